Background: an optimization exercise with open tools, aiming at small area, a short achievable clock period and few clock cycles. Do not read the settings as production practice.
In this exercise RTL edits were held to simulation tests only and were not proved equivalent to the original.
Runs are listed by start time; runs that overlapped did not see each other's results, and the first one shown may already differ from the original design.
The series may have gaps, and a smaller design here may also do less where the tests do not look.
No activity file was given, so power comes from the tool's default toggle rates.

--- flow/run.sh ---
#!/bin/bash
# synth_recipe.tcl (not shown) runs the flow's synth.tcl, then flattens the netlist and writes it again
# the make line also repeats each setting of config.mk as NAME=value (left out here)
make -C /OpenROAD-flow-scripts/flow DESIGN_CONFIG=/design/flow/config.mk WORK_HOME=/design/flow/orfs CLKGATE_MAP_FILE= SYNTH_SCRIPT=/design/flow/synth_recipe.tcl finish
--- flow/config.mk ---
export PLATFORM = sky130hd
export DESIGN_NAME = FPTrig
export DESIGN_NICKNAME = FPTrig
export VERILOG_FILES = /design/flow/design.v
export SDC_FILE = /design/flow/constraint.sdc
export NUM_CORES = 4
export LEC_CHECK = 0
export CAP_MARGIN = 20
export CORE_MARGIN = 2
export CORE_UTILIZATION = 40
export SLEW_MARGIN = 20
--- flow/constraint.sdc ---
create_clock -name core_clock -period 20.0 [get_ports {clock}]
set_input_delay 4.0000 -clock core_clock [delete_from_list [all_inputs] [get_ports {clock}]]
set_output_delay 4.0000 -clock core_clock [all_outputs]
set_load 0.01 [all_outputs]
--- flow/design.v ---
`timescale 1ns / 1ps
module FPTrig(
    input clock,
    input reset,
    input start,
    input [1:0] func,
    input [31:0] a_in,
    output reg [31:0] result,
    output reg done
    );
    reg Input_1_sign, Input_2_sign, Adder_Float_sign, temp_sign;
    reg [7:0] Input_1_exp, Input_2_exp, Adder_Float_exp, Inputs_exp_diff;
    reg [23:0] Input_1_mnt, Input_2_mnt, Larger_Input_mnt, Smallerr_Input_mnt;
    reg [24:0] Adder_Float_mnt;
    reg Multiplier_Float_sign;
    reg [7:0]  Multiplier_Float_exp;
    reg [47:0] Multiplier_Float_mnt, temp_mnt;
    reg [22:0] Divider_Float_mnt;
    reg [7:0]  Divider_Float_exp;
    reg Divider_Float_sign;
    reg Divider_special;
    reg sub_flag;
    reg [24:0] partial_remainder, temp_remainder;
    reg [8:0] temp_exp;
    reg [25:0] quotient;
    reg [31:0] Adder_Float, Subtractor_Float, Multiplier_Float, Divider_Float;
    reg [31:0] Input_1, Input_2;
    reg [31:0] t1, t2, t3, a_tmp;
    reg [1:0] op;
    integer i_for;
    reg [5:0] state;
    reg [5:0] temp_state;
    localparam IDLE = 6'd63;
    always @(posedge clock)
    begin
    done = 1'b0;
    if (reset)
    begin
        state = IDLE;
        sub_flag = 1'b0;
    end
    else
    case (state)
    'd0:
    begin
        Input_1_sign = Input_1[31];
        Input_2_sign = Input_2[31];
        Input_1_exp = Input_1[30:23];
        Input_2_exp = Input_2[30:23];
        Input_1_mnt = {1'b1, Input_1[22:0]};
        Input_2_mnt = {1'b1, Input_2[22:0]};
        if(Input_1_exp == Input_2_exp)
        begin
            Larger_Input_mnt = Input_1_mnt;
            Smallerr_Input_mnt = Input_2_mnt;
            Adder_Float_exp = Input_1_exp + 1'b1;
            Adder_Float_sign = Input_1_sign;
        end
        else if(Input_1_exp > Input_2_exp)
        begin
            Inputs_exp_diff = Input_1_exp - Input_2_exp;
            Larger_Input_mnt = Input_1_mnt;
            Smallerr_Input_mnt = Input_2_mnt >> Inputs_exp_diff;  
            Adder_Float_exp = Input_1_exp + 1'b1;
            Adder_Float_sign = Input_1_sign;
        end
        else
        begin
            Inputs_exp_diff = Input_2_exp - Input_1_exp;
            Larger_Input_mnt = Input_2_mnt;
            Smallerr_Input_mnt = Input_1_mnt >> Inputs_exp_diff;  
            Adder_Float_exp = Input_2_exp + 1'b1;
            Adder_Float_sign = Input_2_sign;
        end
        temp_sign = Input_1_sign ^ Input_2_sign;
        state = 'd1;
    end
    'd1:
    begin
        if(temp_sign == 0)  
        begin
            Adder_Float_mnt = Larger_Input_mnt + Smallerr_Input_mnt;
            Adder_Float_sign = Input_1_sign;
        end
        else                
        begin
            if(Larger_Input_mnt >= Smallerr_Input_mnt)
                Adder_Float_mnt = Larger_Input_mnt - Smallerr_Input_mnt;
            else
                Adder_Float_mnt = Smallerr_Input_mnt - Larger_Input_mnt;
        end
        if(Input_1_sign == 0 && Input_2_sign == 0)               
            Adder_Float_sign = 1'b0;
        else if (Input_1_sign == 1 && Input_2_sign == 1)         
            Adder_Float_sign = 1'b1;
        else if (Input_1_sign == 0 && Input_2_sign == 1)         
        begin
            if(Input_1_exp < Input_2_exp || ((Input_1_exp == Input_2_exp) && (Input_1_mnt < Input_2_mnt)))
                Adder_Float_sign = 1'b1;                         
            else
                Adder_Float_sign = 1'b0;                         
        end
        else
        begin
            if(Input_1_exp < Input_2_exp || ((Input_1_exp == Input_2_exp) && (Input_1_mnt < Input_2_mnt)))
                Adder_Float_sign = 1'b0;                         
            else
                Adder_Float_sign = 1'b1;                         
        end
        state = 'd2;
    end
    'd2:
    begin
        for(i_for = 0; i_for < 12; i_for = i_for + 1)
            if (Adder_Float_mnt[24] == 0)
            begin
                Adder_Float_mnt = Adder_Float_mnt << 1;
                Adder_Float_exp = Adder_Float_exp - 1;
            end
        state = 'd3;
    end
    'd3:
    begin
        for(i_for = 12; i_for < 24; i_for = i_for + 1)
            if (Adder_Float_mnt[24] == 0)
            begin
                Adder_Float_mnt = Adder_Float_mnt << 1;
                Adder_Float_exp = Adder_Float_exp - 1;
            end
        if(Input_1[30:0] == 31'b0)
            Adder_Float = Input_2[31:0];
        else if (Input_2[30:0] == 31'b0)
            Adder_Float = Input_1[31:0];
        else
            Adder_Float = {Adder_Float_sign, Adder_Float_exp, Adder_Float_mnt[23:1]};
        if (sub_flag)
            Subtractor_Float = Adder_Float;
        sub_flag = 1'b0;
        state = temp_state;
    end
    'd4:
    begin
        if (Input_2[30:0] == 31'b0)
        begin
            Subtractor_Float = Input_1[31:0];
            state = temp_state;
        end
        else if(Input_1[31:0] == Input_2[31:0])
        begin
            Subtractor_Float = 32'b0;
            state = temp_state;
        end
        else
        begin
            Input_2[31:0] = {{!Input_2[31]}, {Input_2[30:0]}};
            sub_flag = 1'b1;                     
            state = 'd0;
        end
    end
    'd5:
    begin
        Input_1_sign = Input_1[31];
        Input_2_sign = Input_2[31];
        Input_1_exp = Input_1[30:23];
        Input_2_exp = Input_2[30:23];
        Input_1_mnt = {1'b1, Input_1[22:0]};
        Input_2_mnt = {1'b1, Input_2[22:0]};
        Multiplier_Float_exp = Input_1_exp + Input_2_exp;
        Multiplier_Float_exp = Multiplier_Float_exp - 8'b01111110;
        state = 'd6;
    end
    'd6:
    begin
        temp_mnt = Input_1_mnt * Input_2_mnt;    
        Multiplier_Float_mnt = temp_mnt[47:24];
        state = 'd7;
    end
    'd7:
    begin
        if(Multiplier_Float_mnt == 0)
        begin
            Multiplier_Float = 32'b0;
            state = 'd9;
        end
        else
        begin
            for(i_for = 0; i_for < 12; i_for = i_for + 1)
                if(Multiplier_Float_mnt[23] == 0)
                begin
                    Multiplier_Float_mnt = Multiplier_Float_mnt << 1;
                    Multiplier_Float_exp = Multiplier_Float_exp - 1;
                end
            state = 'd8;
        end
    end
    'd8:
    begin
        for(i_for = 12; i_for < 23; i_for = i_for + 1)
            if (Multiplier_Float_mnt[23] == 0)
            begin
                Multiplier_Float_mnt = Multiplier_Float_mnt << 1;
                Multiplier_Float_exp = Multiplier_Float_exp - 1;
            end
        state = 'd9;
    end
    'd9:
    begin
        Multiplier_Float_sign = Input_1_sign ^ Input_2_sign;     
        if(Input_1[30:0] == 31'b0 || Input_2[30:0] == 31'b0)     
            Multiplier_Float = 32'b0;
        else
            Multiplier_Float = {Multiplier_Float_sign, Multiplier_Float_exp, Multiplier_Float_mnt[22:0]};
        state = temp_state;
    end
    'd10:
    begin
        Input_1_mnt = {1'b0, Input_1[22:0]};
        Input_1_exp = Input_1[30:23];
        Input_1_sign = Input_1[31];
        Input_2_mnt = {1'b0, Input_2[22:0]};
        Input_2_exp = Input_2[30:23];
        Input_2_sign = Input_2[31];
        Divider_Float_sign = Input_1_sign ^ Input_2_sign;    
        Divider_special = 1'b1;
        if(Input_2_exp == 255)                               
        begin
            Divider_Float_exp = 'b0;
            Divider_Float_mnt = 'b0;
        end
        else if(Input_2_exp == 0 || Input_1_exp == 255)      
        begin
            Divider_Float_exp = 'b11111111;
            Divider_Float_mnt = 'b0;
        end
        else
            Divider_special = 1'b0;
        temp_exp = {{1'b0}, Input_1_exp} - {{1'b0}, Input_2_exp} + 127;
        partial_remainder = {{2'b01}, Input_1_mnt[22:0]};   
        state = 'd11;
    end
    'd11:
    begin
        for(i_for = 0; i_for < 3; i_for = i_for + 1)
        begin
            temp_remainder = partial_remainder - {{2'b01}, Input_2_mnt[22:0]};
            if(temp_remainder[24] == 1'b0)
            begin
                quotient = {quotient[24:0], 1'b1};
                partial_remainder = temp_remainder;
            end
            else
                quotient = {quotient[24:0], 1'b0};
            partial_remainder = {{partial_remainder[23:0]}, {1'b0}};
        end
        state = 'd12;
    end
    'd12, 'd13, 'd14, 'd15, 'd16, 'd17, 'd18, 'd19, 'd20, 'd21:
    begin
        for(i_for = 0; i_for < 2; i_for = i_for + 1)
        begin
            temp_remainder = partial_remainder - {{2'b01}, Input_2_mnt[22:0]};
            if(temp_remainder[24] == 1'b0)
            begin
                quotient = {quotient[24:0], 1'b1};
                partial_remainder = temp_remainder;
            end
            else
                quotient = {quotient[24:0], 1'b0};
            partial_remainder = {{partial_remainder[23:0]}, {1'b0}};
        end
        state = state + 1'b1;
    end
    'd22:
    begin
        for(i_for = 0; i_for < 3; i_for = i_for + 1)
        begin
            temp_remainder = partial_remainder - {{2'b01}, Input_2_mnt[22:0]};
            if(temp_remainder[24] == 1'b0)
            begin
                quotient = {quotient[24:0], 1'b1};
                partial_remainder = temp_remainder;
            end
            else
                quotient = {quotient[24:0], 1'b0};
            partial_remainder = {{partial_remainder[23:0]}, {1'b0}};
        end
        state = 'd23;
    end
    'd23:
    begin
        quotient = quotient + 1;         
        if(quotient[25] == 1'b1)
            Divider_Float_mnt = quotient[24:2];
        else
        begin
            Divider_Float_mnt = quotient[23:1];
            temp_exp = temp_exp - 1;
        end
        state = 'd24;
    end
    'd24:
    begin
        if(Divider_special)
        begin
            if(Input_2_exp == 255)
                Divider_Float_exp = 'b0;
            else
                Divider_Float_exp = 'b11111111;
            Divider_Float_mnt = 'b0;
        end
        else if(temp_exp[8] == 1'b1)
        begin
            if(temp_exp[7] == 1'b1)      
            begin
                Divider_Float_exp = 'b0;
                Divider_Float_mnt = 'b0;
            end
            else                         
            begin
                Divider_Float_exp = 'b11111111;
                Divider_Float_mnt = 'b0;
            end
        end
        else
            Divider_Float_exp = temp_exp[7:0];
        Divider_Float[31:0] = {{Divider_Float_sign}, {Divider_Float_exp}, {Divider_Float_mnt}};
        state = temp_state;
    end
    'd25:  
    begin
        Input_1 = a_tmp;
        Input_2 = a_tmp;
        state = 'd5;  
        temp_state = (op == 2'd1) ? 'd40 : 'd26;
    end
    'd26:
    begin
        t1 = Multiplier_Float;
        Input_1 = t1;            
        Input_2 = a_tmp;
        state = 'd5;
        temp_state = 'd27;
    end
    'd27:
    begin
        t2 = Multiplier_Float;
        Input_1 = t1;            
        Input_2 = t2;
        state = 'd5;
        temp_state = (op == 2'd0) ? 'd28 : 'd33;
    end
    'd28:
    begin
        t3 = Multiplier_Float;
        Input_1 = t2;            
        Input_2 = 32'b01000000110000000000000000000000;
        state = 'd10;
        temp_state = 'd29;
    end
    'd29:
    begin
        t2 = Divider_Float;
        Input_1 = t3;            
        Input_2 = 32'b01000010111100000000000000000000;
        state = 'd10;
        temp_state = 'd30;
    end
    'd30:
    begin
        t3 = Divider_Float;
        Input_1 = a_tmp;         
        Input_2 = t2;
        state = 'd4;
        temp_state = 'd31;
    end
    'd31:
    begin
        t1 = Subtractor_Float;
        Input_1 = t1;            
        Input_2 = t3;
        state = 'd0;
        temp_state = 'd32;
    end
    'd32:
    begin
        result = Adder_Float;
        done = 1'b1;
        state = IDLE;
    end
    'd33:
    begin
        t1 = Multiplier_Float;
        Input_1 = t2;            
        Input_2 = 32'b01000000110000000000000000000000;
        state = 'd10;
        temp_state = 'd34;
    end
    'd34:
    begin
        t2 = Divider_Float;
        Input_1 = t1;            
        Input_2 = 32'b01000000010000000000000000000000;
        state = 'd5;
        temp_state = 'd35;
    end
    'd35:
    begin
        t1 = Multiplier_Float;
        Input_1 = t1;            
        Input_2 = 32'b01000010001000000000000000000000;
        state = 'd10;
        temp_state = (op == 2'd2) ? 'd36 : 'd44;
    end
    'd36:
    begin
        t1 = Divider_Float;
        Input_1 = t1;
        Input_2 = t2;
        state = 'd0;
        temp_state = 'd37;
    end
    'd37:
    begin
        t1 = Adder_Float;
        Input_1 = a_tmp;
        Input_2 = t1;
        state = 'd0;
        temp_state = 'd38;
    end
    'd38:
    begin
        result = Adder_Float;
        done = 1'b1;
        state = IDLE;
    end
    'd40:
    begin
        t1 = Multiplier_Float;
        Input_1 = t1;            
        Input_2 = t1;
        state = 'd5;
        temp_state = 'd41;
    end
    'd41:
    begin
        t2 = Multiplier_Float;
        Input_1 = t1;            
        Input_2 = 32'b01000000000000000000000000000000;
        state = 'd10;
        temp_state = 'd42;
    end
    'd42:
    begin
        t1 = Divider_Float;
        Input_1 = t2;            
        Input_2 = 32'b01000001110000000000000000000000;
        state = 'd10;
        temp_state = 'd43;
    end
    'd43:
    begin
        t2 = Divider_Float;
        Input_1 = 32'b00111111100000000000000000000000;  
        Input_2 = t1;
        state = 'd4;
        temp_state = 'd45;
    end
    'd45:
    begin
        t1 = Subtractor_Float;
        Input_1 = t1;            
        Input_2 = t2;
        state = 'd0;
        temp_state = 'd32;
    end
    'd44:
    begin
        t1 = Divider_Float;
        Input_1 = 32'b00111111110010001111010111000011;  
        Input_2 = a_tmp;
        state = 'd4;
        temp_state = 'd46;
    end
    'd46:
    begin
        t3 = Subtractor_Float;
        Input_1 = t3;            
        Input_2 = t2;
        state = 'd4;
        temp_state = 'd47;
    end
    'd47:
    begin
        t2 = Subtractor_Float;
        Input_1 = t2;            
        Input_2 = t1;
        state = 'd4;
        temp_state = 'd48;
    end
    'd48:
    begin
        result = Subtractor_Float;
        done = 1'b1;
        state = IDLE;
    end
    IDLE:
    begin
        if (start)
        begin
            a_tmp = a_in;
            op = func;
            state = 'd25;
        end
    end
    default:
        state = IDLE;
    endcase
    end  
endmodule
==> results of run 1 <==
==> area by class of cell <==
type	count	share of cell area, %
antenna	8	0.0259
clock buffer	84	2.61
clock inverter	56	0.680
inverter	729	3.54
multi-input combinational	6122	61.3
sequential	656	25.4
tap	2355	3.81
timing repair buffer	243	2.58
==> flip-flops by register name (all words and copies together), names as in the netlist, 24 cells and up <==
signal                cells
t3                       32
Input_2_mnt              24
Smallerr_Input_mnt       24
t1                       32
result                   32
Input_2                  32
Multiplier_Float         32
a_tmp                    32
Multiplier_Float_mnt     48
Adder_Float              32
partial_remainder        25
Subtractor_Float         32
quotient                 26
Input_1                  32
Divider_Float            32
t2                       32
Adder_Float_mnt          25
==> cells by family (layout without fill, tap and decap cells) <==
family,after synthesis,after routing
compound gates,1857,1857
xor+xnor,298,298
fa+ha+maj,918,918
buf+inv,1253,1112
flops,656,656
mux,409,409
other cells,0,8
simple gates,2640,2640
==> per-layer routing <==
layer	track usage [%]	up-vias	wire, um
li1	-	27800	-
met1	38.6	30500	107000
met2	42.8	3549	113000
met3	6.13	727	27300
met4	15.7	4	16800
met5	0	-	27
==> power by group <==
| part | switching, mW | internal [mW] |
|---|---|---|
| registers | 0.200 | 1.73 |
| logic | 1.86 | 0.941 |
| clock network | 0.642 | 0.824 |
==> synth_stat cells (61+ instances only) <==
master	n
a21o_1	106
o22ai_1	68
and2_1	236
a222oi_1	103
nand3_1	184
mux2_2	147
xor2_1	107
nor3_1	119
a21oi_1	506
xnor2_1	165
edfxtp_1	648
a22oi_1	149
ha_1	422
fa_1	496
a31oi_1	75
clkbuf_1	450
inv_1	721
nand2_1	1164
nor2_1	528
a211oi_1	61
o21ai_0	375
mux2i_1	247
nor2b_1	66
==> through the flow <==
step	cell area, sq um	cells
6_report	77200	10300
3_3_place_gp	74600	10100
4_1_cts	77200	10200
5_1_grt	77200	10200
2_1_floorplan	71400	8031
3_5_place_dp	74700	10100
==> path summary, 6_finish.rpt <==
path	endpoint	slack, ps	cells past startpoint
setup / recovery	partial_remainder[16]$_DFFE_PP_	6850	40
setup reg to reg	partial_remainder[16]$_DFFE_PP_	6850	40
hold / removal	Divider_Float[31]$_DFFE_PP_	430	0
hold reg to reg	Divider_Float[31]$_DFFE_PP_	430	0
==> worst max-delay path, delay by kind of cell (launching register included) <==
kind                     cells  cell delay, ps
XOR/XNOR                     2            1020
multiplexers                 2             720
flip-flops                   1             980
AND/OR/NAND/NOR              6            1250
adder cells (fa/ha/maj)      3            1210
buffers and inverters        3            1230
AO/OA/AOI/OAI               24            6370
==> run notes, run 1 <==
* Slew Limit Headroom at 15.8%
* Core area at 178,000 sq um
* Final setup fails at 0
* Synth Register Bits at 656
* Leak Pwr at 31.6 nW
* Unrepaired setup endpoints after global routing: false
* Max stage delay on crit path at 980 ps
* Tightest Pin Transition at 1230 ps
* CP startpoint kind: register
* Synth Area in Compound Gates at 17.1%
* PwrDens at 80.3 nW/um^2
* Synth Area in Simple Gates at 17.1%
* Worst Path Max Fanout at 46
* Post-route setup slack at 6850 ps
* DIE HEIGHT at 426 um
* Hold Worst Slack at 427 ps
* Mean Syn Cell Area at 8.89 sq um
* CP Launch Point: Input_2_mnt[1]$_DFFE_PP_
* Initial antenna violation count at 11
* DP HPWL at 188,000 um
* Dominant cells by area after synthesis: edfxtp_1 (27%), fa_1 (14%), ha_1 (7.4%)
* Synth Flop Type: edfxtp_1
* Post-cts sizing count at 0
* WP data required at 20,420 ps
* Achievable Freq at 76.1 MHz
* Mapped cell area at 71,400 sq um
* Num ports at 70
* Main combinational cell family by area after synthesis: adder cells
* Clock sink count at 656
* Pre-CTS WS at 7170 ps
* # DRC at 0
* Routed Antenna Nets at 0
* GRT Total Usage at 28.6%
* Hold buffer count at cts at 0
* Clk buf depth at 3
* CP Data Arrival Time at 13,560 ps
* Netlist cell types at 116
* Clk latency of the worst-skew pair at 700 ps
* Hold path startpoint: Divider_Float_sign$_DFFE_PP_
* Layout area overhead at 8.23%
* Vias at 62,600
* Reg area at 19,600 sq um
* Critical path class: reg2reg
* Synthesis Warnings at 1
* CTS buffer count at 76
* Total setup buffers inserted after CTS at 0
* Total power at 6.20 mW
* Synth area leader: edfxtp_1
* Fin crit share at 65.7%
* # fillers at 17,200
* Remaining global-route overflow at 0
* Synth Area in Adders at 21.3%
* TritonCTS clock tree: built
* Yosys top cell area share at 27.3%
* Final Wtd Congestion at 0.980
* Synth Instances at 8,031
* FF-to-FF Start: Input_2_mnt[1]$_DFFE_PP_
* Clk root buf: clkbuf_16
* Hold Path Class: reg2reg
* Vias per inst at 6.11
* Commonest cells after routing, fill and taps aside: nand2_1 (1,159), inv_1 (720), edfxtp_1 (648), nor2_1 (513), fa_1 (496)
* Fin crit period at 13,150 ps
* Synth Area in XOR/XNOR at 4.08%
* Setup tns final at 0 ps
* Most used cell, CP: a21o_1
* Max Cap Viol at 0
* Crit end category: register
* Max Slew Vio Count at 0
* DR pass1 iterations at 10
* Max H-tree Level at 3
* Final wirelength at 265,000 um
* Post-synthesis mux area share at 6.23%
* Die width at 426 um
* Critical path's slowest cell: edfxtp_1
* Reg clk slew, reported paths at 70 ps
* Pin count of the biggest net entering global routing at 60
* Utilization after layout at 43.4%
* Iteration-0 DRC Markers at 8,284
* Vias in the first global route at 61,000
* I/O Buffers at 69
* Ys async rst share at 0%
* Nets at 8,783
* WL/cell at 25.8 um
* Fin. Hold Viols at 0
* Commonest non-fill, non-tap cell in the layout: nand2_1
* Multi-input logic area at 47,400 sq um
* Max IR drop VDD at 0.0000772 V
* Num rows at 155
* Die area at 182,000 sq um
* Status: finished clean
* Initial Util at 40.1%
* Worst clock skew at 41.9 ps
* Post-synthesis sequential area ratio at 27.5%
* Layout cells sized above 1 at 7.81%
* Number of synthesized flops with an enable pin at 648
* First-pass GRT wire length at 394,000 um
Testbench counts, summed over its fixed seeds: cycles 527,368.
## Run 2: large edit since run 1, in outline
flow/design.v: 519 -> 2704 lines; modules unchanged: 0
  FPTrig: edited, 518 -> 747 lines
  mul24: new, 1956 lines, shown in part
==> module FPTrig as of run 2 <==
module FPTrig(
    input clock,
    input reset,
    input start,
    input [1:0] func,
    input [31:0] a_in,
    output reg [31:0] result,
    output reg done
    );
    localparam [31:0] ONE  = 32'h3f800000;
    localparam [31:0] PI_2 = 32'h3fc8f5c3;
    function [31:0] fadd_core(input [31:0] a, input [31:0] b);
        reg [7:0]  ea, eb, emax, e_far, e_near;
        reg [8:0]  dab, dba;
        reg        blt, eq, esub, near, d1a, d1b, neg, swap;
        reg [7:0]  d;
        reg [23:0] ma, mb, L, Sx, S, Sn;
        reg [24:0] mf, x1, x2, mn, mfar, mns;
        reg [4:0]  lz;
        reg [1:0]  lzf;
        begin
            ea = a[30:23]; eb = b[30:23];
            ma = {1'b1, a[22:0]}; mb = {1'b1, b[22:0]};
            esub = a[31] ^ b[31];
            dab = {1'b0, ea} - {1'b0, eb};
            dba = {1'b0, eb} - {1'b0, ea};
            blt = dab[8];                   
            eq  = ea == eb;
            emax = blt ? eb : ea;
            d  = blt ? dba[7:0] : dab[7:0];
            L  = blt ? mb : ma;
            Sx = blt ? ma : mb;
            S  = (d >= 8'd24) ? 24'd0 : Sx >> d[4:0];
            mf = esub ? {1'b0, L} - {1'b0, S} : {1'b0, L} + {1'b0, S};
            lzf = mf[24] ? 2'd0 : (mf[23] ? 2'd1 : 2'd2);
            mfar = mf << lzf;
            e_far = emax + 8'd1 - {6'd0, lzf};
            d1a = dab == 9'd1;              
            d1b = dba == 9'd1;              
            Sn = d1a ? {1'b0, mb[23:1]} : (d1b ? {1'b0, ma[23:1]} : mb);
            x1 = {1'b0, (d1b ? mb : ma)} - {1'b0, Sn};
            x2 = {1'b0, Sn} - {1'b0, ma};
            neg = eq & x1[24];              
            mn = neg ? x2 : x1;
            lz = 5'd24;
            begin : lzc
                integer k;
                for (k = 0; k < 24; k = k + 1)
                    if (mn[k + 1]) lz = 5'd23 - k;
            end
            near = esub & (eq | d1a | d1b);
            swap = blt | neg;
            e_near = emax + 8'd1 - {3'd0, lz};
            mns = mn << lz;
            if (near)
                fadd_core = {a[31] ^ swap, e_near, mns[23:1]};
            else
                fadd_core = {a[31] ^ (esub & swap), e_far, mfar[23:1]};
        end
    endfunction
    function [31:0] faddsub(input [31:0] a, input [31:0] b, input sub);
        reg [31:0] bb;
        reg a0, b0;
        begin
            bb = {b[31] ^ sub, b[30:0]};
            a0 = a[30:0] == 31'd0;
            b0 = b[30:0] == 31'd0;
            if (sub ? b0 : (b0 & ~a0))
                faddsub = a;
            else if (sub && a == b)
                faddsub = 32'd0;
            else if (a0)
                faddsub = bb;
            else
                faddsub = fadd_core(a, bb);
        end
    endfunction
    function [31:0] fdivk(input [31:0] a, input [1:0] k, input [7:0] ed);
        reg        ge;
        reg [27:0] v;
        reg [1:0]  r3 [1:7];
        reg [2:0]  r5 [1:7];
        reg [22:0] q;
        reg [3:0]  qd;
        reg [8:0]  te;
        integer i;
        begin
            case (k)
            2'd0: begin
                ge = a[22];
                v  = ge ? {3'd0, 1'b1, a[22:0], 1'b0} : {2'd0, 1'b1, a[22:0], 2'b01};
            end
            2'd1: begin
                ge = a[22] & a[21] & a[20];
                v  = ge ? {1'b0, 1'b1, a[22:0], 3'b011} : {1'b1, a[22:0], 4'b0111};
            end
            default: begin
                ge = a[22] | a[21];
                v  = ge ? {2'd0, 1'b1, a[22:0], 2'b01} : {1'd0, 1'b1, a[22:0], 3'b010};
            end
            endcase
            r3[7] = 2'd0;
            r5[7] = 3'd0;
            for (i = 6; i >= 1; i = i - 1) begin
                r3[i] = m3add(r3[i+1], v[4*i +: 4]);
                r5[i] = m5add(r5[i+1], v[4*i +: 4]);
            end
            for (i = 0; i < 6; i = i + 1) begin
                case (k)
                2'd0:    qd = q3(r3[i+1], v[4*i +: 4]);
                2'd1:    qd = q15(r3[i+1], r5[i+1], v[4*i +: 4]);
                default: qd = q5(r5[i+1], v[4*i +: 4]);
                endcase
                if (i < 5) q[4*i +: 4] = qd;
                else       q[22:20] = qd[2:0];
            end
            te = {1'b0, a[30:23]} - {1'b0, ed} + 9'd127 - {8'd0, ~ge};
            if (a[30:23] == 8'd255)
                fdivk = {a[31], 8'd255, 23'd0};
            else if (te[8])
                fdivk = {a[31], te[7] ? 8'd0 : 8'd255, 23'd0};
            else
                fdivk = {a[31], te[7:0], q};
        end
    endfunction
    function [31:0] fhalf(input [31:0] a);
        begin
            if (a[30:23] == 8'd255)
                fhalf = {a[31], 8'd255, 23'd0};
            else if (a[30:23] == 8'd0)
                fhalf = {a[31], 31'd0};
            else
                fhalf = {a[31], a[30:23] - 8'd1, a[22:0]};
        end
    endfunction
    function [31:0] fmul3(input [31:0] a);
        reg [25:0] p;
        begin
            p = {1'b1, a[22:0], 1'b0} + {2'b01, a[22:0]};
            if (a[30:0] == 31'b0)
                fmul3 = 32'b0;
            else if (p[25])
                fmul3 = {a[31], a[30:23] + 8'd2, p[24:2]};
            else
                fmul3 = {a[31], a[30:23] + 8'd1, p[23:2], 1'b0};
        end
    endfunction
    reg [31:0] X, R2, R3;
    reg [1:0]  op;
    reg [2:0]  step;
    reg        busy;
    wire s1 = step == 3'd1, s2 = step == 3'd2, s3 = step == 3'd3,
         s4 = step == 3'd4, s5 = step == 3'd5, s6 = step == 3'd6;
    wire f_sin = op == 2'd0, f_cos = op == 2'd1, f_asin = op == 2'd2, f_acos = op == 2'd3;
    wire [31:0] mul_a = s1 ? X : R2;
    wire [31:0] mul_b = s1 ? X : (s3 ? R3 : (f_cos ? R2 : X));
    wire [47:0] mul_p;
    mul24 u_mul(.x({1'b1, mul_a[22:0]}), .z({1'b1, mul_b[22:0]}), .p(mul_p));
    wire [7:0]  mul_e = mul_a[30:23] + mul_b[30:23] - 8'd126;
    wire [31:0] mul_y = (mul_a[30:0] == 31'b0 || mul_b[30:0] == 31'b0) ? 32'b0 :
                        mul_p[47] ? {mul_a[31] ^ mul_b[31], mul_e, mul_p[46:24]} :
                                    {mul_a[31] ^ mul_b[31], mul_e - 8'd1, mul_p[45:24], 1'b0};
    wire [31:0] div_in = (s3 & ~f_cos) ? R3 :
                         (f_sin | f_cos) ? result : fmul3(f_acos ? R2 : result);
    wire [1:0]  div_k  = (s3 | f_cos) ? 2'd0 : (f_sin ? 2'd1 : 2'd2);
    wire [7:0]  div_ed = f_cos ? 8'd131 : s3 ? 8'd129 : (f_sin ? 8'd133 : 8'd132);
    wire [31:0] div_y  = fdivk(div_in, div_k, div_ed);
    reg  [31:0] add_a, add_b;
    reg         add_sub;
    always @* begin
        case (op)
        2'd0: begin
            add_a = s4 ? X : R3;
            add_b = s4 ? R3 : result;
            add_sub = s4;
        end
        2'd1: begin
            add_a = s2 ? ONE : R3;
            add_b = s2 ? fhalf(R2) : result;
            add_sub = s2;
        end
        2'd2: begin
            add_a = s5 ? result : X;
            add_b = s5 ? R3 : result;
            add_sub = 1'b0;
        end
        default: begin
            add_a = s2 ? PI_2 : result;
            add_b = s2 ? X : (s4 ? R3 : R2);
            add_sub = 1'b1;
        end
        endcase
    end
    wire [31:0] add_y = faddsub(add_a, add_b, add_sub);
    wire last = (f_sin & s5) | (f_cos & s4) | (f_asin & s6) | (f_acos & s5);
    always @(posedge clock) begin
        done <= 1'b0;
        if (reset) begin
            busy <= 1'b0;
            step <= 3'd0;
        end else if (!busy) begin
            if (start) begin
                X <= a_in;
                op <= func;
                busy <= 1'b1;
                step <= 3'd1;
            end
        end else begin
            step <= step + 3'd1;
            if (last) begin
                busy <= 1'b0;
                done <= 1'b1;
            end
            if (s1) R2 <= mul_y;
            else if (f_acos & s3) R2 <= mul_y;
            else if (f_acos & s4) R2 <= div_y;
            if (s2 & ~f_cos) R3 <= mul_y;
            else if (s2 & f_cos) R3 <= add_y;
            else if (s3 & ~f_cos) R3 <= div_y;
            else if (s4 & f_sin) R3 <= add_y;
            if ((s2 & f_cos) | (s3 & (f_sin | f_asin))) result <= mul_y;
            else if ((s3 & f_cos) | (s4 & (f_sin | f_asin))) result <= div_y;
            else if (last | (s2 & f_acos) | (s4 & f_acos) | (s5 & f_asin)) result <= add_y;
        end
    end
    function [1:0] m3add(input [1:0] r, input [3:0] d);
        case ({r, d})
        6'd0: m3add = 2'd0;
        6'd1: m3add = 2'd1;
        6'd2: m3add = 2'd2;
        6'd3: m3add = 2'd0;
        6'd4: m3add = 2'd1;
        6'd5: m3add = 2'd2;
        6'd6: m3add = 2'd0;
        6'd7: m3add = 2'd1;
        6'd8: m3add = 2'd2;
        6'd9: m3add = 2'd0;
        6'd10: m3add = 2'd1;
        6'd11: m3add = 2'd2;
        6'd12: m3add = 2'd0;
        6'd13: m3add = 2'd1;
        6'd14: m3add = 2'd2;
        6'd15: m3add = 2'd0;
        6'd16: m3add = 2'd1;
        6'd17: m3add = 2'd2;
        6'd18: m3add = 2'd0;
        6'd19: m3add = 2'd1;
        6'd20: m3add = 2'd2;
        6'd21: m3add = 2'd0;
        6'd22: m3add = 2'd1;
        6'd23: m3add = 2'd2;
        6'd24: m3add = 2'd0;
        6'd25: m3add = 2'd1;
        6'd26: m3add = 2'd2;
        6'd27: m3add = 2'd0;
        6'd28: m3add = 2'd1;
        6'd29: m3add = 2'd2;
        6'd30: m3add = 2'd0;
        6'd31: m3add = 2'd1;
        6'd32: m3add = 2'd2;
        6'd33: m3add = 2'd0;
        6'd34: m3add = 2'd1;
        6'd35: m3add = 2'd2;
        6'd36: m3add = 2'd0;
        6'd37: m3add = 2'd1;
        6'd38: m3add = 2'd2;
        6'd39: m3add = 2'd0;
        6'd40: m3add = 2'd1;
        6'd41: m3add = 2'd2;
        6'd42: m3add = 2'd0;
        6'd43: m3add = 2'd1;
        6'd44: m3add = 2'd2;
        6'd45: m3add = 2'd0;
        6'd46: m3add = 2'd1;
        6'd47: m3add = 2'd2;
        default: m3add = 2'd0;
        endcase
    endfunction
    function [2:0] m5add(input [2:0] r, input [3:0] d);
        case ({r, d})
        7'd0: m5add = 3'd0;
        7'd1: m5add = 3'd1;
        7'd2: m5add = 3'd2;
        7'd3: m5add = 3'd3;
        7'd4: m5add = 3'd4;
        7'd5: m5add = 3'd0;
        7'd6: m5add = 3'd1;
        7'd7: m5add = 3'd2;
        7'd8: m5add = 3'd3;
        7'd9: m5add = 3'd4;
        7'd10: m5add = 3'd0;
        7'd11: m5add = 3'd1;
        7'd12: m5add = 3'd2;
        7'd13: m5add = 3'd3;
        7'd14: m5add = 3'd4;
        7'd15: m5add = 3'd0;
        7'd16: m5add = 3'd1;
        7'd17: m5add = 3'd2;
        7'd18: m5add = 3'd3;
        7'd19: m5add = 3'd4;
        7'd20: m5add = 3'd0;
        7'd21: m5add = 3'd1;
        7'd22: m5add = 3'd2;
        7'd23: m5add = 3'd3;
        7'd24: m5add = 3'd4;
        7'd25: m5add = 3'd0;
        7'd26: m5add = 3'd1;
        7'd27: m5add = 3'd2;
        7'd28: m5add = 3'd3;
        7'd29: m5add = 3'd4;
        7'd30: m5add = 3'd0;
        7'd31: m5add = 3'd1;
        7'd32: m5add = 3'd2;
        7'd33: m5add = 3'd3;
        7'd34: m5add = 3'd4;
        7'd35: m5add = 3'd0;
        7'd36: m5add = 3'd1;
        7'd37: m5add = 3'd2;
        7'd38: m5add = 3'd3;
        7'd39: m5add = 3'd4;
        7'd40: m5add = 3'd0;
        7'd41: m5add = 3'd1;
        7'd42: m5add = 3'd2;
        7'd43: m5add = 3'd3;
        7'd44: m5add = 3'd4;
        7'd45: m5add = 3'd0;
        7'd46: m5add = 3'd1;
        7'd47: m5add = 3'd2;
        7'd48: m5add = 3'd3;
        7'd49: m5add = 3'd4;
        7'd50: m5add = 3'd0;
        7'd51: m5add = 3'd1;
        7'd52: m5add = 3'd2;
        7'd53: m5add = 3'd3;
        7'd54: m5add = 3'd4;
        7'd55: m5add = 3'd0;
        7'd56: m5add = 3'd1;
        7'd57: m5add = 3'd2;
        7'd58: m5add = 3'd3;
        7'd59: m5add = 3'd4;
        7'd60: m5add = 3'd0;
        7'd61: m5add = 3'd1;
        7'd62: m5add = 3'd2;
        7'd63: m5add = 3'd3;
        7'd64: m5add = 3'd4;
        7'd65: m5add = 3'd0;
        7'd66: m5add = 3'd1;
        7'd67: m5add = 3'd2;
        7'd68: m5add = 3'd3;
        7'd69: m5add = 3'd4;
        7'd70: m5add = 3'd0;
        7'd71: m5add = 3'd1;
        7'd72: m5add = 3'd2;
        7'd73: m5add = 3'd3;
        7'd74: m5add = 3'd4;
        7'd75: m5add = 3'd0;
        7'd76: m5add = 3'd1;
        7'd77: m5add = 3'd2;
        7'd78: m5add = 3'd3;
        7'd79: m5add = 3'd4;
        default: m5add = 3'd0;
        endcase
    endfunction
    function [3:0] q3(input [1:0] r, input [3:0] d);
        case ({r, d})
        6'd0: q3 = 4'd0;
        6'd1: q3 = 4'd0;
        6'd2: q3 = 4'd0;
        6'd3: q3 = 4'd1;
        6'd4: q3 = 4'd1;
        6'd5: q3 = 4'd1;
        6'd6: q3 = 4'd2;
        6'd7: q3 = 4'd2;
        6'd8: q3 = 4'd2;
        6'd9: q3 = 4'd3;
        6'd10: q3 = 4'd3;
        6'd11: q3 = 4'd3;
        6'd12: q3 = 4'd4;
        6'd13: q3 = 4'd4;
        6'd14: q3 = 4'd4;
        6'd15: q3 = 4'd5;
        6'd16: q3 = 4'd5;
        6'd17: q3 = 4'd5;
        6'd18: q3 = 4'd6;
        6'd19: q3 = 4'd6;
        6'd20: q3 = 4'd6;
        6'd21: q3 = 4'd7;
        6'd22: q3 = 4'd7;
        6'd23: q3 = 4'd7;
        6'd24: q3 = 4'd8;
        6'd25: q3 = 4'd8;
        6'd26: q3 = 4'd8;
        6'd27: q3 = 4'd9;
        6'd28: q3 = 4'd9;
        6'd29: q3 = 4'd9;
        6'd30: q3 = 4'd10;
        6'd31: q3 = 4'd10;
        6'd32: q3 = 4'd10;
        6'd33: q3 = 4'd11;
        6'd34: q3 = 4'd11;
        6'd35: q3 = 4'd11;
        6'd36: q3 = 4'd12;
        6'd37: q3 = 4'd12;
        6'd38: q3 = 4'd12;
        6'd39: q3 = 4'd13;
        6'd40: q3 = 4'd13;
        6'd41: q3 = 4'd13;
        6'd42: q3 = 4'd14;
        6'd43: q3 = 4'd14;
        6'd44: q3 = 4'd14;
        6'd45: q3 = 4'd15;
        6'd46: q3 = 4'd15;
        6'd47: q3 = 4'd15;
        default: q3 = 4'd0;
        endcase
    endfunction
    function [3:0] q5(input [2:0] r, input [3:0] d);
        case ({r, d})
        7'd0: q5 = 4'd0;
        7'd1: q5 = 4'd0;
        7'd2: q5 = 4'd0;
        7'd3: q5 = 4'd0;
        7'd4: q5 = 4'd0;
        7'd5: q5 = 4'd1;
        7'd6: q5 = 4'd1;
        7'd7: q5 = 4'd1;
        7'd8: q5 = 4'd1;
        7'd9: q5 = 4'd1;
        7'd10: q5 = 4'd2;
        7'd11: q5 = 4'd2;
        7'd12: q5 = 4'd2;
        7'd13: q5 = 4'd2;
        7'd14: q5 = 4'd2;
        7'd15: q5 = 4'd3;
        7'd16: q5 = 4'd3;
        7'd17: q5 = 4'd3;
        7'd18: q5 = 4'd3;
        7'd19: q5 = 4'd3;
        7'd20: q5 = 4'd4;
        7'd21: q5 = 4'd4;
        7'd22: q5 = 4'd4;
        7'd23: q5 = 4'd4;
        7'd24: q5 = 4'd4;
        7'd25: q5 = 4'd5;
        7'd26: q5 = 4'd5;
        7'd27: q5 = 4'd5;
        7'd28: q5 = 4'd5;
        7'd29: q5 = 4'd5;
        7'd30: q5 = 4'd6;
        7'd31: q5 = 4'd6;
        7'd32: q5 = 4'd6;
        7'd33: q5 = 4'd6;
        7'd34: q5 = 4'd6;
        7'd35: q5 = 4'd7;
        7'd36: q5 = 4'd7;
        7'd37: q5 = 4'd7;
        7'd38: q5 = 4'd7;
        7'd39: q5 = 4'd7;
        7'd40: q5 = 4'd8;
        7'd41: q5 = 4'd8;
        7'd42: q5 = 4'd8;
        7'd43: q5 = 4'd8;
        7'd44: q5 = 4'd8;
        7'd45: q5 = 4'd9;
        7'd46: q5 = 4'd9;
        7'd47: q5 = 4'd9;
        7'd48: q5 = 4'd9;
        7'd49: q5 = 4'd9;
        7'd50: q5 = 4'd10;
        7'd51: q5 = 4'd10;
        7'd52: q5 = 4'd10;
        7'd53: q5 = 4'd10;
        7'd54: q5 = 4'd10;
        7'd55: q5 = 4'd11;
        7'd56: q5 = 4'd11;
        7'd57: q5 = 4'd11;
        7'd58: q5 = 4'd11;
        7'd59: q5 = 4'd11;
        7'd60: q5 = 4'd12;
        7'd61: q5 = 4'd12;
        7'd62: q5 = 4'd12;
        7'd63: q5 = 4'd12;
        7'd64: q5 = 4'd12;
        7'd65: q5 = 4'd13;
        7'd66: q5 = 4'd13;
        7'd67: q5 = 4'd13;
        7'd68: q5 = 4'd13;
        7'd69: q5 = 4'd13;
        7'd70: q5 = 4'd14;
        7'd71: q5 = 4'd14;
        7'd72: q5 = 4'd14;
        7'd73: q5 = 4'd14;
        7'd74: q5 = 4'd14;
        7'd75: q5 = 4'd15;
        7'd76: q5 = 4'd15;
        7'd77: q5 = 4'd15;
        7'd78: q5 = 4'd15;
        7'd79: q5 = 4'd15;
        default: q5 = 4'd0;
        endcase
    endfunction
    function [3:0] q15(input [1:0] r3, input [2:0] r5, input [3:0] d);
        case ({r3, r5, d})
        9'd0: q15 = 4'd0;
        9'd1: q15 = 4'd0;
        9'd2: q15 = 4'd0;
        9'd3: q15 = 4'd0;
        9'd4: q15 = 4'd0;
        9'd5: q15 = 4'd0;
        9'd6: q15 = 4'd0;
        9'd7: q15 = 4'd0;
        9'd8: q15 = 4'd0;
        9'd9: q15 = 4'd0;
        9'd10: q15 = 4'd0;
        9'd11: q15 = 4'd0;
        9'd12: q15 = 4'd0;
        9'd13: q15 = 4'd0;
        9'd14: q15 = 4'd0;
        9'd15: q15 = 4'd1;
        9'd16: q15 = 4'd6;
        9'd17: q15 = 4'd6;
        9'd18: q15 = 4'd6;
        9'd19: q15 = 4'd6;
        9'd20: q15 = 4'd6;
        9'd21: q15 = 4'd6;
        9'd22: q15 = 4'd6;
        9'd23: q15 = 4'd6;
        9'd24: q15 = 4'd6;
        9'd25: q15 = 4'd7;
        9'd26: q15 = 4'd7;
        9'd27: q15 = 4'd7;
        9'd28: q15 = 4'd7;
        9'd29: q15 = 4'd7;
        9'd30: q15 = 4'd7;
        9'd31: q15 = 4'd7;
        9'd32: q15 = 4'd12;
        9'd33: q15 = 4'd12;
        9'd34: q15 = 4'd12;
        9'd35: q15 = 4'd13;
        9'd36: q15 = 4'd13;
        9'd37: q15 = 4'd13;
        9'd38: q15 = 4'd13;
        9'd39: q15 = 4'd13;
        9'd40: q15 = 4'd13;
        9'd41: q15 = 4'd13;
        9'd42: q15 = 4'd13;
        9'd43: q15 = 4'd13;
        9'd44: q15 = 4'd13;
        9'd45: q15 = 4'd13;
        9'd46: q15 = 4'd13;
        9'd47: q15 = 4'd13;
        9'd48: q15 = 4'd3;
        9'd49: q15 = 4'd3;
        9'd50: q15 = 4'd3;
        9'd51: q15 = 4'd3;
        9'd52: q15 = 4'd3;
        9'd53: q15 = 4'd3;
        9'd54: q15 = 4'd3;
        9'd55: q15 = 4'd3;
        9'd56: q15 = 4'd3;
        9'd57: q15 = 4'd3;
        9'd58: q15 = 4'd3;
        9'd59: q15 = 4'd3;
        9'd60: q15 = 4'd4;
        9'd61: q15 = 4'd4;
        9'd62: q15 = 4'd4;
        9'd63: q15 = 4'd4;
        9'd64: q15 = 4'd9;
        9'd65: q15 = 4'd9;
        9'd66: q15 = 4'd9;
        9'd67: q15 = 4'd9;
        9'd68: q15 = 4'd9;
        9'd69: q15 = 4'd9;
        9'd70: q15 = 4'd10;
        9'd71: q15 = 4'd10;
        9'd72: q15 = 4'd10;
        9'd73: q15 = 4'd10;
        9'd74: q15 = 4'd10;
        9'd75: q15 = 4'd10;
        9'd76: q15 = 4'd10;
        9'd77: q15 = 4'd10;
        9'd78: q15 = 4'd10;
        9'd79: q15 = 4'd10;
        9'd128: q15 = 4'd10;
        9'd129: q15 = 4'd10;
        9'd130: q15 = 4'd10;
        9'd131: q15 = 4'd10;
        9'd132: q15 = 4'd10;
        9'd133: q15 = 4'd11;
        9'd134: q15 = 4'd11;
        9'd135: q15 = 4'd11;
        9'd136: q15 = 4'd11;
        9'd137: q15 = 4'd11;
        9'd138: q15 = 4'd11;
        9'd139: q15 = 4'd11;
        9'd140: q15 = 4'd11;
        9'd141: q15 = 4'd11;
        9'd142: q15 = 4'd11;
        9'd143: q15 = 4'd11;
        9'd144: q15 = 4'd1;
        9'd145: q15 = 4'd1;
        9'd146: q15 = 4'd1;
        9'd147: q15 = 4'd1;
        9'd148: q15 = 4'd1;
        9'd149: q15 = 4'd1;
        9'd150: q15 = 4'd1;
        9'd151: q15 = 4'd1;
        9'd152: q15 = 4'd1;
        9'd153: q15 = 4'd1;
        9'd154: q15 = 4'd1;
        9'd155: q15 = 4'd1;
        9'd156: q15 = 4'd1;
        9'd157: q15 = 4'd1;
        9'd158: q15 = 4'd2;
        9'd159: q15 = 4'd2;
        9'd160: q15 = 4'd7;
        9'd161: q15 = 4'd7;
        9'd162: q15 = 4'd7;
        9'd163: q15 = 4'd7;
        9'd164: q15 = 4'd7;
        9'd165: q15 = 4'd7;
        9'd166: q15 = 4'd7;
        9'd167: q15 = 4'd7;
        9'd168: q15 = 4'd8;
        9'd169: q15 = 4'd8;
        9'd170: q15 = 4'd8;
        9'd171: q15 = 4'd8;
        9'd172: q15 = 4'd8;
        9'd173: q15 = 4'd8;
        9'd174: q15 = 4'd8;
        9'd175: q15 = 4'd8;
        9'd176: q15 = 4'd13;
        9'd177: q15 = 4'd13;
        9'd178: q15 = 4'd14;
        9'd179: q15 = 4'd14;
        9'd180: q15 = 4'd14;
        9'd181: q15 = 4'd14;
        9'd182: q15 = 4'd14;
        9'd183: q15 = 4'd14;
        9'd184: q15 = 4'd14;
        9'd185: q15 = 4'd14;
        9'd186: q15 = 4'd14;
        9'd187: q15 = 4'd14;
        9'd188: q15 = 4'd14;
        9'd189: q15 = 4'd14;
        9'd190: q15 = 4'd14;
        9'd191: q15 = 4'd14;
        9'd192: q15 = 4'd4;
        9'd193: q15 = 4'd4;
        9'd194: q15 = 4'd4;
        9'd195: q15 = 4'd4;
        9'd196: q15 = 4'd4;
        9'd197: q15 = 4'd4;
        9'd198: q15 = 4'd4;
        9'd199: q15 = 4'd4;
        9'd200: q15 = 4'd4;
        9'd201: q15 = 4'd4;
        9'd202: q15 = 4'd4;
        9'd203: q15 = 4'd5;
        9'd204: q15 = 4'd5;
        9'd205: q15 = 4'd5;
        9'd206: q15 = 4'd5;
        9'd207: q15 = 4'd5;
        9'd256: q15 = 4'd5;
        9'd257: q15 = 4'd5;
        9'd258: q15 = 4'd5;
        9'd259: q15 = 4'd5;
        9'd260: q15 = 4'd5;
        9'd261: q15 = 4'd5;
        9'd262: q15 = 4'd5;
        9'd263: q15 = 4'd5;
        9'd264: q15 = 4'd5;
        9'd265: q15 = 4'd5;
        9'd266: q15 = 4'd6;
        9'd267: q15 = 4'd6;
        9'd268: q15 = 4'd6;
        9'd269: q15 = 4'd6;
        9'd270: q15 = 4'd6;
        9'd271: q15 = 4'd6;
        9'd272: q15 = 4'd11;
        9'd273: q15 = 4'd11;
        9'd274: q15 = 4'd11;
        9'd275: q15 = 4'd11;
        9'd276: q15 = 4'd12;
        9'd277: q15 = 4'd12;
        9'd278: q15 = 4'd12;
        9'd279: q15 = 4'd12;
        9'd280: q15 = 4'd12;
        9'd281: q15 = 4'd12;
        9'd282: q15 = 4'd12;
        9'd283: q15 = 4'd12;
        9'd284: q15 = 4'd12;
        9'd285: q15 = 4'd12;
        9'd286: q15 = 4'd12;
        9'd287: q15 = 4'd12;
        9'd288: q15 = 4'd2;
        9'd289: q15 = 4'd2;
        9'd290: q15 = 4'd2;
        9'd291: q15 = 4'd2;
        9'd292: q15 = 4'd2;
        9'd293: q15 = 4'd2;
        9'd294: q15 = 4'd2;
        9'd295: q15 = 4'd2;
        9'd296: q15 = 4'd2;
        9'd297: q15 = 4'd2;
        9'd298: q15 = 4'd2;
        9'd299: q15 = 4'd2;
        9'd300: q15 = 4'd2;
        9'd301: q15 = 4'd3;
        9'd302: q15 = 4'd3;
        9'd303: q15 = 4'd3;
        9'd304: q15 = 4'd8;
        9'd305: q15 = 4'd8;
        9'd306: q15 = 4'd8;
        9'd307: q15 = 4'd8;
        9'd308: q15 = 4'd8;
        9'd309: q15 = 4'd8;
        9'd310: q15 = 4'd8;
        9'd311: q15 = 4'd9;
        9'd312: q15 = 4'd9;
        9'd313: q15 = 4'd9;
        9'd314: q15 = 4'd9;
        9'd315: q15 = 4'd9;
        9'd316: q15 = 4'd9;
        9'd317: q15 = 4'd9;
        9'd318: q15 = 4'd9;
        9'd319: q15 = 4'd9;
        9'd320: q15 = 4'd14;
        9'd321: q15 = 4'd15;
        9'd322: q15 = 4'd15;
        9'd323: q15 = 4'd15;
        9'd324: q15 = 4'd15;
        9'd325: q15 = 4'd15;
        9'd326: q15 = 4'd15;
        9'd327: q15 = 4'd15;
        9'd328: q15 = 4'd15;
        9'd329: q15 = 4'd15;
        9'd330: q15 = 4'd15;
        9'd331: q15 = 4'd15;
        9'd332: q15 = 4'd15;
        9'd333: q15 = 4'd15;
        9'd334: q15 = 4'd15;
        9'd335: q15 = 4'd15;
        default: q15 = 4'd0;
        endcase
    endfunction
endmodule
==> module mul24 as of run 2, first 107 of 1956 lines <==
module mul24(input [23:0] x, input [23:0] z, output [47:0] p);
    wire bo0;
    wire bt0;
    wire bn0;
    wire pp0_0;
    wire pp0_1;
    wire pp0_2;
    wire pp0_3;
    wire pp0_4;
    wire pp0_5;
    wire pp0_6;
    wire pp0_7;
    wire pp0_8;
    wire pp0_9;
    wire pp0_10;
    wire pp0_11;
    wire pp0_12;
    wire pp0_13;
    wire pp0_14;
    wire pp0_15;
    wire pp0_16;
    wire pp0_17;
    wire pp0_18;
    wire pp0_19;
    wire pp0_20;
    wire pp0_21;
    wire pp0_22;
    wire pp0_23;
    wire pp0_24;
    wire bnn0;
    wire bo1;
    wire bt1;
    wire bn1;
    wire pp1_0;
    wire pp1_1;
    wire pp1_2;
    wire pp1_3;
    wire pp1_4;
    wire pp1_5;
    wire pp1_6;
    wire pp1_7;
    wire pp1_8;
    wire pp1_9;
    wire pp1_10;
    wire pp1_11;
    wire pp1_12;
    wire pp1_13;
    wire pp1_14;
    wire pp1_15;
    wire pp1_16;
    wire pp1_17;
    wire pp1_18;
    wire pp1_19;
    wire pp1_20;
    wire pp1_21;
    wire pp1_22;
    wire pp1_23;
    wire pp1_24;
    wire bnn1;
    wire bo2;
    wire bt2;
    wire bn2;
    wire pp2_0;
    wire pp2_1;
    wire pp2_2;
    wire pp2_3;
    wire pp2_4;
    wire pp2_5;
    wire pp2_6;
    wire pp2_7;
    wire pp2_8;
    wire pp2_9;
    wire pp2_10;
    wire pp2_11;
    wire pp2_12;
    wire pp2_13;
    wire pp2_14;
    wire pp2_15;
    wire pp2_16;
    wire pp2_17;
    wire pp2_18;
    wire pp2_19;
    wire pp2_20;
    wire pp2_21;
    wire pp2_22;
    wire pp2_23;
    wire pp2_24;
    wire bnn2;
    wire bo3;
    wire bt3;
    wire bn3;
    wire pp3_0;
    wire pp3_1;
    wire pp3_2;
    wire pp3_3;
    wire pp3_4;
    wire pp3_5;
    wire pp3_6;
    wire pp3_7;
    wire pp3_8;
    wire pp3_9;
    wire pp3_10;
    wire pp3_11;
    wire pp3_12;
    wire pp3_13;
    wire pp3_14;
    wire pp3_15;
--- a/flow/config.mk
+++ b/flow/config.mk
@@ -6,4 +6,5 @@
 export NUM_CORES = 4
 export LEC_CHECK = 0
+export ABC_AREA = 1
 export CAP_MARGIN = 20
 export CORE_MARGIN = 2
==> run notes, run 2 <==
* First-pass GRT wire length at 356,000 um (-9.6%)
* Crit end category: register
* Worst clock skew at 42.5 ps (+0.570 ps)
* Fin. Hold Viols at 0 (unchanged)
* Top delay family on crit path: simple AND/OR/NAND/NOR gates
* Pin count of the biggest net entering global routing at 78 (+30%)
* Synthesis Warnings at 3 (+2)
* Num rows at 127 (-18%)
* Reg2reg setup slack at 4760 ps (-2090 ps)
* Netlist cell types at 87 (-25%)
* Clock sink count at 135 (-79%)
* Status: finished clean
* Synth Flop Type: edfxtp_1
* Iteration-0 DRC Markers at 7,182 (-13%)
* CTS buffer count at 17 (-78%)
* Critical path depth at 76 (+90%)
* # DRC at 0 (unchanged)
* Post-cts sizing count at 0 (unchanged)
* Clk root buf: clkbuf_16
* DP HPWL at 191,000 um (+1.7%)
* Core area at 120,000 sq um (-33%)
* Met3 WL at 23,200 um (-15%)
* DR pass1 iterations at 9 (-1)
* TritonCTS clock tree: built
* Nets at 8,261 (-5.9%)
* Ys async rst share at 0% (unchanged)
* Endpoint, Worst Hold: step[2]$_SDFFE_PP0P_
* Reg2Reg Depth at 76 (+90%)
* Die width at 352 um (-17%)
* Setup tns final at 0 ps (unchanged)
* Design Area, Final at 51,000 sq um (-34%)
* Top Metal Used: met5
* Mapped cell area at 48,400 sq um (-32%)
* Routed Antenna Nets at 0 (unchanged)
* Total setup buffers inserted after CTS at 0 (unchanged)
* Vias in the first global route at 52,400 (-14%)
* WP data required at 20,230 ps (-190 ps)
* Max H-tree Level at 4 (+1)
* Vias at 56,400 (-10%)
* Commonest non-fill, non-tap cell in the layout: nand2_1
* Die area at 124,000 sq um (-32%)
* Most used cell, CP: nand2_1
* CP Data Arrival Time at 15,470 ps (+1910 ps)
* Max Cap Viol at 0 (unchanged)
* Final setup fails at 0 (unchanged)
* Initial Util at 40.4% (+0.24 points)
* GRT Total Usage at 38.1% (+9.5 points)
* # fillers at 13,200 (-24%)
* Max stage delay on crit path at 780 ps (-200 ps)
* DIE HEIGHT at 352 um (-17%)
* Utilization after layout at 42.5% (-0.92 points)
* Hold Worst Slack at 551 ps (+124 ps)
* Commonest cells after routing, fill and taps aside: nand2_1 (1,848), inv_1 (1,069), o21ai_0 (678), nor2_1 (511), a21oi_1 (448)
* Fin crit period at 15,240 ps (+2090 ps)
* Critical path's slowest cell: edfxtp_1
* Unrepaired setup endpoints after global routing: false
* Final Wtd Congestion at 1.05 (+7.2%)
* Layout area overhead at 5.30%
* Dominant cells by area after synthesis: nand2_1 (14%), fa_1 (10%), inv_1 (8.3%)
* Cell Area, Placed at 50,400 sq um (-33%)
* Slew Limit Headroom at 15.6% (-0.21 points)
* Worst Path Max Fanout at 32 (-30%)
* Clk buf depth at 2 (-1)
* Wire length on met1 at 102,000 um (-4.2%)
* Critical path class: reg2reg
* Clk latency of the worst-skew pair at 520 ps (-180 ps)
* Achievable Freq at 65.6 MHz (-14%)
* Reg clk slew, reported paths at 100 ps (+30 ps)
* Crit path buffers/inverters at 9 (+6)
* Synth top cells by count: nand2_1 (1,854), inv_1 (1,072), o21ai_0 (679), nor2_1 (521), a21oi_1 (449)
* Num ports at 70 (unchanged)
* Final wirelength at 245,000 um (-7.2%)
* CP startpoint kind: register
* Post-synthesis sequential area ratio at 8.27% (-19 points)
* Hold buffer count at cts at 0 (unchanged)
* Hold path depth at 2 (+2)
* Tightest Pin Transition at 1260 ps (+27.5 ps)
* Yosys top cell area share at 14.4% (-13 points)
* Synth Register Bits at 135 (-79%)
* WL/cell at 26.3 um (+2.1%)
* Remaining global-route overflow at 0 (unchanged)
* Number of synthesized flops with an enable pin at 130 (-80%)
* I/O Buffers at 69 (unchanged)
* Vias per inst at 6.05 (-1.0%)
* R2r endpoint: R3[29]$_DFFE_PP_
* Synth area leader: nand2_1
* Initial antenna violation count at 9 (-2)
* FF-to-FF Start: op[0]$_DFFE_PP_
* Hold Path Class: reg2reg
* Layout cells sized above 1 at 5.55% (-2.3 points)
* Mean Syn Cell Area at 6.15 sq um (-31%)
* Met2 Wirelength at 104,000 um (-8.0%)
* Fin crit share at 76.2% (+10 points)
* Max Slew Vio Count at 0 (unchanged)
* Synth Instances at 7,879 (-1.9%)
* Most common cell in the netlist: nand2_1
* Hold path startpoint: step[2]$_SDFFE_PP0P_
==> run 2: kinds of logic (layout without fill, tap and decap cells) <==
| kind of cell | count (synthesis) | count (layout) | share of synthesized area (%) |
|---|---|---|---|
| AO/OA/AOI/OAI | 2049 | 2049 | 25.1 |
| XOR/XNOR | 459 | 459 | 8.30 |
| adder cells (fa/ha/maj) | 542 | 542 | 17.9 |
| buffers and inverters | 1576 | 1394 | 13.0 |
| flip-flops | 135 | 135 | 8.27 |
| multiplexers | 10 | 10 | 0.207 |
| other | 0 | 11 | 0 |
| AND/OR/NAND/NOR | 3108 | 3108 | 27.3 |
==> run 2: layer usage <==
layer | vias to the layer above | track usage [%]
li1 | 25900 | -
met4 | 4 | 21.1
met3 | 536 | 6.90
met2 | 3128 | 57.5
met1 | 26800 | 51.3
met5 | - | 0
==> run 2: through the flow <==
stage	worst slack, ps	std cells
6_report	4760	9320
5_1_grt	3420	9309
4_1_cts	5010	9309
3_5_place_dp	5060	9277
3_3_place_gp	5090	9277
2_1_floorplan	8660	7879
==> run 2: how the worst max path moves through the flow <==
stage / to / startpoint
floorplan: R3[29]$_DFFE_PP_ / step[0]$_SDFFE_PP0P_
global placement: R3[29]$_DFFE_PP_ / op[0]$_DFFE_PP_
detailed placement: R3[29]$_DFFE_PP_ / op[0]$_DFFE_PP_
CTS: R3[29]$_DFFE_PP_ / op[0]$_DFFE_PP_
global route: R3[29]$_DFFE_PP_ / op[0]$_DFFE_PP_
finish: R3[29]$_DFFE_PP_ / op[0]$_DFFE_PP_
==> run 2: tightest hold or removal path: stages (launching register included) <==
cell	delay, ps
dfxtp_1	350
nand2_1	80
o22ai_1	70
==> run 2: area by class of cell <==
cell class	count	area (sq um)	area share (%)
repair buffers	208	1730	3.40
diodes	11	27.5	0.0540
flip-flops and latches	135	4000	7.85
multi-input cells	6168	38300	75.1
well taps	1612	2020	3.95
clock buffers	17	425	0.834
inverters	1154	4350	8.54
clock inverters	15	158	0.309
Testbench counts for the RTL of run 2, summed over its fixed seeds: cycles 47,984.
Power of run 2 is not shown: default switching activity piles up to over one toggle a cycle in this logic, so the estimate is an artifact.
==> inputs of run 3 (changes only) <==
--- a/flow/design.v
+++ b/flow/design.v
@@ -44,16 +44,15 @@
             neg = eq & x1[24];              
             mn = neg ? x2 : x1;
-            lz = 5'd24;
-            begin : lzc
-                integer k;
-                for (k = 0; k < 24; k = k + 1)
-                    if (mn[k + 1]) lz = 5'd23 - k;
-            end
+            mns = mn;
+            lz[4] = mns[23:8] == 16'd0;  if (lz[4]) mns = mns << 16;
+            lz[3] = mns[23:16] == 8'd0;  if (lz[3]) mns = mns << 8;
+            lz[2] = mns[23:20] == 4'd0;  if (lz[2]) mns = mns << 4;
+            lz[1] = mns[23:22] == 2'd0;  if (lz[1]) mns = mns << 2;
+            lz[0] = ~mns[23];            if (lz[0]) mns = mns << 1;
             near = esub & (eq | d1a | d1b);
             swap = blt | neg;
-            e_near = emax + 8'd1 - {3'd0, lz};
-            mns = mn << lz;
+            e_near = emax - (mns[23] ? {3'd0, lz} : 8'd23);
             if (near)
-                fadd_core = {a[31] ^ swap, e_near, mns[23:1]};
+                fadd_core = {a[31] ^ swap, e_near, mns[22:0]};
             else
                 fadd_core = {a[31] ^ (esub & swap), e_far, mfar[23:1]};
@@ -148,12 +147,14 @@
     endfunction
     reg [31:0] X, R2, R3;
-    reg [1:0]  op;
-    reg [2:0]  step;
-    reg        busy;
-    wire s1 = step == 3'd1, s2 = step == 3'd2, s3 = step == 3'd3,
-         s4 = step == 3'd4, s5 = step == 3'd5, s6 = step == 3'd6;
-    wire f_sin = op == 2'd0, f_cos = op == 2'd1, f_asin = op == 2'd2, f_acos = op == 2'd3;
-    wire [31:0] mul_a = s1 ? X : R2;
-    wire [31:0] mul_b = s1 ? X : (s3 ? R3 : (f_cos ? R2 : X));
+    reg sn1, sn2, sn3, sn4, sn5;
+    reg c1, c2, c3, c4;
+    reg a1, a2, a3, a4, a5, a6;
+    reg ac1, ac2, ac3, ac4, ac5;
+    wire first = sn1 | c1 | a1 | ac1;
+    wire last  = sn5 | c4 | a6 | ac5;
+    wire busy  = first | sn2 | sn3 | sn4 | c2 | c3 | a2 | a3 | a4 | a5 | ac2 | ac3 | ac4;
+    wire mb_r3 = sn3 | a3 | ac3;
+    wire [31:0] mul_a = first ? X : R2;
+    wire [31:0] mul_b = ({32{first | sn2 | a2 | ac2}} & X) | ({32{c2}} & R2) | ({32{mb_r3}} & R3);
     wire [47:0] mul_p;
     mul24 u_mul(.x({1'b1, mul_a[22:0]}), .z({1'b1, mul_b[22:0]}), .p(mul_p));
@@ -162,66 +163,41 @@
                         mul_p[47] ? {mul_a[31] ^ mul_b[31], mul_e, mul_p[46:24]} :
                                     {mul_a[31] ^ mul_b[31], mul_e - 8'd1, mul_p[45:24], 1'b0};
-    wire [31:0] div_in = (s3 & ~f_cos) ? R3 :
-                         (f_sin | f_cos) ? result : fmul3(f_acos ? R2 : result);
-    wire [1:0]  div_k  = (s3 | f_cos) ? 2'd0 : (f_sin ? 2'd1 : 2'd2);
-    wire [7:0]  div_ed = f_cos ? 8'd131 : s3 ? 8'd129 : (f_sin ? 8'd133 : 8'd132);
+    wire [31:0] div_in = ({32{mb_r3}} & R3) | ({32{sn4 | c3}} & result) |
+                         ({32{a4 | ac4}} & fmul3(a4 ? result : R2));
+    wire [1:0]  div_k  = sn4 ? 2'd1 : ((a4 | ac4) ? 2'd2 : 2'd0);
+    wire [7:0]  div_ed = c3 ? 8'd131 : (sn4 ? 8'd133 : ((a4 | ac4) ? 8'd132 : 8'd129));
     wire [31:0] div_y  = fdivk(div_in, div_k, div_ed);
-    reg  [31:0] add_a, add_b;
-    reg         add_sub;
-    always @* begin
-        case (op)
-        2'd0: begin
-            add_a = s4 ? X : R3;
-            add_b = s4 ? R3 : result;
-            add_sub = s4;
-        end
-        2'd1: begin
-            add_a = s2 ? ONE : R3;
-            add_b = s2 ? fhalf(R2) : result;
-            add_sub = s2;
-        end
-        2'd2: begin
-            add_a = s5 ? result : X;
-            add_b = s5 ? R3 : result;
-            add_sub = 1'b0;
-        end
-        default: begin
-            add_a = s2 ? PI_2 : result;
-            add_b = s2 ? X : (s4 ? R3 : R2);
-            add_sub = 1'b1;
-        end
-        endcase
-    end
+    wire [31:0] add_a = ({32{sn4 | a6}} & X) | ({32{sn5 | c4}} & R3) | ({32{c2}} & ONE) |
+                        ({32{a5 | ac4 | ac5}} & result) | ({32{ac2}} & PI_2);
+    wire [31:0] add_b = ({32{sn4 | a5 | ac4}} & R3) | ({32{sn5 | c4 | a6}} & result) |
+                        ({32{c2}} & fhalf(R2)) | ({32{ac2}} & X) | ({32{ac5}} & R2);
+    wire        add_sub = sn4 | c2 | ac2 | ac4 | ac5;
     wire [31:0] add_y = faddsub(add_a, add_b, add_sub);
-    wire last = (f_sin & s5) | (f_cos & s4) | (f_asin & s6) | (f_acos & s5);
     always @(posedge clock) begin
-        done <= 1'b0;
         if (reset) begin
-            busy <= 1'b0;
-            step <= 3'd0;
-        end else if (!busy) begin
-            if (start) begin
-                X <= a_in;
-                op <= func;
-                busy <= 1'b1;
-                step <= 3'd1;
-            end
+            {sn1, sn2, sn3, sn4, sn5} <= 5'd0;
+            {c1, c2, c3, c4} <= 4'd0;
+            {a1, a2, a3, a4, a5, a6} <= 6'd0;
+            {ac1, ac2, ac3, ac4, ac5} <= 5'd0;
         end else begin
-            step <= step + 3'd1;
-            if (last) begin
-                busy <= 1'b0;
-                done <= 1'b1;
-            end
-            if (s1) R2 <= mul_y;
-            else if (f_acos & s3) R2 <= mul_y;
-            else if (f_acos & s4) R2 <= div_y;
-            if (s2 & ~f_cos) R3 <= mul_y;
-            else if (s2 & f_cos) R3 <= add_y;
-            else if (s3 & ~f_cos) R3 <= div_y;
-            else if (s4 & f_sin) R3 <= add_y;
-            if ((s2 & f_cos) | (s3 & (f_sin | f_asin))) result <= mul_y;
-            else if ((s3 & f_cos) | (s4 & (f_sin | f_asin))) result <= div_y;
-            else if (last | (s2 & f_acos) | (s4 & f_acos) | (s5 & f_asin)) result <= add_y;
-        end
+            sn1 <= start & ~busy & (func == 2'd0);
+            c1  <= start & ~busy & (func == 2'd1);
+            a1  <= start & ~busy & (func == 2'd2);
+            ac1  <= start & ~busy & (func == 2'd3);
+            {sn2, sn3, sn4, sn5} <= {sn1, sn2, sn3, sn4};
+            {c2, c3, c4} <= {c1, c2, c3};
+            {a2, a3, a4, a5, a6} <= {a1, a2, a3, a4, a5};
+            {ac2, ac3, ac4, ac5} <= {ac1, ac2, ac3, ac4};
+        end
+        done <= ~reset & last;
+        if (start & ~busy) X <= a_in;
+        if (first | ac3) R2 <= mul_y;
+        else if (ac4) R2 <= div_y;
+        if (sn2 | a2 | ac2) R3 <= mul_y;
+        else if (mb_r3) R3 <= div_y;
+        else if (sn4 | c2) R3 <= add_y;
+        if (c2 | sn3 | a3) result <= mul_y;
+        else if (c3 | sn4 | a4) result <= div_y;
+        else if (sn5 | c4 | a5 | a6 | ac2 | ac4 | ac5) result <= add_y;
     end
     function [1:0] m3add(input [1:0] r, input [3:0] d);
--- a/flow/config.mk
+++ b/flow/config.mk
@@ -10,3 +10,4 @@
 export CORE_MARGIN = 2
 export CORE_UTILIZATION = 40
+export SETUP_SLACK_MARGIN = 5
 export SLEW_MARGIN = 20
==> run notes, run 3 <==
* Nets at 8,034 (-2.7%)
* Most used cell, CP: nand2_1
* Die area at 121,000 sq um (-2.6%)
* Clock sink count at 149 (+10%)
* Fin crit share at 68.8% (-7.4 points)
* Fin. Hold Viols at 0 (unchanged)
* Synth area leader: nand2_1
* Tightest Pin Transition at 1220 ps (-33.5 ps)
* Mean Syn Cell Area at 6.19 sq um (+0.67%)
* Die width at 347 um (-1.3%)
* Number of synthesized flops with an enable pin at 128 (-1.5%)
* CP startpoint kind: register
* Final setup fails at 0 (unchanged)
* Vias per inst at 6.09 (+0.77%)
* Max Slew Vio Count at 0 (unchanged)
* WP data required at 20,230 ps (about the same)
* Synth top cells by count: nand2_1 (1,803), inv_1 (1,061), o21ai_0 (579), nor2_1 (504), nand3_1 (466)
* # DRC at 0 (unchanged)
* Commonest cells after routing, fill and taps aside: nand2_1 (1,798), inv_1 (1,057), o21ai_0 (576), nor2_1 (498), nand3_1 (464)
* Core area at 117,000 sq um (-2.9%)
* DR pass1 iterations at 7 (-2)
* Synth Flop Type: edfxtp_1
* Iteration-0 DRC Markers at 7,404 (+3.1%)
* Max Cap Viol at 0 (unchanged)
* GRT Total Usage at 35.8% (-2.3 points)
* Setup tns final at 0 ps (unchanged)
* Ys async rst share at 0% (unchanged)
* Worst Path Max Fanout at 79 (+150%)
* Dominant cells by area after synthesis: nand2_1 (14%), fa_1 (11%), inv_1 (8.4%)
* # fillers at 12,600 (-4.5%)
* Synth Register Bits at 149 (+10%)
* First-pass GRT wire length at 328,000 um (-7.8%)
* Max H-tree Level at 4 (unchanged)
* TritonCTS clock tree: built
* Clk buf depth at 2 (unchanged)
* Reg clk slew, reported paths at 80 ps (-20 ps)
* WL/cell at 24.9 um (-5.3%)
* Initial antenna violation count at 7 (-2)
* DP HPWL at 172,000 um (-9.9%)
* Hold Path Class: reg2reg
* Initial Util at 40.5% (+0.098 points)
* DIE HEIGHT at 347 um (-1.3%)
* Worst clock skew at 16.9 ps (-25.6 ps)
* Vias at 54,800 (-2.8%)
* Remaining global-route overflow at 0 (unchanged)
* Post-synthesis sequential area ratio at 9.04% (+0.78 points)
* Num ports at 70 (unchanged)
* Reg area at 4270 sq um (+6.5%)
* Mapped cell area at 47,100 sq um (-2.6%)
* CTS buffer count at 17 (unchanged)
* Vias in the first global route at 50,500 (-3.6%)
* Num rows at 125 (-1.6%)
* Crit end category: register
* Synthesis Warnings at 3 (unchanged)
* Yosys top cell area share at 14.4% (-0.016 points)
* Slew Limit Headroom at 17.7% (+2.1 points)
* CP Data Arrival Time at 14,000 ps (-1470 ps)
* Status: finished clean
* Final wirelength at 224,000 um (-8.6%)
* Layout area overhead at 5.86%
* Layout cells sized above 1 at 5.93% (+0.39 points)
* Unrepaired setup endpoints after global routing: false
* I/O Buffers at 69 (unchanged)
* Netlist cell types at 81 (-6.9%)
* Achievable Freq at 72.6 MHz (+11%)
* Critical path class: reg2reg
* Routed Antenna Nets at 0 (unchanged)
* Clk latency of the worst-skew pair at 500 ps (-20 ps)
* Clk root buf: clkbuf_16
* Multi-input logic area at 37,100 sq um (-3.0%)
* Max stage delay on crit path at 520 ps (-260 ps)
* Commonest non-fill, non-tap cell in the layout: nand2_1
* Most common cell in the netlist: nand2_1
* Critical path's slowest cell: nand2_1
* Fin crit period at 13,770 ps (-1470 ps)
* Pin count of the biggest net entering global routing at 92 (+18%)
* Final Wtd Congestion at 1.05 (about the same)
* Synth Instances at 7,620 (-3.3%)
run 3: changes by cell type in the layout (fill, tap and decap cells not counted), sizes merged, moves of 23 or more:
cell | before | now
nor2 | 546 | 523
nor4 | 16 | 43
nand3 | 461 | 492
nand2 | 1910 | 1858
o21ai | 773 | 659
a31oi | 71 | 44
nor3 | 54 | 83
a22oi | 62 | 39
o22ai | 318 | 281
inv | 1144 | 1116
run 3: kinds of logic (layout without fill, tap and decap cells):
| kind of cell | Yosys count | count (layout) | share of synthesized area (%) |
|---|---|---|---|
| xor gates and xnor gates | 436 | 436 | 8.10 |
| other | 0 | 2 | 0 |
| muxes | 14 | 14 | 0.297 |
| DFF | 149 | 149 | 9.04 |
| and+or+nand+nor | 3144 | 3144 | 28.8 |
| buffers and inverters | 1524 | 1370 | 12.7 |
| adders and majority gates | 545 | 545 | 18.5 |
| AOI/OAI and AO/OA | 1808 | 1808 | 22.6 |
run 3: path summary, 6_finish.rpt:
path | start | cells past startpoint | endpoint | slack, ps
worst max register to register | c4$_SDFF_PP0_ | 69 | result[30]$_DFFE_PP_ | 6230
worst min-delay path | a3$_SDFF_PP0_ | 2 | a4$_SDFF_PP0_ | 420
worst min register to register | a3$_SDFF_PP0_ | 2 | a4$_SDFF_PP0_ | 420
worst max-delay path | c4$_SDFF_PP0_ | 69 | result[30]$_DFFE_PP_ | 6230
run 3: final cells by class:
class	instances	area share, %
antenna	2	0.0100
clock inverter	15	0.286
timing repair buffer	210	3.54
clock buffer	17	0.852
tap	1524	3.82
inverter	1128	8.55
sequential	149	8.55
multi-input combinational	5947	74.4
run 3: through the flow:
| stage | hold slack [ps] | util, % | setup WS (ps) | cells | area [sq um] |
|---|---|---|---|---|---|
| after detailed placement | 409 | 42.3 | 4320 | 8956 | 49300 |
| after CTS | 421 | 42.8 | 5190 | 8988 | 49800 |
| after global placement | 408 | 42.2 | 4410 | 8955 | 49200 |
| after floorplan | 403 | - | 9220 | 7620 | 47100 |
| final | 424 | 42.8 | 6230 | 8992 | 49900 |
| after global routing | 440 | 42.8 | 5120 | 8990 | 49900 |
run 3: worst max-delay path: cells and delay by family, from the launching register on:
family / cells / cell delay, ps
adder cells (fa/ha/maj): 6 / 1980
buffers and inverters: 10 / 1940
flip-flops: 1 / 300
AND/OR/NAND/NOR: 26 / 4610
XOR/XNOR: 2 / 340
AO/OA/AOI/OAI: 25 / 4240
run 3: repair_timing:
action / CTS / global route
resized for setup: 2 / 17
hold buffers: 0 / 0
buffers inserted: 0 / 2
setup endpoints to repair: 22 / 60
pin swaps: 0 / 0
run 3: metal layers:
metal | up-vias | share of wire [%] | track usage (%)
li1 | 25000 | - | -
met1 | 25700 | 42 | 49.8
met2 | 3566 | 40 | 51.2
met3 | 518 | 14 | 11.5
met4 | 8 | 4.5 | 13.2
met5 | - | 0.023 | 0.0400
Testbench counts for the RTL of run 3, summed over its fixed seeds: cycles 47,984.
Power of run 3 is left out for the same reason.
==> inputs of run 4 (changes only) <==
==> flow/flow/run.sh (new file) <==
#!/bin/bash
# The standard layout (standard.sh, standard synthesis included) with
# a larger setup margin for the resizer's timing repair, so that it keeps
# shortening paths below the 20 ns clock. Full make output goes to flow.log.
set -euo pipefail
bash standard.sh SETUP_SLACK_MARGIN=10 finish > flow.log 2>&1
==> flow/standard.sh (new file) <==
#!/bin/bash
# synth_recipe.tcl (not shown) runs the flow's synth.tcl, then flattens the netlist and writes it again
# the make line also repeats each setting of config.mk as NAME=value (left out here)
make -C /OpenROAD-flow-scripts/flow DESIGN_CONFIG=/design/flow/config.mk WORK_HOME=/design/flow/orfs CLKGATE_MAP_FILE= SYNTH_SCRIPT=/design/flow/synth_recipe.tcl "${@:-finish}"
--- a/flow/config.mk
+++ b/flow/config.mk
@@ -10,4 +10,3 @@
 export CORE_MARGIN = 2
 export CORE_UTILIZATION = 40
-export SETUP_SLACK_MARGIN = 5
 export SLEW_MARGIN = 20
removed: flow/run.sh
==> run notes, run 4 <==
* GRT Total Usage at 37.0% (+1.2 points)
* Tightest Pin Transition at 1280 ps (+54.5 ps)
* Vias at 57,200 (+4.5%)
* Final wirelength at 235,000 um (+5.0%)
* Max Cap Viol at 0 (unchanged)
* Mapped cell area at 47,100 sq um (unchanged)
* WL/cell at 25.4 um (+1.7%)
* Commonest cells after routing, fill and taps aside: nand2_1 (1,734), inv_1 (1,021), o21ai_0 (461), nor2_1 (459), nand3_1 (439)
* Iteration-0 DRC Markers at 7,669 (+3.6%)
* Mean Syn Cell Area at 6.19 sq um (unchanged)
* Ys async rst share at 0% (unchanged)
* Initial Util at 40.5% (unchanged)
* Number of synthesized flops with an enable pin at 128 (unchanged)
* Met3 usage at 11.6% (+0.085 points)
* Worst Path Max Fanout at 20 (-75%)
* Routed Antenna Nets at 0 (unchanged)
* Die width at 347 um (unchanged)
* Worst clock skew at 26.3 ps (+9.38 ps)
* FF-to-FF Start: R2[26]$_DFFE_PP_
* Setup tns final at 0 ps (unchanged)
* Max stage delay on crit path at 490 ps (-30 ps)
* Netlist cell types at 81 (unchanged)
* Fin crit period at 10,380 ps (-3390 ps)
* Die area at 121,000 sq um (unchanged)
* First-pass GRT wire length at 340,000 um (+3.5%)
* Most Crowded Layer GR: met2
* Clk buf depth at 2 (unchanged)
* Reg clk slew, reported paths at 100 ps (+20 ps)
* Hold buffer count at cts at 0 (unchanged)
* M2 GR Usage at 53.8% (+2.6 points)
* Remaining global-route overflow at 0 (unchanged)
* Slew Limit Headroom at 14.3% (-3.3 points)
* CP startpoint kind: register
* Critical path class: reg2reg
* Hold path startpoint: a1$_SDFF_PP0_
* Dominant cells by area after synthesis: nand2_1 (14%), fa_1 (11%), inv_1 (8.4%)
* Final Wtd Congestion at 1.04 (-1.3%)
* GR Layer Usage met1 at 50.2% (+0.39 points)
* Synth area leader: nand2_1
* Yosys top cell area share at 14.4% (unchanged)
* Clk root buf: clkbuf_16
* Fin. Hold Viols at 0 (unchanged)
* DR pass1 iterations at 9 (+2)
* Layout cells sized above 1 at 14.4% (+8.5 points)
* Most used cell, CP: nand2_2
* CTS buffer count at 17 (unchanged)
* CP Data Arrival Time at 10,580 ps (-3420 ps)
* Fin crit share at 51.9% (-17 points)
* # DRC at 0 (unchanged)
* Reg2Reg Depth at 69 (unchanged)
* Initial antenna violation count at 11 (+4)
* Num rows at 125 (unchanged)
* WP data required at 20,200 ps (-30 ps)
* Clk latency of the worst-skew pair at 480 ps (-20 ps)
* Synth Instances at 7,620 (unchanged)
* Synth top cells by count: nand2_1 (1,803), inv_1 (1,061), o21ai_0 (579), nor2_1 (504), nand3_1 (466)
* Layout area overhead at 17.1%
* Synth Flop Type: edfxtp_1
* Synthesis Warnings at 3 (unchanged)
* Max H-tree Level at 4 (unchanged)
* Commonest non-fill, non-tap cell in the layout: nand2_1
* Inst Count DP at 8,952 (-0.045%)
* Core area at 117,000 sq um (unchanged)
* Nets at 8,323 (+3.6%)
* Hold Path Class: reg2reg
* Vias per inst at 6.17 (+1.2%)
* Status: finished clean
* Post-route insts no fill at 9,283 (+3.2%)
* Unrepaired setup endpoints after global routing: true
* Vias in the first global route at 52,400 (+3.8%)
* Synth Register Bits at 149 (unchanged)
* Final setup fails at 0 (unchanged)
* Pin count of the biggest net entering global routing at 52 (-43%)
* Endpoint, Worst Hold: a2$_SDFF_PP0_
* TritonCTS clock tree: built
* Num ports at 70 (unchanged)
* Hold path depth at 2 (unchanged)
* CP Launch Point: R2[26]$_DFFE_PP_
* Max Slew Vio Count at 0 (unchanged)
* DIE HEIGHT at 347 um (unchanged)
* Crit end category: register
* Critical path's slowest cell: edfxtp_1
* Post-synthesis sequential area ratio at 9.04% (unchanged)
* Utilization after layout at 47.4% (+4.6 points)
* Most common cell in the netlist: nand2_1
* Reg2reg setup slack at 9620 ps (+3390 ps)
* I/O Buffers at 69 (unchanged)
* Clock sink count at 149 (unchanged)
* R2r endpoint: result[30]$_DFFE_PP_
* DP HPWL at 174,000 um (+0.91%)
* Achievable Freq at 96.3 MHz (+33%)
==> run 4: cell counts after synthesis <==
No cell type changed its count.
==> run 4: what timing repair did <==
item | 4_1_cts | 5_1_grt
endpoints found under the setup margin | 93 | 92
pin swaps | 115 | 154
buffers inserted | 154 | 107
gates resized for setup | 388 | 342
gates cloned | 29 | 5
==> run 4: metrics by stage <==
step,hold slack (ps),setup slack (ps),instance area [sq um]
finish,432,9620,55200
global route,464,9140,55200
CTS,447,9830,53000
floorplan,403,10000,47300
global placement,422,5850,49300
detailed placement,424,5610,49300
==> run 4: critical path, delay by kind of cell (launching register included) <==
kind / cells / cell delay [ps]
xor gates and xnor gates: 3 / 530
AOI/OAI and AO/OA: 26 / 3790
adders and majority gates: 6 / 1520
DFF: 1 / 490
and+or+nand+nor: 22 / 2190
buffers and inverters: 11 / 1280
muxes: 1 / 210
==> run 4: layer usage <==
layer  share of wire [%]  wire length (um)  vias up
li1                    -                 -    25600
met1                  40             94200    27000
met2                  41             96100     3818
met3                  14             32700      768
met4                 5.3             12400       14
met5               0.051               121        -
==> run 4: kinds of logic (layout without fill, tap and decap cells) <==
group | count (synthesis) | count (layout) | share of synthesized area (%)
AO/OA/AOI/OAI | 1808 | 1810 | 22.6
XOR/XNOR | 436 | 436 | 8.10
adder cells (fa/ha/maj) | 545 | 545 | 18.5
buffers and inverters | 1524 | 1647 | 12.7
flip-flops | 149 | 149 | 9.04
multiplexers | 14 | 14 | 0.297
other | 0 | 4 | 0
AND/OR/NAND/NOR | 3144 | 3154 | 28.8
==> run 4: worst max-delay path by stage <==
| stage | cells after the start | endpoint | slack, ps |
|---|---|---|---|
| floorplan | 66 | R3[29]$_DFFE_PP_ | 10000 |
| global placement | 70 | result[30]$_DFFE_PP_ | 5850 |
| detailed placement | 67 | result[30]$_DFFE_PP_ | 5610 |
| CTS | 75 | result[30]$_DFFE_PP_ | 9830 |
| global route | 68 | result[30]$_DFFE_PP_ | 9140 |
| finish | 69 | result[30]$_DFFE_PP_ | 9620 |
==> run 4: area by class of cell <==
cell class	count	area [sq um]
repair buffers	482	4500
inverters	1128	4390
diodes	4	10.0
clock buffers	17	425
flip-flops and latches	149	4270
multi-input cells	5959	39500
fillers	12300	61300
well taps	1524	1910
repair inverters	5	32.5
clock inverters	15	199
Power of run 4 is left out for the same reason.
==> inputs of run 5 (changes only) <==
--- a/flow/design.v
+++ b/flow/design.v
@@ -12,49 +12,27 @@
     localparam [31:0] PI_2 = 32'h3fc8f5c3;
     function [31:0] fadd_core(input [31:0] a, input [31:0] b);
-        reg [7:0]  ea, eb, emax, e_far, e_near;
-        reg [8:0]  dab, dba;
-        reg        blt, eq, esub, near, d1a, d1b, neg, swap;
-        reg [7:0]  d;
-        reg [23:0] ma, mb, L, Sx, S, Sn;
-        reg [24:0] mf, x1, x2, mn, mfar, mns;
+        reg        swap;
+        reg [7:0]  d, E;
+        reg [23:0] L, Sx, S;
+        reg [24:0] m;
         reg [4:0]  lz;
-        reg [1:0]  lzf;
         begin
-            ea = a[30:23]; eb = b[30:23];
-            ma = {1'b1, a[22:0]}; mb = {1'b1, b[22:0]};
-            esub = a[31] ^ b[31];
-            dab = {1'b0, ea} - {1'b0, eb};
-            dba = {1'b0, eb} - {1'b0, ea};
-            blt = dab[8];                   
-            eq  = ea == eb;
-            emax = blt ? eb : ea;
-            d  = blt ? dba[7:0] : dab[7:0];
-            L  = blt ? mb : ma;
-            Sx = blt ? ma : mb;
+            swap = b[30:0] > a[30:0];
+            d  = swap ? b[30:23] - a[30:23] : a[30:23] - b[30:23];
+            L  = swap ? {1'b1, b[22:0]} : {1'b1, a[22:0]};
+            Sx = swap ? {1'b1, a[22:0]} : {1'b1, b[22:0]};
             S  = (d >= 8'd24) ? 24'd0 : Sx >> d[4:0];
-            mf = esub ? {1'b0, L} - {1'b0, S} : {1'b0, L} + {1'b0, S};
-            lzf = mf[24] ? 2'd0 : (mf[23] ? 2'd1 : 2'd2);
-            mfar = mf << lzf;
-            e_far = emax + 8'd1 - {6'd0, lzf};
-            d1a = dab == 9'd1;              
-            d1b = dba == 9'd1;              
-            Sn = d1a ? {1'b0, mb[23:1]} : (d1b ? {1'b0, ma[23:1]} : mb);
-            x1 = {1'b0, (d1b ? mb : ma)} - {1'b0, Sn};
-            x2 = {1'b0, Sn} - {1'b0, ma};
-            neg = eq & x1[24];              
-            mn = neg ? x2 : x1;
-            mns = mn;
-            lz[4] = mns[23:8] == 16'd0;  if (lz[4]) mns = mns << 16;
-            lz[3] = mns[23:16] == 8'd0;  if (lz[3]) mns = mns << 8;
-            lz[2] = mns[23:20] == 4'd0;  if (lz[2]) mns = mns << 4;
-            lz[1] = mns[23:22] == 2'd0;  if (lz[1]) mns = mns << 2;
-            lz[0] = ~mns[23];            if (lz[0]) mns = mns << 1;
-            near = esub & (eq | d1a | d1b);
-            swap = blt | neg;
-            e_near = emax - (mns[23] ? {3'd0, lz} : 8'd23);
-            if (near)
-                fadd_core = {a[31] ^ swap, e_near, mns[22:0]};
-            else
-                fadd_core = {a[31] ^ (esub & swap), e_far, mfar[23:1]};
+            E  = swap ? b[30:23] : a[30:23];
+            m  = (a[31] ^ b[31]) ? {1'b0, L} - {1'b0, S} : {1'b0, L} + {1'b0, S};
+            if (m[24]) begin
+                fadd_core = {a[31], E + 8'd1, m[23:1]};
+            end else begin
+                lz[4] = m[23:8] == 16'd0;  if (lz[4]) m = m << 16;
+                lz[3] = m[23:16] == 8'd0;  if (lz[3]) m = m << 8;
+                lz[2] = m[23:20] == 4'd0;  if (lz[2]) m = m << 4;
+                lz[1] = m[23:22] == 2'd0;  if (lz[1]) m = m << 2;
+                lz[0] = ~m[23];            if (lz[0]) m = m << 1;
+                fadd_core = {a[31] ^ ((a[31] ^ b[31]) & swap), E - (m[23] ? {3'd0, lz} : 8'd23), m[22:0]};
+            end
         end
     endfunction
@@ -76,50 +54,75 @@
         end
     endfunction
+    function [3:0] add15(input [3:0] x, input [3:0] y);
+        reg [4:0] s, t;
+        begin
+            s = {1'b0, x} + {1'b0, y};
+            t = {1'b0, x} + {1'b0, y} + 5'd1;
+            add15 = t[4] ? t[3:0] : s[3:0];
+        end
+    endfunction
+    function [3:0] qd15(input [3:0] r, input [3:0] d);
+        reg [4:0] t;
+        begin
+            t = {1'b0, r} + {1'b0, d} + 5'd1;
+            qd15 = r + {3'd0, t[4]};
+        end
+    endfunction
     function [31:0] fdivk(input [31:0] a, input [1:0] k, input [7:0] ed);
-        reg        ge;
-        reg [27:0] v;
-        reg [1:0]  r3 [1:7];
-        reg [2:0]  r5 [1:7];
-        reg [22:0] q;
-        reg [3:0]  qd;
+        reg        ge, p25, k5;
+        reg [23:0] n;
+        reg [21:0] u;
+        reg [2:0]  g;
+        reg [26:0] x, y, t;
+        reg [31:0] v;
+        reg [3:0]  c [0:7];
+        reg [3:0]  s1, s2, s3, s4, s5, s6, p23, p45, p123;
+        reg [23:0] q;
+        reg [7:0]  e;
         reg [8:0]  te;
         integer i;
         begin
+            n  = {1'b1, a[22:0]};
+            k5 = k == 2'd2;
+            u   = n[23:2];
+            g   = n[1] ? (n[0] ? 3'd6 : 3'd3) : 3'd0;
+            p25 = n >= 24'd11184811;
             case (k)
-            2'd0: begin
-                ge = a[22];
-                v  = ge ? {3'd0, 1'b1, a[22:0], 1'b0} : {2'd0, 1'b1, a[22:0], 2'b01};
-            end
-            2'd1: begin
-                ge = a[22] & a[21] & a[20];
-                v  = ge ? {1'b0, 1'b1, a[22:0], 3'b011} : {1'b1, a[22:0], 4'b0111};
-            end
-            default: begin
-                ge = a[22] | a[21];
-                v  = ge ? {2'd0, 1'b1, a[22:0], 2'b01} : {1'd0, 1'b1, a[22:0], 3'b010};
-            end
+            2'd0:    ge = a[22];
+            2'd1:    ge = a[22] & a[21] & a[20];
+            default: ge = ~p25 | (n >= 24'd13981014);
             endcase
-            r3[7] = 2'd0;
-            r5[7] = 3'd0;
-            for (i = 6; i >= 1; i = i - 1) begin
-                r3[i] = m3add(r3[i+1], v[4*i +: 4]);
-                r5[i] = m5add(r5[i+1], v[4*i +: 4]);
-            end
-            for (i = 0; i < 6; i = i + 1) begin
-                case (k)
-                2'd0:    qd = q3(r3[i+1], v[4*i +: 4]);
-                2'd1:    qd = q15(r3[i+1], r5[i+1], v[4*i +: 4]);
-                default: qd = q5(r5[i+1], v[4*i +: 4]);
-                endcase
-                if (i < 5) q[4*i +: 4] = qd;
-                else       q[22:20] = qd[2:0];
-            end
-            te = {1'b0, a[30:23]} - {1'b0, ed} + 9'd127 - {8'd0, ~ge};
-            if (a[30:23] == 8'd255)
+            x = k5 ? {5'd0, u} : {3'd0, n};
+            y = k5 ? {2'd0, u, g} : {1'b0, n, 2'b00};
+            t = x + y + {26'd0, ~k[1] & ~k[0] & ~ge};
+            case (k)
+            2'd0:    v = ge ? {4'd0, t, 1'b0} : {3'd0, t, 2'b01};           
+            2'd1:    v = ge ? {5'd0, n, 3'b011} : {4'd0, n, 4'b0111};       
+            default: v = p25 ? (ge ? {3'd0, t, 2'b11} : {2'd0, t, 3'b110})   
+                             : {2'd0, t, 3'b011};                             
+            endcase
+            for (i = 0; i < 8; i = i + 1)
+                c[i] = (v[4*i +: 4] == 4'd15) ? 4'd0 : v[4*i +: 4];
+            s6   = add15(c[6], c[7]);
+            p45  = add15(c[4], c[5]);
+            p23  = add15(c[2], c[3]);
+            s5   = add15(c[5], s6);
+            s4   = add15(p45, s6);
+            p123 = add15(c[1], p23);
+            s3   = add15(c[3], s4);
+            s2   = add15(p23, s4);
+            s1   = add15(p123, s4);
+            q = {qd15(s6, v[23:20]), qd15(s5, v[19:16]), qd15(s4, v[15:12]),
+                 qd15(s3, v[11:8]), qd15(s2, v[7:4]), qd15(s1, v[3:0])};
+            e  = k5 ? a[30:23] + 8'd1 + {7'd0, p25} : a[30:23];
+            te = {1'b0, e} - {1'b0, ed} + 9'd127 - {8'd0, ~ge};
+            if (k5 && a[30:0] == 31'd0)
+                fdivk = 32'd0;
+            else if (e == 8'd255)
                 fdivk = {a[31], 8'd255, 23'd0};
             else if (te[8])
                 fdivk = {a[31], te[7] ? 8'd0 : 8'd255, 23'd0};
             else
-                fdivk = {a[31], te[7:0], q};
+                fdivk = {a[31], te[7:0], q[22:0]};
         end
     endfunction
@@ -134,17 +137,5 @@
         end
     endfunction
-    function [31:0] fmul3(input [31:0] a);
-        reg [25:0] p;
-        begin
-            p = {1'b1, a[22:0], 1'b0} + {2'b01, a[22:0]};
-            if (a[30:0] == 31'b0)
-                fmul3 = 32'b0;
-            else if (p[25])
-                fmul3 = {a[31], a[30:23] + 8'd2, p[24:2]};
-            else
-                fmul3 = {a[31], a[30:23] + 8'd1, p[23:2], 1'b0};
-        end
-    endfunction
-    reg [31:0] X, R2, R3;
+    reg [31:0] X, A;
     reg sn1, sn2, sn3, sn4, sn5;
     reg c1, c2, c3, c4;
@@ -154,7 +145,8 @@
     wire last  = sn5 | c4 | a6 | ac5;
     wire busy  = first | sn2 | sn3 | sn4 | c2 | c3 | a2 | a3 | a4 | a5 | ac2 | ac3 | ac4;
-    wire mb_r3 = sn3 | a3 | ac3;
-    wire [31:0] mul_a = first ? X : R2;
-    wire [31:0] mul_b = ({32{first | sn2 | a2 | ac2}} & X) | ({32{c2}} & R2) | ({32{mb_r3}} & R3);
+    wire m3    = sn3 | a3 | ac3;           
+    wire m4    = sn4 | a4 | ac4;           
+    wire [31:0] mul_a = first ? X : A;
+    wire [31:0] mul_b = ({32{first | sn2 | a2 | ac2}} & X) | ({32{c2}} & A) | ({32{m3}} & result);
     wire [47:0] mul_p;
     mul24 u_mul(.x({1'b1, mul_a[22:0]}), .z({1'b1, mul_b[22:0]}), .p(mul_p));
@@ -163,13 +155,12 @@
                         mul_p[47] ? {mul_a[31] ^ mul_b[31], mul_e, mul_p[46:24]} :
                                     {mul_a[31] ^ mul_b[31], mul_e - 8'd1, mul_p[45:24], 1'b0};
-    wire [31:0] div_in = ({32{mb_r3}} & R3) | ({32{sn4 | c3}} & result) |
-                         ({32{a4 | ac4}} & fmul3(a4 ? result : R2));
+    wire [31:0] div_in = m4 ? A : result;
     wire [1:0]  div_k  = sn4 ? 2'd1 : ((a4 | ac4) ? 2'd2 : 2'd0);
     wire [7:0]  div_ed = c3 ? 8'd131 : (sn4 ? 8'd133 : ((a4 | ac4) ? 8'd132 : 8'd129));
     wire [31:0] div_y  = fdivk(div_in, div_k, div_ed);
-    wire [31:0] add_a = ({32{sn4 | a6}} & X) | ({32{sn5 | c4}} & R3) | ({32{c2}} & ONE) |
-                        ({32{a5 | ac4 | ac5}} & result) | ({32{ac2}} & PI_2);
-    wire [31:0] add_b = ({32{sn4 | a5 | ac4}} & R3) | ({32{sn5 | c4 | a6}} & result) |
-                        ({32{c2}} & fhalf(R2)) | ({32{ac2}} & X) | ({32{ac5}} & R2);
+    wire [31:0] add_a = ({32{sn4 | a6 | ac4}} & X) | ({32{sn5 | ac5}} & result) | ({32{c2}} & ONE) |
+                        ({32{c4 | a5}} & A) | ({32{ac2}} & PI_2);
+    wire [31:0] add_b = ({32{sn4 | c4 | a5 | ac4}} & result) | ({32{sn5 | a6 | ac5}} & A) |
+                        ({32{c2}} & fhalf(A)) | ({32{ac2}} & X);
     wire        add_sub = sn4 | c2 | ac2 | ac4 | ac5;
     wire [31:0] add_y = faddsub(add_a, add_b, add_sub);
@@ -184,5 +175,5 @@
             c1  <= start & ~busy & (func == 2'd1);
             a1  <= start & ~busy & (func == 2'd2);
-            ac1  <= start & ~busy & (func == 2'd3);
+            ac1 <= start & ~busy & (func == 2'd3);
             {sn2, sn3, sn4, sn5} <= {sn1, sn2, sn3, sn4};
             {c2, c3, c4} <= {c1, c2, c3};
@@ -192,534 +183,12 @@
         done <= ~reset & last;
         if (start & ~busy) X <= a_in;
-        if (first | ac3) R2 <= mul_y;
-        else if (ac4) R2 <= div_y;
-        if (sn2 | a2 | ac2) R3 <= mul_y;
-        else if (mb_r3) R3 <= div_y;
-        else if (sn4 | c2) R3 <= add_y;
-        if (c2 | sn3 | a3) result <= mul_y;
-        else if (c3 | sn4 | a4) result <= div_y;
-        else if (sn5 | c4 | a5 | a6 | ac2 | ac4 | ac5) result <= add_y;
+        else if (ac2) X <= add_y;
+        if (first | m3) A <= mul_y;
+        else if (m4) A <= div_y;
+        else if (c2 | a5) A <= add_y;
+        if (sn2 | a2 | ac2 | c2) result <= mul_y;
+        else if (m3 | c3) result <= div_y;
+        else if (sn4 | sn5 | c4 | a6 | ac4 | ac5) result <= add_y;
     end
-    function [1:0] m3add(input [1:0] r, input [3:0] d);
-        case ({r, d})
-        6'd0: m3add = 2'd0;
-        6'd1: m3add = 2'd1;
-        6'd2: m3add = 2'd2;
-        6'd3: m3add = 2'd0;
-        6'd4: m3add = 2'd1;
-        6'd5: m3add = 2'd2;
-        6'd6: m3add = 2'd0;
-        6'd7: m3add = 2'd1;
-        6'd8: m3add = 2'd2;
-        6'd9: m3add = 2'd0;
-        6'd10: m3add = 2'd1;
-        6'd11: m3add = 2'd2;
-        6'd12: m3add = 2'd0;
-        6'd13: m3add = 2'd1;
-        6'd14: m3add = 2'd2;
-        6'd15: m3add = 2'd0;
-        6'd16: m3add = 2'd1;
-        6'd17: m3add = 2'd2;
-        6'd18: m3add = 2'd0;
-        6'd19: m3add = 2'd1;
-        6'd20: m3add = 2'd2;
-        6'd21: m3add = 2'd0;
-        6'd22: m3add = 2'd1;
-        6'd23: m3add = 2'd2;
-        6'd24: m3add = 2'd0;
-        6'd25: m3add = 2'd1;
-        6'd26: m3add = 2'd2;
-        6'd27: m3add = 2'd0;
-        6'd28: m3add = 2'd1;
-        6'd29: m3add = 2'd2;
-        6'd30: m3add = 2'd0;
-        6'd31: m3add = 2'd1;
-        6'd32: m3add = 2'd2;
-        6'd33: m3add = 2'd0;
-        6'd34: m3add = 2'd1;
-        6'd35: m3add = 2'd2;
-        6'd36: m3add = 2'd0;
-        6'd37: m3add = 2'd1;
-        6'd38: m3add = 2'd2;
-        6'd39: m3add = 2'd0;
-        6'd40: m3add = 2'd1;
-        6'd41: m3add = 2'd2;
-        6'd42: m3add = 2'd0;
-        6'd43: m3add = 2'd1;
-        6'd44: m3add = 2'd2;
-        6'd45: m3add = 2'd0;
-        6'd46: m3add = 2'd1;
-        6'd47: m3add = 2'd2;
-        default: m3add = 2'd0;
-        endcase
-    endfunction
-    function [2:0] m5add(input [2:0] r, input [3:0] d);
-        case ({r, d})
-        7'd0: m5add = 3'd0;
-        7'd1: m5add = 3'd1;
-        7'd2: m5add = 3'd2;
-        7'd3: m5add = 3'd3;
-        7'd4: m5add = 3'd4;
-        7'd5: m5add = 3'd0;
-        7'd6: m5add = 3'd1;
-        7'd7: m5add = 3'd2;
-        7'd8: m5add = 3'd3;
-        7'd9: m5add = 3'd4;
-        7'd10: m5add = 3'd0;
-        7'd11: m5add = 3'd1;
-        7'd12: m5add = 3'd2;
-        7'd13: m5add = 3'd3;
-        7'd14: m5add = 3'd4;
-        7'd15: m5add = 3'd0;
-        7'd16: m5add = 3'd1;
-        7'd17: m5add = 3'd2;
-        7'd18: m5add = 3'd3;
-        7'd19: m5add = 3'd4;
-        7'd20: m5add = 3'd0;
-        7'd21: m5add = 3'd1;
-        7'd22: m5add = 3'd2;
-        7'd23: m5add = 3'd3;
-        7'd24: m5add = 3'd4;
-        7'd25: m5add = 3'd0;
-        7'd26: m5add = 3'd1;
-        7'd27: m5add = 3'd2;
-        7'd28: m5add = 3'd3;
-        7'd29: m5add = 3'd4;
-        7'd30: m5add = 3'd0;
-        7'd31: m5add = 3'd1;
-        7'd32: m5add = 3'd2;
-        7'd33: m5add = 3'd3;
-        7'd34: m5add = 3'd4;
-        7'd35: m5add = 3'd0;
-        7'd36: m5add = 3'd1;
-        7'd37: m5add = 3'd2;
-        7'd38: m5add = 3'd3;
-        7'd39: m5add = 3'd4;
-        7'd40: m5add = 3'd0;
-        7'd41: m5add = 3'd1;
-        7'd42: m5add = 3'd2;
-        7'd43: m5add = 3'd3;
-        7'd44: m5add = 3'd4;
-        7'd45: m5add = 3'd0;
-        7'd46: m5add = 3'd1;
-        7'd47: m5add = 3'd2;
-        7'd48: m5add = 3'd3;
-        7'd49: m5add = 3'd4;
-        7'd50: m5add = 3'd0;
-        7'd51: m5add = 3'd1;
-        7'd52: m5add = 3'd2;
-        7'd53: m5add = 3'd3;
-        7'd54: m5add = 3'd4;
-        7'd55: m5add = 3'd0;
-        7'd56: m5add = 3'd1;
-        7'd57: m5add = 3'd2;
-        7'd58: m5add = 3'd3;
-        7'd59: m5add = 3'd4;
-        7'd60: m5add = 3'd0;
-        7'd61: m5add = 3'd1;
-        7'd62: m5add = 3'd2;
-        7'd63: m5add = 3'd3;
-        7'd64: m5add = 3'd4;
-        7'd65: m5add = 3'd0;
-        7'd66: m5add = 3'd1;
-        7'd67: m5add = 3'd2;
-        7'd68: m5add = 3'd3;
-        7'd69: m5add = 3'd4;
-        7'd70: m5add = 3'd0;
-        7'd71: m5add = 3'd1;
-        7'd72: m5add = 3'd2;
-        7'd73: m5add = 3'd3;
-        7'd74: m5add = 3'd4;
-        7'd75: m5add = 3'd0;
-        7'd76: m5add = 3'd1;
-        7'd77: m5add = 3'd2;
-        7'd78: m5add = 3'd3;
-        7'd79: m5add = 3'd4;
-        default: m5add = 3'd0;
-        endcase
-    endfunction
-    function [3:0] q3(input [1:0] r, input [3:0] d);
-        case ({r, d})
-        6'd0: q3 = 4'd0;
-        6'd1: q3 = 4'd0;
-        6'd2: q3 = 4'd0;
-        6'd3: q3 = 4'd1;
-        6'd4: q3 = 4'd1;
-        6'd5: q3 = 4'd1;
-        6'd6: q3 = 4'd2;
-        6'd7: q3 = 4'd2;
-        6'd8: q3 = 4'd2;
-        6'd9: q3 = 4'd3;
-        6'd10: q3 = 4'd3;
-        6'd11: q3 = 4'd3;
-        6'd12: q3 = 4'd4;
-        6'd13: q3 = 4'd4;
-        6'd14: q3 = 4'd4;
-        6'd15: q3 = 4'd5;
-        6'd16: q3 = 4'd5;
-        6'd17: q3 = 4'd5;
-        6'd18: q3 = 4'd6;
-        6'd19: q3 = 4'd6;
-        6'd20: q3 = 4'd6;
-        6'd21: q3 = 4'd7;
-        6'd22: q3 = 4'd7;
-        6'd23: q3 = 4'd7;
-        6'd24: q3 = 4'd8;
-        6'd25: q3 = 4'd8;
-        6'd26: q3 = 4'd8;
-        6'd27: q3 = 4'd9;
-        6'd28: q3 = 4'd9;
-        6'd29: q3 = 4'd9;
-        6'd30: q3 = 4'd10;
-        6'd31: q3 = 4'd10;
-        6'd32: q3 = 4'd10;
-        6'd33: q3 = 4'd11;
-        6'd34: q3 = 4'd11;
-        6'd35: q3 = 4'd11;
-        6'd36: q3 = 4'd12;
-        6'd37: q3 = 4'd12;
-        6'd38: q3 = 4'd12;
-        6'd39: q3 = 4'd13;
-        6'd40: q3 = 4'd13;
-        6'd41: q3 = 4'd13;
-        6'd42: q3 = 4'd14;
-        6'd43: q3 = 4'd14;
-        6'd44: q3 = 4'd14;
-        6'd45: q3 = 4'd15;
-        6'd46: q3 = 4'd15;
-        6'd47: q3 = 4'd15;
-        default: q3 = 4'd0;
-        endcase
-    endfunction
-    function [3:0] q5(input [2:0] r, input [3:0] d);
-        case ({r, d})
-        7'd0: q5 = 4'd0;
-        7'd1: q5 = 4'd0;
-        7'd2: q5 = 4'd0;
-        7'd3: q5 = 4'd0;
-        7'd4: q5 = 4'd0;
-        7'd5: q5 = 4'd1;
-        7'd6: q5 = 4'd1;
-        7'd7: q5 = 4'd1;
-        7'd8: q5 = 4'd1;
-        7'd9: q5 = 4'd1;
-        7'd10: q5 = 4'd2;
-        7'd11: q5 = 4'd2;
-        7'd12: q5 = 4'd2;
-        7'd13: q5 = 4'd2;
-        7'd14: q5 = 4'd2;
-        7'd15: q5 = 4'd3;
-        7'd16: q5 = 4'd3;
-        7'd17: q5 = 4'd3;
-        7'd18: q5 = 4'd3;
-        7'd19: q5 = 4'd3;
-        7'd20: q5 = 4'd4;
-        7'd21: q5 = 4'd4;
-        7'd22: q5 = 4'd4;
-        7'd23: q5 = 4'd4;
-        7'd24: q5 = 4'd4;
-        7'd25: q5 = 4'd5;
-        7'd26: q5 = 4'd5;
-        7'd27: q5 = 4'd5;
-        7'd28: q5 = 4'd5;
-        7'd29: q5 = 4'd5;
-        7'd30: q5 = 4'd6;
-        7'd31: q5 = 4'd6;
-        7'd32: q5 = 4'd6;
-        7'd33: q5 = 4'd6;
-        7'd34: q5 = 4'd6;
-        7'd35: q5 = 4'd7;
-        7'd36: q5 = 4'd7;
-        7'd37: q5 = 4'd7;
-        7'd38: q5 = 4'd7;
-        7'd39: q5 = 4'd7;
-        7'd40: q5 = 4'd8;
-        7'd41: q5 = 4'd8;
-        7'd42: q5 = 4'd8;
-        7'd43: q5 = 4'd8;
-        7'd44: q5 = 4'd8;
-        7'd45: q5 = 4'd9;
-        7'd46: q5 = 4'd9;
-        7'd47: q5 = 4'd9;
-        7'd48: q5 = 4'd9;
-        7'd49: q5 = 4'd9;
-        7'd50: q5 = 4'd10;
-        7'd51: q5 = 4'd10;
-        7'd52: q5 = 4'd10;
-        7'd53: q5 = 4'd10;
-        7'd54: q5 = 4'd10;
-        7'd55: q5 = 4'd11;
-        7'd56: q5 = 4'd11;
-        7'd57: q5 = 4'd11;
-        7'd58: q5 = 4'd11;
-        7'd59: q5 = 4'd11;
-        7'd60: q5 = 4'd12;
-        7'd61: q5 = 4'd12;
-        7'd62: q5 = 4'd12;
-        7'd63: q5 = 4'd12;
-        7'd64: q5 = 4'd12;
-        7'd65: q5 = 4'd13;
-        7'd66: q5 = 4'd13;
-        7'd67: q5 = 4'd13;
-        7'd68: q5 = 4'd13;
-        7'd69: q5 = 4'd13;
-        7'd70: q5 = 4'd14;
-        7'd71: q5 = 4'd14;
-        7'd72: q5 = 4'd14;
-        7'd73: q5 = 4'd14;
-        7'd74: q5 = 4'd14;
-        7'd75: q5 = 4'd15;
-        7'd76: q5 = 4'd15;
-        7'd77: q5 = 4'd15;
-        7'd78: q5 = 4'd15;
-        7'd79: q5 = 4'd15;
-        default: q5 = 4'd0;
-        endcase
-    endfunction
-    function [3:0] q15(input [1:0] r3, input [2:0] r5, input [3:0] d);
-        case ({r3, r5, d})
-        9'd0: q15 = 4'd0;
-        9'd1: q15 = 4'd0;
-        9'd2: q15 = 4'd0;
-        9'd3: q15 = 4'd0;
-        9'd4: q15 = 4'd0;
-        9'd5: q15 = 4'd0;
-        9'd6: q15 = 4'd0;
-        9'd7: q15 = 4'd0;
-        9'd8: q15 = 4'd0;
-        9'd9: q15 = 4'd0;
-        9'd10: q15 = 4'd0;
-        9'd11: q15 = 4'd0;
-        9'd12: q15 = 4'd0;
-        9'd13: q15 = 4'd0;
-        9'd14: q15 = 4'd0;
-        9'd15: q15 = 4'd1;
-        9'd16: q15 = 4'd6;
-        9'd17: q15 = 4'd6;
-        9'd18: q15 = 4'd6;
-        9'd19: q15 = 4'd6;
-        9'd20: q15 = 4'd6;
-        9'd21: q15 = 4'd6;
-        9'd22: q15 = 4'd6;
-        9'd23: q15 = 4'd6;
-        9'd24: q15 = 4'd6;
-        9'd25: q15 = 4'd7;
-        9'd26: q15 = 4'd7;
-        9'd27: q15 = 4'd7;
-        9'd28: q15 = 4'd7;
-        9'd29: q15 = 4'd7;
-        9'd30: q15 = 4'd7;
-        9'd31: q15 = 4'd7;
-        9'd32: q15 = 4'd12;
-        9'd33: q15 = 4'd12;
-        9'd34: q15 = 4'd12;
-        9'd35: q15 = 4'd13;
-        9'd36: q15 = 4'd13;
-        9'd37: q15 = 4'd13;
-        9'd38: q15 = 4'd13;
-        9'd39: q15 = 4'd13;
-        9'd40: q15 = 4'd13;
-        9'd41: q15 = 4'd13;
-        9'd42: q15 = 4'd13;
-        9'd43: q15 = 4'd13;
-        9'd44: q15 = 4'd13;
-        9'd45: q15 = 4'd13;
-        9'd46: q15 = 4'd13;
-        9'd47: q15 = 4'd13;
-        9'd48: q15 = 4'd3;
-        9'd49: q15 = 4'd3;
-        9'd50: q15 = 4'd3;
-        9'd51: q15 = 4'd3;
-        9'd52: q15 = 4'd3;
-        9'd53: q15 = 4'd3;
-        9'd54: q15 = 4'd3;
-        9'd55: q15 = 4'd3;
-        9'd56: q15 = 4'd3;
-        9'd57: q15 = 4'd3;
-        9'd58: q15 = 4'd3;
-        9'd59: q15 = 4'd3;
-        9'd60: q15 = 4'd4;
-        9'd61: q15 = 4'd4;
-        9'd62: q15 = 4'd4;
-        9'd63: q15 = 4'd4;
-        9'd64: q15 = 4'd9;
-        9'd65: q15 = 4'd9;
-        9'd66: q15 = 4'd9;
-        9'd67: q15 = 4'd9;
-        9'd68: q15 = 4'd9;
-        9'd69: q15 = 4'd9;
-        9'd70: q15 = 4'd10;
-        9'd71: q15 = 4'd10;
-        9'd72: q15 = 4'd10;
-        9'd73: q15 = 4'd10;
-        9'd74: q15 = 4'd10;
-        9'd75: q15 = 4'd10;
-        9'd76: q15 = 4'd10;
-        9'd77: q15 = 4'd10;
-        9'd78: q15 = 4'd10;
-        9'd79: q15 = 4'd10;
-        9'd128: q15 = 4'd10;
-        9'd129: q15 = 4'd10;
-        9'd130: q15 = 4'd10;
-        9'd131: q15 = 4'd10;
-        9'd132: q15 = 4'd10;
-        9'd133: q15 = 4'd11;
-        9'd134: q15 = 4'd11;
-        9'd135: q15 = 4'd11;
-        9'd136: q15 = 4'd11;
-        9'd137: q15 = 4'd11;
-        9'd138: q15 = 4'd11;
-        9'd139: q15 = 4'd11;
-        9'd140: q15 = 4'd11;
-        9'd141: q15 = 4'd11;
-        9'd142: q15 = 4'd11;
-        9'd143: q15 = 4'd11;
-        9'd144: q15 = 4'd1;
-        9'd145: q15 = 4'd1;
-        9'd146: q15 = 4'd1;
-        9'd147: q15 = 4'd1;
-        9'd148: q15 = 4'd1;
-        9'd149: q15 = 4'd1;
-        9'd150: q15 = 4'd1;
-        9'd151: q15 = 4'd1;
-        9'd152: q15 = 4'd1;
-        9'd153: q15 = 4'd1;
-        9'd154: q15 = 4'd1;
-        9'd155: q15 = 4'd1;
-        9'd156: q15 = 4'd1;
-        9'd157: q15 = 4'd1;
-        9'd158: q15 = 4'd2;
-        9'd159: q15 = 4'd2;
-        9'd160: q15 = 4'd7;
-        9'd161: q15 = 4'd7;
-        9'd162: q15 = 4'd7;
-        9'd163: q15 = 4'd7;
-        9'd164: q15 = 4'd7;
-        9'd165: q15 = 4'd7;
-        9'd166: q15 = 4'd7;
-        9'd167: q15 = 4'd7;
-        9'd168: q15 = 4'd8;
-        9'd169: q15 = 4'd8;
-        9'd170: q15 = 4'd8;
-        9'd171: q15 = 4'd8;
-        9'd172: q15 = 4'd8;
-        9'd173: q15 = 4'd8;
-        9'd174: q15 = 4'd8;
-        9'd175: q15 = 4'd8;
-        9'd176: q15 = 4'd13;
-        9'd177: q15 = 4'd13;
-        9'd178: q15 = 4'd14;
-        9'd179: q15 = 4'd14;
-        9'd180: q15 = 4'd14;
-        9'd181: q15 = 4'd14;
-        9'd182: q15 = 4'd14;
-        9'd183: q15 = 4'd14;
-        9'd184: q15 = 4'd14;
-        9'd185: q15 = 4'd14;
-        9'd186: q15 = 4'd14;
-        9'd187: q15 = 4'd14;
-        9'd188: q15 = 4'd14;
-        9'd189: q15 = 4'd14;
-        9'd190: q15 = 4'd14;
-        9'd191: q15 = 4'd14;
-        9'd192: q15 = 4'd4;
-        9'd193: q15 = 4'd4;
-        9'd194: q15 = 4'd4;
-        9'd195: q15 = 4'd4;
-        9'd196: q15 = 4'd4;
-        9'd197: q15 = 4'd4;
-        9'd198: q15 = 4'd4;
-        9'd199: q15 = 4'd4;
-        9'd200: q15 = 4'd4;
-        9'd201: q15 = 4'd4;
-        9'd202: q15 = 4'd4;
-        9'd203: q15 = 4'd5;
-        9'd204: q15 = 4'd5;
-        9'd205: q15 = 4'd5;
-        9'd206: q15 = 4'd5;
-        9'd207: q15 = 4'd5;
-        9'd256: q15 = 4'd5;
-        9'd257: q15 = 4'd5;
-        9'd258: q15 = 4'd5;
-        9'd259: q15 = 4'd5;
-        9'd260: q15 = 4'd5;
-        9'd261: q15 = 4'd5;
-        9'd262: q15 = 4'd5;
-        9'd263: q15 = 4'd5;
-        9'd264: q15 = 4'd5;
-        9'd265: q15 = 4'd5;
-        9'd266: q15 = 4'd6;
-        9'd267: q15 = 4'd6;
-        9'd268: q15 = 4'd6;
-        9'd269: q15 = 4'd6;
-        9'd270: q15 = 4'd6;
-        9'd271: q15 = 4'd6;
-        9'd272: q15 = 4'd11;
-        9'd273: q15 = 4'd11;
-        9'd274: q15 = 4'd11;
-        9'd275: q15 = 4'd11;
-        9'd276: q15 = 4'd12;
-        9'd277: q15 = 4'd12;
-        9'd278: q15 = 4'd12;
-        9'd279: q15 = 4'd12;
-        9'd280: q15 = 4'd12;
-        9'd281: q15 = 4'd12;
-        9'd282: q15 = 4'd12;
-        9'd283: q15 = 4'd12;
-        9'd284: q15 = 4'd12;
-        9'd285: q15 = 4'd12;
-        9'd286: q15 = 4'd12;
-        9'd287: q15 = 4'd12;
-        9'd288: q15 = 4'd2;
-        9'd289: q15 = 4'd2;
-        9'd290: q15 = 4'd2;
-        9'd291: q15 = 4'd2;
-        9'd292: q15 = 4'd2;
-        9'd293: q15 = 4'd2;
-        9'd294: q15 = 4'd2;
-        9'd295: q15 = 4'd2;
-        9'd296: q15 = 4'd2;
-        9'd297: q15 = 4'd2;
-        9'd298: q15 = 4'd2;
-        9'd299: q15 = 4'd2;
-        9'd300: q15 = 4'd2;
-        9'd301: q15 = 4'd3;
-        9'd302: q15 = 4'd3;
-        9'd303: q15 = 4'd3;
-        9'd304: q15 = 4'd8;
-        9'd305: q15 = 4'd8;
-        9'd306: q15 = 4'd8;
-        9'd307: q15 = 4'd8;
-        9'd308: q15 = 4'd8;
-        9'd309: q15 = 4'd8;
-        9'd310: q15 = 4'd8;
-        9'd311: q15 = 4'd9;
-        9'd312: q15 = 4'd9;
-        9'd313: q15 = 4'd9;
-        9'd314: q15 = 4'd9;
-        9'd315: q15 = 4'd9;
-        9'd316: q15 = 4'd9;
-        9'd317: q15 = 4'd9;
-        9'd318: q15 = 4'd9;
-        9'd319: q15 = 4'd9;
-        9'd320: q15 = 4'd14;
-        9'd321: q15 = 4'd15;
-        9'd322: q15 = 4'd15;
-        9'd323: q15 = 4'd15;
-        9'd324: q15 = 4'd15;
-        9'd325: q15 = 4'd15;
-        9'd326: q15 = 4'd15;
-        9'd327: q15 = 4'd15;
-        9'd328: q15 = 4'd15;
-        9'd329: q15 = 4'd15;
-        9'd330: q15 = 4'd15;
-        9'd331: q15 = 4'd15;
-        9'd332: q15 = 4'd15;
-        9'd333: q15 = 4'd15;
-        9'd334: q15 = 4'd15;
-        9'd335: q15 = 4'd15;
-        default: q15 = 4'd0;
-        endcase
-    endfunction
 endmodule
 module mul24(input [23:0] x, input [23:0] z, output [47:0] p);
--- a/flow/flow/run.sh
+++ b/flow/flow/run.sh
@@ -4,3 +4,3 @@
 # shortening paths below the 20 ns clock. Full make output goes to flow.log.
 set -euo pipefail
-bash standard.sh SETUP_SLACK_MARGIN=10 finish > flow.log 2>&1
+bash standard.sh SETUP_SLACK_MARGIN=11 finish > flow.log 2>&1
--- a/flow/config.mk
+++ b/flow/config.mk
@@ -9,4 +9,4 @@
 export CAP_MARGIN = 20
 export CORE_MARGIN = 2
-export CORE_UTILIZATION = 40
+export CORE_UTILIZATION = 30
 export SLEW_MARGIN = 20
==> run notes, run 5 <==
* Status: finished clean
* CP Data Arrival Time at 11,650 ps (+1070 ps)
* Fin crit period at 11,450 ps (+1070 ps)
* WL/cell at 23.3 um (-8.0%)
* CP startpoint kind: register
* Dominant cells by area after synthesis: fa_1 (14%), nand2_1 (12%), ha_1 (10%)
* Fin crit share at 57.3% (+5.4 points)
* Commonest non-fill, non-tap cell in the layout: nand2_1
* Yosys top cell area share at 13.9% (-0.47 points)
* Worst Path Max Fanout at 5 (-75%)
* Die width at 357 um (+2.7%)
* Number of synthesized flops with an enable pin at 96 (-25%)
* Reg2reg setup slack at 8550 ps (-1070 ps)
* Mapped cell area at 37,300 sq um (-21%)
* Clk buf depth at 2 (unchanged)
* Commonest cells after routing, fill and taps aside: nand2_1 (1,018), inv_1 (792), buf_4 (401), xor2_1 (364), o22ai_1 (288)
* First-pass GRT wire length at 261,000 um (-23%)
* Layout area overhead at 30.5%
* Max Cap Viol at 0 (unchanged)
* Achievable Freq at 87.3 MHz (-9.4%)
* Core area at 124,000 sq um (+6.1%)
* ANT cells at 0 (-4)
* Pin count of the biggest net entering global routing at 57 (+9.6%)
* Synth Register Bits at 117 (-21%)
* Synthesis Warnings at 2 (-1)
* DR pass1 iterations at 7 (-2)
* Worst clock skew at 16.0 ps (-10.3 ps)
* Main combinational cell family by area after synthesis: simple AND/OR/NAND/NOR gates
* WP data required at 20,200 ps (about the same)
* Clk root buf: clkbuf_16
* Iteration-0 DRC Markers at 5,901 (-23%)
* Synth Area in XOR/XNOR at 11.2% (+3.1 points)
* Most common cell in the netlist: nand2_1
* Hold path startpoint: ac3$_SDFF_PP0_
* Final setup fails at 0 (unchanged)
* DIE HEIGHT at 357 um (+2.7%)
* Synth Area in Adders at 23.9% (+5.5 points)
* Num ports at 70 (unchanged)
* Synth area leader: fa_1
* Hold path depth at 2 (unchanged)
* Synth Area in Simple Gates at 25.0% (-3.8 points)
* Slew Limit Headroom at 19.2% (+4.9 points)
* Routed Antenna Nets at 0 (unchanged)
* Vias at 44,000 (-23%)
* GRT Total Usage at 26.8% (-10 points)
* Max H-tree Level at 4 (unchanged)
* Tightest Pin Transition at 1200 ps (-77.2 ps)
* Initial Util at 30.2% (-10 points)
* I/O Buffers at 69 (unchanged)
* Clk latency of the worst-skew pair at 450 ps (-30 ps)
* Crit end category: register
* Hold Path Class: reg2reg
* Post-synthesis mux area share at 0.0268% (-0.27 points)
* Reg2Reg Depth at 71 (+2.9%)
* Synth Area in Compound Gates at 18.9% (-3.7 points)
* Nets at 6,583 (-21%)
* Critical path class: reg2reg
* Remaining global-route overflow at 0 (unchanged)
* Final wirelength at 178,000 um (-24%)
* # DRC at 0 (unchanged)
* Fin. Hold Viols at 0 (unchanged)
* Ys async rst share at 0% (unchanged)
* Reg clk slew, reported paths at 60 ps (-40 ps)
* Synth Instances at 5,693 (-25%)
* Vias in the first global route at 42,100 (-20%)
* Initial antenna violation count at 4 (-7)
* CP Launch Point: sn4$_SDFF_PP0_
* Max Slew Vio Count at 0 (unchanged)
* Hold buffer count at cts at 0 (unchanged)
* Die area at 127,000 sq um (+5.5%)
* DP HPWL at 124,000 um (-28%)
* Post-synthesis sequential area ratio at 8.85% (-0.20 points)
* Mean Syn Cell Area at 6.56 sq um (+6.0%)
* Unrepaired setup endpoints after global routing: true
* TritonCTS clock tree: built
* Most used cell, CP: ha_4
* Vias per inst at 5.76 (-6.6%)
* CTS buffer count at 17 (unchanged)
* FF-to-FF Start: sn4$_SDFF_PP0_
* Clock sink count at 117 (-21%)
* Setup tns final at 0 ps (unchanged)
* Layout cells sized above 1 at 22.9% (+8.5 points)
* Netlist cell types at 67 (-17%)
* Final Wtd Congestion at 1.02 (-1.5%)
* Critical path's slowest cell: fa_2
* # fillers at 12,800 (+4.5%)
* Synth Flop Type: edfxtp_1
* Synth top cells by count: nand2_1 (1,218), inv_1 (838), xor2_1 (388), nand3_1 (372), nor2_1 (317)
* Max stage delay on crit path at 600 ps (+110 ps)
* R2r endpoint: result[6]$_DFFE_PP_
* Biggest regs: A: 32 flops, X: 32 flops, result: 32 flops
* Num rows at 129 (+3.2%)
* Endpoint, Worst Hold: ac4$_SDFF_PP0_
==> run 5: how the worst max path moves through the flow <==
stage / slack (ps) / to
2_1_floorplan: 9220 / A[2]$_DFFE_PP_
3_3_place_gp: 6330 / A[2]$_DFFE_PP_
3_5_place_dp: 6200 / A[2]$_DFFE_PP_
4_1_cts: 9080 / A[2]$_DFFE_PP_
5_1_grt: 8110 / A[6]$_DFFE_PP_
6_report: 8550 / result[6]$_DFFE_PP_
==> run 5: metrics by stage <==
stage	setup slack (ps)	hold WS, ps	instances	util (%)	area (sq um)
3_5_place_dp	6200	447	7204	32.7	40400
6_report	8550	453	7638	39.4	48700
5_1_grt	8110	470	7638	39.4	48700
2_1_floorplan	9220	413	5694	-	38100
4_1_cts	9080	448	7549	37.7	46600
3_3_place_gp	6330	445	7204	32.7	40400
==> run 5: area by class of cell <==
class | count | area (sq um) | share of cell area, %
Clock buffer | 25 | 519 | 1.07
Clock inverter | 7 | 43.8 | 0.0899
Inverter | 879 | 3490 | 7.16
Multi-Input combinational cell | 4420 | 34200 | 70.2
Sequential cell | 117 | 3310 | 6.79
Tap cell | 1637 | 2050 | 4.20
Timing Repair Buffer | 546 | 5030 | 10.3
Timing Repair inverter | 7 | 75.1 | 0.154
==> run 5: kinds of logic after synthesis <==
kind of cell	Yosys count
muxes	1
and+or+nand+nor	2164
adders and majority gates	559
xor gates and xnor gates	476
buffers and inverters	1173
AOI/OAI and AO/OA	1202
other	1
DFF	117
==> run 5: critical path: cells and delay by family (launching register included) <==
kind            cells  cell delay, ps
flops               1             360
buf+inv            16            1490
xor+xnor            5             760
simple gates       22            2490
compound gates     14            2110
fa+ha+maj          14            3930
==> run 5: per-layer routing <==
layer | GRT usage, % | up-vias | share of wire (%)
li1 | - | 19500 | -
met1 | 34.8 | 20900 | 39
met2 | 40.7 | 2878 | 42
met3 | 6.12 | 653 | 12
met4 | 15.1 | 6 | 6.9
met5 | 0 | - | 0.022
==> run 5: what timing repair did <==
action,in CTS,in global routing
pin swaps,285,244
resized for setup,623,318
gates cloned,34,3
hold endpoints to repair,0,0
endpoints found under the setup margin,96,96
setup buffers,279,86
Testbench counts for the RTL of run 5, summed over its fixed seeds: cycles 47,984.
Power of run 5 is left out for the same reason.
==> inputs of run 6 (changes only) <==
--- a/flow/flow/run.sh
+++ b/flow/flow/run.sh
@@ -4,3 +4,3 @@
 # shortening paths below the 20 ns clock. Full make output goes to flow.log.
 set -euo pipefail
-bash standard.sh SETUP_SLACK_MARGIN=11 finish > flow.log 2>&1
+bash standard.sh SETUP_SLACK_MARGIN=13 finish > flow.log 2>&1
==> run notes, run 6 <==
* WP data required at 20,300 ps (+100 ps)
* Max H-tree Level at 4 (unchanged)
* WL/cell at 23.3 um (-0.30%)
* CP Data Arrival Time at 11,900 ps (+250 ps)
* Max stage delay on crit path at 570 ps (-30 ps)
* Biggest regs: A: 32 flops, X: 32 flops, result: 32 flops
* Crit end category: register
* Hold path startpoint: ac3$_SDFF_PP0_
* Unrepaired setup endpoints after global routing: true
* Fin crit period at 11,610 ps (+153 ps)
* Dominant cells by area after synthesis: fa_1 (14%), nand2_1 (12%), ha_1 (10%)
* Netlist cell types at 67 (unchanged)
* DR pass1 iterations at 9 (+2)
* Synth Register Bits at 117 (unchanged)
* Clk buf depth at 2 (unchanged)
* Die area at 127,000 sq um (unchanged)
* Nets at 6,644 (+0.93%)
* Final wirelength at 179,000 um (+0.52%)
* Number of synthesized flops with an enable pin at 96 (unchanged)
* Layout area overhead at 30.1%
* Layout cells sized above 1 at 22.3% (-0.61 points)
* Iteration-0 DRC Markers at 5,428 (-8.0%)
* Reg clk slew, reported paths at 60 ps (about the same)
* Reg2reg setup slack at 8390 ps (-150 ps)
* Post-synthesis sequential area ratio at 8.85% (unchanged)
* FF-to-FF Start: ac4$_SDFF_PP0_
* CP startpoint kind: register
* Endpoint, Worst Hold: ac4$_SDFF_PP0_
* Worst Path Max Fanout at 7 (+2)
* Setup tns final at 0 ps (unchanged)
* Clk root buf: clkbuf_16
* Critical path class: reg2reg
* Mean Syn Cell Area at 6.56 sq um (unchanged)
* Max Cap Viol at 0 (unchanged)
* Num ports at 70 (unchanged)
* Num rows at 129 (unchanged)
* Commonest cells after routing, fill and taps aside: nand2_1 (1,048), inv_1 (786), buf_4 (426), xor2_1 (366), o22ai_1 (287)
* Yosys top cell area share at 13.9% (unchanged)
* Achievable Freq at 86.2 MHz (-1.3%)
* DIE HEIGHT at 357 um (unchanged)
* Commonest non-fill, non-tap cell in the layout: nand2_1
* Top delay family on crit path: adder cells
* Reg2Reg Depth at 63 (-11%)
* Max Slew Vio Count at 0 (unchanged)
* Hold Path Class: reg2reg
* Vias in the first global route at 42,600 (+1.1%)
* Core area at 124,000 sq um (unchanged)
* Synth Flop Type: edfxtp_1
* Synth top cells by count: nand2_1 (1,218), inv_1 (838), xor2_1 (388), nand3_1 (372), nor2_1 (317)
* TritonCTS clock tree: built
* Status: finished clean
* DP HPWL at 124,000 um (about the same)
* Synthesis Warnings at 2 (unchanged)
* GRT Total Usage at 26.9% (+0.14 points)
* Ys async rst share at 0% (unchanged)
* Synth area leader: fa_1
* Mapped cell area at 37,300 sq um (unchanged)
* Clk latency of the worst-skew pair at 450 ps (about the same)
* Fin crit share at 58.0% (+0.76 points)
* I/O Buffers at 69 (unchanged)
* CTS buffer count at 17 (unchanged)
* Pin count of the biggest net entering global routing at 57 (unchanged)
* Critical path's slowest cell: fa_2
* First-pass GRT wire length at 263,000 um (+0.74%)
* Remaining global-route overflow at 0 (unchanged)
* Tightest Pin Transition at 1380 ps (+185 ps)
* Fin. Hold Viols at 0 (unchanged)
* Vias per inst at 5.74 (-0.28%)
* Vias at 44,200 (+0.55%)
* Clock sink count at 117 (unchanged)
* Initial antenna violation count at 2 (-2)
* Hold path depth at 2 (unchanged)
* Final Wtd Congestion at 0.995 (-2.6%)
* Die width at 357 um (unchanged)
* Routed Antenna Nets at 0 (unchanged)
* Most used cell, CP: ha_4
* Initial Util at 30.2% (unchanged)
* Most common cell in the netlist: nand2_1
* Slew Limit Headroom at 7.73% (-11 points)
* Crit path buffers/inverters at 13 (-3)
* Synth Instances at 5,693 (unchanged)
* R2r endpoint: A[10]$_DFFE_PP_
* # DRC at 0 (unchanged)
* Worst clock skew at 8.09 ps (-7.95 ps)
* Final setup fails at 0 (unchanged)
-- run 6: cell counts after synthesis --
Identical to the previous run, type by type.
-- run 6: metal layers --
layer / track usage, % / up-vias / wire [um]
met5: 0 / - / 13
met3: 6.99 / 672 / 21600
li1: - / 19700 / -
met1: 34.6 / 21000 / 69000
met4: 14.2 / 2 / 11900
met2: 41.2 / 2860 / 76700
-- run 6: repair_timing --
action | 4_1_cts | 5_1_grt
cloned | 38 | 1
hold endpoints to repair | 0 | 0
hold buffers | 0 | 0
endpoints found under the setup margin | 96 | 96
resized for setup | 585 | 283
pin swaps | 311 | 270
buffers inserted | 315 | 116
-- run 6: kinds of logic (layout without fill, tap and decap cells) --
group	after synthesis	after routing	synth area share, %
XOR/XNOR	476	476	11.2
other	1	4	0.0100
AND/OR/NAND/NOR	2164	2184	25.0
multiplexers	1	1	0.0268
AO/OA/AOI/OAI	1202	1206	18.9
flip-flops	117	117	8.85
buffers and inverters	1173	1517	12.1
adder cells (fa/ha/maj)	559	559	23.9
-- run 6: how the worst max path moves through the flow --
stage                         from  depth (start not counted)  slack (ps)                  end
finish              ac4$_SDFF_PP0_                         63        8390      A[10]$_DFFE_PP_
global route        ac4$_SDFF_PP0_                         73        7950       A[7]$_DFFE_PP_
CTS                 sn4$_SDFF_PP0_                         75        8860  result[2]$_DFFE_PP_
detailed placement  ac5$_SDFF_PP0_                         70        5290      A[30]$_DFFE_PP_
global placement    sn4$_SDFF_PP0_                         68        5580      A[30]$_DFFE_PP_
floorplan           sn4$_SDFF_PP0_                         76        9220       A[2]$_DFFE_PP_
-- run 6: layout make-up --
type	count	area [sq um]
Timing Repair Buffer	599	5350
Clock buffer	23	509
Inverter	879	3450
Timing Repair inverter	7	52.6
Antenna cell	2	5.00
Tap cell	1637	2050
Fill cell	12800	75100
Sequential cell	117	3310
Clock inverter	9	65.1
Multi-Input combinational cell	4428	33800
-- run 6: stage by stage --
stage / hold slack, ps / instances / setup WS (ps) / utilization (%) / area (sq um)
2_1_floorplan: 413 / 5694 / 9220 / - / 38200
3_3_place_gp: 442 / 7196 / 5580 / 32.6 / 40400
3_5_place_dp: 445 / 7197 / 5290 / 32.7 / 40400
4_1_cts: 455 / 7582 / 8860 / 37.5 / 46400
5_1_grt: 478 / 7699 / 7950 / 39.3 / 48600
6_report: 446 / 7701 / 8390 / 39.3 / 48600
-- run 6: worst register-to-register path, delay by kind of cell, from the launching register on --
family,cells,cell delay (ps)
buffers and inverters,13,1400
XOR/XNOR,8,1560
AO/OA/AOI/OAI,14,2630
adder cells (fa/ha/maj),12,3500
AND/OR/NAND/NOR,16,2020
flip-flops,1,330
Power of run 6 is left out for the same reason.
==> inputs of run 7 (changes only) <==
--- a/flow/design.v
+++ b/flow/design.v
@@ -55,16 +55,25 @@
     endfunction
     function [3:0] add15(input [3:0] x, input [3:0] y);
-        reg [4:0] s, t;
+        reg [3:0] g, p, c;
         begin
-            s = {1'b0, x} + {1'b0, y};
-            t = {1'b0, x} + {1'b0, y} + 5'd1;
-            add15 = t[4] ? t[3:0] : s[3:0];
+            g = x & y;
+            p = x | y;
+            c[0] = g[3] | (p[3] & g[2]) | (p[3] & p[2] & g[1]) | (p[3] & p[2] & p[1] & g[0]);
+            c[1] = g[0] | (p[0] & c[0]);
+            c[2] = g[1] | (p[1] & g[0]) | (p[1] & p[0] & c[0]);
+            c[3] = g[2] | (p[2] & g[1]) | (p[2] & p[1] & g[0]) | (p[2] & p[1] & p[0] & c[0]);
+            add15 = x ^ y ^ c;
         end
     endfunction
-    function [3:0] qd15(input [3:0] r, input [3:0] d);
-        reg [4:0] t;
+    function [3:0] qd15(input [3:0] r15, input [3:0] d);
+        reg [3:0] r, g, p;
+        reg       ge;
         begin
-            t = {1'b0, r} + {1'b0, d} + 5'd1;
-            qd15 = r + {3'd0, t[4]};
+            r = (r15 == 4'd15) ? 4'd0 : r15;
+            g = r & d;
+            p = r ^ d;
+            ge = g[3] | (p[3] & g[2]) | (p[3] & p[2] & g[1]) | (p[3] & p[2] & p[1] & g[0]) |
+                 (p[3] & p[2] & p[1] & p[0]);
+            qd15 = {r[3] ^ (ge & r[2] & r[1] & r[0]), r[2] ^ (ge & r[1] & r[0]), r[1] ^ (ge & r[0]), r[0] ^ ge};
         end
     endfunction
@@ -103,5 +112,5 @@
             endcase
             for (i = 0; i < 8; i = i + 1)
-                c[i] = (v[4*i +: 4] == 4'd15) ? 4'd0 : v[4*i +: 4];
+                c[i] = v[4*i +: 4];
             s6   = add15(c[6], c[7]);
             p45  = add15(c[4], c[5]);
--- a/flow/flow/run.sh
+++ b/flow/flow/run.sh
@@ -4,3 +4,3 @@
 # shortening paths below the 20 ns clock. Full make output goes to flow.log.
 set -euo pipefail
-bash standard.sh SETUP_SLACK_MARGIN=13 finish > flow.log 2>&1
+bash standard.sh SETUP_SLACK_MARGIN=11 finish > flow.log 2>&1
==> run notes, run 7 <==
* Main combinational cell family by area after synthesis: simple AND/OR/NAND/NOR gates
* Hold buffer count at cts at 0 (unchanged)
* Achievable Freq at 90.0 MHz (+4.5%)
* Slew Limit Headroom at 18.3% (+11 points)
* Final Wtd Congestion at 1.03 (+3.6%)
* Max H-tree Level at 4 (unchanged)
* CP startpoint kind: register
* GRT Total Usage at 27.6% (+0.72 points)
* Initial Util at 30.3% (+0.13 points)
* Status: finished clean
* Clk buf depth at 2 (unchanged)
* Post-route insts no fill at 7,661 (-0.52%)
* Tightest Pin Transition at 1220 ps (-163 ps)
* Fin crit share at 55.5% (-2.5 points)
* Synth Register Bits at 117 (unchanged)
* # DRC at 0 (unchanged)
* DR pass1 iterations at 7 (-2)
* Reg clk slew, reported paths at 60 ps (about the same)
* Die width at 358 um (+0.34%)
* Critical path class: reg2reg
* Routed Antenna Nets at 0 (unchanged)
* Synth top cells by count: nand2_1 (1,201), inv_1 (907), xor2_1 (371), nor2_1 (359), nand3_1 (353)
* Critical path's slowest cell: xnor2_1
* First-pass GRT wire length at 269,000 um (+2.0%)
* Cell Area, Placed at 40,600 sq um (+0.47%)
* Post-synthesis sequential area ratio at 8.79% (-0.060 points)
* Layout area overhead at 26.1%
* Biggest regs: A: 32 flops, X: 32 flops, result: 32 flops
* Clock sink count at 117 (unchanged)
* Crit path buffers/inverters at 13 (unchanged)
* Max stage delay on crit path at 700 ps (+130 ps)
* Netlist cell types at 67 (unchanged)
* Mapped cell area at 37,600 sq um (+0.68%)
* Synth Area in Simple Gates at 24.8% (-0.16 points)
* Synth Area in XOR/XNOR at 10.1% (-1.1 points)
* CTS buffer count at 17 (unchanged)
* Vias in the first global route at 42,000 (-1.3%)
* Synth Instances at 5,756 (+1.1%)
* Layout cells sized above 1 at 19.3% (-3.0 points)
* Setup tns final at 0 ps (unchanged)
* Clk latency of the worst-skew pair at 440 ps (about the same)
* Most used cell, CP: nand2_2
* Crit end category: register
* Max Slew Vio Count at 0 (unchanged)
* Unrepaired setup endpoints after global routing: true
* Inst Count DP at 7,283 (+1.2%)
* Commonest cells after routing, fill and taps aside: nand2_1 (1,059), inv_1 (862), buf_4 (362), xor2_1 (353), nor2_1 (317)
* Final wirelength at 183,000 um (+2.1%)
* Commonest non-fill, non-tap cell in the layout: nand2_1
* Clk root buf: clkbuf_16
* Num ports at 70 (unchanged)
* Top delay family on crit path: simple AND/OR/NAND/NOR gates
* Dominant cells by area after synthesis: fa_1 (14%), nand2_1 (12%), ha_1 (11%)
* Synth area leader: fa_1
* Final setup fails at 0 (unchanged)
* Pin count of the biggest net entering global routing at 66 (+16%)
* DP HPWL at 131,000 um (+5.3%)
* Worst clock skew at 12.2 ps (+4.11 ps)
* Num rows at 129 (unchanged)
* Core area at 124,000 sq um (+0.26%)
* Design Area, Final at 47,400 sq um (-2.4%)
* CP Data Arrival Time at 11,260 ps (-640 ps)
* WL/cell at 23.9 um (+2.7%)
* Worst Path Max Fanout at 8 (+1)
* Synth Flop Type: edfxtp_1
* Initial antenna violation count at 8 (+6)
* Fin crit period at 11,110 ps (-499 ps)
* Hold Path Class: reg2reg
* Max Cap Viol at 0 (unchanged)
* Synth Area in Adders at 24.6% (+0.64 points)
* Die area at 128,000 sq um (+0.67%)
* Fin. Hold Viols at 0 (unchanged)
* DIE HEIGHT at 358 um (+0.34%)
* Remaining global-route overflow at 0 (unchanged)
* Post-synthesis mux area share at 0.0266% (-0.00018 points)
* WP data required at 20,150 ps (-150 ps)
* Yosys top cell area share at 13.8% (-0.094 points)
* I/O Buffers at 69 (unchanged)
* Iteration-0 DRC Markers at 5,536 (+2.0%)
* Most common cell in the netlist: nand2_1
* Synthesis Warnings at 2 (unchanged)
* Nets at 6,626 (-0.27%)
* TritonCTS clock tree: built
* Ys async rst share at 0% (unchanged)
* Vias at 43,700 (-1.0%)
* Synth Area in Compound Gates at 18.9% (-0.058 points)
* Mean Syn Cell Area at 6.53 sq um (-0.42%)
* Vias per inst at 5.71 (-0.53%)
* Number of synthesized flops with an enable pin at 96 (unchanged)
## run 7: cell count changes in the layout (fill, tap and decap cells not counted), sizes merged, moves of 24 or more
cell / previous run / this run
ha: 299 / 323
buf: 525 / 422
xnor2: 88 / 63
inv: 862 / 931
nand2: 1250 / 1226
nor2: 333 / 379
## run 7: kinds of logic after synthesis
kind of cell	count (synthesis)
AO/OA/AOI/OAI	1211
XOR/XNOR	434
adder cells (fa/ha/maj)	583
buffers and inverters	1237
flip-flops	117
multiplexers	1
other	2
AND/OR/NAND/NOR	2171
## run 7: path summary, 6_finish.rpt
kind                   start                   end  slack, ps  depth (start not counted)
min            a1$_SDFF_PP0_         a2$_SDFF_PP0_        430                          2
max          A[24]$_DFFE_PP_  result[30]$_DFFE_PP_       8890                         73
max reg2reg  A[24]$_DFFE_PP_  result[30]$_DFFE_PP_       8890                         73
min reg2reg    a1$_SDFF_PP0_         a2$_SDFF_PP0_        430                          2
## run 7: stage by stage
stage	utilization (%)	hold WS (ps)	setup WS [ps]
6_report	38.2	433	8890
4_1_cts	36.9	434	9290
2_1_floorplan	-	403	10000
3_3_place_gp	32.7	425	5500
3_5_place_dp	32.7	427	5350
5_1_grt	38.2	458	8310
## run 7: what timing repair did
action | in CTS | in global routing
gates resized for setup | 491 | 229
pin swaps | 186 | 164
setup buffers | 237 | 72
endpoints found under the setup margin | 96 | 96
cloned | 30 | 0
## run 7: cell type report
cell class / count / area [sq um]
Fill cell: 13100 / 76600
Multi-Input combinational cell: 4415 / 33000
Timing Repair Buffer: 500 / 4650
Inverter: 950 / 3690
Sequential cell: 117 / 3310
Tap cell: 1637 / 2050
Clock buffer: 28 / 592
Timing Repair inverter: 6 / 61.3
Clock inverter: 4 / 26.3
Antenna cell: 4 / 10.0
## run 7: metal layers
layer  GRT usage [%]  vias up  wire (um)
li1                -    19500          -
met1            36.5    20800      72400
met2            41.2     2844      77300
met3            6.84      639      21300
met4            15.0        8      12000
met5               0        -         51
## run 7: worst min-delay path: stages, from the launching register on
cell,delay (ps)
dfxtp_1,310
inv_1,50
nor2_1,30
Testbench counts for the RTL of run 7, summed over its fixed seeds: cycles 47,984.
Power of run 7 is left out for the same reason.
==> inputs of run 8 (changes only) <==
--- a/flow/config.mk
+++ b/flow/config.mk
@@ -11,2 +11,3 @@
 export CORE_UTILIZATION = 30
 export SLEW_MARGIN = 20
+export TNS_END_PERCENT = 30
==> run notes, run 8 <==
* Clk buf depth at 2 (unchanged)
* CTS buffer count at 17 (unchanged)
* Max Cap Viol at 0 (unchanged)
* Endpoint, Worst Hold: a2$_SDFF_PP0_
* Fin crit share at 54.9% (-0.67 points)
* Die width at 358 um (unchanged)
* Core area at 124,000 sq um (unchanged)
* Initial antenna violation count at 9 (+1)
* Hold path startpoint: a1$_SDFF_PP0_
* DP HPWL at 131,000 um (about the same)
* Most common cell in the netlist: nand2_1
* Nets at 6,634 (+0.12%)
* GRT Total Usage at 27.6% (about the same)
* Num rows at 129 (unchanged)
* Worst Path Max Fanout at 5 (-3)
* Tightest Pin Transition at 1340 ps (+117 ps)
* Crit end category: register
* CP Data Arrival Time at 11,110 ps (-150 ps)
* Clk latency of the worst-skew pair at 440 ps (about the same)
* Post-synthesis sequential area ratio at 8.79% (unchanged)
* Ys async rst share at 0% (unchanged)
* Synth Flop Type: edfxtp_1
* Vias at 44,200 (+1.1%)
* Iteration-0 DRC Markers at 5,985 (+8.1%)
* Crit path buffers/inverters at 9 (-4)
* Final Wtd Congestion at 1.05 (+1.7%)
* DIE HEIGHT at 358 um (unchanged)
* Achievable Freq at 91.1 MHz (+1.2%)
* Die area at 128,000 sq um (unchanged)
* # DRC at 0 (unchanged)
* Unrepaired setup endpoints after global routing: true
* Max H-tree Level at 4 (unchanged)
* Initial Util at 30.3% (unchanged)
* TritonCTS clock tree: built
* Most used cell, CP: nand2_1
* FF-to-FF Start: result[10]$_DFFE_PP_
* Hold Worst Slack at 435 ps (+1.75 ps)
* Synth Area in Adders at 24.6% (unchanged)
* Yosys top cell area share at 13.8% (unchanged)
* Fin crit period at 10,970 ps (-134 ps)
* Synth Register Bits at 117 (unchanged)
* Main combinational cell family by area after synthesis: simple AND/OR/NAND/NOR gates
* Synth Area in Simple Gates at 24.8% (unchanged)
* Fin. Hold Viols at 0 (unchanged)
* Hold Path Class: reg2reg
* Num ports at 70 (unchanged)
* Pin count of the biggest net entering global routing at 54 (-18%)
* Critical path's slowest cell: edfxtp_1
* Reg2reg setup slack at 9030 ps (+130 ps)
* CP startpoint kind: register
* Synth Instances at 5,756 (unchanged)
* Max stage delay on crit path at 680 ps (-20 ps)
* Top delay family on crit path: compound AO/OA/AOI/OAI gates
* Synth area leader: fa_1
* Post-synthesis mux area share at 0.0266% (unchanged)
* Mean Syn Cell Area at 6.53 sq um (unchanged)
* Setup tns final at 0 ps (unchanged)
* Clock sink count at 117 (unchanged)
* I/O Buffers at 69 (unchanged)
* Vias in the first global route at 41,800 (-0.55%)
* Biggest regs: A: 32 flops, X: 32 flops, result: 32 flops
* Commonest cells after routing, fill and taps aside: nand2_1 (1,081), inv_1 (857), xor2_1 (357), buf_4 (352), nor2_1 (319)
* WL/cell at 24.0 um (+0.27%)
* Dominant cells by area after synthesis: fa_1 (14%), nand2_1 (12%), ha_1 (11%)
* Critical path class: reg2reg
* Layout area overhead at 25.8%
* DR pass1 iterations at 8 (+1)
* Utilization after layout at 38.1% (-0.11 points)
* Netlist cell types at 67 (unchanged)
* Routed Antenna Nets at 0 (unchanged)
* Reg clk slew, reported paths at 60 ps (about the same)
* Hold path depth at 2 (unchanged)
* Synthesis Warnings at 2 (unchanged)
* Clk root buf: clkbuf_16
* Final setup fails at 0 (unchanged)
* Reg2Reg Depth at 72 (-1.4%)
* Synth Area in XOR/XNOR at 10.1% (unchanged)
* Synth Area in Compound Gates at 18.9% (unchanged)
* Max Slew Vio Count at 0 (unchanged)
* Synth top cells by count: nand2_1 (1,201), inv_1 (907), xor2_1 (371), nor2_1 (359), nand3_1 (353)
* Commonest non-fill, non-tap cell in the layout: nand2_1
* Slew Limit Headroom at 9.85% (-8.4 points)
* Vias per inst at 5.77 (+0.96%)
* Remaining global-route overflow at 0 (unchanged)
* Final wirelength at 184,000 um (+0.37%)
* Layout cells sized above 1 at 19.0% (-0.29 points)
* R2r endpoint: result[30]$_DFFE_PP_
* WP data required at 20,140 ps (about the same)
* Status: finished clean
* Mapped cell area at 37,600 sq um (unchanged)
* First-pass GRT wire length at 268,000 um (-0.18%)
* Worst clock skew at 16.0 ps (+3.79 ps)
* Number of synthesized flops with an enable pin at 96 (unchanged)
[run 8: final cells by class]
cell class / instances / area (sq um)
flip-flops and latches: 117 / 3310
inverters: 950 / 3720
clock buffers: 17 / 425
multi-input cells: 4427 / 33000
clock inverters: 15 / 180
diodes: 4 / 10.0
fillers: 13100 / 76700
repair inverters: 11 / 81.3
well taps: 1637 / 2050
repair buffers: 491 / 4470
[run 8: logic make-up (layout without fill, tap and decap cells)]
group,count (synthesis),in the layout
AOI/OAI and AO/OA,1211,1214
buffers and inverters,1237,1484
and+or+nand+nor,2171,2193
adders and majority gates,583,583
xor gates and xnor gates,434,434
muxes,1,1
DFF,117,117
other,2,6
[run 8: what timing repair did]
item / 4_1_cts / 5_1_grt
endpoints found under the setup margin: 96 / 96
setup buffers: 252 / 62
gates cloned: 46 / 1
pin swaps: 186 / 154
resized for setup: 457 / 251
hold buffers: 0 / 0
[run 8: stage by stage]
stage               instances  setup WS [ps]  instance area, sq um
floorplan                5756          10000                 38100
global placement         7272           5100                 40400
detailed placement       7272           4770                 40400
CTS                      7602           9370                 45600
global route             7665           8370                 47300
finish                   7669           9030                 47300
[run 8: how the worst max path moves through the flow]
| stage | start | end | cells after the start |
|---|---|---|---|
| 2_1_floorplan | A[23]$_DFFE_PP_ | A[30]$_DFFE_PP_ | 85 |
| 3_3_place_gp | ac5$_SDFF_PP0_ | result[30]$_DFFE_PP_ | 67 |
| 3_5_place_dp | ac5$_SDFF_PP0_ | result[30]$_DFFE_PP_ | 63 |
| 4_1_cts | A[23]$_DFFE_PP_ | result[30]$_DFFE_PP_ | 89 |
| 5_1_grt | A[24]$_DFFE_PP_ | result[30]$_DFFE_PP_ | 79 |
| 6_report | result[10]$_DFFE_PP_ | result[30]$_DFFE_PP_ | 72 |
[run 8: worst reg2reg max path: cells and delay by family, from the launching register on]
kind | cells | cell delay (ps)
buf+inv | 9 | 1300
flops | 1 | 680
simple gates | 32 | 3370
compound gates | 23 | 3460
xor+xnor | 4 | 720
fa+ha+maj | 4 | 1200
[run 8: metal layers]
metal | wire length [um] | share of wire, % | global-route usage (%)
met5 | 249 | 0.14 | 0.296
met4 | 13700 | 7.4 | 16.6
met3 | 23500 | 13 | 8.41
met2 | 76600 | 42 | 40.8
met1 | 69800 | 38 | 35.2
Power of run 8 is left out for the same reason.
==> inputs of run 9 (changes only) <==
--- a/flow/design.v
+++ b/flow/design.v
@@ -11,4 +11,35 @@
     localparam [31:0] ONE  = 32'h3f800000;
     localparam [31:0] PI_2 = 32'h3fc8f5c3;
+    function [4:0] clz24(input [23:0] m);
+        reg [31:0] x;
+        reg [15:0] v0, c0;
+        reg [7:0]  v1;
+        reg [15:0] c1;
+        reg [3:0]  v2;
+        reg [11:0] c2;
+        reg [1:0]  v3;
+        reg [7:0]  c3;
+        integer j;
+        begin
+            x = {m, 8'hff};
+            for (j = 0; j < 16; j = j + 1) begin
+                v0[j] = x[2*j+1] | x[2*j];
+                c0[j] = ~x[2*j+1];
+            end
+            for (j = 0; j < 8; j = j + 1) begin
+                v1[j] = v0[2*j+1] | v0[2*j];
+                c1[2*j +: 2] = v0[2*j+1] ? {1'b0, c0[2*j+1]} : {1'b1, c0[2*j]};
+            end
+            for (j = 0; j < 4; j = j + 1) begin
+                v2[j] = v1[2*j+1] | v1[2*j];
+                c2[3*j +: 3] = v1[2*j+1] ? {1'b0, c1[2*(2*j+1) +: 2]} : {1'b1, c1[2*(2*j) +: 2]};
+            end
+            for (j = 0; j < 2; j = j + 1) begin
+                v3[j] = v2[2*j+1] | v2[2*j];
+                c3[4*j +: 4] = v2[2*j+1] ? {1'b0, c2[3*(2*j+1) +: 3]} : {1'b1, c2[3*(2*j) +: 3]};
+            end
+            clz24 = v3[1] ? {1'b0, c3[7:4]} : {1'b1, c3[3:0]};
+        end
+    endfunction
     function [31:0] fadd_core(input [31:0] a, input [31:0] b);
         reg        swap;
@@ -16,5 +47,5 @@
         reg [23:0] L, Sx, S;
         reg [24:0] m;
-        reg [4:0]  lz;
+        reg [4:0]  lz, nz;
         begin
             swap = b[30:0] > a[30:0];
@@ -25,4 +56,5 @@
             E  = swap ? b[30:23] : a[30:23];
             m  = (a[31] ^ b[31]) ? {1'b0, L} - {1'b0, S} : {1'b0, L} + {1'b0, S};
+            nz = clz24(m[23:0]);
             if (m[24]) begin
                 fadd_core = {a[31], E + 8'd1, m[23:1]};
@@ -33,5 +65,5 @@
                 lz[1] = m[23:22] == 2'd0;  if (lz[1]) m = m << 2;
                 lz[0] = ~m[23];            if (lz[0]) m = m << 1;
-                fadd_core = {a[31] ^ ((a[31] ^ b[31]) & swap), E - (m[23] ? {3'd0, lz} : 8'd23), m[22:0]};
+                fadd_core = {a[31] ^ ((a[31] ^ b[31]) & swap), E - ((nz == 5'd24) ? 8'd23 : {3'd0, nz}), m[22:0]};
             end
         end
@@ -159,5 +191,5 @@
     wire [31:0] mul_b = ({32{first | sn2 | a2 | ac2}} & X) | ({32{c2}} & A) | ({32{m3}} & result);
     wire [47:0] mul_p;
-    mul24 u_mul(.x({1'b1, mul_a[22:0]}), .z({1'b1, mul_b[22:0]}), .p(mul_p));
+    mul24 u_mul(.x({1'b1, mul_b[22:0]}), .z({1'b1, mul_a[22:0]}), .p(mul_p));
     wire [7:0]  mul_e = mul_a[30:23] + mul_b[30:23] - 8'd126;
     wire [31:0] mul_y = (mul_a[30:0] == 31'b0 || mul_b[30:0] == 31'b0) ? 32'b0 :
--- a/flow/config.mk
+++ b/flow/config.mk
@@ -11,3 +11,2 @@
 export CORE_UTILIZATION = 30
 export SLEW_MARGIN = 20
-export TNS_END_PERCENT = 30
==> run notes, run 9 <==
* Max Cap Viol at 0 (unchanged)
* Number of synthesized flops with an enable pin at 96 (unchanged)
* Pin count of the biggest net entering global routing at 59 (+9.3%)
* Hold Path Class: reg2reg
* Critical path's slowest cell: fa_1
* Endpoint, Worst Hold: a2$_SDFF_PP0_
* TritonCTS clock tree: built
* Mean Syn Cell Area at 6.58 sq um (+0.73%)
* Worst Path Max Fanout at 7 (+2)
* Achievable Freq at 87.7 MHz (-3.7%)
* Clk buf depth at 2 (unchanged)
* GRT Total Usage at 28.1% (+0.46 points)
* Tightest Pin Transition at 1260 ps (-75.0 ps)
* I/O Buffers at 69 (unchanged)
* Synth Flop Type: edfxtp_1
* CP Data Arrival Time at 11,580 ps (+470 ps)
* WL/cell at 24.7 um (+3.0%)
* Setup tns final at 0 ps (unchanged)
* Ys async rst share at 0% (unchanged)
* Die width at 358 um (-0.11%)
* CP startpoint kind: register
* Reg2Reg Depth at 75 (+4.2%)
* CTS buffer count at 17 (unchanged)
* Pre-CTS WS at 5570 ps (+802 ps)
* Critical path class: reg2reg
* WP data required at 20,180 ps (+40 ps)
* Iteration-0 DRC Markers at 6,123 (+2.3%)
* Initial Util at 30.3% (about the same)
* Layout cells sized above 1 at 20.3% (+1.2 points)
* FF-to-FF Start: sn4$_SDFF_PP0_
* Max Slew Vio Count at 0 (unchanged)
* DP HPWL at 134,000 um (+2.7%)
* Design Area, Final at 47,800 sq um (+1.1%)
* R2r endpoint: A[5]$_DFFE_PP_
* Num rows at 129 (unchanged)
* Post-route setup slack at 8600 ps (-423 ps)
* Unrepaired setup endpoints after global routing: true
* Mapped cell area at 37,500 sq um (-0.23%)
* Synthesis Warnings at 2 (unchanged)
* Max stage delay on crit path at 460 ps (-220 ps)
* DR pass1 iterations at 10 (+2)
* Num ports at 70 (unchanged)
* Dominant cells by area after synthesis: fa_1 (14%), nand2_1 (11%), ha_1 (11%)
* # DRC at 0 (unchanged)
* Fin crit share at 57.0% (+2.1 points)
* Vias per inst at 5.83 (+1.0%)
* Core area at 124,000 sq um (-0.13%)
* Status: finished clean
* Reg clk slew, reported paths at 50 ps (about the same)
* Worst clock skew at 18.1 ps (+2.09 ps)
* Synth top cells by count: nand2_1 (1,074), inv_1 (895), nand3_1 (388), xor2_1 (377), nor2_1 (354)
* Die area at 128,000 sq um (-0.23%)
* Final wirelength at 188,000 um (+2.4%)
* Vias in the first global route at 41,900 (+0.24%)
* Commonest non-fill, non-tap cell in the layout: nand2_1
* Nets at 6,587 (-0.71%)
* Most common cell in the netlist: nand2_1
* Clk latency of the worst-skew pair at 440 ps (about the same)
* Remaining global-route overflow at 0 (unchanged)
* Final setup fails at 0 (unchanged)
* Crit path buffers/inverters at 11 (+2)
* Fin. Hold Viols at 0 (unchanged)
* Netlist cell types at 72 (+7.5%)
* Commonest cells after routing, fill and taps aside: nand2_1 (948), inv_1 (830), buf_4 (380), xor2_1 (365), nand3_1 (312)
* Top delay family on crit path: compound AO/OA/AOI/OAI gates
* Max H-tree Level at 4 (unchanged)
* Initial antenna violation count at 4 (-5)
* Hold path startpoint: a1$_SDFF_PP0_
* Yosys top cell area share at 13.8% (+0.032 points)
* Clock sink count at 117 (unchanged)
* Clk root buf: clkbuf_16
* First-pass GRT wire length at 272,000 um (+1.4%)
* Post-synthesis sequential area ratio at 8.81% (+0.020 points)
* Layout area overhead at 27.4%
* Slew Limit Headroom at 14.9% (+5.1 points)
* Final Wtd Congestion at 1.02 (-3.1%)
* Biggest regs: A: 32 flops, X: 32 flops, result: 32 flops
* Synth Register Bits at 117 (unchanged)
* Hold path depth at 2 (unchanged)
* Cell Area, Placed at 40,500 sq um (+0.15%)
* Reg2reg setup slack at 8600 ps (-420 ps)
* Synth Instances at 5,701 (-0.96%)
* Routed Antenna Nets at 0 (unchanged)
* Vias at 44,400 (+0.44%)
* DIE HEIGHT at 358 um (-0.11%)
* Synth area leader: fa_1
* Crit end category: register
* Fin crit period at 11,400 ps (+423 ps)
## run 9: cell types whose count changed after synthesis, sizes merged, moves of 19 or more
cell | previous run | this run
o21ai | 365 | 410
clkbuf | 196 | 215
inv | 936 | 917
nand2 | 1221 | 1089
nand3 | 361 | 395
o221ai | 39 | 13
## run 9: worst max-delay path by stage
| stage | end | from | slack (ps) | depth (start not counted) |
|---|---|---|---|---|
| detailed placement | A[30]$_DFFE_PP_ | ac5$_SDFF_PP0_ | 5570 | 61 |
| CTS | A[9]$_DFFE_PP_ | sn4$_SDFF_PP0_ | 8720 | 78 |
| finish | A[5]$_DFFE_PP_ | sn4$_SDFF_PP0_ | 8600 | 75 |
| global placement | A[30]$_DFFE_PP_ | ac5$_SDFF_PP0_ | 5730 | 61 |
| global route | A[7]$_DFFE_PP_ | ac4$_SDFF_PP0_ | 8020 | 75 |
| floorplan | A[5]$_DFFE_PP_ | sn4$_SDFF_PP0_ | 9290 | 72 |
## run 9: layout make-up
class,count,area (sq um)
Clock buffer,28,517
Sequential cell,117,3310
Antenna cell,1,2.50
Inverter,931,3650
Clock inverter,4,46.3
Tap cell,1637,2050
Timing Repair inverter,6,40.0
Fill cell,12800,76000
Multi-Input combinational cell,4376,33400
Timing Repair Buffer,523,4710
## run 9: tightest hold or removal path: cells and delay by family, from the launching register on
family	cells	cell delay [ps]
flops	1	310
simple gates	1	30
buf+inv	1	50
## run 9: metal layers
metal  GRT usage [%]  vias to the layer above  routed length, um
met1            38.6                    21000              75600
met4            13.0                        4              10400
li1                -                    19500                  -
met5          0.0741                        -                 27
met2            40.2                     3226              76300
met3            8.03                      630              25800
## run 9: through the flow
step | utilization, % | std cells | hold WS [ps]
finish | 38.6 | 7623 | 432
global route | 38.6 | 7622 | 451
CTS | 36.6 | 7497 | 433
detailed placement | 32.7 | 7209 | 426
global placement | 32.7 | 7209 | 424
floorplan | - | 5701 | 409
## run 9: cells by family (layout without fill, tap and decap cells)
kind of cell	after synthesis	count (layout)	synth area share [%]
AND/OR/NAND/NOR	2031	2047	23.2
AO/OA/AOI/OAI	1301	1303	20.4
buffers and inverters	1226	1492	12.6
adder cells (fa/ha/maj)	579	579	24.5
XOR/XNOR	442	442	10.3
flip-flops	117	117	8.81
multiplexers	3	3	0.0801
other	2	3	0.0200
## run 9: repair_timing
| action | in CTS | in global routing |
|---|---|---|
| setup endpoints to repair | 96 | 96 |
| hold buffers | 0 | 0 |
| gates cloned | 28 | 7 |
| gates resized for setup | 509 | 352 |
| pin swaps | 253 | 309 |
| setup buffers | 228 | 118 |
Testbench counts for the RTL of run 9, summed over its fixed seeds: cycles 47,984.
Power of run 9 is left out for the same reason.
==> inputs of run 10 (changes only) <==
==> flow/design.v: back to that of run 7 <==
--- a/flow/config.mk
+++ b/flow/config.mk
@@ -9,4 +9,4 @@
 export CAP_MARGIN = 20
 export CORE_MARGIN = 2
-export CORE_UTILIZATION = 30
+export CORE_UTILIZATION = 40
 export SLEW_MARGIN = 20
==> run notes, run 10 <==
* WL/cell at 24.9 um (+0.89%)
* Initial Util at 40.3% (+10 points)
* Fin crit period at 11,100 ps (-293 ps)
* Unrepaired setup endpoints after global routing: true
* DR pass1 iterations at 7 (-3)
* TritonCTS clock tree: built
* Reg2reg setup slack at 8900 ps (+290 ps)
* WP data required at 20,180 ps (about the same)
* Crit end category: register
* Synth Area in Adders at 24.6% (+0.077 points)
* Num ports at 70 (unchanged)
* Clk buf depth at 2 (unchanged)
* Layout area overhead at 24.6%
* Netlist cell types at 67 (-6.9%)
* Critical path class: reg2reg
* Layout cells sized above 1 at 18.9% (-1.4 points)
* # DRC at 0 (unchanged)
* Biggest regs: A: 32 flops, X: 32 flops, result: 32 flops
* Tightest Pin Transition at 1220 ps (-38.5 ps)
* Synth Area in Compound Gates at 18.9% (-1.6 points)
* Remaining global-route overflow at 0 (unchanged)
* Die width at 311 um (-13%)
* Most common cell in the netlist: nand2_1
* Worst Path Max Fanout at 13 (+6)
* Commonest cells after routing, fill and taps aside: nand2_1 (1,088), inv_1 (861), buf_4 (406), xor2_1 (357), nor2_1 (319)
* Max Slew Vio Count at 0 (unchanged)
* Reg clk slew, reported paths at 70 ps (+20 ps)
* Most used cell, CP: nand2_2
* Clk root buf: clkbuf_16
* Final setup fails at 0 (unchanged)
* Post-synthesis mux area share at 0.0266% (-0.053 points)
* Synth Flop Type: edfxtp_1
* Main combinational cell family by area after synthesis: simple AND/OR/NAND/NOR gates
* Crit path to: result[30]$_DFFE_PP_
* Fin crit share at 55.5% (-1.5 points)
* Vias per inst at 6.06 (+4.0%)
* Hold Worst Slack at 437 ps (+5.04 ps)
* Synth Register Bits at 117 (unchanged)
* FF-to-FF Start: a6$_SDFF_PP0_
* Dominant cells by area after synthesis: fa_1 (14%), nand2_1 (12%), ha_1 (11%)
* CTS buffer count at 17 (unchanged)
* Ys async rst share at 0% (unchanged)
* Reg2Reg Depth at 79 (+5.3%)
* Clock sink count at 117 (unchanged)
* Post-route setup slack at 8900 ps (+293 ps)
* Worst clock skew at 20.6 ps (+2.52 ps)
* Initial antenna violation count at 4 (unchanged)
* Slew Limit Headroom at 17.5% (+2.6 points)
* Mean Syn Cell Area at 6.53 sq um (-0.73%)
* Fin. Hold Viols at 0 (unchanged)
* Synth Instances at 5,756 (+0.96%)
* GRT Total Usage at 36.4% (+8.3 points)
* Number of synthesized flops with an enable pin at 96 (unchanged)
* R2r endpoint: result[30]$_DFFE_PP_
* Critical path's slowest cell: dfxtp_1
* Status: finished clean
* Commonest non-fill, non-tap cell in the layout: nand2_1
* Achievable Freq at 90.1 MHz (+2.6%)
* DIE HEIGHT at 311 um (-13%)
* Synth area leader: fa_1
* Vias in the first global route at 42,200 (+0.81%)
* Inst Count DP at 6,899 (-4.3%)
* Die area at 96,400 sq um (-25%)
* Core area at 93,200 sq um (-25%)
* Clk latency of the worst-skew pair at 460 ps (+20 ps)
* Post-route insts no fill at 7,328 (-3.9%)
* Synthesis Warnings at 2 (unchanged)
* CP Launch Point: a6$_SDFF_PP0_
* CP startpoint kind: register
* Pre-CTS WS at 4670 ps (-900 ps)
* Max Cap Viol at 0 (unchanged)
* Nets at 6,678 (+1.4%)
* Max H-tree Level at 4 (unchanged)
* Post-synthesis sequential area ratio at 8.79% (-0.020 points)
* I/O Buffers at 69 (unchanged)
* Vias at 44,400 (-0.027%)
* Synth Area in XOR/XNOR at 10.1% (-0.21 points)
* Synth Area in Simple Gates at 24.8% (+1.6 points)
* CP Data Arrival Time at 11,280 ps (-300 ps)
* Pin count of the biggest net entering global routing at 54 (-8.5%)
* Setup tns final at 0 ps (unchanged)
* Synth top cells by count: nand2_1 (1,201), inv_1 (907), xor2_1 (371), nor2_1 (359), nand3_1 (353)
* Final wirelength at 182,000 um (-3.0%)
* Yosys top cell area share at 13.8% (-0.032 points)
* Final Wtd Congestion at 1.08 (+6.2%)
* Iteration-0 DRC Markers at 5,917 (-3.4%)
* Hold Path Class: reg2reg
* Max stage delay on crit path at 440 ps (-20 ps)
* DP HPWL at 129,000 um (-3.6%)
* First-pass GRT wire length at 268,000 um (-1.4%)
* Routed Antenna Nets at 0 (unchanged)
* Mapped cell area at 37,600 sq um (+0.23%)
* Num rows at 112 (-13%)
-- run 10: cell types whose count changed after synthesis, sizes merged, moves of 12 or more --
cell / delta
inv: +19
nand2: +132
nor4: +14
clkbuf: -19
o21ai: -45
nand3b: +12
a22oi: -17
o221ai: +26
nand3: -34
a221oi: -12
-- run 10: worst min path at each step --
stage	start	to	slack, ps	cells after the start
5_1_grt	ac3$_SDFF_PP0_	ac4$_SDFF_PP0_	460	2
3_3_place_gp	c1$_SDFF_PP0_	c2$_SDFF_PP0_	430	2
4_1_cts	ac1$_SDFF_PP0_	ac2$_SDFF_PP0_	440	2
6_report	ac1$_SDFF_PP0_	ac2$_SDFF_PP0_	440	2
2_1_floorplan	ac1$_SDFF_PP0_	ac2$_SDFF_PP0_	400	2
3_5_place_dp	a1$_SDFF_PP0_	a2$_SDFF_PP0_	430	2
-- run 10: critical path: cells and delay by family, from the launching register on --
kind                     cells  cell delay [ps]
AND/OR/NAND/NOR             39             4540
adder cells (fa/ha/maj)      4             1080
XOR/XNOR                     3              400
buffers and inverters       13             1490
flip-flops                   1              440
AO/OA/AOI/OAI               20             2760
-- run 10: final cells by class --
cell class | instances | area (sq um)
timing repair inverter | 3 | 23.8
antenna | 2 | 5.00
fill | 9343 | 46300
multi-input combinational | 4420 | 32600
clock buffer | 18 | 429
inverter | 950 | 3670
timing repair buffer | 550 | 5100
clock inverter | 14 | 130
tap | 1254 | 1570
sequential | 117 | 3310
-- run 10: cells by family (layout without fill, tap and decap cells) --
kind of cell	Yosys count	after routing
simple gates	2171	2186
buf+inv	1237	1535
compound gates	1211	1214
fa+ha+maj	583	583
xor+xnor	434	434
flops	117	117
other cells	2	4
mux	1	1
-- run 10: layer usage --
metal | up-vias | GRT usage [%] | wire (um)
li1 | 19600 | - | -
met1 | 20900 | 47.8 | 71400
met2 | 3135 | 54.2 | 75500
met3 | 735 | 9.47 | 22500
met4 | 2 | 19.9 | 12900
met5 | - | 0 | 10
-- run 10: timing repair --
item	in CTS	in global routing
setup endpoints to repair	96	96
gates resized for setup	481	134
pin swaps	207	118
hold endpoints to repair	0	0
gates cloned	32	2
hold buffers	0	0
setup buffers	294	66
-- run 10: through the flow --
| step | utilization (%) | area, sq um |
|---|---|---|
| after floorplan | - | 38200 |
| after global placement | 43.0 | 40000 |
| after detailed placement | 43.0 | 40000 |
| after CTS | 49.0 | 45700 |
| after global routing | 50.3 | 46800 |
| final | 50.3 | 46800 |
Testbench counts for the RTL of run 10, summed over its fixed seeds: cycles 47,984.
Power of run 10 is left out for the same reason.
==> inputs of run 11 (changes only) <==
--- a/flow/design.v
+++ b/flow/design.v
@@ -11,4 +11,35 @@
     localparam [31:0] ONE  = 32'h3f800000;
     localparam [31:0] PI_2 = 32'h3fc8f5c3;
+    function [4:0] clz24(input [23:0] m);
+        reg [31:0] x;
+        reg [15:0] v0, c0;
+        reg [7:0]  v1;
+        reg [15:0] c1;
+        reg [3:0]  v2;
+        reg [11:0] c2;
+        reg [1:0]  v3;
+        reg [7:0]  c3;
+        integer j;
+        begin
+            x = {m, 8'hff};
+            for (j = 0; j < 16; j = j + 1) begin
+                v0[j] = x[2*j+1] | x[2*j];
+                c0[j] = ~x[2*j+1];
+            end
+            for (j = 0; j < 8; j = j + 1) begin
+                v1[j] = v0[2*j+1] | v0[2*j];
+                c1[2*j +: 2] = v0[2*j+1] ? {1'b0, c0[2*j+1]} : {1'b1, c0[2*j]};
+            end
+            for (j = 0; j < 4; j = j + 1) begin
+                v2[j] = v1[2*j+1] | v1[2*j];
+                c2[3*j +: 3] = v1[2*j+1] ? {1'b0, c1[2*(2*j+1) +: 2]} : {1'b1, c1[2*(2*j) +: 2]};
+            end
+            for (j = 0; j < 2; j = j + 1) begin
+                v3[j] = v2[2*j+1] | v2[2*j];
+                c3[4*j +: 4] = v2[2*j+1] ? {1'b0, c2[3*(2*j+1) +: 3]} : {1'b1, c2[3*(2*j) +: 3]};
+            end
+            clz24 = v3[1] ? {1'b0, c3[7:4]} : {1'b1, c3[3:0]};
+        end
+    endfunction
     function [31:0] fadd_core(input [31:0] a, input [31:0] b);
         reg        swap;
@@ -16,5 +47,5 @@
         reg [23:0] L, Sx, S;
         reg [24:0] m;
-        reg [4:0]  lz;
+        reg [4:0]  lz, nz;
         begin
             swap = b[30:0] > a[30:0];
@@ -25,4 +56,5 @@
             E  = swap ? b[30:23] : a[30:23];
             m  = (a[31] ^ b[31]) ? {1'b0, L} - {1'b0, S} : {1'b0, L} + {1'b0, S};
+            nz = clz24(m[23:0]);
             if (m[24]) begin
                 fadd_core = {a[31], E + 8'd1, m[23:1]};
@@ -33,23 +65,19 @@
                 lz[1] = m[23:22] == 2'd0;  if (lz[1]) m = m << 2;
                 lz[0] = ~m[23];            if (lz[0]) m = m << 1;
-                fadd_core = {a[31] ^ ((a[31] ^ b[31]) & swap), E - (m[23] ? {3'd0, lz} : 8'd23), m[22:0]};
+                fadd_core = {a[31] ^ ((a[31] ^ b[31]) & swap), E - ((nz == 5'd24) ? 8'd23 : {3'd0, nz}), m[22:0]};
             end
         end
     endfunction
     function [31:0] faddsub(input [31:0] a, input [31:0] b, input sub);
-        reg [31:0] bb;
-        reg a0, b0;
+        reg [31:0] bb, sv;
+        reg a0, b0, ra, rz;
         begin
             bb = {b[31] ^ sub, b[30:0]};
             a0 = a[30:0] == 31'd0;
             b0 = b[30:0] == 31'd0;
-            if (sub ? b0 : (b0 & ~a0))
-                faddsub = a;
-            else if (sub && a == b)
-                faddsub = 32'd0;
-            else if (a0)
-                faddsub = bb;
-            else
-                faddsub = fadd_core(a, bb);
+            ra = sub ? b0 : (b0 & ~a0);
+            rz = sub && a == b;
+            sv = ra ? a : (rz ? 32'd0 : bb);
+            faddsub = (ra | rz | a0) ? sv : fadd_core(a, bb);
         end
     endfunction
@@ -159,5 +187,5 @@
     wire [31:0] mul_b = ({32{first | sn2 | a2 | ac2}} & X) | ({32{c2}} & A) | ({32{m3}} & result);
     wire [47:0] mul_p;
-    mul24 u_mul(.x({1'b1, mul_a[22:0]}), .z({1'b1, mul_b[22:0]}), .p(mul_p));
+    mul24 u_mul(.x({1'b1, mul_b[22:0]}), .z({1'b1, mul_a[22:0]}), .p(mul_p));
     wire [7:0]  mul_e = mul_a[30:23] + mul_b[30:23] - 8'd126;
     wire [31:0] mul_y = (mul_a[30:0] == 31'b0 || mul_b[30:0] == 31'b0) ? 32'b0 :
--- a/flow/config.mk
+++ b/flow/config.mk
@@ -9,4 +9,5 @@
 export CAP_MARGIN = 20
 export CORE_MARGIN = 2
-export CORE_UTILIZATION = 40
+export CORE_UTILIZATION = 30
 export SLEW_MARGIN = 20
+export TNS_END_PERCENT = 30
==> run notes, run 11 <==
* Status: finished clean
* Vias per inst at 5.74 (-5.2%)
* Achievable Freq at 85.7 MHz (-4.8%)
* Yosys top cell area share at 13.6% (-0.19 points)
* CTS buffer count at 17 (unchanged)
* Clk buf depth at 2 (unchanged)
* Number of synthesized flops with an enable pin at 96 (unchanged)
* Initial antenna violation count at 1 (-3)
* Synth Instances at 5,790 (+0.59%)
* Die area at 130,000 sq um (+35%)
* Core area at 126,000 sq um (+35%)
* Synth Register Bits at 117 (unchanged)
* WP data required at 20,190 ps (about the same)
* Layout area overhead at 24.1%
* First-pass GRT wire length at 260,000 um (-2.9%)
* Pre-CTS WS at 6060 ps (+1390 ps)
* Pin count of the biggest net entering global routing at 70 (+30%)
* Vias at 44,000 (-0.89%)
* Synthesis Warnings at 2 (unchanged)
* Reg clk slew, reported paths at 60 ps (about the same)
* Reg2Reg Depth at 91 (+15%)
* Slew Limit Headroom at 13.3% (-4.2 points)
* Fin crit period at 11,660 ps (+561 ps)
* Utilization after layout at 37.6% (-13 points)
* Hold buffer count at cts at 0 (unchanged)
* Max Cap Viol at 0 (unchanged)
* Post-route setup slack at 8340 ps (-561 ps)
* GRT Total Usage at 26.0% (-10 points)
* # fillers at 13,400 (+43%)
* Unrepaired setup endpoints after global routing: true
* Multi-input logic area at 33,100 sq um (+1.6%)
* Vias in the first global route at 40,900 (-3.1%)
* Biggest regs: A: 32 flops, X: 32 flops, result: 32 flops
* Clk latency of the worst-skew pair at 450 ps (about the same)
* Ys async rst share at 0% (unchanged)
* Tightest Pin Transition at 1300 ps (+74.8 ps)
* Most used cell, CP: nand2_2
* CP Launch Point: sn4$_SDFF_PP0_
* Mapped cell area at 38,100 sq um (+1.4%)
* I/O Buffers at 69 (unchanged)
* Synth area leader: fa_1
* R2r endpoint: A[1]$_DFFE_PP_
* Design Area, Final at 47,300 sq um (+0.96%)
* Max Slew Vio Count at 0 (unchanged)
* DR pass1 iterations at 8 (+1)
* Max H-tree Level at 4 (unchanged)
* CP Data Arrival Time at 11,860 ps (+580 ps)
* Clock sink count at 117 (unchanged)
* Top delay family on crit path: compound AO/OA/AOI/OAI gates
* Reg2reg setup slack at 8340 ps (-560 ps)
* Critical path's slowest cell: fa_2
* Mean Syn Cell Area at 6.58 sq um (+0.82%)
* TritonCTS clock tree: built
* Hold path startpoint: c1$_SDFF_PP0_
* Num ports at 70 (unchanged)
* Nets at 6,612 (-0.99%)
* Critical path class: reg2reg
* Endpoint, Worst Hold: c2$_SDFF_PP0_
* WL/cell at 23.6 um (-5.1%)
* Synth top cells by count: nand2_1 (1,099), inv_1 (923), nand3_1 (453), xor2_1 (371), nor2_1 (351)
* Most common cell in the netlist: nand2_1
* Fin crit share at 58.3% (+2.8 points)
* Num rows at 130 (+16%)
* DP HPWL at 130,000 um (+0.64%)
* Reg area at 3310 sq um (unchanged)
* Iteration-0 DRC Markers at 5,519 (-6.7%)
* Synth Flop Type: edfxtp_1
* Post-synthesis sequential area ratio at 8.67% (-0.12 points)
* Worst clock skew at 10.6 ps (-10.0 ps)
* Layout cells sized above 1 at 18.5% (-0.42 points)
* CP startpoint kind: register
* # DRC at 0 (unchanged)
* Max stage delay on crit path at 430 ps (about the same)
* Dominant cells by area after synthesis: fa_1 (14%), nand2_1 (11%), ha_1 (10%)
* DIE HEIGHT at 360 um (+16%)
* Netlist cell types at 73 (+9.0%)
* Hold Path Class: reg2reg
* Worst Path Max Fanout at 8 (-5)
* FF-to-FF Start: sn4$_SDFF_PP0_
* Commonest cells after routing, fill and taps aside: nand2_1 (1,003), inv_1 (854), nand3_1 (377), xor2_1 (358), buf_4 (342)
* Routed Antenna Nets at 0 (unchanged)
* Crit path buffers/inverters at 15 (+2)
* Clk root buf: clkbuf_16
* Remaining global-route overflow at 0 (unchanged)
* Final Wtd Congestion at 1.00 (-7.0%)
* Setup tns final at 0 ps (unchanged)
* Fin. Hold Viols at 0 (unchanged)
* Die width at 360 um (+16%)
* Final setup fails at 0 (unchanged)
* Final wirelength at 181,000 um (-0.77%)
* Initial Util at 30.3% (-10 points)
* Cell Area, Placed at 40,700 sq um (+1.7%)
* Hold path depth at 2 (unchanged)
* Commonest non-fill, non-tap cell in the layout: nand2_1
* Crit end category: register
==> run 11: cell types whose count changed after synthesis, sizes merged, moves of 11 or more <==
| cell | before | now |
|---|---|---|
| o211ai | 52 | 39 |
| inv | 936 | 947 |
| clkbuf | 196 | 213 |
| o22ai | 280 | 326 |
| o2111ai | 0 | 13 |
| nand3 | 361 | 476 |
| nor4 | 50 | 36 |
| nand2 | 1221 | 1139 |
| o221ai | 39 | 21 |
| nand3b | 15 | 1 |
==> run 11: how the worst max path moves through the flow <==
| stage | slack [ps] | end | depth (start not counted) |
|---|---|---|---|
| after floorplan | 9680 | A[5]$_DFFE_PP_ | 83 |
| after global placement | 6250 | result[3]$_DFFE_PP_ | 69 |
| after detailed placement | 6060 | A[2]$_DFFE_PP_ | 72 |
| after CTS | 8580 | A[5]$_DFFE_PP_ | 89 |
| after global routing | 7620 | A[2]$_DFFE_PP_ | 95 |
| final | 8340 | A[1]$_DFFE_PP_ | 91 |
==> run 11: routing by layer <==
metal	share of wire [%]	vias to the layer above	routed length (um)	track usage (%)
met4	6.6	0	11900	13.9
li1	-	19600	-	-
met5	0	-	0	0
met1	40	20900	71500	33.9
met2	42	2848	76400	39.1
met3	12	655	21200	6.97
==> run 11: layout make-up <==
type,instances,area share [%]
repair inverters,3,0.0476
flip-flops and latches,117,7.01
repair buffers,470,9.26
diodes,3,0.0159
multi-input cells,4430,70.1
inverters,958,7.92
well taps,1650,4.36
clock inverters,11,0.220
clock buffers,21,1.11
==> run 11: per-stage QoR <==
| stage | hold WS (ps) | instances |
|---|---|---|
| after floorplan | 403 | 5790 |
| after CTS | 435 | 7462 |
| after detailed placement | 428 | 7307 |
| after global routing | 456 | 7660 |
| after global placement | 419 | 7307 |
| final | 433 | 7663 |
==> run 11: cells by family (layout without fill, tap and decap cells) <==
| logic type | after synthesis | in the layout | synth area share, % |
|---|---|---|---|
| AO/OA/AOI/OAI | 1234 | 1237 | 19.1 |
| other | 2 | 5 | 0.0197 |
| AND/OR/NAND/NOR | 2163 | 2174 | 25.0 |
| adder cells (fa/ha/maj) | 579 | 579 | 24.1 |
| XOR/XNOR | 438 | 438 | 10.1 |
| flip-flops | 117 | 117 | 8.67 |
| buffers and inverters | 1257 | 1463 | 13.1 |
==> run 11: timing repair <==
action / CTS / global route
setup buffers: 105 / 177
gates cloned: 18 / 19
pin swaps: 105 / 201
setup endpoints to repair: 96 / 96
gates resized for setup: 283 / 445
==> run 11: tightest hold or removal path: cells and delay by family (launching register included) <==
family | cells | cell delay (ps)
flip-flops | 1 | 300
buffers and inverters | 1 | 60
AND/OR/NAND/NOR | 1 | 40
Testbench counts for the RTL of run 11, summed over its fixed seeds: cycles 47,984.
Power of run 11 is left out for the same reason.
==> inputs of run 12 (changes only) <==
==> flow/design.v: back to that of run 7 <==
--- a/flow/flow/run.sh
+++ b/flow/flow/run.sh
@@ -4,3 +4,3 @@
 # shortening paths below the 20 ns clock. Full make output goes to flow.log.
 set -euo pipefail
-bash standard.sh SETUP_SLACK_MARGIN=11 finish > flow.log 2>&1
+bash standard.sh SETUP_SLACK_MARGIN=9 finish > flow.log 2>&1
==> run notes, run 12 <==
* I/O Buffers at 69 (unchanged)
* Synthesis Warnings at 2 (unchanged)
* Commonest cells after routing, fill and taps aside: nand2_1 (1,087), inv_1 (868), xor2_1 (363), nor2_1 (328), buf_4 (309)
* Pre-CTS WS at 4160 ps (-1890 ps)
* Hold Path Class: reg2reg
* CP Data Arrival Time at 11,150 ps (-710 ps)
* Vias in the first global route at 40,500 (-0.88%)
* Critical path class: reg2reg
* Worst clock skew at 14.7 ps (+4.09 ps)
* Wire length on met1 at 74,200 um (+3.7%)
* Core area at 124,000 sq um (-1.5%)
* Clk buf depth at 2 (unchanged)
* Fin crit share at 55.0% (-3.3 points)
* Setup tns final at 0 ps (unchanged)
* Post-route setup slack at 9000 ps (+669 ps)
* Layout area overhead at 22.1%
* Reg2reg setup slack at 9000 ps (+670 ps)
* Num ports at 70 (unchanged)
* Final setup fails at 0 (unchanged)
* Remaining global-route overflow at 0 (unchanged)
* Crit path buffers/inverters at 11 (-4)
* Yosys top cell area share at 13.8% (+0.19 points)
* Initial antenna violation count at 8 (+7)
* Reg clk slew, reported paths at 60 ps (about the same)
* Mapped cell area at 37,600 sq um (-1.4%)
* Design Area, Final at 45,900 sq um (-3.0%)
* First-pass GRT wire length at 266,000 um (+2.1%)
* Nets at 6,562 (-0.76%)
* Die area at 128,000 sq um (-1.4%)
* Fin. Hold Viols at 0 (unchanged)
* Top delay family on crit path: simple AND/OR/NAND/NOR gates
* WP data required at 20,150 ps (-40 ps)
* DP HPWL at 133,000 um (+2.0%)
* Initial Util at 30.3% (+0.045 points)
* R2r endpoint: result[30]$_DFFE_PP_
* Max H-tree Level at 4 (unchanged)
* DR pass1 iterations at 7 (-1)
* Status: finished clean
* Pin count of the biggest net entering global routing at 53 (-24%)
* Unrepaired setup endpoints after global routing: true
* Final wirelength at 185,000 um (+2.4%)
* Top Metal Used: met5
* Synth area leader: fa_1
* Clk latency of the worst-skew pair at 450 ps (about the same)
* Synth Instances at 5,756 (-0.59%)
* CP Launch Point: A[23]$_DFFE_PP_
* Vias at 43,300 (-1.5%)
* Clock sink count at 117 (unchanged)
* Netlist cell types at 67 (-8.2%)
* Max Slew Vio Count at 0 (unchanged)
* Tightest Pin Transition at 1190 ps (-112 ps)
* Clk root buf: clkbuf_16
* Reg2Reg Depth at 78 (-14%)
* CP startpoint kind: register
* Max stage delay on crit path at 420 ps (about the same)
* Iteration-0 DRC Markers at 6,157 (+12%)
* Post-synthesis sequential area ratio at 8.79% (+0.12 points)
* Synth Register Bits at 117 (unchanged)
* Crit end category: register
* Most common cell in the netlist: nand2_1
* Routed Antenna Nets at 0 (unchanged)
* Hold Worst Slack at 434 ps (+0.693 ps)
* Die width at 358 um (-0.69%)
* # fillers at 13,300 (-0.13%)
* Final Wtd Congestion at 1.01 (+1.2%)
* Slew Limit Headroom at 20.0% (+6.7 points)
* Crit path to: result[30]$_DFFE_PP_
* DIE HEIGHT at 358 um (-0.69%)
* Commonest non-fill, non-tap cell in the layout: nand2_1
* CTS buffer count at 17 (unchanged)
* Number of synthesized flops with an enable pin at 96 (unchanged)
* FF-to-FF Start: A[23]$_DFFE_PP_
* GRT Total Usage at 27.6% (+1.6 points)
* Max Cap Viol at 0 (unchanged)
* Met3 WL at 21,100 um (-0.29%)
* Fin crit period at 11,000 ps (-669 ps)
* Synth top cells by count: nand2_1 (1,201), inv_1 (907), xor2_1 (371), nor2_1 (359), nand3_1 (353)
* TritonCTS clock tree: built
* Vias per inst at 5.71 (-0.63%)
* Achievable Freq at 90.9 MHz (+6.1%)
* Cell Area, Placed at 40,100 sq um (-1.6%)
* Worst Path Max Fanout at 8 (unchanged)
* Dominant cells by area after synthesis: fa_1 (14%), nand2_1 (12%), ha_1 (11%)
* # DRC at 0 (unchanged)
* Synth Flop Type: edfxtp_1
* Num rows at 129 (-0.77%)
* Critical path depth at 78 (-14%)
* Critical path's slowest cell: edfxtp_1
* Ys async rst share at 0% (unchanged)
* Mean Syn Cell Area at 6.53 sq um (-0.81%)
* Most used cell, CP: nand2_2
* WL/cell at 24.4 um (+3.4%)
* Met2 Wirelength at 78,500 um (+2.7%)
* Biggest regs: A: 32 flops, X: 32 flops, result: 32 flops
* Layout cells sized above 1 at 16.5% (-2.0 points)
## run 12: cell types whose count changed after synthesis, moves of 18 or more
cell      change
nand2_1     +102
nand3_1     -100
o22ai_1      -46
o21ai_1      +35
o21ai_0      -28
nand2_2      -18
nor4_1       +18
o221ai_1     +18
## run 12: how the worst min path moves through the flow
stage                   start              to  slack [ps]  depth (start not counted)
2_1_floorplan  ac1$_SDFF_PP0_  ac2$_SDFF_PP0_         400                          2
3_3_place_gp    c1$_SDFF_PP0_   c2$_SDFF_PP0_         430                          2
3_5_place_dp   ac1$_SDFF_PP0_  ac2$_SDFF_PP0_         430                          2
4_1_cts        ac1$_SDFF_PP0_  ac2$_SDFF_PP0_         440                          2
5_1_grt         c1$_SDFF_PP0_   c2$_SDFF_PP0_         450                          2
6_report        c1$_SDFF_PP0_   c2$_SDFF_PP0_         430                          2
## run 12: repair_timing
action,CTS,global route
hold endpoints to repair,0,0
hold buffers,0,0
setup endpoints to repair,96,91
pin swaps,89,174
cloned,22,12
gates resized for setup,289,401
setup buffers,117,125
## run 12: logic make-up (layout without fill, tap and decap cells)
group | count (synthesis) | count (layout) | share of synthesized area [%]
AO/OA/AOI/OAI | 1211 | 1213 | 18.9
XOR/XNOR | 434 | 434 | 10.1
adder cells (fa/ha/maj) | 583 | 583 | 24.6
buffers and inverters | 1237 | 1425 | 12.8
flip-flops | 117 | 117 | 8.79
multiplexers | 1 | 1 | 0.0266
other | 2 | 3 | 0.0200
AND/OR/NAND/NOR | 2171 | 2180 | 24.8
## run 12: area by class of cell
type                       instances  area (sq um)  area share [%]
multi-input combinational       4413         32100            70.0
sequential                       117          3300            7.20
antenna                            1          2.50         0.00545
timing repair inverter             8          75.1           0.164
clock buffer                      18           429           0.936
tap                             1637          2050            4.46
clock inverter                    13           183           0.398
timing repair buffer             436          4040            8.80
inverter                         950          3700            8.06
## run 12: metal layers
metal / up-vias / track usage, %
met5: - / 0
met4: 6 / 14.2
met3: 571 / 4.84
met2: 2769 / 41.7
met1: 20600 / 37.6
li1: 19400 / -
## run 12: stage by stage
step	util, %	instances
after floorplan	-	5756
after global placement	32.3	7285
after detailed placement	32.3	7285
after CTS	34.8	7455
after global routing	37.0	7592
final	37.0	7593
## run 12: tightest hold or removal path, cell delays in order (launching register included)
cell,delay (ps)
dfxtp_1,320
inv_1,50
nor2_1,30
Testbench counts for the RTL of run 12, summed over its fixed seeds: cycles 47,984.
Power of run 12 is left out for the same reason.
==> inputs of run 13 (changes only) <==
--- a/flow/flow/run.sh
+++ b/flow/flow/run.sh
@@ -4,3 +4,3 @@
 # shortening paths below the 20 ns clock. Full make output goes to flow.log.
 set -euo pipefail
-bash standard.sh SETUP_SLACK_MARGIN=9 finish > flow.log 2>&1
+bash standard.sh SETUP_SLACK_MARGIN=11 finish > flow.log 2>&1
--- a/flow/config.mk
+++ b/flow/config.mk
@@ -10,4 +10,5 @@
 export CORE_MARGIN = 2
 export CORE_UTILIZATION = 30
+export PLACE_DENSITY = 0.75
 export SLEW_MARGIN = 20
 export TNS_END_PERCENT = 30
==> run notes, run 13 <==
* Status: finished clean
* Fin. Hold Viols at 0 (unchanged)
* Biggest regs: A: 32 flops, X: 32 flops, result: 32 flops
* Synthesis Warnings at 2 (unchanged)
* Crit path buffers/inverters at 12 (+1)
* Yosys top cell area share at 13.8% (unchanged)
* Initial antenna violation count at 12 (+4)
* Vias at 44,500 (+2.6%)
* Worst Path Max Fanout at 13 (+5)
* Most common cell in the netlist: nand2_1
* Routed Antenna Nets at 0 (unchanged)
* Vias per inst at 5.86 (+2.7%)
* Hold Path Class: reg2reg
* Layout cells sized above 1 at 16.7% (+0.21 points)
* Multi-input logic area at 32,300 sq um (+0.71%)
* Unrepaired setup endpoints after global routing: true
* WP data required at 20,150 ps (about the same)
* CTS buffer count at 17 (unchanged)
* WL/cell at 23.0 um (-5.9%)
* Number of synthesized flops with an enable pin at 96 (unchanged)
* # fillers at 12,900 (-3.3%)
* CP Data Arrival Time at 11,410 ps (+260 ps)
* Pin count of the biggest net entering global routing at 65 (+23%)
* Synth area leader: fa_1
* Synth Area in Adders at 24.6% (unchanged)
* Max Cap Viol at 0 (unchanged)
* Achievable Freq at 88.8 MHz (-2.3%)
* Num ports at 70 (unchanged)
* Reg clk slew, reported paths at 60 ps (about the same)
* Max H-tree Level at 4 (unchanged)
* Clk root buf: clkbuf_16
* Nets at 6,552 (-0.15%)
* Synth top cells by count: nand2_1 (1,201), inv_1 (907), xor2_1 (371), nor2_1 (359), nand3_1 (353)
* Final wirelength at 174,000 um (-5.9%)
* Worst clock skew at 18.1 ps (+3.41 ps)
* Reg area at 3310 sq um (+0.23%)
* Num rows at 129 (unchanged)
* TritonCTS clock tree: built
* Clk latency of the worst-skew pair at 440 ps (about the same)
* Max stage delay on crit path at 550 ps (+130 ps)
* Synth Area in Simple Gates at 24.8% (unchanged)
* Iteration-0 DRC Markers at 7,020 (+14%)
* GRT Total Usage at 25.8% (-1.8 points)
* Layout area overhead at 22.2%
* Synth Register Bits at 117 (unchanged)
* Critical path class: reg2reg
* Post-synthesis sequential area ratio at 8.79% (unchanged)
* Dominant cells by area after synthesis: fa_1 (14%), nand2_1 (12%), ha_1 (11%)
* Netlist cell types at 67 (unchanged)
* Synth Area in XOR/XNOR at 10.1% (unchanged)
* Critical path's slowest cell: nor3_2
* Tightest Pin Transition at 1200 ps (+10.2 ps)
* I/O Buffers at 69 (unchanged)
* Most used cell, CP: nand2_1
* Clk buf depth at 2 (unchanged)
* Top delay family on crit path: simple AND/OR/NAND/NOR gates
* Slew Limit Headroom at 19.6% (-0.38 points)
* Core area at 124,000 sq um (unchanged)
* Synth Area in Compound Gates at 18.9% (unchanged)
* First-pass GRT wire length at 254,000 um (-4.3%)
* # DRC at 0 (unchanged)
* Main combinational cell family by area after synthesis: simple AND/OR/NAND/NOR gates
* DP HPWL at 125,000 um (-5.6%)
* Fin crit period at 11,260 ps (+263 ps)
* Clock sink count at 117 (unchanged)
* Synth Flop Type: edfxtp_1
* Die area at 128,000 sq um (unchanged)
* Fin crit share at 56.3% (+1.3 points)
* Final setup fails at 0 (unchanged)
* Crit end category: register
* Mean Syn Cell Area at 6.53 sq um (unchanged)
* Max Slew Vio Count at 0 (unchanged)
* Commonest cells after routing, fill and taps aside: nand2_1 (1,097), inv_1 (862), xor2_1 (355), nor2_1 (324), buf_4 (298)
* DR pass1 iterations at 13 (+6)
* Die width at 358 um (unchanged)
* Remaining global-route overflow at 0 (unchanged)
* Mapped cell area at 37,600 sq um (unchanged)
* Post-synthesis mux area share at 0.0266% (unchanged)
* DIE HEIGHT at 358 um (unchanged)
* Vias in the first global route at 41,400 (+2.1%)
* Commonest non-fill, non-tap cell in the layout: nand2_1
* CP startpoint kind: register
* Setup tns final at 0 ps (unchanged)
* Ys async rst share at 0% (unchanged)
* Initial Util at 30.3% (unchanged)
* Synth Instances at 5,756 (unchanged)
* Final Wtd Congestion at 1.06 (+4.9%)
-- run 13: cell counts after synthesis --
Identical to the previous run, type by type.
-- run 13: cells by family after synthesis --
logic type / count (synthesis)
AOI/OAI and AO/OA: 1211
other: 2
and+or+nand+nor: 2171
buffers and inverters: 1237
xor gates and xnor gates: 434
muxes: 1
DFF: 117
adders and majority gates: 583
-- run 13: layout make-up --
cell class,instances,area share [%]
Clock buffer,17,0.926
Inverter,950,8.04
Timing Repair Buffer,420,8.52
Clock inverter,15,0.360
Tap cell,1637,4.46
Antenna cell,7,0.0381
Multi-Input combinational cell,4422,70.4
Timing Repair inverter,5,0.0926
Sequential cell,117,7.21
-- run 13: worst reg2reg max path: cells and delay by family (launching register included) --
| family | cells | cell delay [ps] |
|---|---|---|
| AO/OA/AOI/OAI | 13 | 1870 |
| XOR/XNOR | 4 | 590 |
| adder cells (fa/ha/maj) | 3 | 930 |
| buffers and inverters | 12 | 1610 |
| flip-flops | 1 | 350 |
| AND/OR/NAND/NOR | 45 | 5640 |
-- run 13: metal layers --
| metal | up-vias | global-route usage, % | share of wire [%] |
|---|---|---|---|
| met5 | - | 0.667 | 0.11 |
| met4 | 12 | 15.2 | 7.7 |
| met3 | 845 | 8.70 | 15 |
| met2 | 3552 | 38.1 | 41 |
| met1 | 20700 | 32.5 | 37 |
| li1 | 19400 | - | - |
-- run 13: timing repair --
item                                    CTS  global route
buffers inserted                        172            81
hold buffers                              0             0
endpoints found under the setup margin   96            96
resized for setup                       306           233
pin swaps                               125           158
gates cloned                             30             3
hold endpoints to repair                  0             0
-- run 13: worst paths after layout --
path | from | endpoint | slack [ps] | cells after the start
setup reg to reg | sn4$_SDFF_PP0_ | result[30]$_DFFE_PP_ | 8740 | 77
hold reg to reg | a1$_SDFF_PP0_ | a2$_SDFF_PP0_ | 440 | 2
setup / recovery | sn4$_SDFF_PP0_ | result[30]$_DFFE_PP_ | 8740 | 77
hold / removal | a1$_SDFF_PP0_ | a2$_SDFF_PP0_ | 440 | 2
-- run 13: stage by stage --
stage	cell area, sq um	worst slack [ps]	utilization [%]	std cells	hold WS [ps]
after floorplan	38100	10000	-	5756	403
after global placement	40300	5120	32.5	7264	426
after detailed placement	40400	4870	32.6	7264	431
after CTS	44200	9230	35.6	7498	439
after global routing	45900	8240	37.0	7583	464
final	45900	8740	37.1	7590	436
Power of run 13 is left out for the same reason.
==> inputs of run 14 (changes only) <==
--- a/flow/flow/run.sh
+++ b/flow/flow/run.sh
@@ -4,3 +4,3 @@
 # shortening paths below the 20 ns clock. Full make output goes to flow.log.
 set -euo pipefail
-bash standard.sh SETUP_SLACK_MARGIN=11 finish > flow.log 2>&1
+bash standard.sh SETUP_SLACK_MARGIN=7 finish > flow.log 2>&1
--- a/flow/config.mk
+++ b/flow/config.mk
@@ -10,5 +10,4 @@
 export CORE_MARGIN = 2
 export CORE_UTILIZATION = 30
-export PLACE_DENSITY = 0.75
 export SLEW_MARGIN = 20
 export TNS_END_PERCENT = 30
==> run notes, run 14 <==
* Num rows at 129 (unchanged)
* # fillers at 13,600 (+5.5%)
* Yosys top cell area share at 13.8% (unchanged)
* GRT Total Usage at 26.7% (+0.86 points)
* Worst Path Max Fanout at 14 (+1)
* Num ports at 70 (unchanged)
* GR Layer Usage met1 at 36.4% (+3.9 points)
* Synth Area in Compound Gates at 18.9% (unchanged)
* Crit end category: register
* Mapped cell area at 37,600 sq um (unchanged)
* Fin crit share at 61.4% (+5.1 points)
* Synth Flop Type: edfxtp_1
* Final wirelength at 177,000 um (+1.5%)
* Synthesis Warnings at 2 (unchanged)
* Max H-tree Level at 4 (unchanged)
* Most common cell in the netlist: nand2_1
* Synth Register Bits at 117 (unchanged)
* Reg clk slew, reported paths at 60 ps (about the same)
* Vias at 42,000 (-5.6%)
* Netlist cell types at 67 (unchanged)
* Nets at 6,354 (-3.0%)
* Reg area at 3300 sq um (-0.23%)
* Vias per inst at 5.68 (-3.0%)
* Multi-input logic area at 30,200 sq um (-6.5%)
* WL/cell at 24.0 um (+4.3%)
* Unrepaired setup endpoints after global routing: false
* Synth Area in XOR/XNOR at 10.1% (unchanged)
* Met3 usage at 4.76% (-3.9 points)
* Commonest cells after routing, fill and taps aside: nand2_1 (1,186), inv_1 (899), xor2_1 (369), nand3_1 (350), nor2_1 (346)
* Clk buf depth at 2 (unchanged)
* CP Data Arrival Time at 12,450 ps (+1040 ps)
* # DRC at 0 (unchanged)
* Synth Area in Adders at 24.6% (unchanged)
* CTS buffer count at 17 (unchanged)
* Fin crit period at 12,290 ps (+1030 ps)
* DIE HEIGHT at 358 um (unchanged)
* First-pass GRT wire length at 257,000 um (+1.1%)
* Max Cap Viol at 0 (unchanged)
* M2 GR Usage at 41.1% (+3.0 points)
* Tightest Pin Transition at 1170 ps (-25.7 ps)
* Status: finished clean
* Achievable Freq at 81.4 MHz (-8.4%)
* Slew Limit Headroom at 21.9% (+2.3 points)
* Ys async rst share at 0% (unchanged)
* Most Crowded Layer GR: met2
* Pin count of the biggest net entering global routing at 65 (unchanged)
* Biggest regs: A: 32 flops, X: 32 flops, result: 32 flops
* Most used cell, CP: nand2_1
* Die area at 128,000 sq um (unchanged)
* Routed Antenna Nets at 0 (unchanged)
* Mean Syn Cell Area at 6.53 sq um (unchanged)
* Layout area overhead at 11.3%
* DR pass1 iterations at 6 (-7)
* Core area at 124,000 sq um (unchanged)
* Synth Area in Simple Gates at 24.8% (unchanged)
* Iteration-0 DRC Markers at 5,805 (-17%)
* Clk latency of the worst-skew pair at 450 ps (about the same)
* Critical path's slowest cell: edfxtp_1
* Final setup fails at 0 (unchanged)
* Synth area leader: fa_1
* Clk root buf: clkbuf_16
* Remaining global-route overflow at 0 (unchanged)
* WP data required at 20,160 ps (about the same)
* Clock sink count at 117 (unchanged)
* Die width at 358 um (unchanged)
* Hold Path Class: reg2reg
* DP HPWL at 134,000 um (+6.7%)
* Max Slew Vio Count at 0 (unchanged)
* Setup tns final at 0 ps (unchanged)
* Synth Instances at 5,756 (unchanged)
* Main combinational cell family by area after synthesis: simple AND/OR/NAND/NOR gates
* Fin. Hold Viols at 0 (unchanged)
* Vias in the first global route at 39,500 (-4.7%)
* Initial antenna violation count at 9 (-3)
* CP startpoint kind: register
* Commonest non-fill, non-tap cell in the layout: nand2_1
* Post-synthesis sequential area ratio at 8.79% (unchanged)
* Worst clock skew at 12.3 ps (-5.77 ps)
* Synth top cells by count: nand2_1 (1,201), inv_1 (907), xor2_1 (371), nor2_1 (359), nand3_1 (353)
* Critical path class: reg2reg
* Max stage delay on crit path at 410 ps (-140 ps)
* TritonCTS clock tree: built
* Layout cells sized above 1 at 7.19% (-9.5 points)
* Initial Util at 30.3% (unchanged)
* Post-synthesis mux area share at 0.0266% (unchanged)
* Dominant cells by area after synthesis: fa_1 (14%), nand2_1 (12%), ha_1 (11%)
* Number of synthesized flops with an enable pin at 96 (unchanged)
* Final Wtd Congestion at 1.02 (-4.5%)
* I/O Buffers at 69 (unchanged)
run 14: cell counts after synthesis:
No cell type changed its count.
run 14: kinds of logic after synthesis:
family / after synthesis
adders and majority gates: 583
AOI/OAI and AO/OA: 1211
and+or+nand+nor: 2171
other: 2
muxes: 1
buffers and inverters: 1237
DFF: 117
xor gates and xnor gates: 434
run 14: critical path, delay by kind of cell, from the launching register on:
kind / cells / cell delay [ps]
AO/OA/AOI/OAI: 21 / 3310
buffers and inverters: 11 / 1370
flip-flops: 1 / 410
adder cells (fa/ha/maj): 5 / 1380
AND/OR/NAND/NOR: 37 / 4810
XOR/XNOR: 4 / 710
run 14: cell type report:
class | count | share of cell area, %
diodes | 2 | 0.0120
clock buffers | 17 | 1.02
clock inverters | 15 | 0.464
inverters | 950 | 8.62
multi-input cells | 4414 | 72.3
flip-flops and latches | 117 | 7.90
well taps | 1637 | 4.90
repair buffers | 233 | 4.77
repair inverters | 2 | 0.0299
run 14: through the flow:
step	instance area, sq um	hold slack, ps	util (%)	setup WS, ps	std cells
finish	41800	431	33.7	7710	7387
global route	41800	449	33.7	6940	7385
CTS	41000	434	33.1	7030	7337
detailed placement	40100	426	32.3	3640	7286
global placement	40100	420	32.3	3790	7286
floorplan	37600	403	-	8960	5756
run 14: metal layers:
metal | vias up | part of all wire [%]
li1 | 18900 | -
met2 | 2617 | 43
met3 | 490 | 11
met5 | - | 0.021
met4 | 6 | 5.1
met1 | 19900 | 41
run 14: timing repair:
action | CTS | global route
hold endpoints to repair | 0 | 0
endpoints found under the setup margin | 96 | 91
hold buffers | 0 | 0
gates resized for setup | 43 | 111
pin swaps | 10 | 27
gates cloned | 6 | 8
buffers inserted | 13 | 40
run 14: worst paths after layout:
check                    endpoint  slack, ps  cells past startpoint            start
max          result[30]$_DFFE_PP_       7710                     78  A[24]$_DFFE_PP_
min                 c2$_SDFF_PP0_        430                      2    c1$_SDFF_PP0_
max reg2reg  result[30]$_DFFE_PP_       7710                     78  A[24]$_DFFE_PP_
min reg2reg         c2$_SDFF_PP0_        430                      2    c1$_SDFF_PP0_
Power of run 14 is left out for the same reason.
==> inputs of run 15 (changes only) <==
--- a/flow/flow/run.sh
+++ b/flow/flow/run.sh
@@ -4,3 +4,3 @@
 # shortening paths below the 20 ns clock. Full make output goes to flow.log.
 set -euo pipefail
-bash standard.sh SETUP_SLACK_MARGIN=7 finish > flow.log 2>&1
+bash standard.sh SETUP_SLACK_MARGIN=8 finish > flow.log 2>&1
==> run notes, run 15 <==
* Setup tns final at 0 ps (unchanged)
* Max Slew Vio Count at 0 (unchanged)
* Synth top cells by count: nand2_1 (1,201), inv_1 (907), xor2_1 (371), nor2_1 (359), nand3_1 (353)
* TritonCTS clock tree: built
* Yosys top cell area share at 13.8% (unchanged)
* Iteration-0 DRC Markers at 6,138 (+5.7%)
* Synth Register Bits at 117 (unchanged)
* Ys async rst share at 0% (unchanged)
* Dominant cells by area after synthesis: fa_1 (14%), nand2_1 (12%), ha_1 (11%)
* Clk root buf: clkbuf_16
* Vias at 42,600 (+1.5%)
* Final Wtd Congestion at 1.02 (unchanged)
* Layout area overhead at 16.4%
* # fillers at 13,500 (-1.1%)
* Num ports at 70 (unchanged)
* # DRC at 0 (unchanged)
* Achievable Freq at 86.5 MHz (+6.3%)
* DIE HEIGHT at 358 um (unchanged)
* Mapped cell area at 37,600 sq um (unchanged)
* Vias per inst at 5.69 (+0.17%)
* Die area at 128,000 sq um (unchanged)
* Reg clk slew, reported paths at 60 ps (about the same)
* Final setup fails at 0 (unchanged)
* Vias in the first global route at 39,700 (+0.54%)
* Tightest Pin Transition at 1160 ps (-7.73 ps)
* Worst Path Max Fanout at 30 (+16)
* Max Cap Viol at 0 (unchanged)
* Biggest regs: A: 32 flops, X: 32 flops, result: 32 flops
* Fin crit share at 57.8% (-3.7 points)
* I/O Buffers at 69 (unchanged)
* Die width at 358 um (unchanged)
* Nets at 6,455 (+1.6%)
* Netlist cell types at 67 (unchanged)
* Hold buffer count at cts at 0 (unchanged)
* Num rows at 129 (unchanged)
* First-pass GRT wire length at 259,000 um (+0.73%)
* CP startpoint kind: register
* Initial antenna violation count at 5 (-4)
* Critical path class: reg2reg
* Most used cell, CP: nand2_2
* Layout cells sized above 1 at 11.4% (+4.2 points)
* Critical path's slowest cell: clkinvlp_4
* Crit end category: register
* Commonest cells after routing, fill and taps aside: nand2_1 (1,148), inv_1 (891), xor2_1 (363), nor2_1 (335), nand3_1 (318)
* Worst clock skew at 9.96 ps (-2.36 ps)
* Unrepaired setup endpoints after global routing: true
* Routed Antenna Nets at 0 (unchanged)
* Commonest non-fill, non-tap cell in the layout: nand2_1
* Fin. Hold Viols at 0 (unchanged)
* Fin crit period at 11,560 ps (-730 ps)
* Core area at 124,000 sq um (unchanged)
* Final wirelength at 180,000 um (+1.4%)
* Remaining global-route overflow at 0 (unchanged)
* Synth Flop Type: edfxtp_1
* DR pass1 iterations at 7 (+1)
* Pin count of the biggest net entering global routing at 65 (unchanged)
* Post-synthesis sequential area ratio at 8.79% (unchanged)
* WP data required at 20,160 ps (about the same)
* Max stage delay on crit path at 550 ps (+140 ps)
* Synthesis Warnings at 2 (unchanged)
* Synth Instances at 5,756 (unchanged)
* Hold Path Class: reg2reg
* Status: finished clean
* DP HPWL at 134,000 um (unchanged)
* Max H-tree Level at 4 (unchanged)
* Number of synthesized flops with an enable pin at 96 (unchanged)
* Initial Util at 30.3% (unchanged)
* CP Data Arrival Time at 11,720 ps (-730 ps)
* WL/cell at 24.0 um (about the same)
* Clk buf depth at 2 (unchanged)
* Synth area leader: fa_1
* CTS buffer count at 17 (unchanged)
* Clock sink count at 117 (unchanged)
* Slew Limit Headroom at 21.7% (-0.20 points)
* Clk latency of the worst-skew pair at 450 ps (about the same)
* Most common cell in the netlist: nand2_1
* GRT Total Usage at 26.8% (+0.18 points)
* ANT cells at 0 (-2)
* Mean Syn Cell Area at 6.53 sq um (unchanged)
## run 15: cell count changes in the layout (fill, tap and decap cells not counted), moves of 8 or more
cell | previous run | this run
buf_12 | 3 | 11
o21ai_0 | 291 | 281
nor2_1 | 346 | 335
inv_1 | 899 | 891
nand2_2 | 23 | 51
nand2_1 | 1186 | 1148
a21oi_1 | 311 | 297
buf_4 | 154 | 235
ha_4 | 2 | 12
nand3_1 | 350 | 318
a21oi_2 | 0 | 13
ha_1 | 319 | 311
nand3_2 | 7 | 37
## run 15: worst paths after layout
| path | endpoint | slack (ps) | depth (start not counted) | startpoint |
|---|---|---|---|---|
| worst min-delay path | c2$_SDFF_PP0_ | 430 | 2 | c1$_SDFF_PP0_ |
| worst min register to register | c2$_SDFF_PP0_ | 430 | 2 | c1$_SDFF_PP0_ |
| worst max register to register | result[30]$_DFFE_PP_ | 8440 | 68 | ac2$_SDFF_PP0_ |
| worst max-delay path | result[30]$_DFFE_PP_ | 8440 | 68 | ac2$_SDFF_PP0_ |
## run 15: cell type report
class	instances	area, sq um	area share (%)
clock inverter	15	194	0.443
tap	1637	2050	4.68
multi-input combinational	4417	31200	71.3
inverter	950	3640	8.32
sequential	117	3300	7.55
timing repair buffer	331	2940	6.71
timing repair inverter	2	16.3	0.0372
clock buffer	17	425	0.972
## run 15: cells by family (layout without fill, tap and decap cells)
logic type / Yosys count / in the layout / share of synthesized area [%]
simple gates: 2171 / 2183 / 24.8
buf+inv: 1237 / 1315 / 12.8
compound gates: 1211 / 1214 / 18.9
fa+ha+maj: 583 / 583 / 24.6
xor+xnor: 434 / 434 / 10.1
flops: 117 / 117 / 8.79
other cells: 2 / 2 / 0.0200
mux: 1 / 1 / 0.0266
## run 15: worst max-delay path: cells and delay by family, from the launching register on
family / cells / cell delay, ps
xor gates and xnor gates: 4 / 940
adders and majority gates: 4 / 1030
buffers and inverters: 7 / 1530
AOI/OAI and AO/OA: 17 / 2700
and+or+nand+nor: 36 / 4700
DFF: 1 / 310
## run 15: per-stage QoR
step                instances  hold slack, ps  utilization, %  worst slack, ps  cell area (sq um)
finish                   7486             431            35.3             8440              43800
global route             7486             449            35.3             7840              43800
CTS                      7365             434            33.5             8000              41500
detailed placement       7286             426            32.3             3640              40100
global placement         7286             420            32.3             3790              40100
floorplan                5756             403               -             8960              37600
## run 15: timing repair
item,in CTS,in global routing
gates cloned,8,13
gates resized for setup,116,288
pin swaps,20,113
endpoints found under the setup margin,96,91
setup buffers,39,108
## run 15: routing by layer
layer / vias up / track usage (%) / wire (um)
met1: 20400 / 36.7 / 74100
met5: - / 0 / 13
met2: 2600 / 41.5 / 77500
li1: 19100 / - / -
met4: 2 / 11.7 / 9370
met3: 501 / 4.51 / 18700
Power of run 15 is left out for the same reason.
==> inputs of run 16 (changes only) <==
--- a/flow/flow/run.sh
+++ b/flow/flow/run.sh
@@ -4,3 +4,3 @@
 # shortening paths below the 20 ns clock. Full make output goes to flow.log.
 set -euo pipefail
-bash standard.sh SETUP_SLACK_MARGIN=8 finish > flow.log 2>&1
+bash standard.sh SETUP_SLACK_MARGIN=9 finish > flow.log 2>&1
--- a/flow/config.mk
+++ b/flow/config.mk
@@ -10,4 +10,5 @@
 export CORE_MARGIN = 2
 export CORE_UTILIZATION = 30
+export PLACE_DENSITY = 0.75
 export SLEW_MARGIN = 20
 export TNS_END_PERCENT = 30
==> run notes, run 16 <==
* Status: finished clean
* DR pass1 iterations at 9 (+2)
* Most used cell, CP: nand2_2
* Clk latency of the worst-skew pair at 440 ps (about the same)
* Crit end category: register
* Pin count of the biggest net entering global routing at 65 (unchanged)
* Synthesis Warnings at 2 (unchanged)
* Critical path's slowest cell: dfxtp_2
* I/O Buffers at 69 (unchanged)
* Ys async rst share at 0% (unchanged)
* DIE HEIGHT at 358 um (unchanged)
* Fin crit share at 55.9% (-1.8 points)
* Clk buf depth at 2 (unchanged)
* Hold Path Class: reg2reg
* Clock sink count at 117 (unchanged)
* Critical path class: reg2reg
* Synth Area in XOR/XNOR at 10.1% (unchanged)
* Commonest non-fill, non-tap cell in the layout: nand2_1
* Core area at 124,000 sq um (unchanged)
* Fin. Hold Viols at 0 (unchanged)
* Routed Antenna Nets at 0 (unchanged)
* TritonCTS clock tree: built
* Main combinational cell family by area after synthesis: simple AND/OR/NAND/NOR gates
* Final Wtd Congestion at 1.04 (+2.0%)
* Biggest regs: A: 32 flops, X: 32 flops, result: 32 flops
* Met3 usage at 7.53% (+3.0 points)
* DP HPWL at 126,000 um (-5.7%)
* Synth top cells by count: nand2_1 (1,201), inv_1 (907), xor2_1 (371), nor2_1 (359), nand3_1 (353)
* Unrepaired setup endpoints after global routing: true
* Synth Flop Type: edfxtp_1
* Vias per inst at 5.83 (+2.5%)
* Synth Register Bits at 117 (unchanged)
* Final wirelength at 174,000 um (-3.4%)
* Vias at 44,400 (+4.1%)
* Layout cells sized above 1 at 16.6% (+5.2 points)
* Final setup fails at 0 (unchanged)
* Remaining global-route overflow at 0 (unchanged)
* Most common cell in the netlist: nand2_1
* Setup tns final at 0 ps (unchanged)
* Fin crit period at 11,190 ps (-368 ps)
* Worst Path Max Fanout at 9 (-70%)
* Slew Limit Headroom at 12.0% (-9.7 points)
* Die area at 128,000 sq um (unchanged)
* Synth area leader: fa_1
* Synth Area in Adders at 24.6% (unchanged)
* Number of synthesized flops with an enable pin at 96 (unchanged)
* Num rows at 129 (unchanged)
* Initial Util at 30.3% (unchanged)
* CP startpoint kind: register
* Achievable Freq at 89.4 MHz (+3.3%)
* Num ports at 70 (unchanged)
* Dominant cells by area after synthesis: fa_1 (14%), nand2_1 (12%), ha_1 (11%)
* Clk root buf: clkbuf_16
* Hold path depth at 2 (unchanged)
* WP data required at 20,140 ps (-20 ps)
* Reg2Reg Depth at 78 (+15%)
* Mean Syn Cell Area at 6.53 sq um (unchanged)
* Synth Area in Simple Gates at 24.8% (unchanged)
* Reg2reg setup slack at 8810 ps (+370 ps)
* Netlist cell types at 67 (unchanged)
* Yosys top cell area share at 13.8% (unchanged)
* Mapped cell area at 37,600 sq um (unchanged)
* Nets at 6,568 (+1.8%)
* # DRC at 0 (unchanged)
* Max stage delay on crit path at 380 ps (-170 ps)
* Commonest cells after routing, fill and taps aside: nand2_1 (1,095), inv_1 (869), xor2_1 (356), nor2_1 (326), buf_4 (316)
* WL/cell at 22.8 um (-4.9%)
* First-pass GRT wire length at 250,000 um (-3.3%)
* Max Cap Viol at 0 (unchanged)
* Layout area overhead at 22.1%
* Worst clock skew at 17.1 ps (+7.19 ps)
* Initial antenna violation count at 7 (+2)
* Iteration-0 DRC Markers at 7,262 (+18%)
* Synth Area in Compound Gates at 18.9% (unchanged)
* Post-synthesis mux area share at 0.0266% (unchanged)
* CTS buffer count at 17 (unchanged)
* # fillers at 12,900 (-4.1%)
* Post-synthesis sequential area ratio at 8.79% (unchanged)
* Die width at 358 um (unchanged)
* Synth Instances at 5,756 (unchanged)
* GR Layer Usage met1 at 32.0% (-4.7 points)
* Tightest Pin Transition at 1310 ps (+142 ps)
* CP Data Arrival Time at 11,330 ps (-390 ps)
* GRT Total Usage at 25.3% (-1.5 points)
* Max Slew Vio Count at 0 (unchanged)
* Reg clk slew, reported paths at 60 ps (about the same)
* Vias in the first global route at 41,000 (+3.3%)
* M2 GR Usage at 38.0% (-3.5 points)
* Max H-tree Level at 4 (unchanged)
* Most Crowded Layer GR: met2
## run 16: cell counts after synthesis
No cell type changed its count.
## run 16: final cells by class
cell class | instances | area, sq um | share of cell area [%]
sequential | 117 | 3310 | 7.20
clock inverter | 15 | 191 | 0.417
tap | 1637 | 2050 | 4.46
timing repair buffer | 438 | 3900 | 8.51
antenna | 5 | 12.5 | 0.0273
timing repair inverter | 7 | 58.8 | 0.128
clock buffer | 17 | 425 | 0.927
inverter | 950 | 3660 | 7.98
multi-input combinational | 4418 | 32300 | 70.3
## run 16: path summary, 6_finish.rpt
kind | start | to
setup / recovery | c4$_SDFF_PP0_ | result[29]$_DFFE_PP_
setup reg to reg | c4$_SDFF_PP0_ | result[29]$_DFFE_PP_
hold reg to reg | ac1$_SDFF_PP0_ | ac2$_SDFF_PP0_
hold / removal | ac1$_SDFF_PP0_ | ac2$_SDFF_PP0_
## run 16: routing by layer
metal  wire length, um  vias up
met5                53        -
met2             72600     3459
met1             63600    20700
met3             23800      839
met4             13500        8
li1                  -    19400
## run 16: metrics by stage
step	std cells	setup slack, ps	instance area (sq um)	hold slack [ps]	util [%]
floorplan	5756	9020	37600	403	-
global placement	7275	3660	40000	426	32.2
detailed placement	7275	3780	40000	433	32.2
CTS	7450	9000	42900	441	34.6
global route	7599	8230	45900	466	37.0
finish	7604	8810	45900	441	37.0
## run 16: worst max-delay path: cells and delay by family (launching register included)
family,cells,cell delay [ps]
buffers and inverters,12,1740
and+or+nand+nor,47,5350
adders and majority gates,3,850
xor gates and xnor gates,3,560
DFF,1,380
AOI/OAI and AO/OA,13,1990
## run 16: cells by family (layout without fill, tap and decap cells)
kind of cell / after synthesis / after routing
xor+xnor: 434 / 434
mux: 1 / 1
simple gates: 2171 / 2185
flops: 117 / 117
buf+inv: 1237 / 1427
other cells: 2 / 7
compound gates: 1211 / 1213
fa+ha+maj: 583 / 583
## run 16: what timing repair did
action,4_1_cts,5_1_grt
hold buffers,0,0
pin swaps,108,199
setup endpoints to repair,96,91
cloned,21,14
setup buffers,122,135
resized for setup,287,405
Power of run 16 is left out for the same reason.

-- separate check: timing with driven ports --
The flow's constraints put no driver on any port. The routed layouts listed below were extracted and timed again, unchanged, in two steps.
Step 1: set_driving_cell puts a clkbuf_16 on clock and a buf_2 on each other input, an assumption about the parent block.
Step 2 moves the port delays by t, midway between the first and last clock arrival at a register: inputs arrive t later, outputs are due t later. That takes back most of the time a late clock gives input paths.
Three values: no drivers, after step 1, after step 2; two values: the first two.
run	t, ns	slack for setup (ns)	worst hold slack (ns)	pins driven straight from the clock port
run 1	0.763	6.853 / 6.853 / 6.853	0.427 / 0.427 / 0.427	1
run 2	0.584	4.760 / 4.760 / 4.760	0.551 / 0.551 / 0.551	1
run 3	0.561	6.231 / 6.231 / 6.231	0.424 / 0.424 / 0.424	1
run 4	0.536	9.618 / 9.618 / 9.618	0.432 / 0.432 / 0.432	1
run 5	0.488	8.546 / 8.546 / 8.546	0.453 / 0.453 / 0.453	1
run 6	0.491	8.393 / 8.393 / 8.393	0.446 / 0.446 / 0.446	1
run 7	0.480	8.893 / 8.893 / 8.893	0.433 / 0.433 / 0.433	1
run 8	0.479	9.026 / 9.026 / 9.026	0.435 / 0.435 / 0.435	1
run 9	0.481	8.603 / 8.603 / 8.603	0.432 / 0.432 / 0.432	1
run 10	0.495	8.896 / 8.896 / 8.896	0.437 / 0.437 / 0.437	1
run 11	0.490	8.336 / 8.336 / 8.336	0.433 / 0.433 / 0.433	1
run 12	0.481	9.004 / 9.004 / 9.004	0.434 / 0.434 / 0.434	1
run 13	0.482	8.742 / 8.742 / 8.742	0.436 / 0.436 / 0.436	1
run 14	0.496	7.712 / 7.712 / 7.712	0.431 / 0.431 / 0.431	1
run 15	0.490	8.442 / 8.442 / 8.442	0.431 / 0.431 / 0.431	1
run 16	0.474	8.811 / 8.811 / 8.811	0.441 / 0.441 / 0.441	1
After both steps every run listed still meets setup and hold.
